Background: an optimization exercise with open tools, aiming at small area. Do not read the settings as production practice.
Only simulation tests tie the RTL to the original design; equivalence was not proved.
The runs stand in the order in which they began. Some may have run side by side, so a run need not build on the results above it, and the first need not be the original design.
Some runs may be left out. An edit can pass the tests and still lose a function that they never use.

==> flow/design.v <==
`timescale 1ns / 10ps
package types_pkg;
  parameter int BITS = 16;
  parameter int DIGITS = 8;
  typedef logic [BITS-1:0] word_t;
  typedef logic [$clog2(BITS+1)-1:0] word_log2_t;
  typedef logic [BITS/2-1:0] word_half_t;
  typedef logic [7:0] byte_t;
  typedef byte_t display_t [7:0];
  typedef enum bit [2:0] {
    RESET = 3'b000,
    ADD = 3'b001,
    SUB = 3'b010,
    MUL = 3'b011,
    LEADING_ONES = 3'b100,
    COUNT_ONES = 3'b101
  } opr_mode_t;
  function automatic [$clog2(BITS+1)-1:0] count_ones_fn(input [BITS-1:0] vec);
    reg [$clog2(BITS+1)-1:0] count;
    integer i;
    begin
      count = 0;
      for (i = 0; i < BITS; i = i + 1) count = count + vec[i];
      count_ones_fn = count;
    end
  endfunction
  function automatic [$clog2(BITS+1)-1:0] leading_ones_fn(input [BITS-1:0] vec);
    integer i;
    begin
      leading_ones_fn = 0;
      for (i = 0; i < BITS; i = i + 1) if (vec[i]) leading_ones_fn = i + 1;
    end
  endfunction
endpackage
`timescale 1ns / 10ps
module unbounce_btn (
    input  logic CPU_RESET,   
    input  logic CLOCK,
    input  logic BTN_IN,
    output logic BTN_OUT
);
  parameter int WAIT_COUNT = 3;
  typedef enum logic [1:0] {
    BTN_OFF        = 2'b00,
    BTN_BEFORE_ON  = 2'b01,
    BTN_ON         = 2'b10,
    BTN_BEFORE_OFF = 2'b11
  } btn_status_t;
  btn_status_t btn_status;
  int count;
  logic [1:0] button_sync;
  always_comb begin
    case (btn_status)
      BTN_OFF, BTN_BEFORE_ON: BTN_OUT = 1'b0;
      BTN_ON, BTN_BEFORE_OFF: BTN_OUT = 1'b1;
      default:                BTN_OUT = 1'b0;
    endcase
  end
  always_ff @(posedge CLOCK or posedge CPU_RESET) begin
    if (CPU_RESET) begin
      btn_status  <= BTN_OFF;
      count       <= 0;
      button_sync <= 2'b00;   
    end else begin
      button_sync <= {button_sync[0], BTN_IN};
      if (button_sync == 2'b01 && btn_status == BTN_OFF) begin
        btn_status <= BTN_BEFORE_ON;
      end else if (button_sync == 2'b10 && btn_status == BTN_ON) begin
        btn_status <= BTN_BEFORE_OFF;
      end else begin
        if (btn_status == BTN_ON && button_sync == 2'b00) btn_status <= BTN_BEFORE_OFF;
        else if (btn_status == BTN_OFF && button_sync == 2'b11) btn_status <= BTN_BEFORE_ON;
      end
      case (btn_status)
        BTN_BEFORE_ON, BTN_BEFORE_OFF: begin
          count <= count + 1;
          if (count == WAIT_COUNT) begin
            btn_status <= (btn_status == BTN_BEFORE_ON) ? BTN_ON : BTN_OFF;
            count <= 0;
          end
        end
        default: count <= 0;
      endcase
    end
  end
endmodule
`timescale 1ns / 10ps
module unbounce_array #(
    parameter int BITS       = 16,   
    parameter int WAIT_COUNT = 3     
) (
    input  logic            CPU_RESET,   
    input  logic            CLOCK,
    input  logic [BITS-1:0] BTN_IN,      
    output logic [BITS-1:0] BTN_OUT      
);
  genvar i;
  for (i = 0; i < BITS; i++) begin : gen_btn
    unbounce_btn #(
        .WAIT_COUNT(WAIT_COUNT)
    ) u_btn (
        .CPU_RESET(CPU_RESET),
        .CLOCK(CLOCK),
        .BTN_IN(BTN_IN[i]),
        .BTN_OUT(BTN_OUT[i])
    );
  end
endmodule
`timescale 1ns / 1ps
module edge_detect (
    input  logic clk,
    input  logic rst,
    input  logic sig,
    output logic rise
);
  logic [1:0] d;
  always_ff @(posedge clk) begin
    if (rst) begin
      d <= 2'b00;
    end else begin
      d <= {d[0], sig};
    end
  end
  assign rise = (d == 2'b01);
endmodule
`timescale 1ns / 10ps
import types_pkg::*;
module divider_nr #(
    parameter BITS = 16
) (
    input  wire                     clk,
    input  wire                     reset,
    input  wire                     start,
    input  wire unsigned [BITS-1:0] dividend,
    input  wire unsigned [BITS-1:0] divisor,
    output logic                     done,
    output logic unsigned [BITS-1:0] quotient,
    output logic unsigned [BITS-1:0] remainder
);
    logic signed [BITS-1:0] divisor_s;
    logic signed [BITS:0]   int_remainder;
    assign divisor_s = $signed(divisor);
    localparam BC = $clog2(BITS);
    logic [BC:0] num_bits_w;
    logic [BC:0] num_bits;
    assign num_bits_w = types_pkg::leading_ones_fn(dividend);
    enum logic [3:0] {
        IDLE,
        INIT,
        LEFT_SHIFT,
        ADJ_REMAINDER0,
        ADJ_REMAINDER1,
        UPDATE_QUOTIENT,
        TEST_N,
        TEST_REMAINDER1,
        ADJ_REMAINDER2,
        DIV_DONE
    } state;
    always_ff @(posedge clk) begin
        if (reset) begin
            state         <= IDLE;
            done          <= 0;
            quotient      <= 0;
            int_remainder <= 0;
            num_bits      <= 0;
        end else begin
            done <= 0;
            case (state)
                IDLE: begin
                    if (start)
                        state <= INIT;
                end
                INIT: begin
                    quotient      <= dividend << (BITS - num_bits_w);
                    int_remainder <= '0;
                    num_bits      <= num_bits_w;
                    state         <= LEFT_SHIFT;
                end
                LEFT_SHIFT: begin
                    {int_remainder, quotient} <= {int_remainder, quotient} << 1;
                    if (int_remainder[BITS])
                        state <= ADJ_REMAINDER0;   
                    else
                        state <= ADJ_REMAINDER1;   
                end
                ADJ_REMAINDER0: begin
                    int_remainder <= int_remainder + divisor_s;
                    state         <= UPDATE_QUOTIENT;
                end
                ADJ_REMAINDER1: begin
                    int_remainder <= int_remainder - divisor_s;
                    state         <= UPDATE_QUOTIENT;
                end
                UPDATE_QUOTIENT: begin
                    quotient[0] <= ~int_remainder[BITS];
                    num_bits    <= num_bits - 1;
                    state       <= TEST_N;
                end
                TEST_N: begin
                    if (num_bits != 0)
                        state <= LEFT_SHIFT;
                    else
                        state <= TEST_REMAINDER1;
                end
                TEST_REMAINDER1: begin
                    if (int_remainder[BITS])
                        state <= ADJ_REMAINDER2;   
                    else
                        state <= DIV_DONE;
                end
                ADJ_REMAINDER2: begin
                    int_remainder <= int_remainder + divisor_s;
                    state         <= DIV_DONE;
                end
                DIV_DONE: begin
                    done  <= 1;
                    state <= IDLE;
                end
                default: state <= IDLE;
            endcase
        end
    end
    assign remainder = int_remainder[BITS-1:0];
endmodule
`timescale 1ns / 10ps
import types_pkg::*;
module select_btn_action (
    input  logic [BITS-1:0] SW,
    output logic [BITS-1:0] LED,
    input  wire   rst,
    input  wire   clk,
    input  wire   BTNC,
    input  wire   BTNU,
    input  wire   BTNL,
    input  wire   BTNR,
    input  wire   BTND,
    output int    calc_displayed,
    output logic  isEdit
);
  logic signed [BITS-1:0] total;
  always_comb begin
    LED = SW;
    calc_displayed = isEdit ? {{(32-BITS){1'b0}}, SW} : {{(32-BITS){total[BITS-1]}}, total};
  end
  logic rise_u, rise_d, rise_r, rise_l, rise_c;
  edge_detect ed_u (.clk(clk), .rst(rst), .sig(BTNU), .rise(rise_u));
  edge_detect ed_d (.clk(clk), .rst(rst), .sig(BTND), .rise(rise_d));
  edge_detect ed_r (.clk(clk), .rst(rst), .sig(BTNR), .rise(rise_r));
  edge_detect ed_l (.clk(clk), .rst(rst), .sig(BTNL), .rise(rise_l));
  edge_detect ed_c (.clk(clk), .rst(rst), .sig(BTNC), .rise(rise_c));
  logic        div_start, div_done, div_busy;
  logic [BITS-1:0] div_quotient, div_remainder;
  divider_nr u_divider (
      .clk(clk),
      .reset(rst),
      .start(div_start),
      .dividend(dividend_abs),
      .divisor(divisor_abs),
      .done(div_done),
      .quotient(div_quotient),
      .remainder(div_remainder)
  );
  logic signed [BITS-1:0] dividend_s, divisor_s;
  assign dividend_s = total;
  assign divisor_s  = $signed(SW);
  logic result_negative;
  assign result_negative = (dividend_s < 0) ^ (divisor_s < 0);
  logic [BITS-1:0] dividend_abs, divisor_abs;
  assign dividend_abs = dividend_s < 0 ? -dividend_s : dividend_s;
  assign divisor_abs  = divisor_s  < 0 ? -divisor_s  : divisor_s;
  logic signed [BITS-1:0] quotient_s;
  always_ff @(posedge clk) begin
    if (rst) begin
      total     <= '0;
      isEdit    <= 1;
      div_start <= 0;
      div_busy  <= 0;
    end else begin
      div_start <= 0;
      if (rise_u) total <= total + $signed(SW);
      if (rise_d) total <= total - $signed(SW);
      if (rise_r) total <= total * $signed(SW);
      if (rise_c) isEdit <= ~isEdit;
      if (rise_l && !div_busy && SW != 0) begin
        div_start <= 1;
        div_busy  <= 1;
      end
      if (div_done) begin
        quotient_s = result_negative
                     ? -$signed(div_quotient)
                     :  $signed(div_quotient);
        total    <= quotient_s;
        div_busy <= 0;
      end
    end
  end
endmodule
`timescale 1ns / 10ps
import types_pkg::*;
module bin_to_bcd (
    input logic [BITS-1:0] bin,
    output logic [DIGITS*4-1:0] bcd
);
  integer i, j;
  logic [DIGITS*4-1:0] temp;
  logic [BITS-1:0] bin_work;   
  int first_used;
  bit found;
  always_comb begin
    bin_work = bin;
    for (j = 0; j < DIGITS; j++) temp[j*4+:4] = 4'd00;
    for (i = BITS - 1; i >= 0; i--) begin
      for (j = 0; j < DIGITS; j++) begin
        if (temp[j*4+:4] >= 5) temp[j*4+:4] = temp[j*4+:4] + 3;
      end
      {temp, bin_work} = {temp, bin_work} << 1;
    end
    bcd = temp;
    first_used = DIGITS;
    found = 0;
    for (j = DIGITS - 1; j >= 0; j--) begin
      if (!found && bcd[j*4+:4] != 0) begin
        first_used = j + 1;
        found = 1;
      end
    end
    if (!found) begin
      bcd[0+:4] = 4'd00;   
      for (j = 1; j < DIGITS; j++) begin
        bcd[j*4+:4] = 4'd10;   
      end
    end else begin
      for (j = 0; j < DIGITS; j++) begin
        if (j >= first_used) bcd[j*4+:4] = 4'd10;
      end
    end
  end
endmodule
`timescale 1ns / 10ps
import types_pkg::*;
module  dec_cat_map (
    input  [3:0] encoded,
    output logic [7:0] cathode
);
always @* begin
    case (encoded)
        4'h0: cathode = 8'b11000000;
        4'h1: cathode = 8'b11111001;
        4'h2: cathode = 8'b10100100;
        4'h3: cathode = 8'b10110000;
        4'h4: cathode = 8'b10011001;
        4'h5: cathode = 8'b10010010;
        4'h6: cathode = 8'b10000010;
        4'h7: cathode = 8'b11111000;
        4'h8: cathode = 8'b10000000;
        4'h9: cathode = 8'b10010000;
        default: cathode = 8'b11111111;
    endcase
end
endmodule
`timescale 1ns / 10ps
import types_pkg::*;
module seg_display_calc (
    output logic  [DIGITS*8-1:0] display,   
    input  wire                  clk,
    input  wire                  rst,
    input  logic [BITS-1:0]                SW,
    output logic [BITS-1:0]                LED,
    input  wire                  BTNC,
    input  wire                  BTNU,
    input  wire                  BTNL,
    input  wire                  BTNR,
    input  wire                  BTND
);
  int   calc_displayed;
  logic isEdit;
  select_btn_action select_btn_action_inst (
      .SW(SW),
      .LED(LED),
      .rst(rst),
      .clk(clk),
      .BTNU(BTNU),
      .BTNC(BTNC),
      .BTNL(BTNL),
      .BTNR(BTNR),
      .BTND(BTND),
      .calc_displayed(calc_displayed),
      .isEdit(isEdit)
  );
  int signed calc_displayed_signed;
  int signed calc_displayed_abs;
  logic [DIGITS*4-1:0] bcd;
  logic [3:0] encoded[DIGITS];
  logic [7:0]      cathode[DIGITS];
  genvar i;
  generate
    for (i = 0; i < DIGITS; i++) begin : decoders
      dec_cat_map dec_cat_map_inst (
          .encoded(encoded[i]),
          .cathode(cathode[i])
      );
    end
  endgenerate
  always_comb begin
    calc_displayed_signed = $signed(calc_displayed);
    calc_displayed_abs =
        (calc_displayed_signed < 0)
        ? -calc_displayed_signed
        :  calc_displayed_signed;
  end
  bin_to_bcd bin_to_bcd_module (
      .bin(calc_displayed_abs[BITS-1:0]),
      .bcd(bcd)
  );
  always_comb begin
    for (int k = 0; k < DIGITS; k++)
      encoded[k] = bcd[k*4 +: 4];
  end
  always_comb begin
    for (int k = 0; k < DIGITS; k++) begin
      if (isEdit && k == DIGITS - 1)
        display[k*8 +: 8] = 8'b0000_0110;   
      else if (!isEdit && k == DIGITS - 1 && calc_displayed_signed < 0)
        display[k*8 +: 8] = 8'b1011_1111;   
      else
        display[k*8 +: 8] = cathode[k];
    end
  end
endmodule
module clock_seg_display #(
    parameter CLK_PER   = 10,
    parameter REFR_RATE = 1000
) (
    input  logic clk,
    input  logic rst,
    output logic tick
);
  localparam INTERVAL = int'(100000000 / (CLK_PER * REFR_RATE));
  localparam CNT_W = $clog2(INTERVAL);
  logic [CNT_W-1:0] cnt;
  always @(posedge clk) begin
    if (rst) begin
      cnt  <= '0;
      tick <= 1'b0;
    end else begin
      if (cnt == CNT_W'(INTERVAL - 1)) begin
        cnt  <= '0;
        tick <= 1'b1;
      end else begin
        cnt  <= cnt + 1'b1;
        tick <= 1'b0;
      end
    end
  end
endmodule
module seg_display #(
    parameter NUM_SEGMENTS = 8
)(
    input  logic clk,
    input  logic rst,
    input  logic tick,                      
    input  logic [NUM_SEGMENTS*8-1:0] display,
    output logic [7:0] AN,
    output logic       CA, CB, CC, CD, CE, CF, CG, DP
);
  logic [7:0] cathode;
  assign {DP, CG, CF, CE, CD, CC, CB, CA} = cathode;
  logic [$clog2(NUM_SEGMENTS)-1:0] anode_count;
  always @(posedge clk) begin
    if (rst) begin
      anode_count <= '0;
    end else if (tick) begin
      anode_count <= anode_count + 1'b1;
    end
    AN              <= '1;
    AN[anode_count] <= '0;
    cathode         <= display[anode_count*8+:8];
  end
endmodule
`timescale 1ns / 100ps
module sys_pll #(
) (
    input  wire clk_in1,
    output wire clk_out1
);
  assign clk_out1 = clk_in1;
endmodule
`timescale 1ns / 100ps
import types_pkg::*;
module top #(
    parameter NUM_SEGMENTS = 8,
    parameter CLK_PER      = 10,    
    parameter REFR_RATE    = 1000   
) (
    input  wire                    CLK100MHZ,
    input  wire                    CPU_RESETN,
    input  wire         [    15:0] SW,
    output logic signed [BITS-1:0] LED,
    input  wire                    BTNC,
    input  wire                    BTNU,
    input  wire                    BTNL,
    input  wire                    BTNR,
    input  wire                    BTND,
    output logic        [     7:0] AN,
    output logic                   CA,
    output logic                   CB,
    output logic                   CC,
    output logic                   CD,
    output logic                   CE,
    output logic                   CF,
    output logic                   CG,
    output logic                   DP,
    output logic                   LED16_B,
    output logic                   LED16_G,
    output logic                   LED16_R,
    output logic                   LED17_B,
    output logic                   LED17_G,
    output logic                   LED17_R
);
  assign {LED16_B, LED16_G, LED16_R, LED17_B, LED17_G, LED17_R} = 6'b000000;
  wire rst;
  assign rst = ~CPU_RESETN;
  wire clk;
  assign clk = CLK100MHZ;
  logic clk_50;
  sys_pll u_sys_pll (
      .clk_in1 (clk),
      .clk_out1(clk_50)
  );
  logic  BTNC_DEB;
  logic  BTNU_DEB;
  logic  BTNL_DEB;
  logic  BTNR_DEB;
  logic  BTND_DEB;
  logic [BITS-1:0] SW_DEB;
  unbounce_btn #(
      .WAIT_COUNT(3)
  ) deb_btnC (
      .CPU_RESET(rst),
      .CLOCK(clk),
      .BTN_IN(BTNC),
      .BTN_OUT(BTNC_DEB)
  );
  unbounce_btn #(
      .WAIT_COUNT(3)
  ) deb_btnU (
      .CPU_RESET(rst),
      .CLOCK(clk),
      .BTN_IN(BTNU),
      .BTN_OUT(BTNU_DEB)
  );
  unbounce_btn #(
      .WAIT_COUNT(3)
  ) deb_btnL (
      .CPU_RESET(rst),
      .CLOCK(clk),
      .BTN_IN(BTNL),
      .BTN_OUT(BTNL_DEB)
  );
  unbounce_btn #(
      .WAIT_COUNT(3)
  ) deb_btnR (
      .CPU_RESET(rst),
      .CLOCK(clk),
      .BTN_IN(BTNR),
      .BTN_OUT(BTNR_DEB)
  );
  unbounce_btn #(
      .WAIT_COUNT(3)
  ) deb_btnD (
      .CPU_RESET(rst),
      .CLOCK(clk),
      .BTN_IN(BTND),
      .BTN_OUT(BTND_DEB)
  );
  unbounce_array debouncer (
      .CPU_RESET(rst),
      .CLOCK(clk),
      .BTN_IN(SW),
      .BTN_OUT(SW_DEB)
  );
  logic [DIGITS*8-1:0] display;
  seg_display_calc seg_display_calc_inst (
      .display(display),
      .clk(clk),
      .rst(rst),
      .SW(SW_DEB),
      .LED(LED),
      .BTNC(BTNC_DEB),
      .BTNU(BTNU_DEB),
      .BTNL(BTNL_DEB),
      .BTNR(BTNR_DEB),
      .BTND(BTND_DEB)
  );
  logic tick_seg;   
  clock_seg_display clock_seg_display_inst (
      .clk (clk_50),
      .rst (rst),
      .tick(tick_seg)
  );
  seg_display seg_display_inst (
      .display(display),
      .clk(clk_50),
      .rst(rst),
      .tick(tick_seg),
      .AN(AN),
      .CA(CA),
      .CB(CB),
      .CC(CC),
      .CD(CD),
      .CE(CE),
      .CF(CF),
      .CG(CG),
      .DP(DP)
  );
endmodule
==> flow/run.sh <==
#!/bin/bash
# synth_recipe.tcl (not shown) runs the flow's synth.tcl, then flattens the netlist and writes it again
# the make line also repeats each setting of config.mk as NAME=value (left out here)
make -C /OpenROAD-flow-scripts/flow DESIGN_CONFIG=/design/flow/config.mk WORK_HOME=/design/flow/orfs CLKGATE_MAP_FILE= SYNTH_SCRIPT=/design/flow/synth_recipe.tcl finish
==> flow/config.mk <==
export PLATFORM = sky130hd
export DESIGN_NAME = top
export DESIGN_NICKNAME = top
export VERILOG_FILES = /design/flow/design.v
export SDC_FILE = /design/flow/constraint.sdc
export NUM_CORES = 4
export LEC_CHECK = 0
export CAP_MARGIN = 20
export CORE_MARGIN = 2
export CORE_UTILIZATION = 40
export PLACE_DENSITY = 0.6
export SLEW_MARGIN = 20
==> flow/constraint.sdc <==
create_clock -name core_clock -period 20.0 [get_ports {CLK100MHZ}]
set_input_delay 4.0000 -clock core_clock [delete_from_list [all_inputs] [get_ports {CLK100MHZ}]]
set_output_delay 4.0000 -clock core_clock [all_outputs]
set_load 0.01 [all_outputs]
==> results.txt, run 1 <==
result of the run=complete, no violations; cell at the root of the clock tree=sky130_fd_sc_hd__clkbuf_16; depth of the worst register-to-register path=a little under 80; setup violation total in the final timing report=0; pin count of the biggest net entering global routing=~160; total global-route track usage=17.8%; final clock period utilization by the worst path=~90%; Max-slew headroom=32.2%; area added between synthesis and finish=10.5%; measured slew at the worst slew-check pin=just over 1 ns; number of antenna violations at the first check in global routing=0; Horiz. Die Dim=about 370 µm; count of flip-flops with a built-in enable after synthesis=0; Worst setup EP type=register; clock sink count=between 800 and 900; fraction of layout cells with a size suffix above 1=roughly 6.7%; ports placed on the boundary=61; area of the multi-input gates=between 0.03 and 0.04 mm²; Fmax achieved=54.2 MHz; Worst path slowest cell=sky130_fd_sc_hd__dfxtp_4; unrepaired setup endpoints after global routing=false; gp weighted congestion=0.869; Seq cells post-synth=roughly 840; DR vias/cell=around 5.3; final critical path time including I/O delays and setup=between 15 and 20 ns; clock tree from TritonCTS=yes; Starting Density=roughly 40%; highest routing layer actually used=met4; largest fanout of any net on the critical path=45; post-route cell area=about 0.06 mm²; Skew-Pair Late Insertion Delay=roughly 0.72 ns; maxcap violations=0; total of buffers placed on input and output ports=54; most common flop cell mapped by yosys=sky130_fd_sc_hd__dfrtp_1; Total Neg Setup Slack=0 ns; sequential-to-total area share from yosys stat=37.8%; length of routed met3 wiring=5000 µm; residual antenna-violating net count after detailed routing=0; critical path arrival=approximately 19 ns; total global routing overflow=0; average footprint of a synthesized cell=just under 9 µm²; # nets final=6,432; number of CTS-inserted buffers=96; drt initial violations=approximately 2,600; worst path required time=20.59 ns; count of unique library cells instantiated by Yosys=roughly 140; synthesized netlist cell count=approximately 6,200; detailed placer's ending HPWL=85,900 µm; routed wire length=between 100,000 and 150,000 µm; length of routed met2 wiring=approximately 56,000 µm; post-detailed-route DRC marker count=0; routed length on met1=a little under 60,000 µm; clock-pin slew on the worst setup and hold paths=0.06 ns; fin. max-slew vios=0; FP Rows=roughly 140; top library cells by usage in the layout, fill and taps aside=sky130_fd_sc_hd__nor2_1 (975), sky130_fd_sc_hd__dfrtp_1 (735), sky130_fd_sc_hd__xor2_1 (539); final antenna diode count=0; die area=roughly 0.14 mm²; end of the worst register-to-register path=seg_display_inst.cathode[4]; buffer and inverter count on the worst path=12; number of fill cells in the layout=approximately 13,000; Async SR Flop Fraction=87.4%; average routed wire per standard cell=about 15 µm; die outline height=approximately 370 µm; via count of the first global-routing pass=slightly above 40,000; maximum clock skew at final layout=0.0343 ns; kind of cell adding the most delay to the critical path=compound AO/OA/AOI/OAI gates; Crit path largest cell delay=between 0.6 and 0.7 ns; mapped cell area=between 0.05 and 0.06 mm²; number of warnings reported in the yosys synthesis log=12; most common cell after layout, fill and taps aside=sky130_fd_sc_hd__nor2_1; instance area after placement=between 0.05 and 0.06 mm²; Hold Path Stages=1; first-pass GRT wire length=about 210,000 µm; H-tree levels=3; HP Class=reg2reg; flop2flop setup slack=around 1.5 ns; kind of start point of the critical path=register; path type of the worst setup path=reg2reg; total number of vias=roughly 43,000; Hold Buf Count CTS=0; Most Frequent Cell on Critical Path=sky130_fd_sc_hd__ha_1; number of buffers between clock root and the deepest sink=3; final count of hold timing violations=0; core box area=0.135 mm²; total iterations of the first detailed-routing run=8; Register Area=~0.021 mm²
flip-flops by register name (all words and copies together) (netlist names), 3 cells and up, named ones only:
name and count:
deb_btnD.count 32, deb_btnR.count 32, deb_btnL.count 32, deb_btnC.count 32, seg_display_calc_inst.select_btn_action_inst.u_divider.state 4, debouncer.gen_btn.u_btn.count 512
deb_btnU.count 32, clock_seg_display_inst.cnt 14, seg_display_calc_inst.select_btn_action_inst.total 16, debouncer.gen_btn.u_btn.btn_status 32, debouncer.gen_btn.u_btn.button_sync 16, seg_display_inst.anode_count 3
seg_display_inst.AN 8, seg_display_inst.cathode 8
metrics by stage:
| stage | utilization, % | hold WS, ns | worst slack (ns) | std cells |
|---|---|---|---|---|
| 2_1_floorplan | - | 0.421 | 3.84 | 6177 |
| 3_3_place_gp | 41.9 | 0.444 | 2.05 | 7811 |
| 3_5_place_dp | 41.9 | 0.471 | 1.41 | 7811 |
| 4_1_cts | 44.4 | 0.466 | 1.33 | 7988 |
| 5_1_grt | 44.4 | 0.477 | 0.00252 | 7988 |
| 6_report | 44.4 | 0.462 | 1.53 | 7988 |
logic make-up after synthesis:
| kind of cell | synth area share (%) |
|---|---|
| simple gates | 24.1 |
| compound gates | 11.0 |
| flops | 37.8 |
| xor+xnor | 13.4 |
| buf+inv | 4.38 |
| fa+ha+maj | 7.60 |
| mux | 1.71 |
| other cells | 0.00691 |
cell type report:
| type | count | share of cell area [%] |
|---|---|---|
| Clock buffer | 139 | 4.80 |
| Multi-Input combinational cell | 4742 | 52.5 |
| Inverter | 328 | 2.06 |
| Timing Repair Buffer | 119 | 1.75 |
| Clock inverter | 38 | 0.923 |
| Tap cell | 1781 | 3.72 |
| Sequential cell | 841 | 34.2 |
how the worst max path moves through the flow:
stage	start	to	slack, ns	cells after the start
6_report	register	seg_display_inst.cathode[4]	1.53	77
5_1_grt	register	seg_display_inst.cathode[4]	0.003	77
4_1_cts	register	seg_display_inst.cathode[4]	1.33	77
3_5_place_dp	register	seg_display_inst.cathode[4]	1.41	77
3_3_place_gp	register	seg_display_inst.cathode[4]	2.05	77
2_1_floorplan	register	seg_display_inst.cathode[4]	3.84	82
cell usage after synthesis, types with 20 or more instances:
| cell type | count | share of area [%] |
|---|---|---|
| sky130_fd_sc_hd__and4_1 | 36 | 0.58 |
| sky130_fd_sc_hd__xnor2_1 | 267 | 4.3 |
| sky130_fd_sc_hd__and3_1 | 124 | 1.4 |
| sky130_fd_sc_hd__fa_1 | 81 | 3.0 |
| sky130_fd_sc_hd__buf_4 | 25 | 0.35 |
| sky130_fd_sc_hd__mux2_2 | 23 | 0.48 |
| sky130_fd_sc_hd__ha_1 | 200 | 4.6 |
| sky130_fd_sc_hd__nor4_1 | 142 | 1.6 |
| sky130_fd_sc_hd__dfxtp_1 | 106 | 3.9 |
| sky130_fd_sc_hd__nand3_1 | 374 | 3.5 |
| sky130_fd_sc_hd__o211ai_1 | 31 | 0.43 |
| sky130_fd_sc_hd__clkbuf_1 | 201 | 1.4 |
| sky130_fd_sc_hd__dfrtp_1 | 735 | 34 |
| sky130_fd_sc_hd__inv_1 | 307 | 2.1 |
| sky130_fd_sc_hd__mux2i_1 | 54 | 1.0 |
| sky130_fd_sc_hd__o21a_1 | 33 | 0.46 |
| sky130_fd_sc_hd__o21bai_1 | 23 | 0.32 |
| sky130_fd_sc_hd__and2_1 | 102 | 1.2 |
| sky130_fd_sc_hd__nand2_1 | 484 | 3.3 |
| sky130_fd_sc_hd__nand4_1 | 142 | 1.6 |
| sky130_fd_sc_hd__or3_1 | 67 | 0.77 |
| sky130_fd_sc_hd__a21o_1 | 20 | 0.28 |
| sky130_fd_sc_hd__nor2b_1 | 23 | 0.27 |
| sky130_fd_sc_hd__nor4b_1 | 24 | 0.39 |
| sky130_fd_sc_hd__a211oi_1 | 57 | 0.79 |
| sky130_fd_sc_hd__nor3_1 | 93 | 0.86 |
| sky130_fd_sc_hd__o31ai_1 | 28 | 0.39 |
| sky130_fd_sc_hd__a31oi_1 | 24 | 0.28 |
| sky130_fd_sc_hd__xor2_1 | 539 | 8.7 |
| sky130_fd_sc_hd__a21oi_1 | 206 | 1.9 |
| sky130_fd_sc_hd__o21ai_0 | 151 | 1.4 |
| sky130_fd_sc_hd__nor2_1 | 975 | 6.7 |
| sky130_fd_sc_hd__nand2b_1 | 40 | 0.46 |
| sky130_fd_sc_hd__o21ai_1 | 38 | 0.35 |
worst register-to-register path, delay by kind of cell, from the launching register on:
kind | cells | cell delay [ns]
xor+xnor | 4 | 1.04
fa+ha+maj | 13 | 2.89
compound gates | 23 | 5.96
buf+inv | 12 | 1.56
simple gates | 21 | 4.55
flops | 1 | 0.67
mux | 4 | 1.69
timing repair:
| action | in CTS | in global routing |
|---|---|---|
| setup endpoints to repair | 0 | 6 |
| setup buffers | 0 | 0 |
| gates resized for setup | 0 | 2 |
| hold endpoints to repair | 0 | 0 |
routing by layer:
metal  global-route usage (%)  vias up
met2                     28.6      720
met3                     2.51      181
li1                         -    21200
met5                        0        -
met1                     24.9    20600
met4                     5.13        0
Power of run 1 is left out: the tool's default activity adds up to more than one toggle a clock period on the data nets, which glitch-free logic cannot reach.
==> inputs of run 2 (changes only) <==
==> flow/design.v (replaced) <==
`timescale 1ns / 10ps
package types_pkg;
  parameter int BITS = 16;
  parameter int DIGITS = 8;
endpackage
`timescale 1ns / 10ps
module unbounce_btn #(
    parameter bit FRESH = 1'b0
) (
    input  logic CPU_RESET,   
    input  logic CLOCK,
    input  logic BTN_IN,
    output logic BTN_OUT,
    output logic FRESH_HI    
);
  logic [2:0] p;
  assign FRESH_HI = BTN_OUT & (p[2] ^ p[1]) & (p[1] ^ p[0]);
  logic x;
  assign x = BTN_IN ^ BTN_OUT;
  always_ff @(posedge CLOCK or posedge CPU_RESET) begin
    if (CPU_RESET) begin
      p       <= 3'b000;
      BTN_OUT <= 1'b0;
    end else begin
      case (p)
        3'b000:  p <= {2'b00, x};
        3'b001:  p <= 3'b011;
        3'b011:  p <= 3'b111;
        3'b111:  p <= 3'b110;
        3'b110:  p <= 3'b100;
        3'b100:  p <= FRESH ? (x ? 3'b010 : 3'b101) : {2'b00, ~x};
        3'b010:  p <= {2'b00, x};
        default: p <= 3'b011;
      endcase
      if (p == 3'b100) BTN_OUT <= ~BTN_OUT;
    end
  end
endmodule
module unbounce_rise (
    input  logic CPU_RESET,
    input  logic CLOCK,
    input  logic rst,         
    input  logic BTN_IN,
    output logic rise
);
  logic o, fresh_hi;
  unbounce_btn #(.FRESH(1'b1)) u_deb (
      .CPU_RESET(CPU_RESET),
      .CLOCK(CLOCK),
      .BTN_IN(BTN_IN),
      .BTN_OUT(o),
      .FRESH_HI(fresh_hi)
  );
  always_ff @(posedge CLOCK) begin
    if (rst) rise <= 1'b0;
    else rise <= fresh_hi;
  end
endmodule
`timescale 1ns / 10ps
module unbounce_array #(
    parameter int BITS = 16
) (
    input  logic            CPU_RESET,   
    input  logic            CLOCK,
    input  logic [BITS-1:0] BTN_IN,
    output logic [BITS-1:0] BTN_OUT
);
  genvar i;
  for (i = 0; i < BITS; i++) begin : gen_btn
    unbounce_btn u_btn (
        .CPU_RESET(CPU_RESET),
        .CLOCK(CLOCK),
        .BTN_IN(BTN_IN[i]),
        .BTN_OUT(BTN_OUT[i]),
        .FRESH_HI()
    );
  end
endmodule
`timescale 1ns / 1ps
`timescale 1ns / 10ps
module divider_nr (
    input  wire         clk,
    input  wire         init,
    input  wire         adj,
    input  wire         adj_sub,
    input  wire         uq,
    input  wire  [15:0] dividend,
    input  wire  [15:0] divisor,      
    input  wire         divisor_neg,  
    output logic [15:0] quotient,
    output logic        rem_neg,
    output logic        last
);
  logic [16:0] rem;
  logic [4:0] count;
  logic [15:0] v1, v2, v3, v4;
  logic s3, s2, s1, s0;
  assign s3 = dividend[15:8] == 8'd0;
  assign v1 = s3 ? {dividend[7:0], 8'd0} : dividend;
  assign s2 = v1[15:12] == 4'd0;
  assign v2 = s2 ? {v1[11:0], 4'd0} : v1;
  assign s1 = v2[15:14] == 2'd0;
  assign v3 = s1 ? {v2[13:0], 2'd0} : v2;
  assign s0 = ~v3[15];
  assign v4 = s0 ? {v3[14:0], 1'b0} : v3;
  logic f;
  assign f = adj_sub ^ divisor_neg;
  logic [16:0] sum;
  assign sum = {rem[15:0], quotient[15]} + ({divisor[15], divisor} ^ {17{f}}) + {16'd0, f};
  assign rem_neg = rem[16];
  assign last = count == 5'd16;
  always_ff @(posedge clk) begin
    if (init) begin
      quotient <= v4;
      rem      <= '0;
      count    <= v4[15] ? {1'b0, s3, s2, s1, s0} : 5'd16;
    end else begin
      if (adj) rem <= sum;
      if (uq) begin
        quotient <= {quotient[14:0], ~rem[16]};
        count    <= count + 5'd1;
      end
    end
  end
endmodule
`timescale 1ns / 10ps
module select_btn_action (
    input  logic        clk,
    input  logic        rst,
    input  logic [15:0] SW,
    input  logic        rise_u,
    input  logic        rise_d,
    input  logic        rise_r,
    input  logic        rise_l,
    input  logic        rise_c,
    output logic [15:0] value,      
    output logic        isEdit,
    output logic        total_neg
);
  localparam logic [3:0]
      IDLE  = 4'd0,    
      START = 4'd1,    
      INIT  = 4'd2,
      LS    = 4'd3,
      ADJ0  = 4'd4,
      ADJ1  = 4'd5,
      UQ    = 4'd6,
      TN    = 4'd7,
      TR1   = 4'd8,
      ADJ2  = 4'd9,
      DONE  = 4'd10,
      FIN   = 4'd11;   
  logic [3:0] st;
  logic signed [15:0] total;
  logic [15:0] abs_total;
  logic [15:0] quotient;
  logic rem_neg, last;
  logic sw_lo_nz;
  assign total_neg = total[15];
  assign abs_total = total[15] ? -total : total;
  assign value = isEdit ? SW : abs_total;
  assign sw_lo_nz = SW[14:0] != 15'd0;
  divider_nr u_divider (
      .clk(clk),
      .init(st == INIT),
      .adj(st == ADJ0 || st == ADJ1),
      .adj_sub(st == ADJ1),
      .uq(st == UQ),
      .dividend(abs_total),
      .divisor(SW),
      .divisor_neg(SW[15] & sw_lo_nz),
      .quotient(quotient),
      .rem_neg(rem_neg),
      .last(last)
  );
  always_ff @(posedge clk) begin
    if (rst) begin
      st <= IDLE;
    end else begin
      case (st)
        IDLE:    if (rise_l && (SW[15] || sw_lo_nz)) st <= START;
        START:   st <= INIT;
        INIT:    st <= LS;
        LS:      st <= rem_neg ? ADJ0 : ADJ1;
        ADJ0:    st <= UQ;
        ADJ1:    st <= UQ;
        UQ:      st <= TN;
        TN:      st <= last ? TR1 : LS;
        TR1:     st <= rem_neg ? ADJ2 : DONE;
        ADJ2:    st <= DONE;
        DONE:    st <= FIN;
        default: st <= IDLE;
      endcase
    end
  end
  always_ff @(posedge clk) begin
    if (rst) begin
      total  <= '0;
      isEdit <= 1'b1;
    end else begin
      if (st == FIN) total <= (total[15] ^ SW[15]) ? -quotient : quotient;
      else if (rise_r) total <= total * $signed(SW);
      else if (rise_d) total <= total - $signed(SW);
      else if (rise_u) total <= total + $signed(SW);
      if (rise_c) isEdit <= ~isEdit;
    end
  end
endmodule
`timescale 1ns / 10ps
module bin_to_bcd (
    input  logic [15:0] bin,
    output logic [19:0] bcd
);
  integer i, j;
  logic [19:0] temp;
  logic [15:0] bin_work;
  always_comb begin
    bin_work = bin;
    temp = '0;
    for (i = 15; i >= 0; i--) begin
      for (j = 0; j < 5; j++) begin
        if (temp[j*4+:4] >= 5) temp[j*4+:4] = temp[j*4+:4] + 4'd3;
      end
      {temp, bin_work} = {temp, bin_work} << 1;
    end
    bcd = temp;
  end
endmodule
`timescale 1ns / 10ps
module dec_cat_map (
    input  [3:0] encoded,
    output logic [7:0] cathode
);
  always @* begin
    case (encoded)
      4'h0: cathode = 8'b11000000;
      4'h1: cathode = 8'b11111001;
      4'h2: cathode = 8'b10100100;
      4'h3: cathode = 8'b10110000;
      4'h4: cathode = 8'b10011001;
      4'h5: cathode = 8'b10010010;
      4'h6: cathode = 8'b10000010;
      4'h7: cathode = 8'b11111000;
      4'h8: cathode = 8'b10000000;
      4'h9: cathode = 8'b10010000;
      4'hb: cathode = 8'b10111111;
      4'hc: cathode = 8'b00000110;
      default: cathode = 8'b11111111;
    endcase
  end
endmodule
`timescale 1ns / 10ps
module seg_display_calc (
    input  logic [15:0] value,
    input  logic        isEdit,
    input  logic        total_neg,
    input  logic [2:0]  digit,
    output logic [3:0]  code
);
  logic [19:0] bcd;
  bin_to_bcd u_bcd (
      .bin(value),
      .bcd(bcd)
  );
  logic z1, z2, z3, z4;
  assign z4 = bcd[19:16] == 4'd0;
  assign z3 = z4 & (bcd[15:12] == 4'd0);
  assign z2 = z3 & (bcd[11:8] == 4'd0);
  assign z1 = z2 & (bcd[7:4] == 4'd0);
  always_comb begin
    case (digit)
      3'd0: code = bcd[3:0];
      3'd1: code = z1 ? 4'd10 : bcd[7:4];
      3'd2: code = z2 ? 4'd10 : bcd[11:8];
      3'd3: code = z3 ? 4'd10 : bcd[15:12];
      3'd4: code = z4 ? 4'd10 : bcd[19:16];
      3'd7: code = isEdit ? 4'd12 : (total_neg ? 4'd11 : 4'd10);
      default: code = 4'd10;
    endcase
  end
endmodule
module clock_seg_display (
    input  logic clk,
    input  logic rst,
    output logic step
);
  localparam logic [13:0] RST_STATE = 14'h3ea0;   
  localparam logic [13:0] LOOP_STATE = 14'h3a80;   
  localparam logic [13:0] HIT_MASK = 14'h3eb7;   
  localparam logic [13:0] HIT_VALUE = 14'h1236;
  logic [13:0] s;
  logic fb;
  assign fb   = ~(s[13] ^ s[4] ^ s[2] ^ s[0]);
  assign step = (s & HIT_MASK) == HIT_VALUE;
  always_ff @(posedge clk) begin
    if (rst) s <= RST_STATE;
    else if (step) s <= LOOP_STATE;
    else s <= {s[12:0], fb};
  end
endmodule
module seg_display (
    input  logic       clk,
    input  logic       rst,
    input  logic       step,
    input  logic [3:0] code_next,
    output logic [2:0] digit_next,
    output logic [7:0] AN,
    output logic       CA, CB, CC, CD, CE, CF, CG, DP
);
  logic [2:0] digit;
  logic [3:0] code;
  logic [7:0] cathode;
  assign digit_next = digit + {2'b00, step};
  always_ff @(posedge clk) begin
    if (rst) digit <= 3'd0;
    else digit <= digit_next;
    code <= code_next;
  end
  always_comb begin
    AN = 8'hff;
    AN[digit] = 1'b0;
  end
  dec_cat_map u_map (
      .encoded(code),
      .cathode(cathode)
  );
  assign {DP, CG, CF, CE, CD, CC, CB, CA} = cathode;
endmodule
`timescale 1ns / 100ps
module sys_pll (
    input  wire clk_in1,
    output wire clk_out1
);
  assign clk_out1 = clk_in1;
endmodule
`timescale 1ns / 100ps
module top (
    input  wire          CLK100MHZ,
    input  wire          CPU_RESETN,
    input  wire   [15:0] SW,
    output logic  [15:0] LED,
    input  wire          BTNC,
    input  wire          BTNU,
    input  wire          BTNL,
    input  wire          BTNR,
    input  wire          BTND,
    output logic  [ 7:0] AN,
    output logic         CA,
    output logic         CB,
    output logic         CC,
    output logic         CD,
    output logic         CE,
    output logic         CF,
    output logic         CG,
    output logic         DP,
    output logic         LED16_B,
    output logic         LED16_G,
    output logic         LED16_R,
    output logic         LED17_B,
    output logic         LED17_G,
    output logic         LED17_R
);
  assign {LED16_B, LED16_G, LED16_R, LED17_B, LED17_G, LED17_R} = 6'b000000;
  wire rst = ~CPU_RESETN;
  wire clk;
  sys_pll u_sys_pll (
      .clk_in1 (CLK100MHZ),
      .clk_out1(clk)
  );
  logic rise_c, rise_u, rise_l, rise_r, rise_d;
  logic [15:0] SW_DEB;
  unbounce_rise deb_btnC (.CPU_RESET(rst), .CLOCK(clk), .rst(rst), .BTN_IN(BTNC), .rise(rise_c));
  unbounce_rise deb_btnU (.CPU_RESET(rst), .CLOCK(clk), .rst(rst), .BTN_IN(BTNU), .rise(rise_u));
  unbounce_rise deb_btnL (.CPU_RESET(rst), .CLOCK(clk), .rst(rst), .BTN_IN(BTNL), .rise(rise_l));
  unbounce_rise deb_btnR (.CPU_RESET(rst), .CLOCK(clk), .rst(rst), .BTN_IN(BTNR), .rise(rise_r));
  unbounce_rise deb_btnD (.CPU_RESET(rst), .CLOCK(clk), .rst(rst), .BTN_IN(BTND), .rise(rise_d));
  unbounce_array debouncer (
      .CPU_RESET(rst),
      .CLOCK(clk),
      .BTN_IN(SW),
      .BTN_OUT(SW_DEB)
  );
  assign LED = SW_DEB;
  logic [15:0] value;
  logic isEdit, total_neg;
  select_btn_action u_calc (
      .clk(clk),
      .rst(rst),
      .SW(SW_DEB),
      .rise_u(rise_u),
      .rise_d(rise_d),
      .rise_r(rise_r),
      .rise_l(rise_l),
      .rise_c(rise_c),
      .value(value),
      .isEdit(isEdit),
      .total_neg(total_neg)
  );
  logic step;
  clock_seg_display u_timer (
      .clk (clk),
      .rst (rst),
      .step(step)
  );
  logic [2:0] digit_next;
  logic [3:0] code_next;
  seg_display_calc u_code (
      .value(value),
      .isEdit(isEdit),
      .total_neg(total_neg),
      .digit(digit_next),
      .code(code_next)
  );
  seg_display u_disp (
      .clk(clk),
      .rst(rst),
      .step(step),
      .code_next(code_next),
      .digit_next(digit_next),
      .AN(AN),
      .CA(CA), .CB(CB), .CC(CC), .CD(CD), .CE(CE), .CF(CF), .CG(CG), .DP(DP)
  );
endmodule
--- a/flow/config.mk
+++ b/flow/config.mk
@@ -7,2 +7,3 @@
 export LEC_CHECK = 0
+export ABC_AREA = 1
 export CAP_MARGIN = 20
==> results.txt, run 2 <==
detailed placer's ending HPWL=37,700 µm (-56%); measured slew at the worst slew-check pin=0.958 ns (-0.0582 ns); critical path arrival=14.37 ns (-4.69 ns); cell at the root of the clock tree=sky130_fd_sc_hd__clkbuf_16; ports placed on the boundary=61 (unchanged); total global-route track usage=19.9% (+2.1 points); Hold Buf Count CTS=0 (unchanged); unrepaired setup endpoints after global routing=false; largest register by flop count=debouncer.gen_btn.u_btn.p; result of the run=complete, no violations; most utilized layer in the global route result=met2; met2 Track Usage GR=33.8% (+5.2 points); Starting Density=40.7% (+0.55 points); setup bufs post-CTS=0 (unchanged); total number of vias=17,300 (-59%); largest fanout of any net on the critical path=18 (-60%); portion of netlist area occupied by mux cells=0.0512% (-1.7 points); final count of hold timing violations=0 (unchanged); Most Frequent Cell on Critical Path=sky130_fd_sc_hd__nand2_1; total iterations of the first detailed-routing run=6 (-2); registers with the most flip-flops=debouncer.gen_btn.u_btn.p: 48 flops, u_calc.u_divider.rem: 17 flops; setup slack at placement=6.13 ns (+4.73 ns); Max-slew headroom=35.6% (+3.4 points); final antenna diode count=0 (unchanged); via count of the first global-routing pass=16,800 (-59%); number of warnings reported in the yosys synthesis log=10 (-2); mapped cell area=0.0195 mm² (-64%); FP Rows=80 (-41%); cell type with the highest aggregate area in the netlist=sky130_fd_sc_hd__nand2_1; post-detailed-route DRC marker count=0 (unchanged); sequential-to-total area share from yosys stat=21.0% (-17 points); # nets final=3,069 (-52%); Fmax achieved=71.6 MHz (+32%); area added between synthesis and finish=7.86%; most common cell after layout, fill and taps aside=sky130_fd_sc_hd__nand2_1; final worst-path setup slack=6.03 ns (+4.50 ns); adder and majority cell fraction of the synthesized area=19.5% (+12 points); setup violation total in the final timing report=0 (unchanged); most instantiated library cell after synthesis=sky130_fd_sc_hd__nand2_1; die outline height=225 µm (-40%); Crit path largest cell delay=0.82 ns (+0.15 ns); core occupancy in the finished layout=43.9% (-0.47 points); HP Class=reg2reg; path type of the worst setup path=reg2reg; residual antenna-violating net count after detailed routing=0 (unchanged); average footprint of a synthesized cell=6.98 µm² (-21%); final clock period utilization by the worst path=69.8% (-22 points); synthesized netlist cell count=2,800 (-55%); Skew-Pair Late Insertion Delay=0.46 ns (-0.26 ns); most common flop cell mapped by yosys=sky130_fd_sc_hd__dfrtp_1; number of gates resized after cts=0 (unchanged); H-tree levels=4 (+1); final critical path time including I/O delays and setup=13.97 ns (-4.50 ns); number of buffers between clock root and the deepest sink=2 (-1); Seq cells post-synth=173 (-79%); first-pass GRT wire length=81,800 µm (-61%); fin. max-slew vios=0 (unchanged); number of CTS-inserted buffers=17 (-82%); gp weighted congestion=0.881 (+1.4%); fraction of layout cells with a size suffix above 1=8.81% (+2.1 points); portion of synthesized cell area occupied by the leading cell type=11.8% (-22 points); main combinational cell family by area after synthesis=simple AND/OR/NAND/NOR gates; kind of start point of the critical path=register; die area=0.0506 mm² (-63%); average routed wire per standard cell=14.3 µm (-6.9%); top library cells by usage in the layout, fill and taps aside=sky130_fd_sc_hd__nand2_1 (613), sky130_fd_sc_hd__inv_1 (507), sky130_fd_sc_hd__nor2_1 (190); routed wire length=49,000 µm (-60%); total of buffers placed on input and output ports=54 (unchanged); drt initial violations=988 (-63%); Synth top cells by count=sky130_fd_sc_hd__nand2_1 (613), sky130_fd_sc_hd__inv_1 (507), sky130_fd_sc_hd__nor2_1 (190), sky130_fd_sc_hd__ha_1 (175), sky130_fd_sc_hd__nand3_1 (160); met1 Track Usage GR=25.9% (+0.99 points); area fraction in and, or, nand and nor cells after synthesis=27.7% (+3.6 points); pin count of the biggest net entering global routing=60 (-63%); worst path required time=20.41 ns (-0.18 ns); max FFs per register=48 (-91%); maximum clock skew at final layout=0.0130 ns (-0.0213 ns); core box area=0.0479 mm² (-64%); post-synthesis xor/xnor area fraction=6.94% (-6.4 points); maxcap violations=0 (unchanged); clock tree from TritonCTS=yes; Total Neg Setup Slack=0 ns (unchanged); clock-pin slew on the worst setup and hold paths=0.08 ns (+0.02 ns); compound-cell area share of the yosys netlist=11.7% (+0.70 points); clock sink count=173 (-79%); DR vias/cell=5.06 (-5.2%); Horiz. Die Dim=225 µm (-40%); most area-consuming cells after synthesis=sky130_fd_sc_hd__nand2_1 (12%), sky130_fd_sc_hd__ha_1 (11%), sky130_fd_sc_hd__dfrtp_1 (11%); met3 Track Usage GR=2.45% (-0.058 points); Worst path slowest cell=sky130_fd_sc_hd__dfxtp_1; Async SR Flop Fraction=48.6% (-39 points); count of flip-flops with a built-in enable after synthesis=21 (+21); count of unique library cells instantiated by Yosys=65 (-53%); total global routing overflow=0 (unchanged); number of antenna violations at the first check in global routing=0 (unchanged); Worst setup EP type=register
## run 2: critical path: cells and delay by family, from the launching register on
family	cells	cell delay, ns
AND/OR/NAND/NOR	57	5.60
adder cells (fa/ha/maj)	16	3.23
buffers and inverters	26	1.98
AO/OA/AOI/OAI	8	1.47
flip-flops	1	0.82
XOR/XNOR	3	0.80
## run 2: cell families (layout without fill, tap and decap cells)
group	after synthesis	count (layout)
fa+ha+maj	256	256
compound gates	384	384
buf+inv	651	649
xor+xnor	153	153
simple gates	1181	1181
other cells	1	6
flops	173	173
mux	1	1
## run 2: per-stage QoR
| step | cells | hold WS [ns] | cell area, µm² |
|---|---|---|---|
| after floorplan | 2805 | 0.393 | 19600 |
| after global placement | 3386 | 0.356 | 20500 |
| after detailed placement | 3386 | 0.372 | 20500 |
| after CTS | 3418 | 0.382 | 21100 |
| after global routing | 3418 | 0.393 | 21100 |
| final | 3418 | 0.377 | 21100 |
## run 2: final cells by class
cell class / instances / area (µm²)
fillers: 4832 / 26900
well taps: 615 / 769
inverters: 547 / 2060
clock buffers: 19 / 464
flip-flops and latches: 173 / 4090
multi-input cells: 1981 / 12900
repair buffers: 70 / 658
clock inverters: 13 / 123
## run 2: worst paths after layout
path,start,end,slack (ns),cells past startpoint
worst min register to register,debouncer.gen_btn[0].u_btn.p[0],debouncer.gen_btn[0].u_btn.p[1],0.38,0
worst min-delay path,debouncer.gen_btn[0].u_btn.p[0],debouncer.gen_btn[0].u_btn.p[1],0.38,0
max in group asynchronous,CPU_RESETN,debouncer.gen_btn[14].u_btn.p[0],15.26,2
worst max-delay path,u_calc.total[0],u_disp.cathode[5],6.03,110
min in group asynchronous,CPU_RESETN,debouncer.gen_btn[15].u_btn.p[0],3.58,1
worst max register to register,u_calc.total[0],u_disp.cathode[5],6.03,110
## run 2: routing by layer
metal	share of wire, %	vias to the layer above
li1	-	8759
met1	46	8074
met2	46	371
met3	4.6	77
met4	3.3	0
met5	0	-
Power of run 2 is left out for the same reason.
==> inputs of run 3 (changes only) <==
--- a/flow/design.v
+++ b/flow/design.v
@@ -6,5 +6,3 @@
 `timescale 1ns / 10ps
-module unbounce_btn #(
-    parameter bit FRESH = 1'b0
-) (
+module unbounce_btn (
     input  logic CPU_RESET,   
@@ -13,8 +11,8 @@
     output logic BTN_OUT,
-    output logic FRESH_HI    
+    output logic RISE
 );
   logic [2:0] p;
-  assign FRESH_HI = BTN_OUT & (p[2] ^ p[1]) & (p[1] ^ p[0]);
-  logic x;
+  logic x, last, rise1;
   assign x = BTN_IN ^ BTN_OUT;
+  assign last = p[2] & ~p[1];
   always_ff @(posedge CLOCK or posedge CPU_RESET) begin
@@ -24,34 +22,11 @@
     end else begin
-      case (p)
-        3'b000:  p <= {2'b00, x};
-        3'b001:  p <= 3'b011;
-        3'b011:  p <= 3'b111;
-        3'b111:  p <= 3'b110;
-        3'b110:  p <= 3'b100;
-        3'b100:  p <= FRESH ? (x ? 3'b010 : 3'b101) : {2'b00, ~x};
-        3'b010:  p <= {2'b00, x};
-        default: p <= 3'b011;
-      endcase
-      if (p == 3'b100) BTN_OUT <= ~BTN_OUT;
+      p[2]    <= p[1];
+      p[1]    <= p[0];
+      p[0]    <= (p[1] | p[0]) ? ~p[2] : (p[2] ^ x);
+      BTN_OUT <= BTN_OUT ^ last;
     end
   end
-endmodule
-module unbounce_rise (
-    input  logic CPU_RESET,
-    input  logic CLOCK,
-    input  logic rst,         
-    input  logic BTN_IN,
-    output logic rise
-);
-  logic o, fresh_hi;
-  unbounce_btn #(.FRESH(1'b1)) u_deb (
-      .CPU_RESET(CPU_RESET),
-      .CLOCK(CLOCK),
-      .BTN_IN(BTN_IN),
-      .BTN_OUT(o),
-      .FRESH_HI(fresh_hi)
-  );
   always_ff @(posedge CLOCK) begin
-    if (rst) rise <= 1'b0;
-    else rise <= fresh_hi;
+    rise1 <= last & ~BTN_OUT;
+    RISE  <= rise1;
   end
@@ -74,3 +49,3 @@
         .BTN_OUT(BTN_OUT[i]),
-        .FRESH_HI()
+        .RISE()
     );
@@ -107,4 +82,18 @@
   assign f = adj_sub ^ divisor_neg;
-  logic [16:0] sum;
-  assign sum = {rem[15:0], quotient[15]} + ({divisor[15], divisor} ^ {17{f}}) + {16'd0, f};
+  logic [16:0] ra, rb, sum;
+  logic [17:0] c;
+  assign ra = {rem[15:0], quotient[15]};
+  assign rb = {divisor[15], divisor} ^ {17{f}};
+  assign c[0] = f;
+  genvar i;
+  for (i = 0; i < 17; i++) begin : g_add
+    assign sum[i] = ra[i] ^ rb[i] ^ c[i];
+    assign c[i+1] = (ra[i] & rb[i]) | (ra[i] & c[i]) | (rb[i] & c[i]);
+  end
+  logic [4:0] count_inc;
+  assign count_inc[0] = ~count[0];
+  assign count_inc[1] = count[1] ^ count[0];
+  assign count_inc[2] = count[2] ^ (count[1] & count[0]);
+  assign count_inc[3] = count[3] ^ (count[2] & count[1] & count[0]);
+  assign count_inc[4] = count[4] ^ (count[3] & count[2] & count[1] & count[0]);
   assign rem_neg = rem[16];
@@ -120,3 +109,3 @@
         quotient <= {quotient[14:0], ~rem[16]};
-        count    <= count + 5'd1;
+        count    <= count_inc;
       end
@@ -153,3 +142,3 @@
   logic [3:0] st;
-  logic signed [15:0] total;
+  logic [15:0] total;
   logic [15:0] abs_total;
@@ -159,3 +148,9 @@
   assign total_neg = total[15];
-  assign abs_total = total[15] ? -total : total;
+  logic [15:0] low_or;
+  assign low_or[0] = 1'b0;
+  genvar i;
+  for (i = 1; i < 16; i++) begin : g_abs
+    assign low_or[i] = low_or[i-1] | total[i-1];
+  end
+  assign abs_total = total ^ ({16{total[15]}} & low_or);
   assign value = isEdit ? SW : abs_total;
@@ -195,14 +190,315 @@
   end
-  always_ff @(posedge clk) begin
+  logic fin, neg, cin;
+  logic [15:0] m, e, y;
+  assign fin = st == FIN;
+  assign neg = total[15] ^ SW[15];
+  always_comb begin
+    m = 16'd1;
+    e = 16'd0;
+    cin = 1'b0;
     if (rst) begin
-      total  <= '0;
-      isEdit <= 1'b1;
-    end else begin
-      if (st == FIN) total <= (total[15] ^ SW[15]) ? -quotient : quotient;
-      else if (rise_r) total <= total * $signed(SW);
-      else if (rise_d) total <= total - $signed(SW);
-      else if (rise_u) total <= total + $signed(SW);
-      if (rise_c) isEdit <= ~isEdit;
+      m = 16'd0;
+    end else if (fin) begin
+      m = 16'd0;
+      e = quotient ^ {16{neg}};
+      cin = neg;
+    end else if (rise_r) begin
+      m = SW;
+    end else if (rise_d) begin
+      e = ~SW;
+      cin = 1'b1;
+    end else if (rise_u) begin
+      e = SW;
     end
   end
+  mac16 u_mac (
+      .a(total),
+      .m(m),
+      .e(e),
+      .cin(cin),
+      .y(y)
+  );
+  always_ff @(posedge clk) begin
+    total <= y;
+    if (rst) isEdit <= 1'b1;
+    else if (rise_c) isEdit <= ~isEdit;
+  end
+endmodule
+module mac16 (
+    input  logic [15:0] a,
+    input  logic [15:0] m,
+    input  logic [15:0] e,
+    input  logic        cin,
+    output logic [15:0] y
+);
+  wire one_0 = m[0] ^ 1'b0;
+  wire two_0 = (m[1] & ~m[0] & ~1'b0) | (~m[1] & m[0] & 1'b0);
+  wire neg_0 = m[1];
+  wire pp_0_0 = (a[0] & one_0) ^ neg_0;
+  wire pp_0_1 = ((a[1] & one_0) | (a[0] & two_0)) ^ neg_0;
+  wire pp_0_2 = ((a[2] & one_0) | (a[1] & two_0)) ^ neg_0;
+  wire pp_0_3 = ((a[3] & one_0) | (a[2] & two_0)) ^ neg_0;
+  wire pp_0_4 = ((a[4] & one_0) | (a[3] & two_0)) ^ neg_0;
+  wire pp_0_5 = ((a[5] & one_0) | (a[4] & two_0)) ^ neg_0;
+  wire pp_0_6 = ((a[6] & one_0) | (a[5] & two_0)) ^ neg_0;
+  wire pp_0_7 = ((a[7] & one_0) | (a[6] & two_0)) ^ neg_0;
+  wire pp_0_8 = ((a[8] & one_0) | (a[7] & two_0)) ^ neg_0;
+  wire pp_0_9 = ((a[9] & one_0) | (a[8] & two_0)) ^ neg_0;
+  wire pp_0_10 = ((a[10] & one_0) | (a[9] & two_0)) ^ neg_0;
+  wire pp_0_11 = ((a[11] & one_0) | (a[10] & two_0)) ^ neg_0;
+  wire pp_0_12 = ((a[12] & one_0) | (a[11] & two_0)) ^ neg_0;
+  wire pp_0_13 = ((a[13] & one_0) | (a[12] & two_0)) ^ neg_0;
+  wire pp_0_14 = ((a[14] & one_0) | (a[13] & two_0)) ^ neg_0;
+  wire pp_0_15 = ((a[15] & one_0) | (a[14] & two_0)) ^ neg_0;
+  wire one_1 = m[2] ^ m[1];
+  wire two_1 = (m[3] & ~m[2] & ~m[1]) | (~m[3] & m[2] & m[1]);
+  wire neg_1 = m[3];
+  wire pp_1_0 = (a[0] & one_1) ^ neg_1;
+  wire pp_1_1 = ((a[1] & one_1) | (a[0] & two_1)) ^ neg_1;
+  wire pp_1_2 = ((a[2] & one_1) | (a[1] & two_1)) ^ neg_1;
+  wire pp_1_3 = ((a[3] & one_1) | (a[2] & two_1)) ^ neg_1;
+  wire pp_1_4 = ((a[4] & one_1) | (a[3] & two_1)) ^ neg_1;
+  wire pp_1_5 = ((a[5] & one_1) | (a[4] & two_1)) ^ neg_1;
+  wire pp_1_6 = ((a[6] & one_1) | (a[5] & two_1)) ^ neg_1;
+  wire pp_1_7 = ((a[7] & one_1) | (a[6] & two_1)) ^ neg_1;
+  wire pp_1_8 = ((a[8] & one_1) | (a[7] & two_1)) ^ neg_1;
+  wire pp_1_9 = ((a[9] & one_1) | (a[8] & two_1)) ^ neg_1;
+  wire pp_1_10 = ((a[10] & one_1) | (a[9] & two_1)) ^ neg_1;
+  wire pp_1_11 = ((a[11] & one_1) | (a[10] & two_1)) ^ neg_1;
+  wire pp_1_12 = ((a[12] & one_1) | (a[11] & two_1)) ^ neg_1;
+  wire pp_1_13 = ((a[13] & one_1) | (a[12] & two_1)) ^ neg_1;
+  wire one_2 = m[4] ^ m[3];
+  wire two_2 = (m[5] & ~m[4] & ~m[3]) | (~m[5] & m[4] & m[3]);
+  wire neg_2 = m[5];
+  wire pp_2_0 = (a[0] & one_2) ^ neg_2;
+  wire pp_2_1 = ((a[1] & one_2) | (a[0] & two_2)) ^ neg_2;
+  wire pp_2_2 = ((a[2] & one_2) | (a[1] & two_2)) ^ neg_2;
+  wire pp_2_3 = ((a[3] & one_2) | (a[2] & two_2)) ^ neg_2;
+  wire pp_2_4 = ((a[4] & one_2) | (a[3] & two_2)) ^ neg_2;
+  wire pp_2_5 = ((a[5] & one_2) | (a[4] & two_2)) ^ neg_2;
+  wire pp_2_6 = ((a[6] & one_2) | (a[5] & two_2)) ^ neg_2;
+  wire pp_2_7 = ((a[7] & one_2) | (a[6] & two_2)) ^ neg_2;
+  wire pp_2_8 = ((a[8] & one_2) | (a[7] & two_2)) ^ neg_2;
+  wire pp_2_9 = ((a[9] & one_2) | (a[8] & two_2)) ^ neg_2;
+  wire pp_2_10 = ((a[10] & one_2) | (a[9] & two_2)) ^ neg_2;
+  wire pp_2_11 = ((a[11] & one_2) | (a[10] & two_2)) ^ neg_2;
+  wire one_3 = m[6] ^ m[5];
+  wire two_3 = (m[7] & ~m[6] & ~m[5]) | (~m[7] & m[6] & m[5]);
+  wire neg_3 = m[7];
+  wire pp_3_0 = (a[0] & one_3) ^ neg_3;
+  wire pp_3_1 = ((a[1] & one_3) | (a[0] & two_3)) ^ neg_3;
+  wire pp_3_2 = ((a[2] & one_3) | (a[1] & two_3)) ^ neg_3;
+  wire pp_3_3 = ((a[3] & one_3) | (a[2] & two_3)) ^ neg_3;
+  wire pp_3_4 = ((a[4] & one_3) | (a[3] & two_3)) ^ neg_3;
+  wire pp_3_5 = ((a[5] & one_3) | (a[4] & two_3)) ^ neg_3;
+  wire pp_3_6 = ((a[6] & one_3) | (a[5] & two_3)) ^ neg_3;
+  wire pp_3_7 = ((a[7] & one_3) | (a[6] & two_3)) ^ neg_3;
+  wire pp_3_8 = ((a[8] & one_3) | (a[7] & two_3)) ^ neg_3;
+  wire pp_3_9 = ((a[9] & one_3) | (a[8] & two_3)) ^ neg_3;
+  wire one_4 = m[8] ^ m[7];
+  wire two_4 = (m[9] & ~m[8] & ~m[7]) | (~m[9] & m[8] & m[7]);
+  wire neg_4 = m[9];
+  wire pp_4_0 = (a[0] & one_4) ^ neg_4;
+  wire pp_4_1 = ((a[1] & one_4) | (a[0] & two_4)) ^ neg_4;
+  wire pp_4_2 = ((a[2] & one_4) | (a[1] & two_4)) ^ neg_4;
+  wire pp_4_3 = ((a[3] & one_4) | (a[2] & two_4)) ^ neg_4;
+  wire pp_4_4 = ((a[4] & one_4) | (a[3] & two_4)) ^ neg_4;
+  wire pp_4_5 = ((a[5] & one_4) | (a[4] & two_4)) ^ neg_4;
+  wire pp_4_6 = ((a[6] & one_4) | (a[5] & two_4)) ^ neg_4;
+  wire pp_4_7 = ((a[7] & one_4) | (a[6] & two_4)) ^ neg_4;
+  wire one_5 = m[10] ^ m[9];
+  wire two_5 = (m[11] & ~m[10] & ~m[9]) | (~m[11] & m[10] & m[9]);
+  wire neg_5 = m[11];
+  wire pp_5_0 = (a[0] & one_5) ^ neg_5;
+  wire pp_5_1 = ((a[1] & one_5) | (a[0] & two_5)) ^ neg_5;
+  wire pp_5_2 = ((a[2] & one_5) | (a[1] & two_5)) ^ neg_5;
+  wire pp_5_3 = ((a[3] & one_5) | (a[2] & two_5)) ^ neg_5;
+  wire pp_5_4 = ((a[4] & one_5) | (a[3] & two_5)) ^ neg_5;
+  wire pp_5_5 = ((a[5] & one_5) | (a[4] & two_5)) ^ neg_5;
+  wire one_6 = m[12] ^ m[11];
+  wire two_6 = (m[13] & ~m[12] & ~m[11]) | (~m[13] & m[12] & m[11]);
+  wire neg_6 = m[13];
+  wire pp_6_0 = (a[0] & one_6) ^ neg_6;
+  wire pp_6_1 = ((a[1] & one_6) | (a[0] & two_6)) ^ neg_6;
+  wire pp_6_2 = ((a[2] & one_6) | (a[1] & two_6)) ^ neg_6;
+  wire pp_6_3 = ((a[3] & one_6) | (a[2] & two_6)) ^ neg_6;
+  wire one_7 = m[14] ^ m[13];
+  wire two_7 = (m[15] & ~m[14] & ~m[13]) | (~m[15] & m[14] & m[13]);
+  wire neg_7 = m[15];
+  wire pp_7_0 = (a[0] & one_7) ^ neg_7;
+  wire pp_7_1 = ((a[1] & one_7) | (a[0] & two_7)) ^ neg_7;
+  wire fs_0 = pp_0_0 ^ neg_0 ^ e[0];
+  wire fc_0 = (pp_0_0 & neg_0) | (pp_0_0 & e[0]) | (neg_0 & e[0]);
+  wire hs_0 = cin ^ fs_0;
+  wire hc_0 = cin & fs_0;
+  assign y[0] = hs_0;
+  wire fs_1 = pp_0_1 ^ e[1] ^ fc_0;
+  wire fc_1 = (pp_0_1 & e[1]) | (pp_0_1 & fc_0) | (e[1] & fc_0);
+  wire hs_1 = hc_0 ^ fs_1;
+  wire hc_1 = hc_0 & fs_1;
+  assign y[1] = hs_1;
+  wire fs_2 = pp_0_2 ^ pp_1_0 ^ neg_1;
+  wire fc_2 = (pp_0_2 & pp_1_0) | (pp_0_2 & neg_1) | (pp_1_0 & neg_1);
+  wire fs_3 = e[2] ^ fc_1 ^ hc_1;
+  wire fc_3 = (e[2] & fc_1) | (e[2] & hc_1) | (fc_1 & hc_1);
+  wire hs_2 = fs_2 ^ fs_3;
+  wire hc_2 = fs_2 & fs_3;
+  assign y[2] = hs_2;
+  wire fs_4 = pp_0_3 ^ pp_1_1 ^ e[3];
+  wire fc_4 = (pp_0_3 & pp_1_1) | (pp_0_3 & e[3]) | (pp_1_1 & e[3]);
+  wire fs_5 = fc_2 ^ fc_3 ^ hc_2;
+  wire fc_5 = (fc_2 & fc_3) | (fc_2 & hc_2) | (fc_3 & hc_2);
+  wire hs_3 = fs_4 ^ fs_5;
+  wire hc_3 = fs_4 & fs_5;
+  assign y[3] = hs_3;
+  wire fs_6 = pp_0_4 ^ pp_1_2 ^ pp_2_0;
+  wire fc_6 = (pp_0_4 & pp_1_2) | (pp_0_4 & pp_2_0) | (pp_1_2 & pp_2_0);
+  wire fs_7 = neg_2 ^ e[4] ^ fc_4;
+  wire fc_7 = (neg_2 & e[4]) | (neg_2 & fc_4) | (e[4] & fc_4);
+  wire fs_8 = fc_5 ^ hc_3 ^ fs_6;
+  wire fc_8 = (fc_5 & hc_3) | (fc_5 & fs_6) | (hc_3 & fs_6);
+  wire hs_4 = fs_7 ^ fs_8;
+  wire hc_4 = fs_7 & fs_8;
+  assign y[4] = hs_4;
+  wire fs_9 = pp_0_5 ^ pp_1_3 ^ pp_2_1;
+  wire fc_9 = (pp_0_5 & pp_1_3) | (pp_0_5 & pp_2_1) | (pp_1_3 & pp_2_1);
+  wire fs_10 = e[5] ^ fc_6 ^ fc_7;
+  wire fc_10 = (e[5] & fc_6) | (e[5] & fc_7) | (fc_6 & fc_7);
+  wire fs_11 = fc_8 ^ hc_4 ^ fs_9;
+  wire fc_11 = (fc_8 & hc_4) | (fc_8 & fs_9) | (hc_4 & fs_9);
+  wire hs_5 = fs_10 ^ fs_11;
+  wire hc_5 = fs_10 & fs_11;
+  assign y[5] = hs_5;
+  wire fs_12 = pp_0_6 ^ pp_1_4 ^ pp_2_2;
+  wire fc_12 = (pp_0_6 & pp_1_4) | (pp_0_6 & pp_2_2) | (pp_1_4 & pp_2_2);
+  wire fs_13 = pp_3_0 ^ neg_3 ^ e[6];
+  wire fc_13 = (pp_3_0 & neg_3) | (pp_3_0 & e[6]) | (neg_3 & e[6]);
+  wire fs_14 = fc_9 ^ fc_10 ^ fc_11;
+  wire fc_14 = (fc_9 & fc_10) | (fc_9 & fc_11) | (fc_10 & fc_11);
+  wire fs_15 = hc_5 ^ fs_12 ^ fs_13;
+  wire fc_15 = (hc_5 & fs_12) | (hc_5 & fs_13) | (fs_12 & fs_13);
+  wire hs_6 = fs_14 ^ fs_15;
+  wire hc_6 = fs_14 & fs_15;
+  assign y[6] = hs_6;
+  wire fs_16 = pp_0_7 ^ pp_1_5 ^ pp_2_3;
+  wire fc_16 = (pp_0_7 & pp_1_5) | (pp_0_7 & pp_2_3) | (pp_1_5 & pp_2_3);
+  wire fs_17 = pp_3_1 ^ e[7] ^ fc_12;
+  wire fc_17 = (pp_3_1 & e[7]) | (pp_3_1 & fc_12) | (e[7] & fc_12);
+  wire fs_18 = fc_13 ^ fc_14 ^ fc_15;
+  wire fc_18 = (fc_13 & fc_14) | (fc_13 & fc_15) | (fc_14 & fc_15);
+  wire fs_19 = hc_6 ^ fs_16 ^ fs_17;
+  wire fc_19 = (hc_6 & fs_16) | (hc_6 & fs_17) | (fs_16 & fs_17);
+  wire hs_7 = fs_18 ^ fs_19;
+  wire hc_7 = fs_18 & fs_19;
+  assign y[7] = hs_7;
+  wire fs_20 = pp_0_8 ^ pp_1_6 ^ pp_2_4;
+  wire fc_20 = (pp_0_8 & pp_1_6) | (pp_0_8 & pp_2_4) | (pp_1_6 & pp_2_4);
+  wire fs_21 = pp_3_2 ^ pp_4_0 ^ neg_4;
+  wire fc_21 = (pp_3_2 & pp_4_0) | (pp_3_2 & neg_4) | (pp_4_0 & neg_4);
+  wire fs_22 = e[8] ^ fc_16 ^ fc_17;
+  wire fc_22 = (e[8] & fc_16) | (e[8] & fc_17) | (fc_16 & fc_17);
+  wire fs_23 = fc_18 ^ fc_19 ^ hc_7;
+  wire fc_23 = (fc_18 & fc_19) | (fc_18 & hc_7) | (fc_19 & hc_7);
+  wire fs_24 = fs_20 ^ fs_21 ^ fs_22;
+  wire fc_24 = (fs_20 & fs_21) | (fs_20 & fs_22) | (fs_21 & fs_22);
+  wire hs_8 = fs_23 ^ fs_24;
+  wire hc_8 = fs_23 & fs_24;
+  assign y[8] = hs_8;
+  wire fs_25 = pp_0_9 ^ pp_1_7 ^ pp_2_5;
+  wire fc_25 = (pp_0_9 & pp_1_7) | (pp_0_9 & pp_2_5) | (pp_1_7 & pp_2_5);
+  wire fs_26 = pp_3_3 ^ pp_4_1 ^ e[9];
+  wire fc_26 = (pp_3_3 & pp_4_1) | (pp_3_3 & e[9]) | (pp_4_1 & e[9]);
+  wire fs_27 = fc_20 ^ fc_21 ^ fc_22;
+  wire fc_27 = (fc_20 & fc_21) | (fc_20 & fc_22) | (fc_21 & fc_22);
+  wire fs_28 = fc_23 ^ fc_24 ^ hc_8;
+  wire fc_28 = (fc_23 & fc_24) | (fc_23 & hc_8) | (fc_24 & hc_8);
+  wire fs_29 = fs_25 ^ fs_26 ^ fs_27;
+  wire fc_29 = (fs_25 & fs_26) | (fs_25 & fs_27) | (fs_26 & fs_27);
+  wire hs_9 = fs_28 ^ fs_29;
+  wire hc_9 = fs_28 & fs_29;
+  assign y[9] = hs_9;
+  wire fs_30 = pp_0_10 ^ pp_1_8 ^ pp_2_6;
+  wire fc_30 = (pp_0_10 & pp_1_8) | (pp_0_10 & pp_2_6) | (pp_1_8 & pp_2_6);
+  wire fs_31 = pp_3_4 ^ pp_4_2 ^ pp_5_0;
+  wire fc_31 = (pp_3_4 & pp_4_2) | (pp_3_4 & pp_5_0) | (pp_4_2 & pp_5_0);
+  wire fs_32 = neg_5 ^ e[10] ^ fc_25;
+  wire fc_32 = (neg_5 & e[10]) | (neg_5 & fc_25) | (e[10] & fc_25);
+  wire fs_33 = fc_26 ^ fc_27 ^ fc_28;
+  wire fc_33 = (fc_26 & fc_27) | (fc_26 & fc_28) | (fc_27 & fc_28);
+  wire fs_34 = fc_29 ^ hc_9 ^ fs_30;
+  wire fc_34 = (fc_29 & hc_9) | (fc_29 & fs_30) | (hc_9 & fs_30);
+  wire fs_35 = fs_31 ^ fs_32 ^ fs_33;
+  wire fc_35 = (fs_31 & fs_32) | (fs_31 & fs_33) | (fs_32 & fs_33);
+  wire hs_10 = fs_34 ^ fs_35;
+  wire hc_10 = fs_34 & fs_35;
+  assign y[10] = hs_10;
+  wire fs_36 = pp_0_11 ^ pp_1_9 ^ pp_2_7;
+  wire fc_36 = (pp_0_11 & pp_1_9) | (pp_0_11 & pp_2_7) | (pp_1_9 & pp_2_7);
+  wire fs_37 = pp_3_5 ^ pp_4_3 ^ pp_5_1;
+  wire fc_37 = (pp_3_5 & pp_4_3) | (pp_3_5 & pp_5_1) | (pp_4_3 & pp_5_1);
+  wire fs_38 = e[11] ^ fc_30 ^ fc_31;
+  wire fc_38 = (e[11] & fc_30) | (e[11] & fc_31) | (fc_30 & fc_31);
+  wire fs_39 = fc_32 ^ fc_33 ^ fc_34;
+  wire fc_39 = (fc_32 & fc_33) | (fc_32 & fc_34) | (fc_33 & fc_34);
+  wire fs_40 = fc_35 ^ hc_10 ^ fs_36;
+  wire fc_40 = (fc_35 & hc_10) | (fc_35 & fs_36) | (hc_10 & fs_36);
+  wire fs_41 = fs_37 ^ fs_38 ^ fs_39;
+  wire fc_41 = (fs_37 & fs_38) | (fs_37 & fs_39) | (fs_38 & fs_39);
+  wire hs_11 = fs_40 ^ fs_41;
+  wire hc_11 = fs_40 & fs_41;
+  assign y[11] = hs_11;
+  wire fs_42 = pp_0_12 ^ pp_1_10 ^ pp_2_8;
+  wire fc_42 = (pp_0_12 & pp_1_10) | (pp_0_12 & pp_2_8) | (pp_1_10 & pp_2_8);
+  wire fs_43 = pp_3_6 ^ pp_4_4 ^ pp_5_2;
+  wire fc_43 = (pp_3_6 & pp_4_4) | (pp_3_6 & pp_5_2) | (pp_4_4 & pp_5_2);
+  wire fs_44 = pp_6_0 ^ neg_6 ^ e[12];
+  wire fc_44 = (pp_6_0 & neg_6) | (pp_6_0 & e[12]) | (neg_6 & e[12]);
+  wire fs_45 = fc_36 ^ fc_37 ^ fc_38;
+  wire fc_45 = (fc_36 & fc_37) | (fc_36 & fc_38) | (fc_37 & fc_38);
+  wire fs_46 = fc_39 ^ fc_40 ^ fc_41;
+  wire fc_46 = (fc_39 & fc_40) | (fc_39 & fc_41) | (fc_40 & fc_41);
+  wire fs_47 = hc_11 ^ fs_42 ^ fs_43;
+  wire fc_47 = (hc_11 & fs_42) | (hc_11 & fs_43) | (fs_42 & fs_43);
+  wire fs_48 = fs_44 ^ fs_45 ^ fs_46;
+  wire fc_48 = (fs_44 & fs_45) | (fs_44 & fs_46) | (fs_45 & fs_46);
+  wire hs_12 = fs_47 ^ fs_48;
+  wire hc_12 = fs_47 & fs_48;
+  assign y[12] = hs_12;
+  wire fs_49 = pp_0_13 ^ pp_1_11 ^ pp_2_9;
+  wire fc_49 = (pp_0_13 & pp_1_11) | (pp_0_13 & pp_2_9) | (pp_1_11 & pp_2_9);
+  wire fs_50 = pp_3_7 ^ pp_4_5 ^ pp_5_3;
+  wire fc_50 = (pp_3_7 & pp_4_5) | (pp_3_7 & pp_5_3) | (pp_4_5 & pp_5_3);
+  wire fs_51 = pp_6_1 ^ e[13] ^ fc_42;
+  wire fc_51 = (pp_6_1 & e[13]) | (pp_6_1 & fc_42) | (e[13] & fc_42);
+  wire fs_52 = fc_43 ^ fc_44 ^ fc_45;
+  wire fc_52 = (fc_43 & fc_44) | (fc_43 & fc_45) | (fc_44 & fc_45);
+  wire fs_53 = fc_46 ^ fc_47 ^ fc_48;
+  wire fc_53 = (fc_46 & fc_47) | (fc_46 & fc_48) | (fc_47 & fc_48);
+  wire fs_54 = hc_12 ^ fs_49 ^ fs_50;
+  wire fc_54 = (hc_12 & fs_49) | (hc_12 & fs_50) | (fs_49 & fs_50);
+  wire fs_55 = fs_51 ^ fs_52 ^ fs_53;
+  wire fc_55 = (fs_51 & fs_52) | (fs_51 & fs_53) | (fs_52 & fs_53);
+  wire hs_13 = fs_54 ^ fs_55;
+  wire hc_13 = fs_54 & fs_55;
+  assign y[13] = hs_13;
+  wire fs_56 = pp_0_14 ^ pp_1_12 ^ pp_2_10;
+  wire fc_56 = (pp_0_14 & pp_1_12) | (pp_0_14 & pp_2_10) | (pp_1_12 & pp_2_10);
+  wire fs_57 = pp_3_8 ^ pp_4_6 ^ pp_5_4;
+  wire fc_57 = (pp_3_8 & pp_4_6) | (pp_3_8 & pp_5_4) | (pp_4_6 & pp_5_4);
+  wire fs_58 = pp_6_2 ^ pp_7_0 ^ neg_7;
+  wire fc_58 = (pp_6_2 & pp_7_0) | (pp_6_2 & neg_7) | (pp_7_0 & neg_7);
+  wire fs_59 = e[14] ^ fc_49 ^ fc_50;
+  wire fc_59 = (e[14] & fc_49) | (e[14] & fc_50) | (fc_49 & fc_50);
+  wire fs_60 = fc_51 ^ fc_52 ^ fc_53;
+  wire fc_60 = (fc_51 & fc_52) | (fc_51 & fc_53) | (fc_52 & fc_53);
+  wire fs_61 = fc_54 ^ fc_55 ^ hc_13;
+  wire fc_61 = (fc_54 & fc_55) | (fc_54 & hc_13) | (fc_55 & hc_13);
+  wire fs_62 = fs_56 ^ fs_57 ^ fs_58;
+  wire fc_62 = (fs_56 & fs_57) | (fs_56 & fs_58) | (fs_57 & fs_58);
+  wire fs_63 = fs_59 ^ fs_60 ^ fs_61;
+  wire fc_63 = (fs_59 & fs_60) | (fs_59 & fs_61) | (fs_60 & fs_61);
+  wire hs_14 = fs_62 ^ fs_63;
+  wire hc_14 = fs_62 & fs_63;
+  assign y[14] = hs_14;
+  assign y[15] = pp_0_15 ^ pp_1_13 ^ pp_2_11 ^ pp_3_9 ^ pp_4_7 ^ pp_5_5 ^ pp_6_3 ^ pp_7_1 ^ e[15] ^ fc_56 ^ fc_57 ^ fc_58 ^ fc_59 ^ fc_60 ^ fc_61 ^ fc_62 ^ fc_63 ^ hc_14;
 endmodule
@@ -213,2 +509,8 @@
 );
+  function automatic [3:0] add3(input [3:0] d);
+    add3[3] = d[3] | (d[2] & (d[1] | d[0]));
+    add3[2] = (d[2] & ~d[1] & ~d[0]) | (d[3] & d[0]);
+    add3[1] = (~d[2] & d[1]) | (d[1] & d[0]) | (d[3] & ~d[0]);
+    add3[0] = (~d[3] & ~d[2] & d[0]) | (d[2] & d[1] & ~d[0]) | (d[3] & ~d[0]);
+  endfunction
   integer i, j;
@@ -220,5 +522,3 @@
     for (i = 15; i >= 0; i--) begin
-      for (j = 0; j < 5; j++) begin
-        if (temp[j*4+:4] >= 5) temp[j*4+:4] = temp[j*4+:4] + 4'd3;
-      end
+      for (j = 0; j < 5; j++) temp[j*4+:4] = add3(temp[j*4+:4]);
       {temp, bin_work} = {temp, bin_work} << 1;
@@ -312,7 +612,8 @@
   logic [7:0] cathode;
-  assign digit_next = digit + {2'b00, step};
+  assign digit_next[0] = digit[0] ^ step;
+  assign digit_next[1] = digit[1] ^ (digit[0] & step);
+  assign digit_next[2] = digit[2] ^ (digit[1] & digit[0] & step);
   always_ff @(posedge clk) begin
-    if (rst) digit <= 3'd0;
-    else digit <= digit_next;
-    code <= code_next;
+    digit <= rst ? 3'd0 : digit_next;
+    code  <= code_next;
   end
@@ -371,7 +672,7 @@
   logic [15:0] SW_DEB;
-  unbounce_rise deb_btnC (.CPU_RESET(rst), .CLOCK(clk), .rst(rst), .BTN_IN(BTNC), .rise(rise_c));
-  unbounce_rise deb_btnU (.CPU_RESET(rst), .CLOCK(clk), .rst(rst), .BTN_IN(BTNU), .rise(rise_u));
-  unbounce_rise deb_btnL (.CPU_RESET(rst), .CLOCK(clk), .rst(rst), .BTN_IN(BTNL), .rise(rise_l));
-  unbounce_rise deb_btnR (.CPU_RESET(rst), .CLOCK(clk), .rst(rst), .BTN_IN(BTNR), .rise(rise_r));
-  unbounce_rise deb_btnD (.CPU_RESET(rst), .CLOCK(clk), .rst(rst), .BTN_IN(BTND), .rise(rise_d));
+  unbounce_btn deb_btnC (.CPU_RESET(rst), .CLOCK(clk), .BTN_IN(BTNC), .BTN_OUT(), .RISE(rise_c));
+  unbounce_btn deb_btnU (.CPU_RESET(rst), .CLOCK(clk), .BTN_IN(BTNU), .BTN_OUT(), .RISE(rise_u));
+  unbounce_btn deb_btnL (.CPU_RESET(rst), .CLOCK(clk), .BTN_IN(BTNL), .BTN_OUT(), .RISE(rise_l));
+  unbounce_btn deb_btnR (.CPU_RESET(rst), .CLOCK(clk), .BTN_IN(BTNR), .BTN_OUT(), .RISE(rise_r));
+  unbounce_btn deb_btnD (.CPU_RESET(rst), .CLOCK(clk), .BTN_IN(BTND), .BTN_OUT(), .RISE(rise_d));
   unbounce_array debouncer (
==> results.txt, run 3 <==
sequential-to-total area share from yosys stat=28.1% (+7.2 points); first-pass GRT wire length=63,700 µm (-22%); count of flip-flops with a built-in enable after synthesis=21 (unchanged); final clock period utilization by the worst path=85.3% (+15 points); area added between synthesis and finish=9.80%; clock sink count=178 (+2.9%); number of CTS-inserted buffers=17 (unchanged); Skew-Pair Late Insertion Delay=0.45 ns (about the same); via count of the first global-routing pass=12,800 (-24%); FP Rows=70 (-13%); number of antenna violations at the first check in global routing=0 (unchanged); die outline height=197 µm (-12%); result of the run=complete, no violations; total global routing overflow=0 (unchanged); portion of netlist area occupied by mux cells=0.134% (+0.083 points); critical path arrival=17.44 ns (+3.07 ns); count of unique library cells instantiated by Yosys=51 (-22%); Total Neg Setup Slack=0 ns (unchanged); pin count of the biggest net entering global routing=63 (+5.0%); Crit path largest cell delay=0.54 ns (-0.28 ns); Most Frequent Cell on Critical Path=sky130_fd_sc_hd__fa_1; portion of synthesized cell area occupied by the leading cell type=14.1% (+2.3 points); registers with the most flip-flops=debouncer.gen_btn.u_btn.p: 48 flops, u_calc.u_divider.rem: 17 flops; number of gates resized after cts=0 (unchanged); total global-route track usage=20.5% (+0.54 points); most common cell after layout, fill and taps aside=sky130_fd_sc_hd__nand2_1; Hold Path Stages=0 (unchanged); kind of start point of the critical path=input port; main combinational cell family by area after synthesis=simple AND/OR/NAND/NOR gates; clock tree from TritonCTS=yes; final critical path time including I/O delays and setup=17.06 ns (+3.09 ns); detailed placer's ending HPWL=29,900 µm (-21%); most area-consuming cells after synthesis=sky130_fd_sc_hd__dfrtp_1 (14%), sky130_fd_sc_hd__nand2_1 (11%), sky130_fd_sc_hd__dfxtp_1 (9.8%); Hold Buf Count CTS=0 (unchanged); number of fill cells in the layout=3,662 (-24%); worst path required time=20.38 ns (-0.03 ns); max FFs per register=48 (unchanged); clock-pin slew on the worst setup and hold paths=0.07 ns (about the same); core box area=0.0367 mm² (-23%); beginning of the worst hold path=deb_btnL.rise1; most common flop cell mapped by yosys=sky130_fd_sc_hd__dfrtp_1; Seq cells post-synth=178 (+2.9%); depth of the worst register-to-register path=56 (-49%); routed wire length=38,600 µm (-21%); end of the worst register-to-register path=u_calc.total[15]; HP Class=reg2reg; Fmax achieved=58.6 MHz (-18%); setup slack at placement=2.46 ns (-3.67 ns); # nets final=2,199 (-28%); maximum clock skew at final layout=0.0168 ns (+0.00382 ns); Starting Density=40.6% (-0.12 points); setup violation total in the final timing report=0 (unchanged); setup bufs post-CTS=0 (unchanged); area fraction in and, or, nand and nor cells after synthesis=25.2% (-2.5 points); gp weighted congestion=0.904 (+2.6%); final count of hold timing violations=0 (unchanged); number of buffers between clock root and the deepest sink=2 (unchanged); final worst-path setup slack=2.94 ns (-3.09 ns); adder and majority cell fraction of the synthesized area=12.5% (-7.0 points); Synth top cells by count=sky130_fd_sc_hd__nand2_1 (424), sky130_fd_sc_hd__inv_1 (287), sky130_fd_sc_hd__nor2_1 (169), sky130_fd_sc_hd__xor2_1 (141), sky130_fd_sc_hd__o21ai_0 (119); mapped cell area=0.0149 mm² (-24%); measured slew at the worst slew-check pin=1.01 ns (+0.0518 ns); end of the worst hold path=deb_btnL.RISE; Worst path slowest cell=sky130_fd_sc_hd__fa_1; cell type with the highest aggregate area in the netlist=sky130_fd_sc_hd__dfrtp_1; die area=0.0388 mm² (-23%); post-detailed-route DRC marker count=0 (unchanged); number of warnings reported in the yosys synthesis log=8 (-2); average routed wire per standard cell=15.1 µm (+5.4%); unrepaired setup endpoints after global routing=false; DR vias/cell=5.17 (+2.3%); largest fanout of any net on the critical path=37 (+19); synthesized netlist cell count=2,052 (-27%); Max-slew headroom=32.7% (-2.9 points); flop2flop setup slack=6.20 ns (+0.17 ns); largest register by flop count=debouncer.gen_btn.u_btn.p; final antenna diode count=0 (unchanged); residual antenna-violating net count after detailed routing=0 (unchanged); drt initial violations=860 (-13%); fin. max-slew vios=0 (unchanged); ports placed on the boundary=61 (unchanged); compound-cell area share of the yosys netlist=14.2% (+2.5 points); maxcap violations=0 (unchanged); top library cells by usage in the layout, fill and taps aside=sky130_fd_sc_hd__nand2_1 (424), sky130_fd_sc_hd__inv_1 (287), sky130_fd_sc_hd__nor2_1 (169); total iterations of the first detailed-routing run=6 (unchanged); post-synthesis xor/xnor area fraction=9.17% (+2.2 points); r2r startpoint=u_calc.st[1]; total of buffers placed on input and output ports=54 (unchanged); path type of the worst setup path=in2reg; Worst setup EP type=register; average footprint of a synthesized cell=7.26 µm² (+4.1%); cell at the root of the clock tree=sky130_fd_sc_hd__clkbuf_16; most instantiated library cell after synthesis=sky130_fd_sc_hd__nand2_1; total number of vias=13,200 (-24%); fraction of layout cells with a size suffix above 1=7.92% (-0.89 points); H-tree levels=4 (unchanged); Horiz. Die Dim=197 µm (-12%); Async SR Flop Fraction=47.2% (-1.4 points)
run 3: critical path: cells and delay by family:
kind	cells	cell delay [ns]
buffers and inverters	16	1.84
XOR/XNOR	5	0.86
AND/OR/NAND/NOR	4	0.54
adder cells (fa/ha/maj)	28	10.00
AO/OA/AOI/OAI	1	0.20
run 3: cell families (layout without fill, tap and decap cells):
family / after synthesis / count (layout)
adders and majority gates: 105 / 105
other: 1 / 6
xor gates and xnor gates: 156 / 156
AOI/OAI and AO/OA: 363 / 363
and+or+nand+nor: 847 / 847
DFF: 178 / 178
muxes: 2 / 2
buffers and inverters: 400 / 427
run 3: per-stage QoR:
stage               utilization (%)  cells  cell area (µm²)  hold WS (ns)
floorplan                         -   2057            14900         0.310
global placement               43.0   2520            15800         0.313
detailed placement             43.0   2520            15800         0.313
CTS                            44.6   2552            16400         0.331
global route                   44.6   2552            16400         0.338
finish                         44.6   2552            16400         0.331
run 3: cell type report:
| cell class | instances | area [µm²] | share of cell area, % |
|---|---|---|---|
| clock buffer | 18 | 429 | 2.62 |
| sequential | 178 | 4190 | 25.6 |
| timing repair buffer | 62 | 598 | 3.65 |
| multi-input combinational | 1479 | 9160 | 55.9 |
| inverter | 333 | 1250 | 7.64 |
| clock inverter | 14 | 156 | 0.956 |
| tap | 468 | 586 | 3.58 |
run 3: layer usage:
layer	share of wire (%)	vias up	wire, µm	GRT usage, %
li1	-	6641	-	-
met1	47	6137	17900	27.5
met2	45	354	17300	33.4
met3	5.5	69	2120	3.33
met4	3.0	0	1180	7.32
met5	0	-	0	0
run 3: worst max-delay path by stage:
stage / to / slack [ns] / startpoint / cells past startpoint
after floorplan: u_calc.total[15] / 3.49 / CPU_RESETN / 53
after global placement: u_calc.total[15] / 2.59 / CPU_RESETN / 54
after detailed placement: u_calc.total[15] / 2.46 / CPU_RESETN / 54
after CTS: u_calc.total[15] / 2.94 / CPU_RESETN / 54
after global routing: u_calc.total[15] / 2.18 / CPU_RESETN / 54
final: u_calc.total[15] / 2.94 / CPU_RESETN / 54
Power of run 3 is left out for the same reason.
==> inputs of run 4 (changes only) <==
==> flow/flow/run.sh (new file) <==
#!/bin/bash
# Own layout flow: the standard flow, except that synthesis maps the logic
# with an area-oriented ABC script (amap) and without extract_fa's adder
# cells, which ABC cannot restructure. Registers come out of the same
# synthesis steps as the standard synthesis, so their names and cell types
# are unchanged. Each step's full output goes to a log file here.
set -euo pipefail
here=$(pwd)
rm -rf "$here/scripts_area"
cp -r "$FLOW_HOME/scripts" "$here/scripts_area"
cp "$here/flow/abc_area.script" "$here/scripts_area/abc_area.script"
bash standard.sh SCRIPTS_DIR="$here/scripts_area" ADDER_MAP_FILE= synth > "$here/synth.log" 2>&1
bash standard.sh > "$here/layout.log" 2>&1
test -f "$here/out/final.def"
==> flow/flow/abc_area.script (new file) <==
strash
dch -f
amap
topo
==> flow/standard.sh (new file) <==
#!/bin/bash
# synth_recipe.tcl (not shown) runs the flow's synth.tcl, then flattens the netlist and writes it again
# the make line also repeats each setting of config.mk as NAME=value (left out here)
make -C /OpenROAD-flow-scripts/flow DESIGN_CONFIG=/design/flow/config.mk WORK_HOME=/design/flow/orfs CLKGATE_MAP_FILE= SYNTH_SCRIPT=/design/flow/synth_recipe.tcl "${@:-finish}"
removed: flow/run.sh
==> results.txt, run 4 <==
result of the run=complete, no violations; Hold Buf Count CTS=0 (unchanged); critical path arrival=14.73 ns (-2.71 ns); most common flop cell mapped by yosys=sky130_fd_sc_hd__dfrtp_1; Async SR Flop Fraction=47.2% (unchanged); number of placed cells counting well taps=2,487 (-1.3%); via count of the first global-routing pass=12,500 (-2.7%); count of unique library cells instantiated by Yosys=47 (-7.8%); count of flip-flops with a built-in enable after synthesis=21 (unchanged); sequential-to-total area share from yosys stat=31.8% (+3.7 points); clock-pin slew on the worst setup and hold paths=0.07 ns (about the same); final count of hold timing violations=0 (unchanged); met3 Track Usage GR=5.13% (+1.8 points); Synth top cells by count=sky130_fd_sc_hd__nor2_1 (462), sky130_fd_sc_hd__clkinv_1 (239), sky130_fd_sc_hd__a21oi_1 (210), sky130_fd_sc_hd__nand2_1 (197), sky130_fd_sc_hd__o21ai_0 (182); number of buffers between clock root and the deepest sink=2 (unchanged); Crit path largest cell delay=0.50 ns (-0.04 ns); Finished Layout Cells=2,519 (-1.3%); detailed placer's ending HPWL=29,500 µm (-1.4%); first-pass GRT wire length=62,900 µm (-1.4%); maxcap violations=0 (unchanged); synthesized netlist cell count=1,989 (-3.1%); setup violation total in the final timing report=0 (unchanged); total iterations of the first detailed-routing run=9 (+3); fin. max-slew vios=0 (unchanged); Worst path slowest cell=sky130_fd_sc_hd__nand2_1; path type of the worst setup path=in2reg; total of buffers placed on input and output ports=54 (unchanged); maximum clock skew at final layout=0.0196 ns (+0.00273 ns); met2 Track Usage GR=37.7% (+4.3 points); worst path required time=20.34 ns (-0.04 ns); Seq cells post-synth=178 (unchanged); cell type with the highest aggregate area in the netlist=sky130_fd_sc_hd__dfrtp_1; Total Neg Setup Slack=0 ns (unchanged); number of antenna violations at the first check in global routing=1 (+1); residual antenna-violating net count after detailed routing=0 (unchanged); die outline height=186 µm (-5.8%); most utilized layer in the global route result=met2; post-detailed-route DRC marker count=0 (unchanged); unrepaired setup endpoints after global routing=false; FP Rows=66 (-5.7%); gp weighted congestion=0.914 (+1.2%); final critical path time including I/O delays and setup=14.39 ns (-2.68 ns); cell at the root of the clock tree=sky130_fd_sc_hd__clkbuf_16; portion of synthesized cell area occupied by the leading cell type=15.9% (+1.8 points); average footprint of a synthesized cell=6.63 µm² (-8.8%); Most Frequent Cell on Critical Path=sky130_fd_sc_hd__nor2_1; kind of start point of the critical path=input port; buffer and inverter count on the worst path=5 (-11); Worst setup EP type=register; top library cells by usage in the layout, fill and taps aside=sky130_fd_sc_hd__nor2_1 (462), sky130_fd_sc_hd__clkinv_1 (239), sky130_fd_sc_hd__a21oi_1 (210); final antenna diode count=0 (unchanged); Skew-Pair Late Insertion Delay=0.46 ns (about the same); core box area=0.0325 mm² (-11%); measured slew at the worst slew-check pin=0.898 ns (-0.112 ns); max FFs per register=48 (unchanged); fraction of layout cells with a size suffix above 1=2.74% (-5.2 points); H-tree levels=4 (unchanged); pin count of the biggest net entering global routing=38 (-40%); most instantiated library cell after synthesis=sky130_fd_sc_hd__nor2_1; mapped cell area=0.0132 mm² (-12%); die area=0.0344 mm² (-11%); clock sink count=178 (unchanged); clock tree from TritonCTS=yes; number of warnings reported in the yosys synthesis log=8 (unchanged); total global-route track usage=23.0% (+2.6 points); DR vias/cell=5.57 (+7.7%); kind of cell adding the most delay to the critical path=simple AND/OR/NAND/NOR gates; number of gates resized after cts=0 (unchanged); # nets final=2,087 (-5.1%); met1 Track Usage GR=30.2% (+2.8 points); Fmax achieved=69.5 MHz (+19%); total number of vias=14,000 (+6.3%); number of CTS-inserted buffers=17 (unchanged); setup bufs post-CTS=0 (unchanged); total global routing overflow=0 (unchanged); number of fill cells in the layout=3,372 (-7.9%); average routed wire per standard cell=15.5 µm (+2.5%); largest fanout of any net on the critical path=37 (unchanged); most common cell after layout, fill and taps aside=sky130_fd_sc_hd__nor2_1; Starting Density=40.5% (-0.10 points); registers with the most flip-flops=debouncer.gen_btn.u_btn.p: 48 flops, u_calc.u_divider.rem: 17 flops; largest register by flop count=debouncer.gen_btn.u_btn.p; HP Class=reg2reg; Horiz. Die Dim=186 µm (-5.8%); ports placed on the boundary=61 (unchanged); area added between synthesis and finish=12.9%; final clock period utilization by the worst path=71.9% (-13 points); drt initial violations=1,320 (+53%); most area-consuming cells after synthesis=sky130_fd_sc_hd__dfrtp_1 (16%), sky130_fd_sc_hd__nor2_1 (13%), sky130_fd_sc_hd__dfxtp_1 (11%); Max-slew headroom=40.0% (+7.3 points); routed wire length=39,000 µm (+1.2%)
==> run 4: layer usage <==
| metal | share of wire (%) | vias to the layer above |
|---|---|---|
| met4 | 2.5 | 2 |
| met5 | 0.028 | - |
| met3 | 7.3 | 58 |
| li1 | - | 7285 |
| met2 | 45 | 423 |
| met1 | 45 | 6271 |
==> run 4: layout make-up <==
cell class	count	area [µm²]	share of cell area [%]
well taps	442	553	3.72
clock inverters	12	125	0.841
repair buffers	73	681	4.57
multi-input cells	1555	7980	53.7
inverters	239	897	6.03
clock buffers	20	447	3.00
flip-flops and latches	178	4190	28.2
==> run 4: final timing paths <==
| check | depth (start not counted) | from | end | slack (ns) |
|---|---|---|---|---|
| setup / recovery | 70 | CPU_RESETN | u_calc.total[15] | 5.61 |
| hold / removal | 0 | deb_btnL.rise1 | deb_btnL.RISE | 0.33 |
| setup reg to reg | 72 | u_calc.st[3] | u_calc.total[15] | 8.45 |
| hold reg to reg | 0 | deb_btnL.rise1 | deb_btnL.RISE | 0.33 |
| max in group asynchronous | 2 | CPU_RESETN | debouncer.gen_btn[13].u_btn.p[2] | 15.66 |
| min in group asynchronous | 1 | CPU_RESETN | deb_btnU.p[2] | 3.52 |
==> run 4: worst register-to-register path, delay by kind of cell, from the launching register on <==
family / cells / cell delay [ns]
AOI/OAI and AO/OA: 23 / 4.16
DFF: 1 / 0.41
and+or+nand+nor: 42 / 5.14
buffers and inverters: 7 / 1.70
==> run 4: kinds of logic (layout without fill, tap and decap cells) <==
| kind of cell | after synthesis | in the layout | share of synthesized area (%) |
|---|---|---|---|
| other | 1 | 6 | 0.0284 |
| DFF | 178 | 178 | 31.8 |
| AOI/OAI and AO/OA | 732 | 732 | 34.3 |
| xor gates and xnor gates | 5 | 5 | 0.332 |
| and+or+nand+nor | 812 | 812 | 25.5 |
| buffers and inverters | 261 | 344 | 8.06 |
==> run 4: stage by stage <==
stage / cell area (µm²) / hold slack (ns) / utilization (%) / setup slack, ns
floorplan: 13200 / 0.310 / - / 5.63
global placement: 14300 / 0.312 / 44.0 / 5.78
detailed placement: 14300 / 0.316 / 44.0 / 5.25
CTS: 14900 / 0.329 / 45.7 / 5.71
global route: 14900 / 0.340 / 45.7 / 4.04
finish: 14900 / 0.328 / 45.7 / 5.61
Power of run 4 is left out for the same reason.
==> inputs of run 5 (changes only) <==
--- a/flow/design.v
+++ b/flow/design.v
@@ -24,3 +24,3 @@
       p[1]    <= p[0];
-      p[0]    <= (p[1] | p[0]) ? ~p[2] : (p[2] ^ x);
+      p[0]    <= ~(p[2] ^ ~(p[1] | p[0] | x));   
       BTN_OUT <= BTN_OUT ^ last;
@@ -190,30 +190,23 @@
   end
-  logic fin, neg, cin;
-  logic [15:0] m, e, y;
-  assign fin = st == FIN;
-  assign neg = total[15] ^ SW[15];
-  always_comb begin
-    m = 16'd1;
-    e = 16'd0;
-    cin = 1'b0;
-    if (rst) begin
-      m = 16'd0;
-    end else if (fin) begin
-      m = 16'd0;
-      e = quotient ^ {16{neg}};
-      cin = neg;
-    end else if (rise_r) begin
-      m = SW;
-    end else if (rise_d) begin
-      e = ~SW;
-      cin = 1'b1;
-    end else if (rise_u) begin
-      e = SW;
-    end
-  end
+  logic fin, neg;
+  logic mul, unit, as, sub, qfin, qneg;
+  logic [15:0] y;
+  assign fin  = st == FIN;
+  assign neg  = total[15] ^ SW[15];
+  assign qfin = fin & ~rst;
+  assign qneg = qfin & neg;
+  assign mul  = ~rst & ~fin & rise_r;
+  assign unit = ~rst & ~fin & ~rise_r;
+  assign as   = unit & (rise_d | rise_u);
+  assign sub  = unit & rise_d;
   mac16 u_mac (
       .a(total),
-      .m(m),
-      .e(e),
-      .cin(cin),
+      .sw(SW),
+      .q(quotient),
+      .mul(mul),
+      .unit(unit),
+      .as(as),
+      .sub(sub),
+      .fin(qfin),
+      .qneg(qneg),
       .y(y)
@@ -227,44 +220,51 @@
 module mac16 (
-    input  logic [15:0] a,
-    input  logic [15:0] m,
-    input  logic [15:0] e,
-    input  logic        cin,
+    input  logic [15:0] a,      
+    input  logic [15:0] sw,     
+    input  logic [15:0] q,      
+    input  logic        mul,    
+    input  logic        unit,   
+    input  logic        as,     
+    input  logic        sub,
+    input  logic        fin,    
+    input  logic        qneg,
     output logic [15:0] y
 );
+  logic [15:0] m;
+  assign m = mul ? sw : {15'd0, unit};
   wire one_0 = m[0] ^ 1'b0;
   wire two_0 = (m[1] & ~m[0] & ~1'b0) | (~m[1] & m[0] & 1'b0);
-  wire neg_0 = m[1];
-  wire pp_0_0 = (a[0] & one_0) ^ neg_0;
-  wire pp_0_1 = ((a[1] & one_0) | (a[0] & two_0)) ^ neg_0;
-  wire pp_0_2 = ((a[2] & one_0) | (a[1] & two_0)) ^ neg_0;
-  wire pp_0_3 = ((a[3] & one_0) | (a[2] & two_0)) ^ neg_0;
-  wire pp_0_4 = ((a[4] & one_0) | (a[3] & two_0)) ^ neg_0;
-  wire pp_0_5 = ((a[5] & one_0) | (a[4] & two_0)) ^ neg_0;
-  wire pp_0_6 = ((a[6] & one_0) | (a[5] & two_0)) ^ neg_0;
-  wire pp_0_7 = ((a[7] & one_0) | (a[6] & two_0)) ^ neg_0;
-  wire pp_0_8 = ((a[8] & one_0) | (a[7] & two_0)) ^ neg_0;
-  wire pp_0_9 = ((a[9] & one_0) | (a[8] & two_0)) ^ neg_0;
-  wire pp_0_10 = ((a[10] & one_0) | (a[9] & two_0)) ^ neg_0;
-  wire pp_0_11 = ((a[11] & one_0) | (a[10] & two_0)) ^ neg_0;
-  wire pp_0_12 = ((a[12] & one_0) | (a[11] & two_0)) ^ neg_0;
-  wire pp_0_13 = ((a[13] & one_0) | (a[12] & two_0)) ^ neg_0;
-  wire pp_0_14 = ((a[14] & one_0) | (a[13] & two_0)) ^ neg_0;
-  wire pp_0_15 = ((a[15] & one_0) | (a[14] & two_0)) ^ neg_0;
+  wire neg_0 = m[1] ^ qneg;
+  wire pp_0_0 = ((a[0] & one_0) | (q[0] & fin)) ^ neg_0;
+  wire pp_0_1 = ((a[1] & one_0) | (a[0] & two_0) | (q[1] & fin)) ^ neg_0;
+  wire pp_0_2 = ((a[2] & one_0) | (a[1] & two_0) | (q[2] & fin)) ^ neg_0;
+  wire pp_0_3 = ((a[3] & one_0) | (a[2] & two_0) | (q[3] & fin)) ^ neg_0;
+  wire pp_0_4 = ((a[4] & one_0) | (a[3] & two_0) | (q[4] & fin)) ^ neg_0;
+  wire pp_0_5 = ((a[5] & one_0) | (a[4] & two_0) | (q[5] & fin)) ^ neg_0;
+  wire pp_0_6 = ((a[6] & one_0) | (a[5] & two_0) | (q[6] & fin)) ^ neg_0;
+  wire pp_0_7 = ((a[7] & one_0) | (a[6] & two_0) | (q[7] & fin)) ^ neg_0;
+  wire pp_0_8 = ((a[8] & one_0) | (a[7] & two_0) | (q[8] & fin)) ^ neg_0;
+  wire pp_0_9 = ((a[9] & one_0) | (a[8] & two_0) | (q[9] & fin)) ^ neg_0;
+  wire pp_0_10 = ((a[10] & one_0) | (a[9] & two_0) | (q[10] & fin)) ^ neg_0;
+  wire pp_0_11 = ((a[11] & one_0) | (a[10] & two_0) | (q[11] & fin)) ^ neg_0;
+  wire pp_0_12 = ((a[12] & one_0) | (a[11] & two_0) | (q[12] & fin)) ^ neg_0;
+  wire pp_0_13 = ((a[13] & one_0) | (a[12] & two_0) | (q[13] & fin)) ^ neg_0;
+  wire pp_0_14 = ((a[14] & one_0) | (a[13] & two_0) | (q[14] & fin)) ^ neg_0;
+  wire pp_0_15 = ((a[15] & one_0) | (a[14] & two_0) | (q[15] & fin)) ^ neg_0;
   wire one_1 = m[2] ^ m[1];
   wire two_1 = (m[3] & ~m[2] & ~m[1]) | (~m[3] & m[2] & m[1]);
-  wire neg_1 = m[3];
-  wire pp_1_0 = (a[0] & one_1) ^ neg_1;
-  wire pp_1_1 = ((a[1] & one_1) | (a[0] & two_1)) ^ neg_1;
-  wire pp_1_2 = ((a[2] & one_1) | (a[1] & two_1)) ^ neg_1;
-  wire pp_1_3 = ((a[3] & one_1) | (a[2] & two_1)) ^ neg_1;
-  wire pp_1_4 = ((a[4] & one_1) | (a[3] & two_1)) ^ neg_1;
-  wire pp_1_5 = ((a[5] & one_1) | (a[4] & two_1)) ^ neg_1;
-  wire pp_1_6 = ((a[6] & one_1) | (a[5] & two_1)) ^ neg_1;
-  wire pp_1_7 = ((a[7] & one_1) | (a[6] & two_1)) ^ neg_1;
-  wire pp_1_8 = ((a[8] & one_1) | (a[7] & two_1)) ^ neg_1;
-  wire pp_1_9 = ((a[9] & one_1) | (a[8] & two_1)) ^ neg_1;
-  wire pp_1_10 = ((a[10] & one_1) | (a[9] & two_1)) ^ neg_1;
-  wire pp_1_11 = ((a[11] & one_1) | (a[10] & two_1)) ^ neg_1;
-  wire pp_1_12 = ((a[12] & one_1) | (a[11] & two_1)) ^ neg_1;
-  wire pp_1_13 = ((a[13] & one_1) | (a[12] & two_1)) ^ neg_1;
+  wire neg_1 = m[3] ^ sub;
+  wire pp_1_0 = ((a[0] & one_1) | (sw[2] & as)) ^ neg_1;
+  wire pp_1_1 = ((a[1] & one_1) | (a[0] & two_1) | (sw[3] & as)) ^ neg_1;
+  wire pp_1_2 = ((a[2] & one_1) | (a[1] & two_1) | (sw[4] & as)) ^ neg_1;
+  wire pp_1_3 = ((a[3] & one_1) | (a[2] & two_1) | (sw[5] & as)) ^ neg_1;
+  wire pp_1_4 = ((a[4] & one_1) | (a[3] & two_1) | (sw[6] & as)) ^ neg_1;
+  wire pp_1_5 = ((a[5] & one_1) | (a[4] & two_1) | (sw[7] & as)) ^ neg_1;
+  wire pp_1_6 = ((a[6] & one_1) | (a[5] & two_1) | (sw[8] & as)) ^ neg_1;
+  wire pp_1_7 = ((a[7] & one_1) | (a[6] & two_1) | (sw[9] & as)) ^ neg_1;
+  wire pp_1_8 = ((a[8] & one_1) | (a[7] & two_1) | (sw[10] & as)) ^ neg_1;
+  wire pp_1_9 = ((a[9] & one_1) | (a[8] & two_1) | (sw[11] & as)) ^ neg_1;
+  wire pp_1_10 = ((a[10] & one_1) | (a[9] & two_1) | (sw[12] & as)) ^ neg_1;
+  wire pp_1_11 = ((a[11] & one_1) | (a[10] & two_1) | (sw[13] & as)) ^ neg_1;
+  wire pp_1_12 = ((a[12] & one_1) | (a[11] & two_1) | (sw[14] & as)) ^ neg_1;
+  wire pp_1_13 = ((a[13] & one_1) | (a[12] & two_1) | (sw[15] & as)) ^ neg_1;
   wire one_2 = m[4] ^ m[3];
@@ -272,3 +272,3 @@
   wire neg_2 = m[5];
-  wire pp_2_0 = (a[0] & one_2) ^ neg_2;
+  wire pp_2_0 = ((a[0] & one_2)) ^ neg_2;
   wire pp_2_1 = ((a[1] & one_2) | (a[0] & two_2)) ^ neg_2;
@@ -287,3 +287,3 @@
   wire neg_3 = m[7];
-  wire pp_3_0 = (a[0] & one_3) ^ neg_3;
+  wire pp_3_0 = ((a[0] & one_3)) ^ neg_3;
   wire pp_3_1 = ((a[1] & one_3) | (a[0] & two_3)) ^ neg_3;
@@ -300,3 +300,3 @@
   wire neg_4 = m[9];
-  wire pp_4_0 = (a[0] & one_4) ^ neg_4;
+  wire pp_4_0 = ((a[0] & one_4)) ^ neg_4;
   wire pp_4_1 = ((a[1] & one_4) | (a[0] & two_4)) ^ neg_4;
@@ -311,3 +311,3 @@
   wire neg_5 = m[11];
-  wire pp_5_0 = (a[0] & one_5) ^ neg_5;
+  wire pp_5_0 = ((a[0] & one_5)) ^ neg_5;
   wire pp_5_1 = ((a[1] & one_5) | (a[0] & two_5)) ^ neg_5;
@@ -320,3 +320,3 @@
   wire neg_6 = m[13];
-  wire pp_6_0 = (a[0] & one_6) ^ neg_6;
+  wire pp_6_0 = ((a[0] & one_6)) ^ neg_6;
   wire pp_6_1 = ((a[1] & one_6) | (a[0] & two_6)) ^ neg_6;
@@ -327,178 +327,153 @@
   wire neg_7 = m[15];
-  wire pp_7_0 = (a[0] & one_7) ^ neg_7;
+  wire pp_7_0 = ((a[0] & one_7)) ^ neg_7;
   wire pp_7_1 = ((a[1] & one_7) | (a[0] & two_7)) ^ neg_7;
-  wire fs_0 = pp_0_0 ^ neg_0 ^ e[0];
-  wire fc_0 = (pp_0_0 & neg_0) | (pp_0_0 & e[0]) | (neg_0 & e[0]);
-  wire hs_0 = cin ^ fs_0;
-  wire hc_0 = cin & fs_0;
-  assign y[0] = hs_0;
-  wire fs_1 = pp_0_1 ^ e[1] ^ fc_0;
-  wire fc_1 = (pp_0_1 & e[1]) | (pp_0_1 & fc_0) | (e[1] & fc_0);
-  wire hs_1 = hc_0 ^ fs_1;
-  wire hc_1 = hc_0 & fs_1;
-  assign y[1] = hs_1;
-  wire fs_2 = pp_0_2 ^ pp_1_0 ^ neg_1;
-  wire fc_2 = (pp_0_2 & pp_1_0) | (pp_0_2 & neg_1) | (pp_1_0 & neg_1);
-  wire fs_3 = e[2] ^ fc_1 ^ hc_1;
-  wire fc_3 = (e[2] & fc_1) | (e[2] & hc_1) | (fc_1 & hc_1);
-  wire hs_2 = fs_2 ^ fs_3;
-  wire hc_2 = fs_2 & fs_3;
-  assign y[2] = hs_2;
-  wire fs_4 = pp_0_3 ^ pp_1_1 ^ e[3];
-  wire fc_4 = (pp_0_3 & pp_1_1) | (pp_0_3 & e[3]) | (pp_1_1 & e[3]);
-  wire fs_5 = fc_2 ^ fc_3 ^ hc_2;
-  wire fc_5 = (fc_2 & fc_3) | (fc_2 & hc_2) | (fc_3 & hc_2);
-  wire hs_3 = fs_4 ^ fs_5;
-  wire hc_3 = fs_4 & fs_5;
-  assign y[3] = hs_3;
-  wire fs_6 = pp_0_4 ^ pp_1_2 ^ pp_2_0;
-  wire fc_6 = (pp_0_4 & pp_1_2) | (pp_0_4 & pp_2_0) | (pp_1_2 & pp_2_0);
-  wire fs_7 = neg_2 ^ e[4] ^ fc_4;
-  wire fc_7 = (neg_2 & e[4]) | (neg_2 & fc_4) | (e[4] & fc_4);
-  wire fs_8 = fc_5 ^ hc_3 ^ fs_6;
-  wire fc_8 = (fc_5 & hc_3) | (fc_5 & fs_6) | (hc_3 & fs_6);
-  wire hs_4 = fs_7 ^ fs_8;
-  wire hc_4 = fs_7 & fs_8;
-  assign y[4] = hs_4;
-  wire fs_9 = pp_0_5 ^ pp_1_3 ^ pp_2_1;
-  wire fc_9 = (pp_0_5 & pp_1_3) | (pp_0_5 & pp_2_1) | (pp_1_3 & pp_2_1);
-  wire fs_10 = e[5] ^ fc_6 ^ fc_7;
-  wire fc_10 = (e[5] & fc_6) | (e[5] & fc_7) | (fc_6 & fc_7);
-  wire fs_11 = fc_8 ^ hc_4 ^ fs_9;
-  wire fc_11 = (fc_8 & hc_4) | (fc_8 & fs_9) | (hc_4 & fs_9);
-  wire hs_5 = fs_10 ^ fs_11;
-  wire hc_5 = fs_10 & fs_11;
-  assign y[5] = hs_5;
-  wire fs_12 = pp_0_6 ^ pp_1_4 ^ pp_2_2;
-  wire fc_12 = (pp_0_6 & pp_1_4) | (pp_0_6 & pp_2_2) | (pp_1_4 & pp_2_2);
-  wire fs_13 = pp_3_0 ^ neg_3 ^ e[6];
-  wire fc_13 = (pp_3_0 & neg_3) | (pp_3_0 & e[6]) | (neg_3 & e[6]);
-  wire fs_14 = fc_9 ^ fc_10 ^ fc_11;
-  wire fc_14 = (fc_9 & fc_10) | (fc_9 & fc_11) | (fc_10 & fc_11);
-  wire fs_15 = hc_5 ^ fs_12 ^ fs_13;
-  wire fc_15 = (hc_5 & fs_12) | (hc_5 & fs_13) | (fs_12 & fs_13);
-  wire hs_6 = fs_14 ^ fs_15;
-  wire hc_6 = fs_14 & fs_15;
-  assign y[6] = hs_6;
-  wire fs_16 = pp_0_7 ^ pp_1_5 ^ pp_2_3;
-  wire fc_16 = (pp_0_7 & pp_1_5) | (pp_0_7 & pp_2_3) | (pp_1_5 & pp_2_3);
-  wire fs_17 = pp_3_1 ^ e[7] ^ fc_12;
-  wire fc_17 = (pp_3_1 & e[7]) | (pp_3_1 & fc_12) | (e[7] & fc_12);
-  wire fs_18 = fc_13 ^ fc_14 ^ fc_15;
-  wire fc_18 = (fc_13 & fc_14) | (fc_13 & fc_15) | (fc_14 & fc_15);
-  wire fs_19 = hc_6 ^ fs_16 ^ fs_17;
-  wire fc_19 = (hc_6 & fs_16) | (hc_6 & fs_17) | (fs_16 & fs_17);
-  wire hs_7 = fs_18 ^ fs_19;
-  wire hc_7 = fs_18 & fs_19;
-  assign y[7] = hs_7;
-  wire fs_20 = pp_0_8 ^ pp_1_6 ^ pp_2_4;
-  wire fc_20 = (pp_0_8 & pp_1_6) | (pp_0_8 & pp_2_4) | (pp_1_6 & pp_2_4);
-  wire fs_21 = pp_3_2 ^ pp_4_0 ^ neg_4;
-  wire fc_21 = (pp_3_2 & pp_4_0) | (pp_3_2 & neg_4) | (pp_4_0 & neg_4);
-  wire fs_22 = e[8] ^ fc_16 ^ fc_17;
-  wire fc_22 = (e[8] & fc_16) | (e[8] & fc_17) | (fc_16 & fc_17);
-  wire fs_23 = fc_18 ^ fc_19 ^ hc_7;
-  wire fc_23 = (fc_18 & fc_19) | (fc_18 & hc_7) | (fc_19 & hc_7);
-  wire fs_24 = fs_20 ^ fs_21 ^ fs_22;
-  wire fc_24 = (fs_20 & fs_21) | (fs_20 & fs_22) | (fs_21 & fs_22);
-  wire hs_8 = fs_23 ^ fs_24;
-  wire hc_8 = fs_23 & fs_24;
-  assign y[8] = hs_8;
-  wire fs_25 = pp_0_9 ^ pp_1_7 ^ pp_2_5;
-  wire fc_25 = (pp_0_9 & pp_1_7) | (pp_0_9 & pp_2_5) | (pp_1_7 & pp_2_5);
-  wire fs_26 = pp_3_3 ^ pp_4_1 ^ e[9];
-  wire fc_26 = (pp_3_3 & pp_4_1) | (pp_3_3 & e[9]) | (pp_4_1 & e[9]);
-  wire fs_27 = fc_20 ^ fc_21 ^ fc_22;
-  wire fc_27 = (fc_20 & fc_21) | (fc_20 & fc_22) | (fc_21 & fc_22);
-  wire fs_28 = fc_23 ^ fc_24 ^ hc_8;
-  wire fc_28 = (fc_23 & fc_24) | (fc_23 & hc_8) | (fc_24 & hc_8);
-  wire fs_29 = fs_25 ^ fs_26 ^ fs_27;
-  wire fc_29 = (fs_25 & fs_26) | (fs_25 & fs_27) | (fs_26 & fs_27);
-  wire hs_9 = fs_28 ^ fs_29;
-  wire hc_9 = fs_28 & fs_29;
-  assign y[9] = hs_9;
-  wire fs_30 = pp_0_10 ^ pp_1_8 ^ pp_2_6;
-  wire fc_30 = (pp_0_10 & pp_1_8) | (pp_0_10 & pp_2_6) | (pp_1_8 & pp_2_6);
-  wire fs_31 = pp_3_4 ^ pp_4_2 ^ pp_5_0;
-  wire fc_31 = (pp_3_4 & pp_4_2) | (pp_3_4 & pp_5_0) | (pp_4_2 & pp_5_0);
-  wire fs_32 = neg_5 ^ e[10] ^ fc_25;
-  wire fc_32 = (neg_5 & e[10]) | (neg_5 & fc_25) | (e[10] & fc_25);
-  wire fs_33 = fc_26 ^ fc_27 ^ fc_28;
-  wire fc_33 = (fc_26 & fc_27) | (fc_26 & fc_28) | (fc_27 & fc_28);
-  wire fs_34 = fc_29 ^ hc_9 ^ fs_30;
-  wire fc_34 = (fc_29 & hc_9) | (fc_29 & fs_30) | (hc_9 & fs_30);
-  wire fs_35 = fs_31 ^ fs_32 ^ fs_33;
-  wire fc_35 = (fs_31 & fs_32) | (fs_31 & fs_33) | (fs_32 & fs_33);
-  wire hs_10 = fs_34 ^ fs_35;
-  wire hc_10 = fs_34 & fs_35;
-  assign y[10] = hs_10;
-  wire fs_36 = pp_0_11 ^ pp_1_9 ^ pp_2_7;
-  wire fc_36 = (pp_0_11 & pp_1_9) | (pp_0_11 & pp_2_7) | (pp_1_9 & pp_2_7);
-  wire fs_37 = pp_3_5 ^ pp_4_3 ^ pp_5_1;
-  wire fc_37 = (pp_3_5 & pp_4_3) | (pp_3_5 & pp_5_1) | (pp_4_3 & pp_5_1);
-  wire fs_38 = e[11] ^ fc_30 ^ fc_31;
-  wire fc_38 = (e[11] & fc_30) | (e[11] & fc_31) | (fc_30 & fc_31);
-  wire fs_39 = fc_32 ^ fc_33 ^ fc_34;
-  wire fc_39 = (fc_32 & fc_33) | (fc_32 & fc_34) | (fc_33 & fc_34);
-  wire fs_40 = fc_35 ^ hc_10 ^ fs_36;
-  wire fc_40 = (fc_35 & hc_10) | (fc_35 & fs_36) | (hc_10 & fs_36);
-  wire fs_41 = fs_37 ^ fs_38 ^ fs_39;
-  wire fc_41 = (fs_37 & fs_38) | (fs_37 & fs_39) | (fs_38 & fs_39);
-  wire hs_11 = fs_40 ^ fs_41;
-  wire hc_11 = fs_40 & fs_41;
-  assign y[11] = hs_11;
-  wire fs_42 = pp_0_12 ^ pp_1_10 ^ pp_2_8;
-  wire fc_42 = (pp_0_12 & pp_1_10) | (pp_0_12 & pp_2_8) | (pp_1_10 & pp_2_8);
-  wire fs_43 = pp_3_6 ^ pp_4_4 ^ pp_5_2;
-  wire fc_43 = (pp_3_6 & pp_4_4) | (pp_3_6 & pp_5_2) | (pp_4_4 & pp_5_2);
-  wire fs_44 = pp_6_0 ^ neg_6 ^ e[12];
-  wire fc_44 = (pp_6_0 & neg_6) | (pp_6_0 & e[12]) | (neg_6 & e[12]);
-  wire fs_45 = fc_36 ^ fc_37 ^ fc_38;
-  wire fc_45 = (fc_36 & fc_37) | (fc_36 & fc_38) | (fc_37 & fc_38);
-  wire fs_46 = fc_39 ^ fc_40 ^ fc_41;
-  wire fc_46 = (fc_39 & fc_40) | (fc_39 & fc_41) | (fc_40 & fc_41);
-  wire fs_47 = hc_11 ^ fs_42 ^ fs_43;
-  wire fc_47 = (hc_11 & fs_42) | (hc_11 & fs_43) | (fs_42 & fs_43);
-  wire fs_48 = fs_44 ^ fs_45 ^ fs_46;
-  wire fc_48 = (fs_44 & fs_45) | (fs_44 & fs_46) | (fs_45 & fs_46);
-  wire hs_12 = fs_47 ^ fs_48;
-  wire hc_12 = fs_47 & fs_48;
-  assign y[12] = hs_12;
-  wire fs_49 = pp_0_13 ^ pp_1_11 ^ pp_2_9;
-  wire fc_49 = (pp_0_13 & pp_1_11) | (pp_0_13 & pp_2_9) | (pp_1_11 & pp_2_9);
-  wire fs_50 = pp_3_7 ^ pp_4_5 ^ pp_5_3;
-  wire fc_50 = (pp_3_7 & pp_4_5) | (pp_3_7 & pp_5_3) | (pp_4_5 & pp_5_3);
-  wire fs_51 = pp_6_1 ^ e[13] ^ fc_42;
-  wire fc_51 = (pp_6_1 & e[13]) | (pp_6_1 & fc_42) | (e[13] & fc_42);
-  wire fs_52 = fc_43 ^ fc_44 ^ fc_45;
-  wire fc_52 = (fc_43 & fc_44) | (fc_43 & fc_45) | (fc_44 & fc_45);
-  wire fs_53 = fc_46 ^ fc_47 ^ fc_48;
-  wire fc_53 = (fc_46 & fc_47) | (fc_46 & fc_48) | (fc_47 & fc_48);
-  wire fs_54 = hc_12 ^ fs_49 ^ fs_50;
-  wire fc_54 = (hc_12 & fs_49) | (hc_12 & fs_50) | (fs_49 & fs_50);
-  wire fs_55 = fs_51 ^ fs_52 ^ fs_53;
-  wire fc_55 = (fs_51 & fs_52) | (fs_51 & fs_53) | (fs_52 & fs_53);
-  wire hs_13 = fs_54 ^ fs_55;
-  wire hc_13 = fs_54 & fs_55;
-  assign y[13] = hs_13;
-  wire fs_56 = pp_0_14 ^ pp_1_12 ^ pp_2_10;
-  wire fc_56 = (pp_0_14 & pp_1_12) | (pp_0_14 & pp_2_10) | (pp_1_12 & pp_2_10);
-  wire fs_57 = pp_3_8 ^ pp_4_6 ^ pp_5_4;
-  wire fc_57 = (pp_3_8 & pp_4_6) | (pp_3_8 & pp_5_4) | (pp_4_6 & pp_5_4);
-  wire fs_58 = pp_6_2 ^ pp_7_0 ^ neg_7;
-  wire fc_58 = (pp_6_2 & pp_7_0) | (pp_6_2 & neg_7) | (pp_7_0 & neg_7);
-  wire fs_59 = e[14] ^ fc_49 ^ fc_50;
-  wire fc_59 = (e[14] & fc_49) | (e[14] & fc_50) | (fc_49 & fc_50);
-  wire fs_60 = fc_51 ^ fc_52 ^ fc_53;
-  wire fc_60 = (fc_51 & fc_52) | (fc_51 & fc_53) | (fc_52 & fc_53);
-  wire fs_61 = fc_54 ^ fc_55 ^ hc_13;
-  wire fc_61 = (fc_54 & fc_55) | (fc_54 & hc_13) | (fc_55 & hc_13);
-  wire fs_62 = fs_56 ^ fs_57 ^ fs_58;
-  wire fc_62 = (fs_56 & fs_57) | (fs_56 & fs_58) | (fs_57 & fs_58);
-  wire fs_63 = fs_59 ^ fs_60 ^ fs_61;
-  wire fc_63 = (fs_59 & fs_60) | (fs_59 & fs_61) | (fs_60 & fs_61);
-  wire hs_14 = fs_62 ^ fs_63;
-  wire hc_14 = fs_62 & fs_63;
-  assign y[14] = hs_14;
-  assign y[15] = pp_0_15 ^ pp_1_13 ^ pp_2_11 ^ pp_3_9 ^ pp_4_7 ^ pp_5_5 ^ pp_6_3 ^ pp_7_1 ^ e[15] ^ fc_56 ^ fc_57 ^ fc_58 ^ fc_59 ^ fc_60 ^ fc_61 ^ fc_62 ^ fc_63 ^ hc_14;
+  wire e_0 = (sw[0] & as) ^ sub;
+  wire e_1 = (sw[1] & as) ^ sub;
+  wire n01 = m[1] | m[3];   
+  wire cin = qneg | sub | m[1];
+  wire r1p = m[3];
+  wire fs_0 = pp_0_0 ^ e_0 ^ cin;
+  wire fc_0 = (pp_0_0 & e_0) | (pp_0_0 & cin) | (e_0 & cin);
+  assign y[0] = fs_0;
+  wire fs_1 = pp_0_1 ^ e_1 ^ fc_0;
+  wire fc_1 = (pp_0_1 & e_1) | (pp_0_1 & fc_0) | (e_1 & fc_0);
+  assign y[1] = fs_1;
+  wire fs_2 = pp_0_2 ^ pp_1_0 ^ r1p;
+  wire fc_2 = (pp_0_2 & pp_1_0) | (pp_0_2 & r1p) | (pp_1_0 & r1p);
+  wire hs_0 = fc_1 ^ fs_2;
+  wire hc_0 = fc_1 & fs_2;
+  assign y[2] = hs_0;
+  wire fs_3 = pp_0_3 ^ pp_1_1 ^ fc_2;
+  wire fc_3 = (pp_0_3 & pp_1_1) | (pp_0_3 & fc_2) | (pp_1_1 & fc_2);
+  wire hs_1 = hc_0 ^ fs_3;
+  wire hc_1 = hc_0 & fs_3;
+  assign y[3] = hs_1;
+  wire fs_4 = pp_0_4 ^ pp_1_2 ^ pp_2_0;
+  wire fc_4 = (pp_0_4 & pp_1_2) | (pp_0_4 & pp_2_0) | (pp_1_2 & pp_2_0);
+  wire fs_5 = neg_2 ^ fc_3 ^ hc_1;
+  wire fc_5 = (neg_2 & fc_3) | (neg_2 & hc_1) | (fc_3 & hc_1);
+  wire hs_2 = fs_4 ^ fs_5;
+  wire hc_2 = fs_4 & fs_5;
+  assign y[4] = hs_2;
+  wire fs_6 = pp_0_5 ^ pp_1_3 ^ pp_2_1;
+  wire fc_6 = (pp_0_5 & pp_1_3) | (pp_0_5 & pp_2_1) | (pp_1_3 & pp_2_1);
+  wire fs_7 = fc_4 ^ fc_5 ^ hc_2;
+  wire fc_7 = (fc_4 & fc_5) | (fc_4 & hc_2) | (fc_5 & hc_2);
+  wire hs_3 = fs_6 ^ fs_7;
+  wire hc_3 = fs_6 & fs_7;
+  assign y[5] = hs_3;
+  wire fs_8 = pp_0_6 ^ pp_1_4 ^ pp_2_2;
+  wire fc_8 = (pp_0_6 & pp_1_4) | (pp_0_6 & pp_2_2) | (pp_1_4 & pp_2_2);
+  wire fs_9 = pp_3_0 ^ neg_3 ^ fc_6;
+  wire fc_9 = (pp_3_0 & neg_3) | (pp_3_0 & fc_6) | (neg_3 & fc_6);
+  wire fs_10 = fc_7 ^ hc_3 ^ fs_8;
+  wire fc_10 = (fc_7 & hc_3) | (fc_7 & fs_8) | (hc_3 & fs_8);
+  wire hs_4 = fs_9 ^ fs_10;
+  wire hc_4 = fs_9 & fs_10;
+  assign y[6] = hs_4;
+  wire fs_11 = pp_0_7 ^ pp_1_5 ^ pp_2_3;
+  wire fc_11 = (pp_0_7 & pp_1_5) | (pp_0_7 & pp_2_3) | (pp_1_5 & pp_2_3);
+  wire fs_12 = pp_3_1 ^ fc_8 ^ fc_9;
+  wire fc_12 = (pp_3_1 & fc_8) | (pp_3_1 & fc_9) | (fc_8 & fc_9);
+  wire fs_13 = fc_10 ^ hc_4 ^ fs_11;
+  wire fc_13 = (fc_10 & hc_4) | (fc_10 & fs_11) | (hc_4 & fs_11);
+  wire hs_5 = fs_12 ^ fs_13;
+  wire hc_5 = fs_12 & fs_13;
+  assign y[7] = hs_5;
+  wire fs_14 = pp_0_8 ^ pp_1_6 ^ pp_2_4;
+  wire fc_14 = (pp_0_8 & pp_1_6) | (pp_0_8 & pp_2_4) | (pp_1_6 & pp_2_4);
+  wire fs_15 = pp_3_2 ^ pp_4_0 ^ neg_4;
+  wire fc_15 = (pp_3_2 & pp_4_0) | (pp_3_2 & neg_4) | (pp_4_0 & neg_4);
+  wire fs_16 = fc_11 ^ fc_12 ^ fc_13;
+  wire fc_16 = (fc_11 & fc_12) | (fc_11 & fc_13) | (fc_12 & fc_13);
+  wire fs_17 = hc_5 ^ fs_14 ^ fs_15;
+  wire fc_17 = (hc_5 & fs_14) | (hc_5 & fs_15) | (fs_14 & fs_15);
+  wire hs_6 = fs_16 ^ fs_17;
+  wire hc_6 = fs_16 & fs_17;
+  assign y[8] = hs_6;
+  wire fs_18 = pp_0_9 ^ pp_1_7 ^ pp_2_5;
+  wire fc_18 = (pp_0_9 & pp_1_7) | (pp_0_9 & pp_2_5) | (pp_1_7 & pp_2_5);
+  wire fs_19 = pp_3_3 ^ pp_4_1 ^ fc_14;
+  wire fc_19 = (pp_3_3 & pp_4_1) | (pp_3_3 & fc_14) | (pp_4_1 & fc_14);
+  wire fs_20 = fc_15 ^ fc_16 ^ fc_17;
+  wire fc_20 = (fc_15 & fc_16) | (fc_15 & fc_17) | (fc_16 & fc_17);
+  wire fs_21 = hc_6 ^ fs_18 ^ fs_19;
+  wire fc_21 = (hc_6 & fs_18) | (hc_6 & fs_19) | (fs_18 & fs_19);
+  wire hs_7 = fs_20 ^ fs_21;
+  wire hc_7 = fs_20 & fs_21;
+  assign y[9] = hs_7;
+  wire fs_22 = pp_0_10 ^ pp_1_8 ^ pp_2_6;
+  wire fc_22 = (pp_0_10 & pp_1_8) | (pp_0_10 & pp_2_6) | (pp_1_8 & pp_2_6);
+  wire fs_23 = pp_3_4 ^ pp_4_2 ^ pp_5_0;
+  wire fc_23 = (pp_3_4 & pp_4_2) | (pp_3_4 & pp_5_0) | (pp_4_2 & pp_5_0);
+  wire fs_24 = neg_5 ^ fc_18 ^ fc_19;
+  wire fc_24 = (neg_5 & fc_18) | (neg_5 & fc_19) | (fc_18 & fc_19);
+  wire fs_25 = fc_20 ^ fc_21 ^ hc_7;
+  wire fc_25 = (fc_20 & fc_21) | (fc_20 & hc_7) | (fc_21 & hc_7);
+  wire fs_26 = fs_22 ^ fs_23 ^ fs_24;
+  wire fc_26 = (fs_22 & fs_23) | (fs_22 & fs_24) | (fs_23 & fs_24);
+  wire hs_8 = fs_25 ^ fs_26;
+  wire hc_8 = fs_25 & fs_26;
+  assign y[10] = hs_8;
+  wire fs_27 = pp_0_11 ^ pp_1_9 ^ pp_2_7;
+  wire fc_27 = (pp_0_11 & pp_1_9) | (pp_0_11 & pp_2_7) | (pp_1_9 & pp_2_7);
+  wire fs_28 = pp_3_5 ^ pp_4_3 ^ pp_5_1;
+  wire fc_28 = (pp_3_5 & pp_4_3) | (pp_3_5 & pp_5_1) | (pp_4_3 & pp_5_1);
+  wire fs_29 = fc_22 ^ fc_23 ^ fc_24;
+  wire fc_29 = (fc_22 & fc_23) | (fc_22 & fc_24) | (fc_23 & fc_24);
+  wire fs_30 = fc_25 ^ fc_26 ^ hc_8;
+  wire fc_30 = (fc_25 & fc_26) | (fc_25 & hc_8) | (fc_26 & hc_8);
+  wire fs_31 = fs_27 ^ fs_28 ^ fs_29;
+  wire fc_31 = (fs_27 & fs_28) | (fs_27 & fs_29) | (fs_28 & fs_29);
+  wire hs_9 = fs_30 ^ fs_31;
+  wire hc_9 = fs_30 & fs_31;
+  assign y[11] = hs_9;
+  wire fs_32 = pp_0_12 ^ pp_1_10 ^ pp_2_8;
+  wire fc_32 = (pp_0_12 & pp_1_10) | (pp_0_12 & pp_2_8) | (pp_1_10 & pp_2_8);
+  wire fs_33 = pp_3_6 ^ pp_4_4 ^ pp_5_2;
+  wire fc_33 = (pp_3_6 & pp_4_4) | (pp_3_6 & pp_5_2) | (pp_4_4 & pp_5_2);
+  wire fs_34 = pp_6_0 ^ neg_6 ^ fc_27;
+  wire fc_34 = (pp_6_0 & neg_6) | (pp_6_0 & fc_27) | (neg_6 & fc_27);
+  wire fs_35 = fc_28 ^ fc_29 ^ fc_30;
+  wire fc_35 = (fc_28 & fc_29) | (fc_28 & fc_30) | (fc_29 & fc_30);
+  wire fs_36 = fc_31 ^ hc_9 ^ fs_32;
+  wire fc_36 = (fc_31 & hc_9) | (fc_31 & fs_32) | (hc_9 & fs_32);
+  wire fs_37 = fs_33 ^ fs_34 ^ fs_35;
+  wire fc_37 = (fs_33 & fs_34) | (fs_33 & fs_35) | (fs_34 & fs_35);
+  wire hs_10 = fs_36 ^ fs_37;
+  wire hc_10 = fs_36 & fs_37;
+  assign y[12] = hs_10;
+  wire fs_38 = pp_0_13 ^ pp_1_11 ^ pp_2_9;
+  wire fc_38 = (pp_0_13 & pp_1_11) | (pp_0_13 & pp_2_9) | (pp_1_11 & pp_2_9);
+  wire fs_39 = pp_3_7 ^ pp_4_5 ^ pp_5_3;
+  wire fc_39 = (pp_3_7 & pp_4_5) | (pp_3_7 & pp_5_3) | (pp_4_5 & pp_5_3);
+  wire fs_40 = pp_6_1 ^ fc_32 ^ fc_33;
+  wire fc_40 = (pp_6_1 & fc_32) | (pp_6_1 & fc_33) | (fc_32 & fc_33);
+  wire fs_41 = fc_34 ^ fc_35 ^ fc_36;
+  wire fc_41 = (fc_34 & fc_35) | (fc_34 & fc_36) | (fc_35 & fc_36);
+  wire fs_42 = fc_37 ^ hc_10 ^ fs_38;
+  wire fc_42 = (fc_37 & hc_10) | (fc_37 & fs_38) | (hc_10 & fs_38);
+  wire fs_43 = fs_39 ^ fs_40 ^ fs_41;
+  wire fc_43 = (fs_39 & fs_40) | (fs_39 & fs_41) | (fs_40 & fs_41);
+  wire hs_11 = fs_42 ^ fs_43;
+  wire hc_11 = fs_42 & fs_43;
+  assign y[13] = hs_11;
+  wire fs_44 = pp_0_14 ^ pp_1_12 ^ pp_2_10;
+  wire fc_44 = (pp_0_14 & pp_1_12) | (pp_0_14 & pp_2_10) | (pp_1_12 & pp_2_10);
+  wire fs_45 = pp_3_8 ^ pp_4_6 ^ pp_5_4;
+  wire fc_45 = (pp_3_8 & pp_4_6) | (pp_3_8 & pp_5_4) | (pp_4_6 & pp_5_4);
+  wire fs_46 = pp_6_2 ^ pp_7_0 ^ neg_7;
+  wire fc_46 = (pp_6_2 & pp_7_0) | (pp_6_2 & neg_7) | (pp_7_0 & neg_7);
+  wire fs_47 = fc_38 ^ fc_39 ^ fc_40;
+  wire fc_47 = (fc_38 & fc_39) | (fc_38 & fc_40) | (fc_39 & fc_40);
+  wire fs_48 = fc_41 ^ fc_42 ^ fc_43;
+  wire fc_48 = (fc_41 & fc_42) | (fc_41 & fc_43) | (fc_42 & fc_43);
+  wire fs_49 = hc_11 ^ fs_44 ^ fs_45;
+  wire fc_49 = (hc_11 & fs_44) | (hc_11 & fs_45) | (fs_44 & fs_45);
+  wire fs_50 = fs_46 ^ fs_47 ^ fs_48;
+  wire fc_50 = (fs_46 & fs_47) | (fs_46 & fs_48) | (fs_47 & fs_48);
+  wire hs_12 = fs_49 ^ fs_50;
+  wire hc_12 = fs_49 & fs_50;
+  assign y[14] = hs_12;
+  assign y[15] = pp_0_15 ^ pp_1_13 ^ pp_2_11 ^ pp_3_9 ^ pp_4_7 ^ pp_5_5 ^ pp_6_3 ^ pp_7_1 ^ fc_44 ^ fc_45 ^ fc_46 ^ fc_47 ^ fc_48 ^ fc_49 ^ fc_50 ^ hc_12;
 endmodule
@@ -509,8 +484,2 @@
 );
-  function automatic [3:0] add3(input [3:0] d);
-    add3[3] = d[3] | (d[2] & (d[1] | d[0]));
-    add3[2] = (d[2] & ~d[1] & ~d[0]) | (d[3] & d[0]);
-    add3[1] = (~d[2] & d[1]) | (d[1] & d[0]) | (d[3] & ~d[0]);
-    add3[0] = (~d[3] & ~d[2] & d[0]) | (d[2] & d[1] & ~d[0]) | (d[3] & ~d[0]);
-  endfunction
   integer i, j;
@@ -522,3 +491,5 @@
     for (i = 15; i >= 0; i--) begin
-      for (j = 0; j < 5; j++) temp[j*4+:4] = add3(temp[j*4+:4]);
+      for (j = 0; j < 5; j++) begin
+        if (temp[j*4+:4] >= 4'd5) temp[j*4+:4] = temp[j*4+:4] + 4'd3;
+      end
       {temp, bin_work} = {temp, bin_work} << 1;
==> flow/flow/run.sh (replaced) <==
#!/bin/bash
# Own layout flow: the standard flow, except that
#  - synthesis maps the logic with an area-oriented ABC script (amap) and
#    without extract_fa's adder cells, which ABC cannot restructure;
#    registers come out of the same synthesis steps as the standard
#    synthesis, so their names and cell types are unchanged;
#  - ports are buffered with the smallest buffer;
#  - the clock tree uses small clock buffers and no dummy loads.
# Each step's full output goes to a log file here.
set -euo pipefail
here=$(pwd)
CTS_BUF=${CTS_BUF:-sky130_fd_sc_hd__clkbuf_8}
rm -rf "$here/scripts_area"
cp -r "$FLOW_HOME/scripts" "$here/scripts_area"
cp "$here/flow/abc_area.script" "$here/scripts_area/abc_area.script"
bash standard.sh SCRIPTS_DIR="$here/scripts_area" ADDER_MAP_FILE= synth > "$here/synth.log" 2>&1
export BUFFER_PORTS_ARGS="-buffer_cell sky130_fd_sc_hd__buf_1"
export CTS_ARGS="-sink_clustering_enable -repair_clock_nets -dont_use_dummy_load -buf_list $CTS_BUF"
bash standard.sh > "$here/layout.log" 2>&1
test -f "$here/out/final.def"
==> flow/flow/abc_area.script (replaced) <==
strash
dch -f
amap
topo
strash
dch -f
amap
topo
==> results.txt, run 5 <==
number of warnings reported in the yosys synthesis log=8 (unchanged); routed length on met1=16,700 µm (-5.2%); pin count of the biggest net entering global routing=54 (+42%); kind of cell adding the most delay to the critical path=simple AND/OR/NAND/NOR gates; length of routed met3 wiring=2570 µm (-9.9%); most common cell after layout, fill and taps aside=sky130_fd_sc_hd__nor2_1; Async SR Flop Fraction=47.2% (unchanged); final clock period utilization by the worst path=76.4% (+4.5 points); final critical path time including I/O delays and setup=15.28 ns (+0.894 ns); setup slack at placement=4.98 ns (-0.264 ns); final count of hold timing violations=0 (unchanged); FP Rows=64 (-3.0%); Horiz. Die Dim=181 µm (-2.5%); portion of synthesized cell area occupied by the leading cell type=16.8% (+0.84 points); via count of the first global-routing pass=11,700 (-6.4%); # nets final=1,955 (-6.3%); kind of start point of the critical path=register; most instantiated library cell after synthesis=sky130_fd_sc_hd__nor2_1; end of the worst register-to-register path=u_disp.cathode[3]; area added between synthesis and finish=7.14%; cell type with the highest aggregate area in the netlist=sky130_fd_sc_hd__dfrtp_1; number of CTS-inserted buffers=17 (unchanged); final antenna diode count=0 (unchanged); depth of the worst register-to-register path=77 (+6.9%); number of antenna violations at the first check in global routing=0 (-1); number of gates resized after cts=0 (unchanged); H-tree levels=4 (unchanged); clock sink count=178 (unchanged); max FFs per register=48 (unchanged); Worst path slowest cell=sky130_fd_sc_hd__o21ai_0; die outline height=181 µm (-2.5%); synthesized netlist cell count=1,862 (-6.4%); result of the run=complete, no violations; largest fanout of any net on the critical path=7 (-81%); post-detailed-route DRC marker count=0 (unchanged); Seq cells post-synth=178 (unchanged); average routed wire per standard cell=15.6 µm (+0.75%); drt initial violations=963 (-27%); Worst setup EP type=register; path type of the worst setup path=reg2reg; critical path arrival=15.62 ns (+0.89 ns); measured slew at the worst slew-check pin=1.01 ns (+0.116 ns); logic depth of the worst path, buffers included=77 (+10%); residual antenna-violating net count after detailed routing=0 (unchanged); total global-route track usage=22.0% (-1.1 points); unrepaired setup endpoints after global routing=false; Most Frequent Cell on Critical Path=sky130_fd_sc_hd__nor2_1; count of unique library cells instantiated by Yosys=45 (-4.3%); total of buffers placed on input and output ports=54 (unchanged); most area-consuming cells after synthesis=sky130_fd_sc_hd__dfrtp_1 (17%), sky130_fd_sc_hd__nor2_1 (15%), sky130_fd_sc_hd__dfxtp_1 (12%); buffer and inverter count on the worst path=10 (+5); core box area=0.0307 mm² (-5.5%); capture point of the critical path=u_disp.cathode[3]; flop2flop setup slack=4.72 ns (-3.73 ns); largest register by flop count=debouncer.gen_btn.u_btn.p; Fmax achieved=65.4 MHz (-5.8%); average footprint of a synthesized cell=6.73 µm² (+1.5%); detailed placer's ending HPWL=27,700 µm (-5.9%); Finished Layout Cells=2,326 (-7.7%); fin. max-slew vios=0 (unchanged); cell at the root of the clock tree=sky130_fd_sc_hd__clkbuf_8; total iterations of the first detailed-routing run=6 (-3); number of buffers between clock root and the deepest sink=2 (unchanged); ports placed on the boundary=61 (unchanged); maximum clock skew at final layout=0.0405 ns (+0.0210 ns); Crit path largest cell delay=0.49 ns (about the same); clock-pin slew on the worst setup and hold paths=0.08 ns (about the same); number of placed cells counting well taps=2,309 (-7.2%); DR vias/cell=5.57 (-0.14%); clock tree from TritonCTS=yes; Hold Buf Count CTS=0 (unchanged); Critical path origin=u_calc.total[0]; final hold slack=0.329 ns (+0.00128 ns); first-pass GRT wire length=58,400 µm (-7.1%); die area=0.0327 mm² (-4.9%); most common flop cell mapped by yosys=sky130_fd_sc_hd__dfrtp_1; Max-slew headroom=32.1% (-7.9 points); fraction of layout cells with a size suffix above 1=1.66% (-1.1 points); Total Neg Setup Slack=0 ns (unchanged); Starting Density=40.7% (+0.22 points); total global routing overflow=0 (unchanged); HP Class=reg2reg; mapped cell area=0.0125 mm² (-5.0%); Skew-Pair Late Insertion Delay=0.47 ns (about the same); worst path required time=20.34 ns (about the same); setup bufs post-CTS=0 (unchanged); count of flip-flops with a built-in enable after synthesis=21 (unchanged); setup violation total in the final timing report=0 (unchanged); gp weighted congestion=0.894 (-2.2%); maxcap violations=0 (unchanged); r2r startpoint=u_calc.total[0]; registers with the most flip-flops=debouncer.gen_btn.u_btn.p: 48 flops, u_calc.u_divider.rem: 17 flops; length of routed met2 wiring=16,200 µm (-7.6%); Synth top cells by count=sky130_fd_sc_hd__nor2_1 (517), sky130_fd_sc_hd__a21oi_1 (208), sky130_fd_sc_hd__nand2_1 (159), sky130_fd_sc_hd__clkinv_1 (155), sky130_fd_sc_hd__o21ai_0 (150); final worst-path setup slack=4.72 ns (-0.894 ns); highest routing layer actually used=met4; top library cells by usage in the layout, fill and taps aside=sky130_fd_sc_hd__nor2_1 (517), sky130_fd_sc_hd__a21oi_1 (208), sky130_fd_sc_hd__nand2_1 (159); sequential-to-total area share from yosys stat=33.5% (+1.7 points); routed wire length=36,300 µm (-7.0%); total number of vias=12,900 (-7.8%); number of fill cells in the layout=3,229 (-4.2%)
==> run 5: layout make-up <==
class                   instances  area (µm²)  share of cell area [%]
clock buffers                  17         234                    1.74
multi-input cells            1512        7600                    56.7
flip-flops and latches        178        4190                    31.2
repair buffers                 68         312                    2.32
well taps                     396         495                    3.69
inverters                     155         582                    4.33
==> run 5: how the worst min path moves through the flow <==
stage | from | to | slack (ns) | cells after the start
after detailed placement | deb_btnU.rise1 | deb_btnU.RISE | 0.32 | 0
after floorplan | deb_btnC.rise1 | deb_btnC.RISE | 0.31 | 0
final | deb_btnL.rise1 | deb_btnL.RISE | 0.33 | 0
after global routing | deb_btnL.rise1 | deb_btnL.RISE | 0.33 | 0
after CTS | deb_btnL.rise1 | deb_btnL.RISE | 0.33 | 0
after global placement | deb_btnC.rise1 | deb_btnC.RISE | 0.31 | 0
==> run 5: layer usage <==
metal  up-vias  GRT usage (%)
met2       405           35.6
met4         0           6.89
met5         -              0
li1       6772              -
met3        60           4.05
met1      5708           29.7
==> run 5: stage by stage <==
step	area, µm²	utilization [%]
3_3_place_gp	13200	42.9
3_5_place_dp	13200	42.9
2_1_floorplan	12500	-
5_1_grt	13400	43.6
6_report	13400	43.6
4_1_cts	13400	43.6
==> run 5: cells by family (layout without fill, tap and decap cells) <==
kind of cell | count (synthesis) | after routing | share of synthesized area [%]
simple gates | 851 | 851 | 28.5
buf+inv | 177 | 240 | 5.96
xor+xnor | 6 | 6 | 0.419
flops | 178 | 178 | 33.5
other cells | 1 | 6 | 0.0299
compound gates | 649 | 649 | 31.6
==> run 5: worst register-to-register path, delay by kind of cell, from the launching register on <==
family,cells,cell delay (ns)
buffers and inverters,10,1.46
AO/OA/AOI/OAI,23,5.55
flip-flops,1,0.44
AND/OR/NAND/NOR,44,7.76
Power of run 5 is left out for the same reason.
==> inputs of run 6 (changes only) <==
--- a/flow/flow/run.sh
+++ b/flow/flow/run.sh
@@ -6,3 +6,4 @@
 #    synthesis, so their names and cell types are unchanged;
-#  - ports are buffered with the smallest buffer;
+#  - no buffers from synthesis, and ports are buffered with the smallest
+#    buffer;
 #  - the clock tree uses small clock buffers and no dummy loads.
@@ -15,3 +16,4 @@
 cp "$here/flow/abc_area.script" "$here/scripts_area/abc_area.script"
-bash standard.sh SCRIPTS_DIR="$here/scripts_area" ADDER_MAP_FILE= synth > "$here/synth.log" 2>&1
+bash standard.sh SCRIPTS_DIR="$here/scripts_area" ADDER_MAP_FILE= SYNTH_INSBUF=0 synth > "$here/synth.log" 2>&1
+export REMOVE_ABC_BUFFERS=1
 export BUFFER_PORTS_ARGS="-buffer_cell sky130_fd_sc_hd__buf_1"
--- a/flow/config.mk
+++ b/flow/config.mk
@@ -11,2 +11,3 @@
 export CORE_UTILIZATION = 40
+export GPL_TIMING_DRIVEN = 0
 export PLACE_DENSITY = 0.6
==> results.txt, run 6 <==
cell at the root of the clock tree=sky130_fd_sc_hd__clkbuf_8; worst path required time=20.38 ns (+0.04 ns); average routed wire per standard cell=14.8 µm (-5.0%); synthesized netlist cell count=1,840 (-1.2%); clock-pin slew on the worst setup and hold paths=0.09 ns (about the same); total global routing overflow=0 (unchanged); Total Neg Setup Slack=0 ns (unchanged); number of antenna violations at the first check in global routing=0 (unchanged); count of flip-flops with a built-in enable after synthesis=21 (unchanged); top library cells by usage in the layout, fill and taps aside=sky130_fd_sc_hd__nor2_1 (514), sky130_fd_sc_hd__a21oi_1 (208), sky130_fd_sc_hd__nand2_1 (159); sequential-to-total area share from yosys stat=33.9% (+0.45 points); first-pass GRT wire length=56,900 µm (-2.6%); total iterations of the first detailed-routing run=5 (-1); Skew-Pair Late Insertion Delay=0.48 ns (about the same); clock sink count=178 (unchanged); fraction of layout cells with a size suffix above 1=1.77% (+0.11 points); Most Frequent Cell on Critical Path=sky130_fd_sc_hd__nor2_1; portion of synthesized cell area occupied by the leading cell type=17.0% (+0.22 points); post-detailed-route DRC marker count=0 (unchanged); FP Rows=64 (unchanged); drt initial violations=995 (+3.3%); number of warnings reported in the yosys synthesis log=8 (unchanged); die outline height=180 µm (-0.65%); area added between synthesis and finish=9.04%; most instantiated library cell after synthesis=sky130_fd_sc_hd__nor2_1; Synth top cells by count=sky130_fd_sc_hd__nor2_1 (517), sky130_fd_sc_hd__a21oi_1 (208), sky130_fd_sc_hd__nand2_1 (159), sky130_fd_sc_hd__clkinv_1 (155), sky130_fd_sc_hd__o21ai_0 (150); final clock period utilization by the worst path=75.2% (-1.2 points); Starting Density=40.5% (-0.22 points); Hold Buf Count CTS=0 (unchanged); number of CTS-inserted buffers=17 (unchanged); path type of the worst setup path=reg2reg; measured slew at the worst slew-check pin=1.00 ns (-0.00970 ns); average footprint of a synthesized cell=6.72 µm² (-0.14%); setup bufs post-CTS=0 (unchanged); pin count of the biggest net entering global routing=34 (-37%); via count of the first global-routing pass=11,700 (+0.077%); number of fill cells in the layout=3,140 (-2.8%); final critical path time including I/O delays and setup=15.04 ns (-0.236 ns); most area-consuming cells after synthesis=sky130_fd_sc_hd__dfrtp_1 (17%), sky130_fd_sc_hd__nor2_1 (16%), sky130_fd_sc_hd__dfxtp_1 (12%); mapped cell area=0.0124 mm² (-1.3%); gp weighted congestion=0.884 (-1.2%); critical path arrival=15.42 ns (-0.20 ns); largest fanout of any net on the critical path=7 (unchanged); max FFs per register=48 (unchanged); total global-route track usage=21.2% (-0.78 points); Seq cells post-synth=178 (unchanged); result of the run=complete, no violations; most common flop cell mapped by yosys=sky130_fd_sc_hd__dfrtp_1; Horiz. Die Dim=180 µm (-0.65%); count of unique library cells instantiated by Yosys=44 (-2.2%); unrepaired setup endpoints after global routing=false; Finished Layout Cells=2,322 (-0.17%); final antenna diode count=0 (unchanged); HP Class=reg2reg; total of buffers placed on input and output ports=54 (unchanged); final count of hold timing violations=0 (unchanged); maxcap violations=0 (unchanged); Worst path slowest cell=sky130_fd_sc_hd__o21ai_0; Async SR Flop Fraction=47.2% (unchanged); number of buffers between clock root and the deepest sink=2 (unchanged); clock tree from TritonCTS=yes; DR vias/cell=5.52 (-0.90%); H-tree levels=4 (unchanged); Fmax achieved=66.5 MHz (+1.6%); post-route cell area=0.0135 mm² (+0.43%); ports placed on the boundary=61 (unchanged); largest register by flop count=debouncer.gen_btn.u_btn.p; kind of start point of the critical path=register; core occupancy in the finished layout=44.2% (+0.53 points); # nets final=1,951 (-0.20%); residual antenna-violating net count after detailed routing=0 (unchanged); routed wire length=34,400 µm (-5.1%); registers with the most flip-flops=debouncer.gen_btn.u_btn.p: 48 flops, u_calc.u_divider.rem: 17 flops; Worst setup EP type=register; maximum clock skew at final layout=0.0282 ns (-0.0123 ns); Crit path largest cell delay=0.48 ns (about the same); total number of vias=12,800 (-1.1%); Max-slew headroom=32.8% (+0.65 points); fin. max-slew vios=0 (unchanged); detailed placer's ending HPWL=26,700 µm (-3.7%); number of placed cells counting well taps=2,305 (-0.17%); number of gates resized after cts=0 (unchanged); core box area=0.0305 mm² (-0.78%); most common cell after layout, fill and taps aside=sky130_fd_sc_hd__nor2_1; cell type with the highest aggregate area in the netlist=sky130_fd_sc_hd__dfrtp_1; die area=0.0323 mm² (-1.3%); setup violation total in the final timing report=0 (unchanged); instance area after placement=0.0132 mm² (+0.44%)
[run 6: cell types whose count changed after synthesis]
cell	delta
sky130_fd_sc_hd__buf_4	-22
[run 6: path summary, 6_finish.rpt]
path / start / end / slack [ns] / depth (start not counted)
hold / removal: deb_btnC.rise1 / deb_btnC.RISE / 0.32 / 0
setup / recovery: u_calc.total[0] / u_disp.cathode[3] / 4.96 / 83
max in group asynchronous: CPU_RESETN / debouncer.gen_btn[10].u_btn.p[2] / 15.75 / 3
setup reg to reg: u_calc.total[0] / u_disp.cathode[3] / 4.96 / 83
min in group asynchronous: CPU_RESETN / deb_btnD.BTN_OUT / 3.50 / 1
hold reg to reg: deb_btnC.rise1 / deb_btnC.RISE / 0.32 / 0
[run 6: metrics by stage]
stage / worst slack (ns) / hold WS, ns
6_report: 4.96 / 0.324
5_1_grt: 2.74 / 0.341
4_1_cts: 4.98 / 0.327
3_5_place_dp: 5.04 / 0.312
3_3_place_gp: -0.782 / 0.313
2_1_floorplan: 7.10 / 0.310
[run 6: final cells by class]
type | instances | area, µm² | area share [%]
tap | 396 | 495 | 3.68
clock buffer | 17 | 234 | 1.74
multi-input combinational | 1512 | 7630 | 56.6
inverter | 155 | 582 | 4.32
sequential | 178 | 4190 | 31.1
timing repair buffer | 64 | 347 | 2.57
[run 6: cells by family after synthesis]
kind of cell | Yosys count | synth area share, %
xor+xnor | 6 | 0.425
other cells | 1 | 0.0303
compound gates | 649 | 32.0
flops | 178 | 33.9
simple gates | 851 | 28.9
buf+inv | 155 | 4.71
[run 6: layer usage]
metal | wire length (µm) | global-route usage (%) | up-vias
li1 | - | - | 6756
met1 | 16300 | 28.7 | 5665
met2 | 15500 | 34.7 | 328
met3 | 2020 | 3.44 | 57
met4 | 688 | 6.57 | 0
met5 | 0 | 0 | -
[run 6: worst max-delay path: cells and delay by family, from the launching register on]
family	cells	cell delay, ns
AO/OA/AOI/OAI	18	3.48
buffers and inverters	7	1.07
AND/OR/NAND/NOR	58	9.89
flip-flops	1	0.43
Power of run 6 is left out for the same reason.
==> inputs of run 7 (changes only) <==
--- a/flow/flow/run.sh
+++ b/flow/flow/run.sh
@@ -2,3 +2,4 @@
 # Own layout flow: the standard flow, except that
-#  - synthesis maps the logic with an area-oriented ABC script (amap) and
+#  - synthesis maps the logic with an area-oriented ABC script (deepsyn,
+#    then amap) and
 #    without extract_fa's adder cells, which ABC cannot restructure;
@@ -6,4 +7,3 @@
 #    synthesis, so their names and cell types are unchanged;
-#  - no buffers from synthesis, and ports are buffered with the smallest
-#    buffer;
+#  - ports are buffered with the smallest buffer;
 #  - the clock tree uses small clock buffers and no dummy loads.
@@ -16,4 +16,3 @@
 cp "$here/flow/abc_area.script" "$here/scripts_area/abc_area.script"
-bash standard.sh SCRIPTS_DIR="$here/scripts_area" ADDER_MAP_FILE= SYNTH_INSBUF=0 synth > "$here/synth.log" 2>&1
-export REMOVE_ABC_BUFFERS=1
+bash standard.sh SCRIPTS_DIR="$here/scripts_area" ADDER_MAP_FILE= synth > "$here/synth.log" 2>&1
 export BUFFER_PORTS_ARGS="-buffer_cell sky130_fd_sc_hd__buf_1"
==> flow/flow/abc_area.script (replaced) <==
strash
&get -n
&deepsyn -T 60
&put
dch -f
amap
topo
--- a/flow/config.mk
+++ b/flow/config.mk
@@ -11,4 +11,3 @@
 export CORE_UTILIZATION = 40
-export GPL_TIMING_DRIVEN = 0
-export PLACE_DENSITY = 0.6
+export PLACE_DENSITY = 0.62
 export SLEW_MARGIN = 20
==> results.txt, run 7 <==
Horiz. Die Dim=177 µm (-1.5%); number of warnings reported in the yosys synthesis log=8 (unchanged); residual antenna-violating net count after detailed routing=0 (unchanged); Async SR Flop Fraction=47.2% (unchanged); die outline height=177 µm (-1.5%); ports placed on the boundary=61 (unchanged); cell at the root of the clock tree=sky130_fd_sc_hd__clkbuf_8; mapped cell area=0.0120 mm² (-3.0%); Skew-Pair Late Insertion Delay=0.48 ns (about the same); clock-pin slew on the worst setup and hold paths=0.10 ns (about the same); area added between synthesis and finish=7.37%; number of antenna violations at the first check in global routing=0 (unchanged); sequential-to-total area share from yosys stat=35.0% (+1.1 points); number of CTS-inserted buffers=17 (unchanged); H-tree levels=4 (unchanged); clock tree from TritonCTS=yes; max FFs per register=48 (unchanged); Worst path slowest cell=sky130_fd_sc_hd__a221oi_1; fin. max-slew vios=0 (unchanged); Hold Path Stages=0 (unchanged); Fmax achieved=68.1 MHz (+2.5%); number of fill cells in the layout=3,055 (-2.7%); core box area=0.0296 mm² (-3.1%); total global-route track usage=22.6% (+1.4 points); kind of start point of the critical path=register; Most Frequent Cell on Critical Path=sky130_fd_sc_hd__nor2_1; r2r startpoint=u_calc.total[3]; FP Rows=63 (-1.6%); end of the worst register-to-register path=u_disp.cathode[4]; final clock period utilization by the worst path=73.4% (-1.8 points); total of buffers placed on input and output ports=54 (unchanged); number of gates resized after cts=0 (unchanged); result of the run=complete, no violations; final count of hold timing violations=0 (unchanged); average footprint of a synthesized cell=6.83 µm² (+1.6%); worst path required time=20.36 ns (-0.02 ns); drt initial violations=989 (-0.60%); Total Neg Setup Slack=0 ns (unchanged); die area=0.0314 mm² (-3.0%); setup bufs post-CTS=0 (unchanged); flop2flop setup slack=5.32 ns (+0.36 ns); Seq cells post-synth=178 (unchanged); most area-consuming cells after synthesis=sky130_fd_sc_hd__dfrtp_1 (18%), sky130_fd_sc_hd__nor2_1 (13%), sky130_fd_sc_hd__dfxtp_1 (12%); critical path arrival=15.05 ns (-0.37 ns); number of buffers between clock root and the deepest sink=2 (unchanged); top library cells by usage in the layout, fill and taps aside=sky130_fd_sc_hd__nor2_1 (401), sky130_fd_sc_hd__a21oi_1 (219), sky130_fd_sc_hd__o21ai_0 (205); setup violation total in the final timing report=0 (unchanged); largest fanout of any net on the critical path=12 (+5); Synth top cells by count=sky130_fd_sc_hd__nor2_1 (401), sky130_fd_sc_hd__a21oi_1 (219), sky130_fd_sc_hd__o21ai_0 (205), sky130_fd_sc_hd__clkinv_1 (180), sky130_fd_sc_hd__nand2_1 (168); DR vias/cell=5.59 (+1.4%); Crit path largest cell delay=0.57 ns (+0.09 ns); measured slew at the worst slew-check pin=0.950 ns (-0.0551 ns); largest register by flop count=debouncer.gen_btn.u_btn.p; path type of the worst setup path=reg2reg; Worst setup EP type=register; gp weighted congestion=0.904 (+2.3%); most common flop cell mapped by yosys=sky130_fd_sc_hd__dfrtp_1; synthesized netlist cell count=1,756 (-4.6%); unrepaired setup endpoints after global routing=false; final critical path time including I/O delays and setup=14.68 ns (-0.362 ns); depth of the worst register-to-register path=81 (-2.4%); # nets final=1,847 (-5.3%); total iterations of the first detailed-routing run=6 (+1); total number of vias=12,400 (-3.4%); count of unique library cells instantiated by Yosys=45 (+2.3%); pin count of the biggest net entering global routing=68 (+100%); Max-slew headroom=36.3% (+3.5 points); maxcap violations=0 (unchanged); Starting Density=40.6% (about the same); final hold slack=0.326 ns (+0.00249 ns); beginning of the worst hold path=deb_btnL.rise1; total global routing overflow=0 (unchanged); final antenna diode count=0 (unchanged); HP Class=reg2reg; fraction of layout cells with a size suffix above 1=1.76% (-0.0090 points); Hold Buf Count CTS=0 (unchanged); area of the multi-input gates=0.00698 mm² (-8.4%); count of flip-flops with a built-in enable after synthesis=21 (unchanged); cell type with the highest aggregate area in the netlist=sky130_fd_sc_hd__dfrtp_1; via count of the first global-routing pass=11,100 (-5.3%); end of the worst hold path=deb_btnL.RISE; average routed wire per standard cell=15.7 µm (+6.0%); most instantiated library cell after synthesis=sky130_fd_sc_hd__nor2_1; portion of synthesized cell area occupied by the leading cell type=17.5% (+0.53 points); maximum clock skew at final layout=0.0299 ns (+0.00162 ns); first-pass GRT wire length=56,300 µm (-1.0%); detailed placer's ending HPWL=26,000 µm (-2.6%); post-detailed-route DRC marker count=0 (unchanged); routed wire length=34,800 µm (+0.98%); clock sink count=178 (unchanged); Register Area=0.00419 mm² (unchanged); registers with the most flip-flops=debouncer.gen_btn.u_btn.p: 48 flops, u_calc.u_divider.rem: 17 flops; most common cell after layout, fill and taps aside=sky130_fd_sc_hd__nor2_1
run 7: cell count changes in the layout (fill, tap and decap cells not counted), sizes merged, moves of 14 or more:
cell	change
a222oi	+14
o21a	+17
o21ai	+55
nor3	-14
o221ai	-17
nor2b	-37
nor2	-116
and2	-21
clkinv	+25
run 7: cells by family (layout without fill, tap and decap cells):
kind of cell,count (synthesis),after routing,synth area share [%]
flops,178,178,35.0
buf+inv,202,263,7.01
xor+xnor,2,2,0.146
other cells,1,6,0.0313
compound gates,708,708,35.3
simple gates,665,665,22.6
run 7: final cells by class:
| class | instances | share of cell area (%) |
|---|---|---|
| clock buffers | 17 | 1.82 |
| repair buffers | 66 | 2.30 |
| flip-flops and latches | 178 | 32.6 |
| inverters | 180 | 5.25 |
| well taps | 390 | 3.79 |
| multi-input cells | 1381 | 54.3 |
run 7: critical path: cells and delay by family (launching register included):
kind	cells	cell delay (ns)
buffers and inverters	12	2.10
AND/OR/NAND/NOR	40	5.21
flip-flops	1	0.39
AO/OA/AOI/OAI	29	6.85
run 7: through the flow:
| stage | utilization, % | setup WS, ns | instances | area (µm²) |
|---|---|---|---|---|
| after floorplan | - | 7.72 | 1761 | 12000 |
| after CTS | 43.5 | 5.47 | 2211 | 12900 |
| after detailed placement | 42.7 | 5.53 | 2194 | 12600 |
| final | 43.5 | 5.32 | 2212 | 12900 |
| after global placement | 42.7 | 6.15 | 2194 | 12600 |
| after global routing | 43.5 | 2.98 | 2212 | 12900 |
run 7: metal layers:
layer | global-route usage [%] | share of wire (%) | wire length, µm | vias to the layer above
met5 | 0 | 0 | 0 | -
met2 | 36.6 | 44 | 15400 | 338
met3 | 3.03 | 4.9 | 1710 | 54
li1 | - | - | - | 6421
met4 | 6.51 | 2.2 | 766 | 0
met1 | 31.4 | 48 | 16900 | 5559
run 7: how the worst max path moves through the flow:
stage / startpoint / to / slack [ns]
finish: u_calc.total[3] / u_disp.cathode[4] / 5.32
global route: u_calc.total[1] / u_disp.cathode[3] / 2.98
CTS: u_calc.total[3] / u_disp.cathode[4] / 5.47
detailed placement: u_calc.total[3] / u_disp.cathode[4] / 5.53
global placement: u_calc.total[1] / u_disp.cathode[4] / 6.15
floorplan: u_calc.total[1] / u_disp.cathode[3] / 7.72
Power of run 7 is left out for the same reason.
==> inputs of run 8 (changes only) <==
--- a/flow/design.v
+++ b/flow/design.v
@@ -70,12 +70,18 @@
   logic [4:0] count;
-  logic [15:0] v1, v2, v3, v4;
-  logic s3, s2, s1, s0;
-  assign s3 = dividend[15:8] == 8'd0;
-  assign v1 = s3 ? {dividend[7:0], 8'd0} : dividend;
-  assign s2 = v1[15:12] == 4'd0;
-  assign v2 = s2 ? {v1[11:0], 4'd0} : v1;
-  assign s1 = v2[15:14] == 2'd0;
-  assign v3 = s1 ? {v2[13:0], 2'd0} : v2;
-  assign s0 = ~v3[15];
-  assign v4 = s0 ? {v3[14:0], 1'b0} : v3;
+  logic [7:0] h8;
+  logic [3:0] h4;
+  logic [1:0] h2;
+  logic z8, z4, z2, z1, zero;
+  assign z8 = dividend[15:8] == 8'd0;
+  assign h8 = z8 ? dividend[7:0] : dividend[15:8];
+  assign z4 = h8[7:4] == 4'd0;
+  assign h4 = z4 ? h8[3:0] : h8[7:4];
+  assign z2 = h4[3:2] == 2'd0;
+  assign h2 = z2 ? h4[1:0] : h4[3:2];
+  assign z1 = ~h2[1];
+  assign zero = z8 & z4 & z2 & z1 & ~h2[0];
+  logic [3:0] p;
+  assign p = ~count[3:0];
+  logic qbit;
+  assign qbit = quotient[p];
   logic f;
@@ -84,3 +90,3 @@
   logic [17:0] c;
-  assign ra = {rem[15:0], quotient[15]};
+  assign ra = {rem[15:0], qbit};
   assign rb = {divisor[15], divisor} ^ {17{f}};
@@ -102,5 +108,5 @@
     if (init) begin
-      quotient <= v4;
+      quotient <= dividend;
       rem      <= '0;
-      count    <= v4[15] ? {1'b0, s3, s2, s1, s0} : 5'd16;
+      count    <= zero ? 5'd16 : {1'b0, z8, z4, z2, z1};
     end else begin
@@ -108,4 +114,4 @@
       if (uq) begin
-        quotient <= {quotient[14:0], ~rem[16]};
-        count    <= count_inc;
+        quotient[p] <= ~rem[16];
+        count       <= count_inc;
       end
==> results.txt, run 8 <==
result of the run=complete, no violations; average routed wire per standard cell=15.1 µm (-4.2%); routed length on met1=15,800 µm (-6.4%); clock sink count=178 (unchanged); Starting Density=40.5% (about the same); pin count of the biggest net entering global routing=57 (-16%); count of flip-flops with a built-in enable after synthesis=21 (unchanged); final critical path time including I/O delays and setup=14.28 ns (-0.402 ns); Async SR Flop Fraction=47.2% (unchanged); maximum clock skew at final layout=0.0255 ns (-0.00434 ns); registers with the most flip-flops=debouncer.gen_btn.u_btn.p: 48 flops, u_calc.u_divider.rem: 17 flops; portion of synthesized cell area occupied by the leading cell type=17.5% (about the same); measured slew at the worst slew-check pin=1.13 ns (+0.181 ns); count of unique library cells instantiated by Yosys=47 (+4.4%); number of CTS-inserted buffers=17 (unchanged); number of warnings reported in the yosys synthesis log=8 (unchanged); average footprint of a synthesized cell=6.87 µm² (+0.67%); area added between synthesis and finish=7.26%; most area-consuming cells after synthesis=sky130_fd_sc_hd__dfrtp_1 (18%), sky130_fd_sc_hd__dfxtp_1 (12%), sky130_fd_sc_hd__nor2_1 (12%); cell at the root of the clock tree=sky130_fd_sc_hd__clkbuf_8; residual antenna-violating net count after detailed routing=0 (unchanged); number of gates resized after cts=0 (unchanged); critical path arrival=14.65 ns (-0.40 ns); final antenna diode count=0 (unchanged); die outline height=177 µm (about the same); Hold Buf Count CTS=0 (unchanged); kind of start point of the critical path=register; FP Rows=63 (unchanged); DR vias/cell=5.51 (-1.5%); gp weighted congestion=0.876 (-3.0%); length of routed met2 wiring=14,200 µm (-8.0%); Skew-Pair Late Insertion Delay=0.49 ns (about the same); Worst setup EP type=register; total number of vias=12,100 (-2.1%); path type of the worst setup path=reg2reg; length of routed met3 wiring=2090 µm (+22%); ports placed on the boundary=61 (unchanged); final clock period utilization by the worst path=71.4% (-2.0 points); top library cells by usage in the layout, fill and taps aside=sky130_fd_sc_hd__nor2_1 (389), sky130_fd_sc_hd__a21oi_1 (215), sky130_fd_sc_hd__o21ai_0 (211); Worst path slowest cell=sky130_fd_sc_hd__nor4_1; cell type with the highest aggregate area in the netlist=sky130_fd_sc_hd__dfrtp_1; via count of the first global-routing pass=10,700 (-2.9%); Horiz. Die Dim=177 µm (about the same); routed wire length=33,100 µm (-4.8%); Max-slew headroom=24.6% (-12 points); clock tree from TritonCTS=yes; post-detailed-route DRC marker count=0 (unchanged); highest routing layer actually used=met4; Seq cells post-synth=178 (unchanged); detailed placer's ending HPWL=25,200 µm (-3.1%); total of buffers placed on input and output ports=54 (unchanged); most common cell after layout, fill and taps aside=sky130_fd_sc_hd__nor2_1; largest fanout of any net on the critical path=6 (-6); clock-pin slew on the worst setup and hold paths=0.10 ns (about the same); final count of hold timing violations=0 (unchanged); most common flop cell mapped by yosys=sky130_fd_sc_hd__dfrtp_1; core box area=0.0296 mm² (unchanged); H-tree levels=4 (unchanged); setup bufs post-CTS=0 (unchanged); drt initial violations=1,077 (+8.9%); Fmax achieved=70.0 MHz (+2.8%); setup violation total in the final timing report=0 (unchanged); largest register by flop count=debouncer.gen_btn.u_btn.p; sequential-to-total area share from yosys stat=35.0% (about the same); fraction of layout cells with a size suffix above 1=1.66% (-0.098 points); mapped cell area=0.0120 mm² (about the same); number of antenna violations at the first check in global routing=0 (unchanged); total global routing overflow=0 (unchanged); worst path required time=20.37 ns (about the same); Synth top cells by count=sky130_fd_sc_hd__nor2_1 (389), sky130_fd_sc_hd__a21oi_1 (215), sky130_fd_sc_hd__o21ai_0 (211), sky130_fd_sc_hd__clkinv_1 (182), sky130_fd_sc_hd__nand2_1 (168); Most Frequent Cell on Critical Path=sky130_fd_sc_hd__nor2_1; number of buffers between clock root and the deepest sink=2 (unchanged); max FFs per register=48 (unchanged); Total Neg Setup Slack=0 ns (unchanged); total iterations of the first detailed-routing run=6 (unchanged); total global-route track usage=21.7% (-0.95 points); most instantiated library cell after synthesis=sky130_fd_sc_hd__nor2_1; first-pass GRT wire length=54,200 µm (-3.7%); HP Class=reg2reg; # nets final=1,834 (-0.70%); synthesized netlist cell count=1,744 (-0.68%); unrepaired setup endpoints after global routing=false; fin. max-slew vios=0 (unchanged); die area=0.0314 mm² (about the same); maxcap violations=0 (unchanged); Crit path largest cell delay=0.51 ns (-0.06 ns)
## run 8: kinds of logic (layout without fill, tap and decap cells)
group           Yosys count  in the layout  share of synthesized area (%)
other cells               1              6                         0.0313
compound gates          701            701                           35.3
buf+inv                 204            264                           7.08
simple gates            657            657                           22.4
flops                   178            178                           35.0
xor+xnor                  3              3                          0.219
## run 8: worst paths after layout
check,slack [ns],cells after the start,startpoint,endpoint
hold / removal,0.33,0,deb_btnD.rise1,deb_btnD.RISE
setup reg to reg,5.72,79,u_calc.total[1],u_disp.cathode[4]
hold reg to reg,0.33,0,deb_btnD.rise1,deb_btnD.RISE
setup / recovery,5.72,79,u_calc.total[1],u_disp.cathode[4]
max in group asynchronous,15.43,2,CPU_RESETN,debouncer.gen_btn[7].u_btn.p[1]
min in group asynchronous,3.48,1,CPU_RESETN,deb_btnU.BTN_OUT
## run 8: per-stage QoR
step | instance area (µm²) | worst slack, ns | hold WS (ns) | utilization (%) | std cells
after floorplan | 12000 | 8.18 | 0.310 | - | 1749
after global placement | 12600 | 6.10 | 0.312 | 42.7 | 2182
after detailed placement | 12600 | 5.84 | 0.312 | 42.7 | 2182
after CTS | 12900 | 5.77 | 0.330 | 43.5 | 2199
after global routing | 12900 | 3.30 | 0.339 | 43.5 | 2199
final | 12900 | 5.72 | 0.330 | 43.5 | 2199
## run 8: cell type report
class / count / area, µm²
clock buffers: 17 / 234
fillers: 3063 / 16700
inverters: 182 / 683
multi-input cells: 1367 / 6970
flip-flops and latches: 178 / 4190
well taps: 390 / 488
repair buffers: 65 / 289
## run 8: routing by layer
metal / up-vias / track usage [%]
li1: 6412 / -
met3: 55 / 4.10
met4: 0 / 7.78
met5: - / 0
met1: 5298 / 30.4
met2: 349 / 33.1
## run 8: critical path, delay by kind of cell (launching register included)
family / cells / cell delay (ns)
flip-flops: 1 / 0.37
buffers and inverters: 14 / 2.15
AND/OR/NAND/NOR: 36 / 5.51
AO/OA/AOI/OAI: 29 / 6.15
Power of run 8 is left out for the same reason.
==> inputs of run 9 (changes only) <==
--- a/flow/config.mk
+++ b/flow/config.mk
@@ -8,3 +8,3 @@
 export ABC_AREA = 1
-export CAP_MARGIN = 20
+export CAP_MARGIN = 5
 export CORE_MARGIN = 2
@@ -12,2 +12,2 @@
 export PLACE_DENSITY = 0.62
-export SLEW_MARGIN = 20
+export SLEW_MARGIN = 5
==> results.txt, run 9 <==
die area=0.0314 mm² (unchanged); Horiz. Die Dim=177 µm (unchanged); end of the worst register-to-register path=u_disp.cathode[4]; most common flop cell mapped by yosys=sky130_fd_sc_hd__dfrtp_1; detailed placer's ending HPWL=25,200 µm (unchanged); most instantiated library cell after synthesis=sky130_fd_sc_hd__nor2_1; most area-consuming cells after synthesis=sky130_fd_sc_hd__dfrtp_1 (18%), sky130_fd_sc_hd__dfxtp_1 (12%), sky130_fd_sc_hd__nor2_1 (12%); sequential-to-total area share from yosys stat=35.0% (unchanged); unrepaired setup endpoints after global routing=false; pin count of the biggest net entering global routing=57 (unchanged); H-tree levels=4 (unchanged); path type of the worst setup path=reg2reg; final clock period utilization by the worst path=71.4% (unchanged); setup bufs post-CTS=0 (unchanged); core box area=0.0296 mm² (unchanged); Hold Buf Count CTS=0 (unchanged); setup slack at placement=5.84 ns (unchanged); Crit path largest cell delay=0.51 ns (about the same); count of unique library cells instantiated by Yosys=47 (unchanged); number of buffers between clock root and the deepest sink=2 (unchanged); # nets final=1,834 (unchanged); number of CTS-inserted buffers=17 (unchanged); Max-slew headroom=24.6% (unchanged); HP Class=reg2reg; routed wire length=33,100 µm (unchanged); Most Frequent Cell on Critical Path=sky130_fd_sc_hd__nor2_1; Hold Path Stages=0 (unchanged); fin. max-slew vios=0 (unchanged); critical path arrival=14.65 ns (about the same); setup violation total in the final timing report=0 (unchanged); maximum clock skew at final layout=0.0255 ns (unchanged); average routed wire per standard cell=15.1 µm (unchanged); final antenna diode count=0 (unchanged); number of antenna violations at the first check in global routing=0 (unchanged); Worst setup EP type=register; largest register by flop count=debouncer.gen_btn.u_btn.p; measured slew at the worst slew-check pin=1.13 ns (unchanged); count of flip-flops with a built-in enable after synthesis=21 (unchanged); registers with the most flip-flops=debouncer.gen_btn.u_btn.p: 48 flops, u_calc.u_divider.rem: 17 flops; r2r startpoint=u_calc.total[1]; ports placed on the boundary=61 (unchanged); DR vias/cell=5.51 (unchanged); kind of start point of the critical path=register; number of fill cells in the layout=3,063 (unchanged); Total Neg Setup Slack=0 ns (unchanged); clock sink count=178 (unchanged); number of gates resized after cts=0 (unchanged); average footprint of a synthesized cell=6.87 µm² (unchanged); FP Rows=63 (unchanged); Register Area=0.00419 mm² (unchanged); residual antenna-violating net count after detailed routing=0 (unchanged); mapped cell area=0.0120 mm² (unchanged); drt initial violations=1,077 (unchanged); Starting Density=40.5% (unchanged); cell type with the highest aggregate area in the netlist=sky130_fd_sc_hd__dfrtp_1; post-detailed-route DRC marker count=0 (unchanged); largest fanout of any net on the critical path=6 (unchanged); end of the worst hold path=deb_btnD.RISE; via count of the first global-routing pass=10,700 (unchanged); max FFs per register=48 (unchanged); depth of the worst register-to-register path=79 (unchanged); final worst-path setup slack=5.72 ns (unchanged); Seq cells post-synth=178 (unchanged); area of the multi-input gates=0.00697 mm² (unchanged); portion of synthesized cell area occupied by the leading cell type=17.5% (unchanged); most common cell after layout, fill and taps aside=sky130_fd_sc_hd__nor2_1; worst path required time=20.37 ns (about the same); synthesized netlist cell count=1,744 (unchanged); fraction of layout cells with a size suffix above 1=1.66% (unchanged); Fmax achieved=70.0 MHz (unchanged); top library cells by usage in the layout, fill and taps aside=sky130_fd_sc_hd__nor2_1 (389), sky130_fd_sc_hd__a21oi_1 (215), sky130_fd_sc_hd__o21ai_0 (211); total global-route track usage=21.7% (unchanged); Worst path slowest cell=sky130_fd_sc_hd__nor4_1; total global routing overflow=0 (unchanged); maxcap violations=0 (unchanged); Skew-Pair Late Insertion Delay=0.49 ns (about the same); area added between synthesis and finish=7.26% (unchanged); final critical path time including I/O delays and setup=14.28 ns (unchanged); total of buffers placed on input and output ports=54 (unchanged); first-pass GRT wire length=54,200 µm (unchanged); result of the run=complete, no violations; die outline height=177 µm (unchanged); number of warnings reported in the yosys synthesis log=8 (unchanged); total iterations of the first detailed-routing run=6 (unchanged); total number of vias=12,100 (unchanged); final count of hold timing violations=0 (unchanged); Async SR Flop Fraction=47.2% (unchanged); Synth top cells by count=sky130_fd_sc_hd__nor2_1 (389), sky130_fd_sc_hd__a21oi_1 (215), sky130_fd_sc_hd__o21ai_0 (211), sky130_fd_sc_hd__clkinv_1 (182), sky130_fd_sc_hd__nand2_1 (168); cell at the root of the clock tree=sky130_fd_sc_hd__clkbuf_8; gp weighted congestion=0.876 (unchanged); beginning of the worst hold path=deb_btnD.rise1; clock tree from TritonCTS=yes; clock-pin slew on the worst setup and hold paths=0.10 ns (about the same); flop2flop setup slack=5.72 ns (about the same)
## run 9: stage by stage
step	cell area, µm²	util (%)	instances	hold WS, ns
floorplan	12000	-	1749	0.310
finish	12900	43.5	2199	0.330
global route	12900	43.5	2199	0.339
CTS	12900	43.5	2199	0.330
detailed placement	12600	42.7	2182	0.312
global placement	12600	42.7	2182	0.312
## run 9: worst max-delay path, delay by kind of cell, from the launching register on
| kind | cells | cell delay, ns |
|---|---|---|
| and+or+nand+nor | 36 | 5.51 |
| DFF | 1 | 0.37 |
| AOI/OAI and AO/OA | 29 | 6.15 |
| buffers and inverters | 14 | 2.15 |
## run 9: final cells by class
class / count / share of cell area [%]
repair buffers: 65 / 2.25
inverters: 182 / 5.31
well taps: 390 / 3.80
flip-flops and latches: 178 / 32.6
clock buffers: 17 / 1.82
multi-input cells: 1367 / 54.2
## run 9: logic make-up after synthesis
| kind of cell | synth area share, % |
|---|---|
| compound gates | 35.3 |
| xor+xnor | 0.219 |
| buf+inv | 7.08 |
| flops | 35.0 |
| other cells | 0.0313 |
| simple gates | 22.4 |
## run 9: worst max path at each step
stage                                    to  cells after the start       startpoint  slack [ns]
after floorplan            u_calc.total[15]                     52       CPU_RESETN        8.18
after global placement    u_disp.cathode[4]                     79  u_calc.total[3]        6.10
after detailed placement  u_disp.cathode[4]                     79  u_calc.total[3]        5.84
after CTS                 u_disp.cathode[4]                     79  u_calc.total[0]        5.77
after global routing      u_disp.cathode[3]                     79  u_calc.total[0]        3.30
final                     u_disp.cathode[4]                     79  u_calc.total[1]        5.72
## run 9: routing by layer
| layer | vias to the layer above | GRT usage [%] | routed length, µm |
|---|---|---|---|
| met4 | 0 | 7.78 | 1030 |
| met3 | 55 | 4.10 | 2090 |
| met2 | 349 | 33.1 | 14200 |
| li1 | 6412 | - | - |
| met5 | - | 0 | 0 |
| met1 | 5298 | 30.4 | 15800 |
Power of run 9 is left out for the same reason.
==> inputs of run 10 (changes only) <==
--- a/flow/flow/run.sh
+++ b/flow/flow/run.sh
@@ -18,3 +18,3 @@
 export BUFFER_PORTS_ARGS="-buffer_cell sky130_fd_sc_hd__buf_1"
-export CTS_ARGS="-sink_clustering_enable -repair_clock_nets -dont_use_dummy_load -buf_list $CTS_BUF"
+export CTS_ARGS="-sink_clustering_enable -repair_clock_nets -dont_use_dummy_load -buf_list $CTS_BUF -sink_clustering_size 30 -sink_clustering_max_diameter 100"
 bash standard.sh > "$here/layout.log" 2>&1
--- a/flow/config.mk
+++ b/flow/config.mk
@@ -8,3 +8,3 @@
 export ABC_AREA = 1
-export CAP_MARGIN = 5
+export CAP_MARGIN = 20
 export CORE_MARGIN = 2
@@ -12,2 +12,2 @@
 export PLACE_DENSITY = 0.62
-export SLEW_MARGIN = 5
+export SLEW_MARGIN = 20
==> results.txt, run 10 <==
result of the run=complete, no violations; post-detailed-route DRC marker count=0 (unchanged); number of fill cells in the layout=3,063 (unchanged); unrepaired setup endpoints after global routing=false; Worst path slowest cell=sky130_fd_sc_hd__nor4_1; number of buffers between clock root and the deepest sink=2 (unchanged); most common cell after layout, fill and taps aside=sky130_fd_sc_hd__nor2_1; Synth top cells by count=sky130_fd_sc_hd__nor2_1 (389), sky130_fd_sc_hd__a21oi_1 (215), sky130_fd_sc_hd__o21ai_0 (211), sky130_fd_sc_hd__clkinv_1 (182), sky130_fd_sc_hd__nand2_1 (168); Worst setup EP type=register; final critical path time including I/O delays and setup=14.28 ns (unchanged); most common flop cell mapped by yosys=sky130_fd_sc_hd__dfrtp_1; number of antenna violations at the first check in global routing=0 (unchanged); detailed placer's ending HPWL=25,200 µm (unchanged); H-tree levels=4 (unchanged); Total Neg Setup Slack=0 ns (unchanged); mapped cell area=0.0120 mm² (unchanged); largest fanout of any net on the critical path=6 (unchanged); most area-consuming cells after synthesis=sky130_fd_sc_hd__dfrtp_1 (18%), sky130_fd_sc_hd__dfxtp_1 (12%), sky130_fd_sc_hd__nor2_1 (12%); first-pass GRT wire length=54,200 µm (unchanged); fraction of layout cells with a size suffix above 1=1.66% (unchanged); residual antenna-violating net count after detailed routing=0 (unchanged); largest register by flop count=debouncer.gen_btn.u_btn.p; final worst-path setup slack=5.72 ns (unchanged); area added between synthesis and finish=7.26% (unchanged); r2r startpoint=u_calc.total[1]; DR vias/cell=5.51 (unchanged); flop2flop setup slack=5.72 ns (about the same); Async SR Flop Fraction=47.2% (unchanged); clock tree from TritonCTS=yes; setup bufs post-CTS=0 (unchanged); number of CTS-inserted buffers=17 (unchanged); # nets final=1,834 (unchanged); Most Frequent Cell on Critical Path=sky130_fd_sc_hd__nor2_1; die outline height=177 µm (unchanged); end of the worst register-to-register path=u_disp.cathode[4]; worst path required time=20.37 ns (about the same); max FFs per register=48 (unchanged); total of buffers placed on input and output ports=54 (unchanged); count of flip-flops with a built-in enable after synthesis=21 (unchanged); Fmax achieved=70.0 MHz (unchanged); gp weighted congestion=0.876 (unchanged); core box area=0.0296 mm² (unchanged); registers with the most flip-flops=debouncer.gen_btn.u_btn.p: 48 flops, u_calc.u_divider.rem: 17 flops; Skew-Pair Late Insertion Delay=0.49 ns (about the same); total global-route track usage=21.7% (unchanged); setup slack at placement=5.84 ns (unchanged); average footprint of a synthesized cell=6.87 µm² (unchanged); critical path arrival=14.65 ns (about the same); average routed wire per standard cell=15.1 µm (unchanged); clock-pin slew on the worst setup and hold paths=0.10 ns (about the same); Critical path origin=u_calc.total[1]; total number of vias=12,100 (unchanged); Hold Path Stages=0 (unchanged); count of unique library cells instantiated by Yosys=47 (unchanged); Seq cells post-synth=178 (unchanged); final count of hold timing violations=0 (unchanged); path type of the worst setup path=reg2reg; synthesized netlist cell count=1,744 (unchanged); capture point of the critical path=u_disp.cathode[4]; Horiz. Die Dim=177 µm (unchanged); number of warnings reported in the yosys synthesis log=8 (unchanged); kind of start point of the critical path=register; cell at the root of the clock tree=sky130_fd_sc_hd__clkbuf_8; final antenna diode count=0 (unchanged); maxcap violations=0 (unchanged); area of the multi-input gates=0.00697 mm² (unchanged); number of gates resized after cts=0 (unchanged); clock sink count=178 (unchanged); Crit path largest cell delay=0.51 ns (about the same); total iterations of the first detailed-routing run=6 (unchanged); depth of the worst register-to-register path=79 (unchanged); routed wire length=33,100 µm (unchanged); setup violation total in the final timing report=0 (unchanged); via count of the first global-routing pass=10,700 (unchanged); Max-slew headroom=24.6% (unchanged); FP Rows=63 (unchanged); total global routing overflow=0 (unchanged); portion of synthesized cell area occupied by the leading cell type=17.5% (unchanged); maximum clock skew at final layout=0.0255 ns (unchanged); cell type with the highest aggregate area in the netlist=sky130_fd_sc_hd__dfrtp_1; final clock period utilization by the worst path=71.4% (unchanged); sequential-to-total area share from yosys stat=35.0% (unchanged); Hold Buf Count CTS=0 (unchanged); ports placed on the boundary=61 (unchanged); fin. max-slew vios=0 (unchanged); measured slew at the worst slew-check pin=1.13 ns (unchanged); top library cells by usage in the layout, fill and taps aside=sky130_fd_sc_hd__nor2_1 (389), sky130_fd_sc_hd__a21oi_1 (215), sky130_fd_sc_hd__o21ai_0 (211); Register Area=0.00419 mm² (unchanged); HP Class=reg2reg; die area=0.0314 mm² (unchanged); beginning of the worst hold path=deb_btnD.rise1; pin count of the biggest net entering global routing=57 (unchanged); Starting Density=40.5% (unchanged); most instantiated library cell after synthesis=sky130_fd_sc_hd__nor2_1; drt initial violations=1,077 (unchanged)
==> run 10: final cells by class <==
cell class	count	area share, %
inverter	182	5.31
clock buffer	17	1.82
sequential	178	32.6
timing repair buffer	65	2.25
multi-input combinational	1367	54.2
tap	390	3.80
==> run 10: layer usage <==
| layer | up-vias | part of all wire (%) | GRT usage (%) |
|---|---|---|---|
| met3 | 55 | 6.3 | 4.10 |
| met2 | 349 | 43 | 33.1 |
| met1 | 5298 | 48 | 30.4 |
| li1 | 6412 | - | - |
| met5 | - | 0 | 0 |
| met4 | 0 | 3.1 | 7.78 |
==> run 10: metrics by stage <==
stage	util, %	cell area, µm²	hold WS [ns]	std cells
CTS	43.5	12900	0.330	2199
finish	43.5	12900	0.330	2199
detailed placement	42.7	12600	0.312	2182
global route	43.5	12900	0.339	2199
floorplan	-	12000	0.310	1749
global placement	42.7	12600	0.312	2182
==> run 10: critical path: cells and delay by family (launching register included) <==
family                 cells  cell delay [ns]
AO/OA/AOI/OAI             29             6.15
AND/OR/NAND/NOR           36             5.51
buffers and inverters     14             2.15
flip-flops                 1             0.37
==> run 10: how the worst min path moves through the flow <==
stage,slack [ns],to
2_1_floorplan,0.31,deb_btnC.RISE
3_3_place_gp,0.31,deb_btnC.RISE
3_5_place_dp,0.31,deb_btnL.RISE
4_1_cts,0.33,deb_btnD.RISE
5_1_grt,0.34,deb_btnD.RISE
6_report,0.33,deb_btnD.RISE
==> run 10: logic make-up after synthesis <==
kind of cell / count (synthesis) / synth area share (%)
other: 1 / 0.0313
AOI/OAI and AO/OA: 701 / 35.3
buffers and inverters: 204 / 7.08
xor gates and xnor gates: 3 / 0.219
DFF: 178 / 35.0
and+or+nand+nor: 657 / 22.4
Power of run 10 is left out for the same reason.
==> inputs of run 11 (changes only) <==
--- a/flow/flow/run.sh
+++ b/flow/flow/run.sh
@@ -12,3 +12,3 @@
 here=$(pwd)
-CTS_BUF=${CTS_BUF:-sky130_fd_sc_hd__clkbuf_8}
+CTS_BUF=${CTS_BUF:-sky130_fd_sc_hd__clkbuf_16}
 rm -rf "$here/scripts_area"
@@ -18,3 +18,3 @@
 export BUFFER_PORTS_ARGS="-buffer_cell sky130_fd_sc_hd__buf_1"
-export CTS_ARGS="-sink_clustering_enable -repair_clock_nets -dont_use_dummy_load -buf_list $CTS_BUF -sink_clustering_size 30 -sink_clustering_max_diameter 100"
+export CTS_ARGS="-sink_clustering_enable -repair_clock_nets -dont_use_dummy_load -buf_list $CTS_BUF -sink_clustering_size 40 -sink_clustering_max_diameter 120"
 bash standard.sh > "$here/layout.log" 2>&1
==> results.txt, run 11 <==
Horiz. Die Dim=177 µm (unchanged); pin count of the biggest net entering global routing=57 (unchanged); instance area after placement=0.0126 mm² (unchanged); setup violation total in the final timing report=0 (unchanged); Synth top cells by count=sky130_fd_sc_hd__nor2_1 (389), sky130_fd_sc_hd__a21oi_1 (215), sky130_fd_sc_hd__o21ai_0 (211), sky130_fd_sc_hd__clkinv_1 (182), sky130_fd_sc_hd__nand2_1 (168); Worst setup EP type=register; Crit path largest cell delay=0.50 ns (about the same); Worst path slowest cell=sky130_fd_sc_hd__nor4_1; Total Neg Setup Slack=0 ns (unchanged); routed wire length=33,300 µm (+0.57%); drt initial violations=1,111 (+3.2%); total global-route track usage=21.6% (about the same); Max-slew headroom=23.3% (-1.3 points); number of CTS-inserted buffers=17 (unchanged); total number of vias=12,100 (+0.0083%); depth of the worst register-to-register path=79 (unchanged); most common flop cell mapped by yosys=sky130_fd_sc_hd__dfrtp_1; area added between synthesis and finish=8.85%; final critical path time including I/O delays and setup=14.27 ns (-0.00705 ns); # nets final=1,834 (unchanged); path type of the worst setup path=reg2reg; total of buffers placed on input and output ports=54 (unchanged); Async SR Flop Fraction=47.2% (unchanged); result of the run=complete, no violations; total iterations of the first detailed-routing run=9 (+3); count of flip-flops with a built-in enable after synthesis=21 (unchanged); portion of synthesized cell area occupied by the leading cell type=17.5% (unchanged); largest register by flop count=debouncer.gen_btn.u_btn.p; buffer and inverter count on the worst path=15 (+1); sequential-to-total area share from yosys stat=35.0% (unchanged); met2 Track Usage GR=33.4% (+0.37 points); number of warnings reported in the yosys synthesis log=8 (unchanged); beginning of the worst hold path=deb_btnL.rise1; post-route cell area=0.0130 mm² (+1.5%); cell type with the highest aggregate area in the netlist=sky130_fd_sc_hd__dfrtp_1; met1 Track Usage GR=30.2% (-0.19 points); final antenna diode count=0 (unchanged); Hold Buf Count CTS=0 (unchanged); HP Class=reg2reg; worst path required time=20.32 ns (-0.05 ns); clock sink count=178 (unchanged); maxcap violations=0 (unchanged); max FFs per register=48 (unchanged); post-detailed-route DRC marker count=0 (unchanged); Fmax achieved=70.1 MHz (about the same); measured slew at the worst slew-check pin=1.15 ns (+0.0197 ns); Starting Density=40.5% (unchanged); most instantiated library cell after synthesis=sky130_fd_sc_hd__nor2_1; number of buffers between clock root and the deepest sink=2 (unchanged); die area=0.0314 mm² (unchanged); largest fanout of any net on the critical path=14 (+8); number of fill cells in the layout=3,031 (-1.0%); DR vias/cell=5.51 (about the same); first-pass GRT wire length=54,300 µm (+0.15%); Hold Path Stages=0 (unchanged); final hold slack=0.330 ns (-0.000816 ns); count of unique library cells instantiated by Yosys=47 (unchanged); Seq cells post-synth=178 (unchanged); via count of the first global-routing pass=10,800 (+0.19%); cell at the root of the clock tree=sky130_fd_sc_hd__clkbuf_16; Most Frequent Cell on Critical Path=sky130_fd_sc_hd__nor2_1; logic depth of the worst path, buffers included=79 (unchanged); most area-consuming cells after synthesis=sky130_fd_sc_hd__dfrtp_1 (18%), sky130_fd_sc_hd__dfxtp_1 (12%), sky130_fd_sc_hd__nor2_1 (12%); clock tree from TritonCTS=yes; maximum clock skew at final layout=0.0191 ns (-0.00638 ns); core box area=0.0296 mm² (unchanged); top library cells by usage in the layout, fill and taps aside=sky130_fd_sc_hd__nor2_1 (389), sky130_fd_sc_hd__a21oi_1 (215), sky130_fd_sc_hd__o21ai_0 (211); most common cell after layout, fill and taps aside=sky130_fd_sc_hd__nor2_1; die outline height=177 µm (unchanged); number of gates resized after cts=0 (unchanged); r2r startpoint=u_calc.total[3]; critical path arrival=14.59 ns (-0.06 ns); Critical path origin=u_calc.total[3]; setup bufs post-CTS=0 (unchanged); most utilized layer in the global route result=met2; gp weighted congestion=0.876 (unchanged); registers with the most flip-flops=debouncer.gen_btn.u_btn.p: 48 flops, u_calc.u_divider.rem: 17 flops; average routed wire per standard cell=15.1 µm (+0.57%); synthesized netlist cell count=1,744 (unchanged); final count of hold timing violations=0 (unchanged); final clock period utilization by the worst path=71.4% (about the same); met3 Track Usage GR=4.10% (unchanged); mapped cell area=0.0120 mm² (unchanged); Skew-Pair Late Insertion Delay=0.44 ns (-0.05 ns); final worst-path setup slack=5.73 ns (+0.00705 ns); FP Rows=63 (unchanged); H-tree levels=4 (unchanged); total global routing overflow=0 (unchanged); fraction of layout cells with a size suffix above 1=1.66% (unchanged); setup slack at placement=5.84 ns (unchanged); detailed placer's ending HPWL=25,200 µm (unchanged); number of antenna violations at the first check in global routing=0 (unchanged); ports placed on the boundary=61 (unchanged); kind of start point of the critical path=register; kind of cell adding the most delay to the critical path=compound AO/OA/AOI/OAI gates; clock-pin slew on the worst setup and hold paths=0.08 ns (-0.02 ns); average footprint of a synthesized cell=6.87 µm² (unchanged); residual antenna-violating net count after detailed routing=0 (unchanged); fin. max-slew vios=0 (unchanged); unrepaired setup endpoints after global routing=false
-- run 11: changes by cell type in the layout (fill, tap and decap cells not counted) --
cell | previous run | this run
sky130_fd_sc_hd__clkbuf_16 | 0 | 17
sky130_fd_sc_hd__clkbuf_8 | 17 | 0
-- run 11: cell families after synthesis --
logic type | synth area share, %
DFF | 35.0
AOI/OAI and AO/OA | 35.3
xor gates and xnor gates | 0.219
buffers and inverters | 7.08
and+or+nand+nor | 22.4
other | 0.0313
-- run 11: path summary, 6_finish.rpt --
| path | endpoint | slack (ns) |
|---|---|---|
| min in group asynchronous | deb_btnU.BTN_OUT | 3.54 |
| max | u_disp.cathode[4] | 5.73 |
| min | deb_btnL.RISE | 0.33 |
| min reg2reg | deb_btnL.RISE | 0.33 |
| max in group asynchronous | debouncer.gen_btn[7].u_btn.p[1] | 15.38 |
| max reg2reg | u_disp.cathode[4] | 5.73 |
-- run 11: area by class of cell --
| type | count | area [µm²] | area share (%) |
|---|---|---|---|
| clock buffer | 17 | 425 | 3.26 |
| inverter | 182 | 683 | 5.24 |
| multi-input combinational | 1367 | 6970 | 53.4 |
| sequential | 178 | 4190 | 32.1 |
| tap | 390 | 488 | 3.74 |
| timing repair buffer | 65 | 289 | 2.22 |
-- run 11: stage by stage --
step / util (%) / std cells
floorplan: - / 1749
global placement: 42.7 / 2182
detailed placement: 42.7 / 2182
CTS: 44.1 / 2199
global route: 44.1 / 2199
finish: 44.1 / 2199
-- run 11: worst register-to-register path, delay by kind of cell, from the launching register on --
| family | cells | cell delay, ns |
|---|---|---|
| AO/OA/AOI/OAI | 29 | 6.18 |
| buffers and inverters | 15 | 2.47 |
| flip-flops | 1 | 0.33 |
| AND/OR/NAND/NOR | 35 | 5.23 |
-- run 11: layer usage --
| metal | wire length, µm | vias to the layer above | part of all wire (%) |
|---|---|---|---|
| met5 | 0 | - | 0 |
| met4 | 998 | 0 | 3.0 |
| met3 | 2260 | 53 | 6.8 |
| met2 | 14400 | 374 | 43 |
| met1 | 15700 | 5285 | 47 |
| li1 | - | 6403 | - |
Power of run 11 is left out for the same reason.
==> inputs of run 12 (changes only) <==
--- a/flow/flow/run.sh
+++ b/flow/flow/run.sh
@@ -12,3 +12,3 @@
 here=$(pwd)
-CTS_BUF=${CTS_BUF:-sky130_fd_sc_hd__clkbuf_16}
+CTS_BUF=${CTS_BUF:-sky130_fd_sc_hd__clkbuf_8}
 rm -rf "$here/scripts_area"
@@ -18,3 +18,3 @@
 export BUFFER_PORTS_ARGS="-buffer_cell sky130_fd_sc_hd__buf_1"
-export CTS_ARGS="-sink_clustering_enable -repair_clock_nets -dont_use_dummy_load -buf_list $CTS_BUF -sink_clustering_size 40 -sink_clustering_max_diameter 120"
+export CTS_ARGS="-sink_clustering_enable -repair_clock_nets -dont_use_dummy_load -buf_list $CTS_BUF"
 bash standard.sh > "$here/layout.log" 2>&1
==> flow/flow/abc_area.script (replaced) <==
strash
&get -n
&deepsyn -T 60
&put
dch
amap -F 5 -A 16
topo
==> results.txt, run 12 <==
result of the run=complete, no violations; clock-pin slew on the worst setup and hold paths=0.09 ns (about the same); Most Frequent Cell on Critical Path=sky130_fd_sc_hd__nor2_1; drt initial violations=1,389 (+25%); average routed wire per standard cell=16.4 µm (+8.5%); cell at the root of the clock tree=sky130_fd_sc_hd__clkbuf_8; area added between synthesis and finish=7.27%; most instantiated library cell after synthesis=sky130_fd_sc_hd__nor2_1; final worst-path setup slack=4.72 ns (-1.01 ns); final critical path time including I/O delays and setup=15.28 ns (+1.01 ns); highest routing layer actually used=met4; most common flop cell mapped by yosys=sky130_fd_sc_hd__dfrtp_1; final clock period utilization by the worst path=76.4% (+5.1 points); maximum clock skew at final layout=0.0288 ns (+0.00971 ns); Horiz. Die Dim=176 µm (-0.55%); Seq cells post-synth=178 (unchanged); total global-route track usage=23.1% (+1.4 points); unrepaired setup endpoints after global routing=false; most area-consuming cells after synthesis=sky130_fd_sc_hd__dfrtp_1 (18%), sky130_fd_sc_hd__dfxtp_1 (12%), sky130_fd_sc_hd__nor2_1 (11%); Worst path slowest cell=sky130_fd_sc_hd__a222oi_1; worst path required time=20.38 ns (+0.06 ns); registers with the most flip-flops=debouncer.gen_btn.u_btn.p: 48 flops, u_calc.u_divider.rem: 17 flops; path type of the worst setup path=reg2reg; portion of synthesized cell area occupied by the leading cell type=17.7% (+0.20 points); number of buffers between clock root and the deepest sink=2 (unchanged); measured slew at the worst slew-check pin=1.09 ns (-0.0598 ns); die outline height=176 µm (-0.55%); count of flip-flops with a built-in enable after synthesis=21 (unchanged); HP Class=reg2reg; total of buffers placed on input and output ports=54 (unchanged); mapped cell area=0.0119 mm² (-1.1%); setup slack at placement=5.03 ns (-0.816 ns); number of antenna violations at the first check in global routing=0 (unchanged); detailed placer's ending HPWL=26,200 µm (+3.7%); count of unique library cells instantiated by Yosys=43 (-8.5%); adder and majority cell fraction of the synthesized area=0% (unchanged); synthesized netlist cell count=1,687 (-3.3%); largest fanout of any net on the critical path=10 (-4); number of CTS-inserted buffers=17 (unchanged); total iterations of the first detailed-routing run=11 (+2); number of fill cells in the layout=3,022 (-0.30%); clock tree from TritonCTS=yes; length of routed met3 wiring=2470 µm (+9.6%); Crit path largest cell delay=0.59 ns (+0.09 ns); cell type with the highest aggregate area in the netlist=sky130_fd_sc_hd__dfrtp_1; FP Rows=63 (unchanged); length of routed met2 wiring=15,600 µm (+8.3%); Async SR Flop Fraction=47.2% (unchanged); ports placed on the boundary=61 (unchanged); final count of hold timing violations=0 (unchanged); residual antenna-violating net count after detailed routing=0 (unchanged); kind of start point of the critical path=register; Starting Density=40.3% (-0.24 points); via count of the first global-routing pass=10,900 (+1.3%); gp weighted congestion=0.915 (+4.5%); area fraction in and, or, nand and nor cells after synthesis=22.2% (-0.20 points); setup bufs post-CTS=0 (unchanged); Max-slew headroom=27.0% (+3.7 points); Hold Buf Count CTS=0 (unchanged); core box area=0.0294 mm² (-0.53%); # nets final=1,776 (-3.2%); largest register by flop count=debouncer.gen_btn.u_btn.p; fraction of layout cells with a size suffix above 1=1.66% (-0.0022 points); H-tree levels=4 (unchanged); portion of netlist area occupied by mux cells=0% (unchanged); compound-cell area share of the yosys netlist=35.6% (+0.38 points); number of gates resized after cts=0 (unchanged); Total Neg Setup Slack=0 ns (unchanged); die area=0.0310 mm² (-1.1%); final antenna diode count=0 (unchanged); maxcap violations=0 (unchanged); sequential-to-total area share from yosys stat=35.4% (+0.40 points); Synth top cells by count=sky130_fd_sc_hd__nor2_1 (352), sky130_fd_sc_hd__a21oi_1 (208), sky130_fd_sc_hd__o21ai_0 (184), sky130_fd_sc_hd__nand2_1 (164), sky130_fd_sc_hd__clkinv_1 (159); main combinational cell family by area after synthesis=compound AO/OA/AOI/OAI gates; max FFs per register=48 (unchanged); most common cell after layout, fill and taps aside=sky130_fd_sc_hd__nor2_1; DR vias/cell=5.71 (+3.6%); average footprint of a synthesized cell=7.03 µm² (+2.2%); top library cells by usage in the layout, fill and taps aside=sky130_fd_sc_hd__nor2_1 (352), sky130_fd_sc_hd__a21oi_1 (208), sky130_fd_sc_hd__o21ai_0 (183); total global routing overflow=0 (unchanged); first-pass GRT wire length=57,800 µm (+6.5%); critical path arrival=15.67 ns (+1.08 ns); Worst setup EP type=register; routed wire length=35,200 µm (+5.7%); number of warnings reported in the yosys synthesis log=8 (unchanged); clock sink count=178 (unchanged); setup violation total in the final timing report=0 (unchanged); Skew-Pair Late Insertion Delay=0.46 ns (+0.02 ns); Fmax achieved=65.4 MHz (-6.6%); fin. max-slew vios=0 (unchanged); post-detailed-route DRC marker count=0 (unchanged); total number of vias=12,200 (+0.85%); pin count of the biggest net entering global routing=64 (+12%); post-synthesis xor/xnor area fraction=0.296% (+0.076 points); routed length on met1=16,300 µm (+4.1%)
-- run 12: cell types whose count changed in the layout (fill, tap and decap cells not counted), sizes merged, moves of 12 or more --
cell / before / now
nor2: 389 / 352
o21ai: 211 / 184
clkinv: 182 / 159
o22ai: 92 / 113
o21a: 33 / 14
nor2b: 12 / 29
a222oi: 15 / 31
o22a: 16 / 1
a22oi: 21 / 9
-- run 12: cell families (layout without fill, tap and decap cells) --
group	after synthesis	count (layout)
flip-flops	178	178
other	1	6
buffers and inverters	181	240
AND/OR/NAND/NOR	635	635
AO/OA/AOI/OAI	688	688
XOR/XNOR	4	4
-- run 12: final cells by class --
cell class | instances | area, µm² | area share (%)
Tap cell | 390 | 488 | 3.84
Timing Repair Buffer | 64 | 282 | 2.21
Multi-Input combinational cell | 1333 | 6920 | 54.4
Clock buffer | 17 | 234 | 1.84
Sequential cell | 178 | 4190 | 33.0
Inverter | 159 | 597 | 4.69
-- run 12: layer usage --
layer	vias to the layer above	global-route usage [%]
li1	6284	-
met1	5408	33.1
met2	466	36.6
met3	60	2.56
met4	0	6.99
met5	-	0
-- run 12: worst paths after layout --
path | startpoint | end | slack [ns] | cells past startpoint
setup / recovery | u_calc.total[0] | u_disp.cathode[3] | 4.72 | 78
hold / removal | deb_btnD.rise1 | deb_btnD.RISE | 0.34 | 0
setup reg to reg | u_calc.total[0] | u_disp.cathode[3] | 4.72 | 78
hold reg to reg | deb_btnD.rise1 | deb_btnD.RISE | 0.34 | 0
max in group asynchronous | CPU_RESETN | debouncer.gen_btn[14].u_btn.BTN_OUT | 15.29 | 2
min in group asynchronous | CPU_RESETN | deb_btnL.p[2] | 3.47 | 1
-- run 12: stage by stage --
step | std cells | utilization (%) | hold slack (ns) | instance area, µm²
6_report | 2141 | 43.2 | 0.336 | 12700
5_1_grt | 2141 | 43.2 | 0.344 | 12700
4_1_cts | 2140 | 43.2 | 0.339 | 12700
3_5_place_dp | 2123 | 42.4 | 0.315 | 12500
3_3_place_gp | 2123 | 42.4 | 0.313 | 12500
2_1_floorplan | 1692 | - | 0.310 | 11900
-- run 12: critical path, delay by kind of cell (launching register included) --
kind | cells | cell delay, ns
buffers and inverters | 12 | 1.91
flip-flops | 1 | 0.47
AO/OA/AOI/OAI | 29 | 7.50
AND/OR/NAND/NOR | 37 | 5.32
Power of run 12 is left out for the same reason.
==> inputs of run 13 (changes only) <==
--- a/flow/config.mk
+++ b/flow/config.mk
@@ -10,4 +10,4 @@
 export CORE_MARGIN = 2
-export CORE_UTILIZATION = 40
-export PLACE_DENSITY = 0.62
+export CORE_UTILIZATION = 55
+export PLACE_DENSITY = 0.72
 export SLEW_MARGIN = 20
==> results.txt, run 13 <==
result of the run=complete, no violations; area added between synthesis and finish=6.18%; number of buffers between clock root and the deepest sink=2 (unchanged); total global-route track usage=30.6% (+7.5 points); Seq cells post-synth=178 (unchanged); setup violation total in the final timing report=0 (unchanged); number of warnings reported in the yosys synthesis log=8 (unchanged); die area=0.0227 mm² (-27%); most common cell after layout, fill and taps aside=sky130_fd_sc_hd__nor2_1; critical path arrival=15.83 ns (+0.16 ns); most common flop cell mapped by yosys=sky130_fd_sc_hd__dfrtp_1; HP Class=reg2reg; cell type with the highest aggregate area in the netlist=sky130_fd_sc_hd__dfrtp_1; number of CTS-inserted buffers=17 (unchanged); Worst path slowest cell=sky130_fd_sc_hd__a222oi_1; cell at the root of the clock tree=sky130_fd_sc_hd__clkbuf_8; final antenna diode count=0 (unchanged); Most Frequent Cell on Critical Path=sky130_fd_sc_hd__nor2_1; average routed wire per standard cell=17.0 µm (+3.5%); # nets final=1,777 (+0.056%); Worst setup EP type=register; worst path required time=20.40 ns (+0.02 ns); final count of hold timing violations=0 (unchanged); Max-slew headroom=30.4% (+3.3 points); detailed placer's ending HPWL=26,000 µm (-0.46%); DR vias/cell=6.11 (+7.1%); pin count of the biggest net entering global routing=50 (-22%); most area-consuming cells after synthesis=sky130_fd_sc_hd__dfrtp_1 (18%), sky130_fd_sc_hd__dfxtp_1 (12%), sky130_fd_sc_hd__nor2_1 (11%); clock sink count=178 (unchanged); ports placed on the boundary=61 (unchanged); Hold Buf Count CTS=0 (unchanged); Crit path largest cell delay=0.79 ns (+0.20 ns); clock tree from TritonCTS=yes; instance area after placement=0.0123 mm² (-1.0%); post-route cell area=0.0126 mm² (-1.0%); path type of the worst setup path=reg2reg; buffer and inverter count on the worst path=12 (unchanged); FP Rows=53 (-16%); number of fill cells in the layout=1,954 (-35%); total iterations of the first detailed-routing run=11 (unchanged); Starting Density=56.2% (+16 points); final critical path time including I/O delays and setup=15.42 ns (+0.138 ns); portion of synthesized cell area occupied by the leading cell type=17.7% (unchanged); routed wire length=34,500 µm (-2.0%); registers with the most flip-flops=debouncer.gen_btn.u_btn.p: 48 flops, u_calc.u_divider.rem: 17 flops; largest fanout of any net on the critical path=10 (unchanged); Horiz. Die Dim=151 µm (-14%); via count of the first global-routing pass=11,000 (+1.3%); core box area=0.0211 mm² (-28%); fin. max-slew vios=0 (unchanged); number of antenna violations at the first check in global routing=0 (unchanged); residual antenna-violating net count after detailed routing=0 (unchanged); maximum clock skew at final layout=0.0471 ns (+0.0183 ns); synthesized netlist cell count=1,687 (unchanged); gp weighted congestion=1.02 (+12%); die outline height=151 µm (-14%); total number of vias=12,400 (+1.4%); clock-pin slew on the worst setup and hold paths=0.11 ns (+0.02 ns); maxcap violations=0 (unchanged); unrepaired setup endpoints after global routing=false; post-detailed-route DRC marker count=0 (unchanged); most instantiated library cell after synthesis=sky130_fd_sc_hd__nor2_1; final clock period utilization by the worst path=77.1% (+0.69 points); top library cells by usage in the layout, fill and taps aside=sky130_fd_sc_hd__nor2_1 (352), sky130_fd_sc_hd__a21oi_1 (208), sky130_fd_sc_hd__o21ai_0 (183); count of unique library cells instantiated by Yosys=43 (unchanged); measured slew at the worst slew-check pin=1.04 ns (-0.0495 ns); total global routing overflow=0 (unchanged); drt initial violations=1,572 (+13%); Async SR Flop Fraction=47.2% (unchanged); setup bufs post-CTS=0 (unchanged); mapped cell area=0.0119 mm² (unchanged); number of gates resized after cts=0 (unchanged); Total Neg Setup Slack=0 ns (unchanged); final hold slack=0.344 ns (+0.00747 ns); sequential-to-total area share from yosys stat=35.4% (unchanged); largest register by flop count=debouncer.gen_btn.u_btn.p; kind of start point of the critical path=register; Fmax achieved=64.8 MHz (-0.90%); fraction of layout cells with a size suffix above 1=1.77% (+0.11 points); Skew-Pair Late Insertion Delay=0.45 ns (about the same); max FFs per register=48 (unchanged); first-pass GRT wire length=55,100 µm (-4.7%); Synth top cells by count=sky130_fd_sc_hd__nor2_1 (352), sky130_fd_sc_hd__a21oi_1 (208), sky130_fd_sc_hd__o21ai_0 (184), sky130_fd_sc_hd__nand2_1 (164), sky130_fd_sc_hd__clkinv_1 (159); count of flip-flops with a built-in enable after synthesis=21 (unchanged); H-tree levels=4 (unchanged); average footprint of a synthesized cell=7.03 µm² (unchanged); total of buffers placed on input and output ports=54 (unchanged); kind of cell adding the most delay to the critical path=compound AO/OA/AOI/OAI gates
==> run 13: path summary, 6_finish.rpt <==
| check | startpoint | end | slack, ns | cells after the start |
|---|---|---|---|---|
| max | u_calc.total[0] | u_disp.cathode[3] | 4.58 | 78 |
| min | deb_btnC.rise1 | deb_btnC.RISE | 0.34 | 0 |
| max reg2reg | u_calc.total[0] | u_disp.cathode[3] | 4.58 | 78 |
| min reg2reg | deb_btnC.rise1 | deb_btnC.RISE | 0.34 | 0 |
| max in group asynchronous | CPU_RESETN | debouncer.gen_btn[10].u_btn.BTN_OUT | 15.39 | 2 |
| min in group asynchronous | CPU_RESETN | deb_btnU.p[0] | 3.54 | 1 |
==> run 13: logic make-up (layout without fill, tap and decap cells) <==
group / after synthesis / count (layout) / share of synthesized area [%]
AOI/OAI and AO/OA: 688 / 688 / 35.6
DFF: 178 / 178 / 35.4
xor gates and xnor gates: 4 / 4 / 0.296
other: 1 / 6 / 0.0316
buffers and inverters: 181 / 241 / 6.43
and+or+nand+nor: 635 / 635 / 22.2
==> run 13: metrics by stage <==
| stage | util [%] | worst slack [ns] | instances |
|---|---|---|---|
| after floorplan | - | 7.45 | 1692 |
| after global placement | 58.5 | 5.11 | 2010 |
| after detailed placement | 58.5 | 4.80 | 2010 |
| after CTS | 59.6 | 4.78 | 2027 |
| after global routing | 59.7 | 2.14 | 2027 |
| final | 59.7 | 4.58 | 2027 |
==> run 13: layout make-up <==
cell class	instances	area (µm²)	area share, %
clock buffer	17	234	1.86
inverter	159	597	4.74
multi-input combinational	1333	6930	55.0
sequential	178	4190	33.3
tap	275	344	2.73
timing repair buffer	65	289	2.30
==> run 13: metal layers <==
| layer | vias up | share of wire (%) | wire, µm | global-route usage, % |
|---|---|---|---|---|
| li1 | 6287 | - | - | - |
| met3 | 103 | 8.1 | 2790 | 5.30 |
| met1 | 5462 | 44 | 15100 | 41.3 |
| met2 | 534 | 44 | 15200 | 48.5 |
| met5 | - | 0 | 0 | 0 |
| met4 | 0 | 4.1 | 1430 | 13.7 |
Power of run 13 is left out for the same reason.
==> inputs of run 14 (changes only) <==
--- a/flow/flow/run.sh
+++ b/flow/flow/run.sh
@@ -18,3 +18,3 @@
 export BUFFER_PORTS_ARGS="-buffer_cell sky130_fd_sc_hd__buf_1"
-export CTS_ARGS="-sink_clustering_enable -repair_clock_nets -dont_use_dummy_load -buf_list $CTS_BUF"
+export CTS_ARGS="-sink_clustering_enable -repair_clock_nets -dont_use_dummy_load -buf_list $CTS_BUF -sink_clustering_size 20 -sink_buffer_max_cap_derate 0.6"
 bash standard.sh > "$here/layout.log" 2>&1
--- a/flow/config.mk
+++ b/flow/config.mk
@@ -10,4 +10,4 @@
 export CORE_MARGIN = 2
-export CORE_UTILIZATION = 55
-export PLACE_DENSITY = 0.72
+export CORE_UTILIZATION = 40
+export PLACE_DENSITY = 0.62
 export SLEW_MARGIN = 20
==> results.txt, run 14 <==
die outline height=176 µm (+17%); fraction of layout cells with a size suffix above 1=1.66% (-0.11 points); Worst path slowest cell=sky130_fd_sc_hd__a222oi_1; Seq cells post-synth=178 (unchanged); final critical path time including I/O delays and setup=15.28 ns (-0.138 ns); number of placed cells counting well taps=2,123 (+5.6%); Most Frequent Cell on Critical Path=sky130_fd_sc_hd__nor2_1; die area=0.0310 mm² (+36%); most instantiated library cell after synthesis=sky130_fd_sc_hd__nor2_1; most area-consuming cells after synthesis=sky130_fd_sc_hd__dfrtp_1 (18%), sky130_fd_sc_hd__dfxtp_1 (12%), sky130_fd_sc_hd__nor2_1 (11%); detailed placer's ending HPWL=26,200 µm (+0.46%); max FFs per register=48 (unchanged); post-detailed-route DRC marker count=0 (unchanged); flop2flop setup slack=4.72 ns (+0.14 ns); total of buffers placed on input and output ports=54 (unchanged); path type of the worst setup path=reg2reg; Hold Buf Count CTS=0 (unchanged); total iterations of the first detailed-routing run=11 (unchanged); setup violation total in the final timing report=0 (unchanged); Total Neg Setup Slack=0 ns (unchanged); synthesized netlist cell count=1,687 (unchanged); number of warnings reported in the yosys synthesis log=8 (unchanged); Synth top cells by count=sky130_fd_sc_hd__nor2_1 (352), sky130_fd_sc_hd__a21oi_1 (208), sky130_fd_sc_hd__o21ai_0 (184), sky130_fd_sc_hd__nand2_1 (164), sky130_fd_sc_hd__clkinv_1 (159); Finished Layout Cells=2,141 (+5.6%); area added between synthesis and finish=7.27%; measured slew at the worst slew-check pin=1.09 ns (+0.0495 ns); Horiz. Die Dim=176 µm (+17%); cell type with the highest aggregate area in the netlist=sky130_fd_sc_hd__dfrtp_1; Worst setup EP type=register; worst path required time=20.38 ns (-0.02 ns); registers with the most flip-flops=debouncer.gen_btn.u_btn.p: 48 flops, u_calc.u_divider.rem: 17 flops; final count of hold timing violations=0 (unchanged); pin count of the biggest net entering global routing=64 (+28%); Async SR Flop Fraction=47.2% (unchanged); most common flop cell mapped by yosys=sky130_fd_sc_hd__dfrtp_1; total number of vias=12,200 (-1.4%); Skew-Pair Late Insertion Delay=0.46 ns (about the same); largest register by flop count=debouncer.gen_btn.u_btn.p; FP Rows=63 (+19%); first-pass GRT wire length=57,800 µm (+4.9%); core box area=0.0294 mm² (+39%); maximum clock skew at final layout=0.0288 ns (-0.0183 ns); number of antenna violations at the first check in global routing=0 (unchanged); H-tree levels=4 (unchanged); top library cells by usage in the layout, fill and taps aside=sky130_fd_sc_hd__nor2_1 (352), sky130_fd_sc_hd__a21oi_1 (208), sky130_fd_sc_hd__o21ai_0 (183); maxcap violations=0 (unchanged); kind of start point of the critical path=register; clock tree from TritonCTS=yes; routed wire length=35,200 µm (+2.0%); Starting Density=40.3% (-16 points); portion of synthesized cell area occupied by the leading cell type=17.7% (unchanged); drt initial violations=1,389 (-12%); via count of the first global-routing pass=10,900 (-1.3%); residual antenna-violating net count after detailed routing=0 (unchanged); Fmax achieved=65.4 MHz (+0.91%); number of CTS-inserted buffers=17 (unchanged); final clock period utilization by the worst path=76.4% (-0.69 points); gp weighted congestion=0.915 (-11%); unrepaired setup endpoints after global routing=false; average footprint of a synthesized cell=7.03 µm² (unchanged); average routed wire per standard cell=16.4 µm (-3.4%); sequential-to-total area share from yosys stat=35.4% (unchanged); count of flip-flops with a built-in enable after synthesis=21 (unchanged); most common cell after layout, fill and taps aside=sky130_fd_sc_hd__nor2_1; HP Class=reg2reg; Max-slew headroom=27.0% (-3.3 points); DR vias/cell=5.71 (-6.6%); clock sink count=178 (unchanged); final antenna diode count=0 (unchanged); # nets final=1,776 (-0.056%); cell at the root of the clock tree=sky130_fd_sc_hd__clkbuf_8; mapped cell area=0.0119 mm² (unchanged); total global routing overflow=0 (unchanged); critical path arrival=15.67 ns (-0.16 ns); setup bufs post-CTS=0 (unchanged); result of the run=complete, no violations; total global-route track usage=23.1% (-7.5 points); largest fanout of any net on the critical path=10 (unchanged); number of gates resized after cts=0 (unchanged); count of unique library cells instantiated by Yosys=43 (unchanged); clock-pin slew on the worst setup and hold paths=0.09 ns (-0.02 ns); ports placed on the boundary=61 (unchanged); Crit path largest cell delay=0.59 ns (-0.20 ns); number of buffers between clock root and the deepest sink=2 (unchanged); fin. max-slew vios=0 (unchanged)
run 14: cell counts after synthesis:
No cell type changed its count.
run 14: area by class of cell:
class	instances	area, µm²
sequential	178	4190
inverter	159	597
clock buffer	17	234
tap	390	488
timing repair buffer	64	282
fill	3022	16700
multi-input combinational	1333	6920
run 14: final timing paths:
| check | from | endpoint | cells past startpoint |
|---|---|---|---|
| worst max-delay path | u_calc.total[0] | u_disp.cathode[3] | 78 |
| worst min-delay path | deb_btnD.rise1 | deb_btnD.RISE | 0 |
| worst max register to register | u_calc.total[0] | u_disp.cathode[3] | 78 |
| worst min register to register | deb_btnD.rise1 | deb_btnD.RISE | 0 |
| max in group asynchronous | CPU_RESETN | debouncer.gen_btn[14].u_btn.BTN_OUT | 2 |
| min in group asynchronous | CPU_RESETN | deb_btnL.p[2] | 1 |
run 14: logic make-up (layout without fill, tap and decap cells):
family | Yosys count | count (layout) | synth area share [%]
other cells | 1 | 6 | 0.0316
compound gates | 688 | 688 | 35.6
simple gates | 635 | 635 | 22.2
xor+xnor | 4 | 4 | 0.296
buf+inv | 181 | 240 | 6.43
flops | 178 | 178 | 35.4
run 14: worst max-delay path, delay by kind of cell, from the launching register on:
kind                   cells  cell delay, ns
DFF                        1            0.47
and+or+nand+nor           37            5.32
buffers and inverters     12            1.91
AOI/OAI and AO/OA         29            7.50
run 14: routing by layer:
layer	up-vias	global-route usage (%)	routed length, µm	part of all wire (%)
li1	6284	-	-	-
met1	5408	33.1	16300	46
met2	466	36.6	15600	44
met3	60	2.56	2470	7.0
met4	0	6.99	825	2.3
met5	-	0	0	0
run 14: metrics by stage:
step | hold WS (ns) | utilization (%) | worst slack, ns | instance area (µm²)
3_3_place_gp | 0.313 | 42.4 | 5.34 | 12500
5_1_grt | 0.344 | 43.2 | 2.41 | 12700
2_1_floorplan | 0.310 | - | 7.45 | 11900
6_report | 0.336 | 43.2 | 4.72 | 12700
3_5_place_dp | 0.315 | 42.4 | 5.03 | 12500
4_1_cts | 0.339 | 43.2 | 4.91 | 12700
Power of run 14 is left out for the same reason.

afterwards: timing with drivers on the ports:
The flow's constraints put no driver on any port. The routed layouts listed below were extracted and timed again, unchanged, in two steps.
Step 1 assumes that a clkbuf_16 drives the clock port and a buf_2 every other input.
Step 2 moves the port delays by t, midway between the first and last clock arrival at a register: inputs arrive t later, outputs are due t later. That takes back most of the time a late clock gives input paths.
a / b / c = no drivers / after step 1 / after step 2; a / b = the first two.
run	t, ns	setup WS [ns]	worst setup path at the end
run 1	0.784	1.534 / 1.534 / 1.534	register to register
run 2	0.505	6.031 / 6.031 / 6.031	register to register
run 3	0.489	2.939 / 2.967 / 2.478	input to register
run 4	0.498	5.614 / 5.644 / 5.145	input to register
run 5	0.496	4.720 / 4.720 / 4.720	register to register
run 6	0.512	4.956 / 4.956 / 4.956	register to register
run 7	0.512	5.318 / 5.318 / 5.318	register to register
run 8	0.518	5.720 / 5.720 / 5.720	register to register
run 9	0.518	5.720 / 5.720 / 5.720	register to register
run 10	0.518	5.720 / 5.720 / 5.720	register to register
run 11	0.482	5.727 / 5.727 / 5.727	register to register
run 12	0.488	4.716 / 4.716 / 4.716	register to register
run 13	0.478	4.578 / 4.578 / 4.578	register to register
run 14	0.488	4.716 / 4.716 / 4.716	register to register
After both steps setup and hold are still met in every run listed. For run 4, which loses most, drivers alone change the setup slack by +0.030 ns; drivers and shift together by -0.469 ns.
